This design comes from an exercise in tuning for small area on the open sky130 flow, not from production work. The RTL was checked by simulation tests, not by an equivalence proof against the original design. The runs stand in the order in which they began. Some may have run side by side, so a run need not build on the results above it, and the first need not be the original design. Not every run is shown, and edits may drop behaviour that the tests do not exercise. Power and IR drop assume default switching activity.

## design.v

```verilog
`timescale 1ns / 1ps
module Reg_32bit(clk, en, d, q);
    input clk, en;
    input [31:0] d;
    output reg [31:0] q;
    always @(posedge clk) begin  
        if (en)
           q <= d;    
        else
           q <= q;
    end
endmodule
`timescale 1ns / 1ps
module RegFile_32bit
(
	clk, rst, RegWrite, Read_Reg_1, Read_Reg_2, 
	Read_Reg_1_en, Read_Reg_2_en,
	Write_Reg, Write_Bus_in,
	Read_Bus_1, Read_Bus_2
);
  input clk, rst;
  input RegWrite;  
  input Read_Reg_1_en;
  input Read_Reg_2_en; 
  input [4:0] Read_Reg_1;
  input [4:0] Read_Reg_2;
  input [4:0] Write_Reg;
  input [31:0] Write_Bus_in;
  output reg [31:0] Read_Bus_1;
  output reg [31:0] Read_Bus_2;
  localparam   REG_0     =    5'b00000;
  localparam   REG_1     =    5'b00001;
  localparam   REG_2     =    5'b00010;
  localparam   REG_3     =    5'b00011;
  localparam   REG_4     =    5'b00100;
  localparam   REG_5     =    5'b00101;
  localparam   REG_6     =    5'b00110;
  localparam   REG_7     =    5'b00111;
  localparam   REG_8     =    5'b01000;
  localparam   REG_9     =    5'b01001;
  localparam   REG_10    =    5'b01010;
  localparam   REG_11    =    5'b01011;
  localparam   REG_12    =    5'b01100;
  localparam   REG_13    =    5'b01101;
  localparam   REG_14    =    5'b01110;
  localparam   REG_15    =    5'b01111;
  localparam   REG_16    =    5'b10000;
  localparam   REG_17    =    5'b10001;
  localparam   REG_18    =    5'b10010;
  localparam   REG_19    =    5'b10011;
  localparam   REG_20    =    5'b10100;
  localparam   REG_21    =    5'b10101;
  localparam   REG_22    =    5'b10110;
  localparam   REG_23    =    5'b10111;
  localparam   REG_24    =    5'b11000;
  localparam   REG_25    =    5'b11001;
  localparam   REG_26    =    5'b11010;
  localparam   REG_27    =    5'b11011;
  localparam   REG_28    =    5'b11100;
  localparam   REG_29    =    5'b11101;
  localparam   REG_30    =    5'b11110;
  localparam   REG_31    =    5'b11111;
  wire [31:0] 	out1,out2,out3,out4,
              	out5,out6,out7,out8,
              	out9,out10,out11,out12,
              	out13,out14,out15,out16,
					out17,out18,out19,out20,
					out21,out22,out23,out24,
					out25,out26,out27,out28,
					out29,out30,out31;
	wire [31:0] Write_Bus;
	wire [31:0] zero,at,v0,v1,a0,a1,a2,a3,t0,t1,t2,t3,t4,t5,t6,t7,s0,s1,s2,s3,s4,s5,s6,s7,t8,t9,t10,au,idr,sp,epc,ra;
	assign zero = 32'h00000000;
	assign at = out1;
	assign v0 = out2;
	assign v1 = out3;
	assign a0 = out4;
	assign a1 = out5;
	assign a2 = out6;
	assign a3 = out7;
	assign t0 = out8;
	assign t1 = out9;
	assign t2 = out10;
	assign t3 = out11;
	assign t4 = out12;
	assign t5 = out13;
	assign t6 = out14;
	assign t7 = out15;
	assign s0 = out16;
	assign s1 = out17;
	assign s2 = out18;
	assign s3 = out19;
	assign s4 = out20;
	assign s5 = out21;
	assign s6 = out22;
	assign s7 = out23;
	assign t8 = out24;
	assign t9 = out25;
	assign t10 = out26;
	assign au = out27;
	assign idr = out28;
	assign sp = out29;
	assign epc = out30;
	assign ra = out31;
	assign Write_Bus = (rst) ? 32'h00000000 : Write_Bus_in;
  reg [30:0] RegWriteSel;
  Reg_32bit Assembler_Temp(.clk(clk), .en(RegWriteSel[0]), .d(Write_Bus), .q(out1));	 
  Reg_32bit Func_Result_1(.clk(clk), .en(RegWriteSel[1]), .d(Write_Bus), .q(out2));		 
  Reg_32bit Func_Result_2(.clk(clk), .en(RegWriteSel[2]), .d(Write_Bus), .q(out3));		 
  Reg_32bit Arg_Reg_1(.clk(clk), .en(RegWriteSel[3]), .d(Write_Bus), .q(out4));			 
  Reg_32bit Arg_Reg_2(.clk(clk), .en(RegWriteSel[4]), .d(Write_Bus), .q(out5));			 
  Reg_32bit Arg_Reg_3(.clk(clk), .en(RegWriteSel[5]), .d(Write_Bus), .q(out6));			 
  Reg_32bit Arg_Reg_4(.clk(clk), .en(RegWriteSel[6]), .d(Write_Bus), .q(out7));			 
  Reg_32bit Temp_Reg_1(.clk(clk), .en(RegWriteSel[7]), .d(Write_Bus), .q(out8));		 
  Reg_32bit Temp_Reg_2(.clk(clk), .en(RegWriteSel[8]), .d(Write_Bus), .q(out9));		 
  Reg_32bit Temp_Reg_3(.clk(clk), .en(RegWriteSel[9]), .d(Write_Bus), .q(out10));		 
  Reg_32bit Temp_Reg_4(.clk(clk), .en(RegWriteSel[10]), .d(Write_Bus), .q(out11));		 
  Reg_32bit Temp_Reg_5(.clk(clk), .en(RegWriteSel[11]), .d(Write_Bus), .q(out12));		 
  Reg_32bit Temp_Reg_6(.clk(clk), .en(RegWriteSel[12]), .d(Write_Bus), .q(out13));		 
  Reg_32bit Temp_Reg_7(.clk(clk), .en(RegWriteSel[13]), .d(Write_Bus), .q(out14));		 
  Reg_32bit Temp_Reg_8(.clk(clk), .en(RegWriteSel[14]), .d(Write_Bus), .q(out15));		 
  Reg_32bit Temp_Reg_9(.clk(clk), .en(RegWriteSel[15]), .d(Write_Bus), .q(out16));		 
  Reg_32bit Temp_Reg_10(.clk(clk), .en(RegWriteSel[16]), .d(Write_Bus), .q(out17));		 
  Reg_32bit Temp_Reg_11(.clk(clk), .en(RegWriteSel[17]), .d(Write_Bus), .q(out18));		 
  Reg_32bit Saved_Temp_Reg_1(.clk(clk), .en(RegWriteSel[18]), .d(Write_Bus), .q(out19));	 
  Reg_32bit Saved_Temp_Reg_2(.clk(clk), .en(RegWriteSel[19]), .d(Write_Bus), .q(out20));	 
  Reg_32bit Saved_Temp_Reg_3(.clk(clk), .en(RegWriteSel[20]), .d(Write_Bus), .q(out21));	 
  Reg_32bit Saved_Temp_Reg_4(.clk(clk), .en(RegWriteSel[21]), .d(Write_Bus), .q(out22));	 
  Reg_32bit Saved_Temp_Reg_5(.clk(clk), .en(RegWriteSel[22]), .d(Write_Bus), .q(out23));	 
  Reg_32bit Saved_Temp_Reg_6(.clk(clk), .en(RegWriteSel[23]), .d(Write_Bus), .q(out24));	 
  Reg_32bit Saved_Temp_Reg_7(.clk(clk), .en(RegWriteSel[24]), .d(Write_Bus), .q(out25));	 
  Reg_32bit Saved_Temp_Reg_8(.clk(clk), .en(RegWriteSel[25]), .d(Write_Bus), .q(out26));	 
  Reg_32bit Audio_Address(.clk(clk), .en(RegWriteSel[26]), .d(Write_Bus), .q(out27));		 
  Reg_32bit Global_Pointer(.clk(clk), .en(RegWriteSel[27]), .d(Write_Bus), .q(out28));		 
  Reg_32bit Stack_Pointer(.clk(clk), .en(RegWriteSel[28]), .d(Write_Bus_in), .q(out29));		 
  Reg_32bit Frame_Pointer(.clk(clk), .en(RegWriteSel[29]), .d(Write_Bus), .q(out30));		 
  Reg_32bit Return_Address(.clk(clk), .en(RegWriteSel[30]), .d(Write_Bus), .q(out31));		 
always @(negedge clk) begin
	if (Read_Reg_1_en) begin
		case(Read_Reg_1)
			REG_0 : Read_Bus_1 <= 32'h00000000;
			REG_1 : Read_Bus_1 <= out1;
			REG_2 : Read_Bus_1 <= out2;
			REG_3 : Read_Bus_1 <= out3;
			REG_4 : Read_Bus_1 <= out4;
			REG_5 : Read_Bus_1 <= out5;
			REG_6 : Read_Bus_1 <= out6;
			REG_7 : Read_Bus_1 <= out7;
			REG_8 : Read_Bus_1 <= out8;
			REG_9 : Read_Bus_1 <= out9;
			REG_10 : Read_Bus_1 <= out10;
			REG_11 : Read_Bus_1 <= out11;
			REG_12 : Read_Bus_1 <= out12;
			REG_13 : Read_Bus_1 <= out13;
			REG_14 : Read_Bus_1 <= out14;
			REG_15 : Read_Bus_1 <= out15;
			REG_16 : Read_Bus_1 <= out16;
			REG_17 : Read_Bus_1 <= out17;
			REG_18 : Read_Bus_1 <= out18;
			REG_19 : Read_Bus_1 <= out19;
			REG_20 : Read_Bus_1 <= out20;
			REG_21 : Read_Bus_1 <= out21;
			REG_22 : Read_Bus_1 <= out22;
			REG_23 : Read_Bus_1 <= out23;
			REG_24 : Read_Bus_1 <= out24;
			REG_25 : Read_Bus_1 <= out25;
			REG_26 : Read_Bus_1 <= out26;
			REG_27 : Read_Bus_1 <= out27;
			REG_28 : Read_Bus_1 <= out28;
			REG_29 : Read_Bus_1 <= out29;
			REG_30 : Read_Bus_1 <= out30;
			REG_31 : Read_Bus_1 <= out31;
		endcase
	end
	else begin
		Read_Bus_1 <= 32'h00000000;
	end
	if (Read_Reg_2_en) begin
		case(Read_Reg_2)
			REG_0 : Read_Bus_2 <= 32'h00000000;
			REG_1 : Read_Bus_2 <= out1;
			REG_2 : Read_Bus_2 <= out2;
			REG_3 : Read_Bus_2 <= out3;
			REG_4 : Read_Bus_2 <= out4;
			REG_5 : Read_Bus_2 <= out5;
			REG_6 : Read_Bus_2 <= out6;
			REG_7 : Read_Bus_2 <= out7;
			REG_8 : Read_Bus_2 <= out8;
			REG_9 : Read_Bus_2 <= out9;
			REG_10 : Read_Bus_2 <= out10;
			REG_11 : Read_Bus_2 <= out11;
			REG_12 : Read_Bus_2 <= out12;
			REG_13 : Read_Bus_2 <= out13;
			REG_14 : Read_Bus_2 <= out14;
			REG_15 : Read_Bus_2 <= out15;
			REG_16 : Read_Bus_2 <= out16;
			REG_17 : Read_Bus_2 <= out17;
			REG_18 : Read_Bus_2 <= out18;
			REG_19 : Read_Bus_2 <= out19;
			REG_20 : Read_Bus_2 <= out20;
			REG_21 : Read_Bus_2 <= out21;
			REG_22 : Read_Bus_2 <= out22;
			REG_23 : Read_Bus_2 <= out23;
			REG_24 : Read_Bus_2 <= out24;
			REG_25 : Read_Bus_2 <= out25;
			REG_26 : Read_Bus_2 <= out26;
			REG_27 : Read_Bus_2 <= out27;
			REG_28 : Read_Bus_2 <= out28;
			REG_29 : Read_Bus_2 <= out29;
			REG_30 : Read_Bus_2 <= out30;
			REG_31 : Read_Bus_2 <= out31;
		endcase
	end
	else begin
		Read_Bus_2 <= 32'h00000000;
	end
end
always @(negedge clk) begin
	if (rst) begin
			RegWriteSel 	<= 31'h7FFFFFFF;
	end
	else if (RegWrite) begin
		case(Write_Reg)
			REG_1 : RegWriteSel 	<= 31'h00000001;
			REG_2 : RegWriteSel 	<= 31'h00000002;
			REG_3 : RegWriteSel 	<= 31'h00000004;
			REG_4 : RegWriteSel 	<= 31'h00000008;
			REG_5 : RegWriteSel 	<= 31'h00000010;
			REG_6 : RegWriteSel 	<= 31'h00000020;
			REG_7 : RegWriteSel 	<= 31'h00000040;
			REG_8 : RegWriteSel 	<= 31'h00000080;
			REG_9 : RegWriteSel 	<= 31'h00000100;
			REG_10 : RegWriteSel 	<= 31'h00000200;
			REG_11 : RegWriteSel 	<= 31'h00000400;
			REG_12 : RegWriteSel 	<= 31'h00000800;
			REG_13 : RegWriteSel 	<= 31'h00001000;
			REG_14 : RegWriteSel 	<= 31'h00002000;
			REG_15 : RegWriteSel 	<= 31'h00004000;
			REG_16 : RegWriteSel 	<= 31'h00008000;
			REG_17 : RegWriteSel 	<= 31'h00010000;
			REG_18 : RegWriteSel 	<= 31'h00020000;
			REG_19 : RegWriteSel 	<= 31'h00040000;
			REG_20 : RegWriteSel 	<= 31'h00080000;
			REG_21 : RegWriteSel 	<= 31'h00100000;
			REG_22 : RegWriteSel 	<= 31'h00200000;
			REG_23 : RegWriteSel 	<= 31'h00400000;
			REG_24 : RegWriteSel 	<= 31'h00800000;
			REG_25 : RegWriteSel 	<= 31'h01000000;
			REG_26 : RegWriteSel 	<= 31'h02000000;
			REG_27 : RegWriteSel 	<= 31'h04000000;
			REG_28 : RegWriteSel 	<= 31'h08000000;
			REG_29 : RegWriteSel 	<= 31'h10000000;
			REG_30 : RegWriteSel 	<= 31'h20000000;
			REG_31 : RegWriteSel 	<= 31'h40000000;
			default : RegWriteSel	<= 31'h00000000;
		endcase
	end
	else begin
		RegWriteSel <= 31'h00000000;
	end
end
endmodule
`timescale 1ns / 1ps
module ALU(clk, N, Z, V, ALU_in1, ALU_in2, ALU_out, opcode, ALU_done);
   input [31:0] ALU_in1, ALU_in2;  
   input [4:0] opcode;
   input clk;
   reg V_hold;
   always @(posedge clk) V_hold <= V;
   output reg N, Z, V, ALU_done;
   output reg [31:0] ALU_out;
	localparam ADD		= 5'h00;
	localparam ADDI	= 5'h01;
	localparam SUB		= 5'h02;
	localparam NAND	= 5'h03;
	localparam AND		= 5'h04;
	localparam ANDI	= 5'h05;
	localparam SRL		= 5'h06; 
	localparam SLL		= 5'h07;
	localparam XOR		= 5'h08;
	localparam OR		= 5'h0A; 
	localparam NO_OP	= 5'h1F;
always@(*) begin
	case(opcode)
		ADD: begin
			{V, ALU_out} = ALU_in1 + ALU_in2;
			ALU_done = 1;
			if((ALU_out & 32'h8000_0000) > 0)
				N = 1;
			else
				N = 0;
			if((ALU_out | 32'h0000_0000) == 0)
				Z = 1;
			else
				Z = 0;
		end
		ADDI: begin
			{V, ALU_out} = ALU_in1 + ALU_in2;
			ALU_done = 1;      
			if((ALU_out & 32'h8000_0000) > 0)
				N = 1;
			else
				N = 0;
			if((ALU_out | 32'h0000_0000) == 0)
				Z = 1;
			else
				Z = 0;
		end
		SUB: begin
			{V, ALU_out} = (ALU_in1 - ALU_in2);  
			ALU_done = 1;
			if((ALU_out & 32'h8000_0000) > 0)
				N = 1;
			else
				N = 0;
			if((ALU_out | 32'h0000_0000) == 0)
				Z = 1;
			else
				Z = 0;
		end
		AND: begin
			ALU_out = (ALU_in1 & ALU_in2);
			ALU_done = 1;
			V = 0;
			if((ALU_out & 32'h8000_0000) > 0)
				N = 1;
			else
				N = 0;
			if((ALU_out | 32'h0000_0000) == 0)
				Z = 1;
			else
				Z = 0;
		end
		ANDI: begin
			V = 0;
			ALU_out = (ALU_in1 & ALU_in2);
			ALU_done = 1;
			if((ALU_out & 32'h8000_0000) > 0)
				N = 1;
			else
				N = 0;
			if((ALU_out | 32'h0000_0000) == 0)
				Z = 1;
			else
				Z = 0;
		end
		SLL: begin
			ALU_out = (ALU_in1 << ALU_in2);
			ALU_done = 1;
			V = V_hold;
			if((ALU_out & 32'h8000_0000) > 0)
				N = 1;
			else
				N = 0;
			if((ALU_out | 32'h0000_0000) == 0)
				Z = 1;
			else
				Z = 0;
		end
		SRL: begin
			ALU_out = (ALU_in1 >> ALU_in2);
			ALU_done = 1;
			V = V_hold;
			if((ALU_out & 32'h8000_0000) > 0)
				N = 1;
			else
				N = 0;
			if((ALU_out | 32'h0000_0000) == 0)
				Z = 1;
			else
				Z = 0;
		end
		NAND: begin
			ALU_out = ~(ALU_in1 & ALU_in2);
			ALU_done = 1;
			V = 0;
			if((ALU_out & 32'h8000_0000) > 0)
				N = 1;
			else
				N = 0;
			if((ALU_out | 32'h0000_0000) == 0)
				Z = 1;
			else
				Z = 0;
		end
		XOR: begin
			ALU_out = (ALU_in1 ^ ALU_in2);
			ALU_done = 1;
			V = 0;
			if((ALU_out & 32'h8000_0000) > 0)
				N = 1;
			else
				N = 0;
			if((ALU_out | 32'h0000_0000) == 0)
				Z = 1;
			else
				Z = 0;
		end   
		OR: begin
			ALU_out = (ALU_in1 | ALU_in2);
			ALU_done = 1;
			V = 0;
			if((ALU_out & 32'h8000_0000) > 0)
				N = 1;
			else
				N = 0;
			if((ALU_out | 32'h0000_0000) == 0)
				Z = 1;
			else
				Z = 0;
		end		
		NO_OP: begin 
			N = 0;
			Z = 0;
			V = 0;
			ALU_done = 0;
			ALU_out = 32'h00000000;
		end 
		default: begin
			N = 0;
			Z = 0;
			V = 0;
			ALU_done = 0;
			ALU_out = 32'h00000000;
		end
	endcase
end
endmodule
`timescale 1ns / 1ps
module Flags_reg(clk, en, d, q, rst);
    input clk, en, rst;
    input [2:0] d;
    output reg [2:0] q;
    always @(posedge clk, posedge rst) begin  
        if(rst)
			  q <= 3'b000;
		  else if (en)
           q <= d;    
        else
           q <= q;
    end
endmodule
`timescale 1ns / 1ps
module IF_Unit
(	
	clk, rst, 								 
	data_hazard, PC_hazard,				 
	keyboard_hazard, pop_haz,	
	PC_control, PC_src,					 
	instruction_in,						 
	ld_idr, ld_epc,						 
	branch_to_keyboard_ISR,
	branch_to_gametick_ISR,
	branch_to_stackoverflow_ISR,
	idr_data, EPC,
	jreg_noRead,
	stack_overflow_hazard,
	game_tick_hazard,
	PC_plus_1, PC_curr,	PC_IM,	 
	keep_flags, instr_en,
	instruction_out						 
);
input				clk, rst;
input 			PC_src;
input [31:0]	PC_control;
input				PC_hazard;
input				data_hazard;
input				pop_haz;
input 			ld_idr;
input				ld_epc;
input				branch_to_keyboard_ISR;
input				branch_to_stackoverflow_ISR;
input				branch_to_gametick_ISR;
input [7:0]		idr_data;
input [31:0]	EPC;
input				keyboard_hazard;
input				game_tick_hazard;
input				stack_overflow_hazard;
input				jreg_noRead;
input [31:0]	instruction_in;
output 					keep_flags;
output reg 	[31:0]	PC_plus_1;
output reg	[31:0]	PC_curr;		 
output		[31:0]	PC_IM;		 
output					instr_en;
output 		[31:0]	instruction_out;
wire						interrupt_hazard;
reg [31:0]				PC_update;
assign instr_en 			= !(data_hazard | PC_hazard | pop_haz);
assign cond_jreg 			= (jreg_noRead & !rst);
assign interrupt_hazard = (game_tick_hazard | stack_overflow_hazard | keyboard_hazard);
assign interrupt_branch = (branch_to_keyboard_ISR | branch_to_stackoverflow_ISR | branch_to_gametick_ISR);
assign PC_IM				=	(branch_to_keyboard_ISR) 			? 32'h0000_03FE:  
									(branch_to_gametick_ISR) 			? 32'h0000_03FD:
									(branch_to_stackoverflow_ISR) 	? 32'h0000_03FF:
									PC_curr;
assign instruction_out	=	(ld_epc) 																			? {16'b001001_11110_00000, EPC[15:0]}:				 
									(ld_idr) 																			? {24'b001001_11100_00000_00000000, idr_data}:	 
									((interrupt_hazard&~interrupt_branch&~ld_idr&~ld_epc)|cond_jreg)	?	32'hFFFF_FFFF:	
									instruction_in;
assign keep_flags = (ld_epc | ld_idr); 
always @(negedge clk, posedge rst) begin
	if(rst) begin
		PC_plus_1 <= 32'h0000_0001;
	end
	else if(!PC_hazard) begin
		PC_plus_1 <= PC_IM + 1;
	end
	else begin
		PC_plus_1 <= PC_plus_1;
	end
end
always @(*) begin
	if (PC_src) begin
		PC_update = PC_control;
	end
	else begin
		PC_update = PC_plus_1;
	end
end
always @(posedge clk) begin
	if (rst) begin
		PC_curr <= 32'h00000000;
	end
	else if (!data_hazard & !pop_haz) begin
		PC_curr <= PC_update;
	end
	else begin
		PC_curr <= PC_curr;
	end
end
endmodule
`timescale 1ns / 1ps
module IFID_reg
(
	clk, rst, keep_flags_in,
	data_hazard, PC_hazard, pop_haz,
	instruction_in, PC_in, 
	PC_out, instruction_out,
	pop_haz_out, keep_flags_out
);
input clk, rst, data_hazard, PC_hazard, pop_haz, keep_flags_in;
input [31:0] instruction_in;   		 
input [31:0] PC_in;         			 
output reg [31:0] PC_out;        	 
output reg [31:0] instruction_out;	 
output reg	  		pop_haz_out;
output reg 			keep_flags_out;
always @(posedge clk) begin
	if (rst) begin
		instruction_out	<= 32'hFC000000;
		PC_out 				<= 32'h00000000;
		pop_haz_out			<= 1'b0;
		keep_flags_out		<= 1'b0;
	end
   else if (!data_hazard & !PC_hazard & !pop_haz) begin
		instruction_out 	<= instruction_in;
		PC_out 				<= PC_in;
		pop_haz_out			<= pop_haz;
		keep_flags_out		<= keep_flags_in;
   end
   else begin
		instruction_out	<= instruction_out;
		PC_out 				<= PC_out;
		pop_haz_out			<= pop_haz;
		keep_flags_out		<= keep_flags_in;
   end
end
endmodule
`timescale 1ns / 1ps
module ID_Unit
(
	clk, rst, data_hazard,
	call, ret, branch, push, jreg,				 
	pop, reg_2_sel, sign_ext_sel,
	alu_src, Read_Reg_1_en, Read_Reg_2_en,
	RegWrite_in,										 
	RegWrite_Reg_in,	
	RegWrite_Data_in,
	instruction_in, PC_in,							 
	ID_forward_src_in1, ID_forward_src_in2,	 
	opcode,												 
	DestReg, J_type_imm_out, 						 
	ALU_input1_mux_out, ALU_input2_mux_out,
	PC_out,
	Read_Reg_1_out, Read_Reg_2_out,
	Read_Reg_1_en_haz, Read_Reg_2_en_haz,
	MemWrite_data, intr_return,
	S_type_index, S_type_value						 
);
input 			clk, rst, data_hazard;
input 			call, ret, branch, push, jreg,
					pop, reg_2_sel, sign_ext_sel,
					Read_Reg_1_en, Read_Reg_2_en;
input [1:0] 	alu_src;				 
input 			RegWrite_in;
input [4:0]		RegWrite_Reg_in;	 
input [31:0] 	RegWrite_Data_in;	 
input [31:0]	instruction_in;	 
input [31:0] 	PC_in;        		 
input 			ID_forward_src_in1;
input 			ID_forward_src_in2;
output 		[5:0] 	opcode;					 
output reg	[4:0]		DestReg;					 
output reg	[4:0]		Read_Reg_1_out;		 
output reg	[4:0]		Read_Reg_2_out;		 
output		[25:0] 	J_type_imm_out;		 
output 		[31:0] 	PC_out;					 
output		[31:0] 	ALU_input1_mux_out;	 
output		[31:0] 	ALU_input2_mux_out;	 
output		[31:0] 	MemWrite_data;			 
output 					Read_Reg_1_en_haz;
output 					Read_Reg_2_en_haz;
output					intr_return;			 
output 		[9:0]		S_type_index;	
output 		[31:0]	S_type_value;	
wire	[4:0] 	R_I_A_type_rd;	 
wire	[4:0] 	R_I_type_rs;	 
wire	[4:0] 	R_type_rt;		 
wire	[4:0] 	R_type_shamt;	 
wire	[15:0] 	I_type_imm;		 
wire	[25:0] 	J_type_imm;		 
wire	[20:0] 	A_type_imm;		 
reg 				RegWrite;
reg	[4:0]		RegWrite_Reg;	 
reg	[31:0] 	RegWrite_Data;	 
wire	[31:0] 	Read_Bus_1;		 
wire	[31:0] 	Read_Bus_2;		 
reg 	[31:0] 	sign_ext;		 
wire 				SP_update;		 
reg 	[31:0] 	ALU_input_1;	
reg 	[31:0] 	ALU_input_2;
assign SP_update 				= (call | ret | push | pop);
assign PC_out					= PC_in;
assign J_type_imm_out 		= J_type_imm;
assign Read_Reg_1_en_haz 	= (Read_Reg_1_en & (~data_hazard));
assign Read_Reg_2_en_haz 	= (Read_Reg_2_en & (~data_hazard));
assign intr_return 			=	1'b1 ? (jreg & (Read_Reg_1_out == 5'h1E)):
										1'b0;
assign opcode 			= instruction_in[31:26];																				
assign R_I_A_type_rd = instruction_in[25:21];																				
assign R_I_type_rs 	= instruction_in[20:16];																				
assign R_type_rt 		= instruction_in[15:11];																				
assign R_type_shamt 	= instruction_in[10:6];																					
assign I_type_imm 	= instruction_in[15:0];																					
assign J_type_imm 	= instruction_in[25:0];																					
assign S_type_value 	= (ID_forward_src_in1 == 1'b1) ? RegWrite_Data_in: Read_Bus_1;								
assign S_type_index 	= ((ID_forward_src_in2 == 1'b1)&&(~SP_update)) ? RegWrite_Data_in: Read_Bus_2[9:0];	
assign A_type_imm 	= instruction_in[20:0];																					
RegFile_32bit RegFile
( 	
	.clk(clk), .rst(rst),
	.RegWrite(RegWrite),
	.Read_Reg_1(Read_Reg_1_out),
	.Read_Reg_2(Read_Reg_2_out),
	.Read_Reg_1_en(Read_Reg_1_en_haz),
	.Read_Reg_2_en(Read_Reg_2_en_haz),
	.Write_Reg(RegWrite_Reg),
	.Write_Bus_in(RegWrite_Data),
	.Read_Bus_1(Read_Bus_1),
	.Read_Bus_2(Read_Bus_2)
);
always @(*) begin
	case (alu_src)
		2'b00 :	begin
			ALU_input_1 = Read_Bus_1;
			ALU_input_2 = Read_Bus_2;
		end
		2'b01 :	begin
			if (branch) begin
				ALU_input_1 = PC_in; 
			end
			else begin
				ALU_input_1 = Read_Bus_1;
			end
			ALU_input_2 = sign_ext;
		end
		2'b10 :	begin
			ALU_input_1 = Read_Bus_1;
			if (SP_update) begin
				ALU_input_2 = 32'h0001;
			end
			else begin
				ALU_input_2 = {26'h0000000, R_type_shamt};
			end
		end
		2'b11 :	begin
			ALU_input_1 = 32'h00000000;
			ALU_input_2 = 32'h00000000;
		end
	endcase
end
assign ALU_input1_mux_out 	= (ID_forward_src_in1 == 1'b1) ? RegWrite_Data_in: ALU_input_1;
assign ALU_input2_mux_out 	= ((ID_forward_src_in2 == 1'b1)&&(~SP_update)) ? RegWrite_Data_in: ALU_input_2;
assign MemWrite_data	  		= (ID_forward_src_in2 == 1'b1) ? RegWrite_Data_in: Read_Bus_2;
always @(*) begin
	if (SP_update) begin
		Read_Reg_1_out = 5'b11101;
	end
	else if (jreg) begin
		Read_Reg_1_out = 5'h1E;
	end
	else begin
		Read_Reg_1_out = R_I_type_rs;
	end
end
always @(*) begin
	if (reg_2_sel) begin
		Read_Reg_2_out = R_type_rt;
	end
	else begin
		Read_Reg_2_out = R_I_A_type_rd;
	end
end
always @(*) begin
	if (sign_ext_sel) begin
		sign_ext = {{6{J_type_imm[25]}}, J_type_imm};
	end
	else begin
 		sign_ext = {{16{I_type_imm[15]}}, I_type_imm};
	end
end
always @(*) begin
	if (call | ret | push) begin
		DestReg = 5'h1D;
	end
	else begin
 		DestReg = R_I_A_type_rd;
	end
end
always @(*) begin
	if (rst) begin
		RegWrite  		= 1'b1;       		 
		RegWrite_Reg  	= 5'b11101;  		 
		RegWrite_Data 	= 32'h00000FFF; 	 
	end
	else begin
		RegWrite  		= RegWrite_in;
		RegWrite_Reg  	= RegWrite_Reg_in;
		RegWrite_Data 	= RegWrite_Data_in;
	end
end
endmodule
`timescale 1ns / 1ps
module CPU_control
(
	rst, opcode_in,
	call, ret, branch, branch_cond, push, pop, jreg,
	reg_2_sel, mem_to_reg, mem_src, sign_ext_sel,
	load_imm, alu_src, RegWrite, MemWrite, MemRead,
	OAMWrite, Read_Reg_1_en, Read_Reg_2_en, opcode_out
);
input					rst;
input [5:0]  		opcode_in; 	 
output reg			call;				 
output reg			ret;				 
output reg			branch;			 
output reg [1:0]	branch_cond;	 
output reg			push;				 
output reg			pop;				 
output reg			jreg;				 
output reg			Read_Reg_1_en;	 
output reg			Read_Reg_2_en;
output reg			reg_2_sel;		 
output reg			mem_to_reg;		 
output reg			mem_src;			
output reg			load_imm;		 
output reg			sign_ext_sel;	
output reg [1:0] 	alu_src;			 
output reg			RegWrite;		 
output reg			MemWrite;		 
output reg			OAMWrite;		 
output reg			MemRead;			 
output reg [4:0] 	opcode_out;		 
always @(rst, opcode_in) begin
	if (rst | &opcode_in) begin
		call				= 1'b0;
		ret				= 1'b0;
		branch			= 1'b0;
		branch_cond		= 2'b11;
		push				= 1'b0;
		pop				= 1'b0;
		jreg				= 1'b0;
		reg_2_sel		= 1'b0;
		mem_to_reg		= 1'b0;
		mem_src			= 1'b0;
		load_imm 		= 1'b0;
		sign_ext_sel 	= 1'b0;
		alu_src 			= 2'b11;
		RegWrite			= 1'b0;
		MemWrite			= 1'b0;
		OAMWrite			= 1'b0;
		MemRead			= 1'b0;
		Read_Reg_1_en	= 1'b0;
		Read_Reg_2_en	= 1'b0;
		opcode_out		= opcode_in[4:0]; 
	end
	else if (opcode_in[5]) begin
		call				= 1'b0;
		ret				= 1'b0;
		branch			= 1'b0;
		branch_cond		= 2'b11;
		push				= 1'b0;
		pop				= 1'b0;
		jreg				= 1'b0;
		reg_2_sel		= 1'b1;
		mem_to_reg		= 1'b0;
		mem_src			= 1'b0;
		load_imm 		= 1'b0;
		sign_ext_sel 	= 1'b0;
		RegWrite			= 1'b1;
		MemWrite			= 1'b0;
		OAMWrite			= 1'b0;
		MemRead			= 1'b0;
		opcode_out	= opcode_in[4:0];
		if (!opcode_in[1]) begin
			if (opcode_in[0]) begin
				alu_src			= 2'b01;
				Read_Reg_1_en	= 1'b1;
				Read_Reg_2_en	= 1'b0;
			end
			else begin
				alu_src 			= 2'b00;
				Read_Reg_1_en	= 1'b1;
				Read_Reg_2_en	= 1'b1;
			end
		end
		else begin
			if (opcode_in[2]) begin
				alu_src 			= 2'b10;
				Read_Reg_1_en	= 1'b1;
				Read_Reg_2_en	= 1'b0;
			end
			else begin
				alu_src 			= 2'b00;
				Read_Reg_1_en	= 1'b1;
				Read_Reg_2_en	= 1'b1;
			end
		end
	end
	else if (~(|opcode_in[5:3])) begin
		OAMWrite			= 1'b0;
		load_imm 		= 1'b0;
		sign_ext_sel 	= 1'b1;
		push				= 1'b0;
		pop				= 1'b0;
		reg_2_sel		= 1'b0;
		Read_Reg_2_en	= 1'b0;
		if (!opcode_in[2]) begin
			call				= 1'b0;
			ret				= 1'b0;
			branch			= 1'b1;
			jreg				= 1'b0;
			branch_cond		= opcode_in[1:0];
			mem_to_reg		= 1'b0;
			mem_src			= 1'b0;
			RegWrite			= 1'b0;
			MemWrite			= 1'b0;
			MemRead			= 1'b0;
			alu_src 			= 2'b01;
			Read_Reg_1_en	= 1'b0;
			opcode_out	= 5'b00000;
		end
		else if (opcode_in[1]) begin
			call				= 1'b0;
			ret				= 1'b0;
			branch			= 1'b0;
			jreg 				= 1'b1;
			branch_cond		= 2'b11;
			mem_to_reg		= 1'b0;
			mem_src			= 1'b0;
			RegWrite			= 1'b0;
			MemWrite			= 1'b0;
			MemRead			= 1'b0;
			alu_src			= 2'b00;
			Read_Reg_1_en	= 1'b1;
			opcode_out	= 5'b00000;
		end
		else begin
			branch			= 1'b0;
			jreg 				= 1'b0;
			branch_cond		= 2'b11;
			RegWrite			= 1'b1;
			alu_src 			= 2'b10;
			mem_to_reg		= 1'b0;
			Read_Reg_1_en	= 1'b1;
			if (!opcode_in[0]) begin
				call			= 1'b1;
				ret			= 1'b0;
				mem_src		= 1'b1;
				MemWrite		= 1'b1;
				MemRead		= 1'b0;
				opcode_out	= 5'b00010;
			end
			else begin
				call			= 1'b0;
				ret			= 1'b1;
				mem_src		= 1'b0;
				MemWrite		= 1'b0;
				MemRead		= 1'b1;
				opcode_out	= 5'b00000;
			end
		end
	end
	else if (~(|opcode_in[5:4])) begin
		call				= 1'b0;
		ret				= 1'b0;
		branch			= 1'b0;
		jreg 				= 1'b0;
		branch_cond		= 2'b11;
		OAMWrite			= 1'b0;
		sign_ext_sel 	= 1'b0;
		Read_Reg_1_en	= 1'b1;
		if (!(opcode_in[2])) begin
			mem_to_reg		= !(opcode_in[0]);
			mem_src			= 1'b0;
			load_imm 		= opcode_in[0];
			push				= 1'b0;
			RegWrite			= 1'b1;
			MemWrite			= 1'b0;
			MemRead			= !(opcode_in[0]);
			reg_2_sel		= 1'b1;
			Read_Reg_2_en	= 1'b0;
			opcode_out		= 5'b00000;
			if (opcode_in[1]) begin
				alu_src		= 2'b10;
				pop			= 1'b1;
			end
			else begin
				alu_src		= 2'b01;
				pop			= 1'b0;
			end
		end
		else begin
			mem_to_reg	= 1'b0;
			load_imm 	= 1'b0;
			pop		= 1'b0;
			RegWrite	= opcode_in[1];
			MemWrite	= 1'b1;
			MemRead		= 1'b0;
			reg_2_sel	= 1'b0;
			Read_Reg_2_en	= 1'b1;
			if (opcode_in[1]) begin
				alu_src		= 2'b10;
				push		= 1'b1;
				mem_src		= 1'b1;
				opcode_out	= 5'b00010;
			end
			else begin
				alu_src		= 2'b01;
				push		= 1'b0;
				mem_src		= 1'b0;
				opcode_out	= 5'b00000;
			end
		end
	end
	else if (opcode_in[4]) begin
		call				= 1'b0;
		ret				= 1'b0;
		branch			= 1'b0;
		jreg 				= 1'b0;
		branch_cond		= 2'b11;
		push				= 1'b0;
		pop				= 1'b0;
		reg_2_sel		= 1'b0;
		mem_to_reg		= 1'b0;
		mem_src			= 1'b0;
		load_imm 		= 1'b0;
		sign_ext_sel 	= 1'b0;
		alu_src 			= 2'b11;
		RegWrite			= 1'b0;
		MemWrite			= 1'b0;
		OAMWrite			= 1'b1;
		MemRead			= 1'b0;
		Read_Reg_1_en	= 1'b1;
		Read_Reg_2_en	= 1'b1;
		opcode_out		= 5'b00000;
	end
	else begin
		call				= 1'b0;
		ret				= 1'b0;
		branch			= 1'b0;
		jreg 				= 1'b0;
		branch_cond		= 2'b11;
		push				= 1'b0;
		pop				= 1'b0;
		reg_2_sel		= 1'b0;
		mem_to_reg		= 1'b0;
		mem_src			= 1'b0;
		load_imm 		= 1'b0;
		sign_ext_sel 	= 1'b0;
		alu_src 			= 2'b11;
		RegWrite			= 1'b0;
		MemWrite			= 1'b0;
		OAMWrite			= 1'b0;
		MemRead			= 1'b0;
		Read_Reg_1_en	= 1'b0;
		Read_Reg_2_en	= 1'b0;
		opcode_out		= 5'b00000; 
	end
  end
endmodule
`timescale 1ns / 1ps
module Hazard_Detect
(
	clk, rst, Read_Reg_1, Read_Reg_2,
	Read_Reg_1_en, Read_Reg_2_en,
	IDEX_reg_rd,
	IDEX_RegWrite, EXMEM_RegWrite, MEMWB_RegWrite,
	call, ret, branch, PC_update, ID_MemToReg,
	pop, PC_src, PC_branch_ff,
	jreg, keyboard_hazard,
	data_hazard, PC_hazard, pop_haz
);
input clk, rst, call, ret, branch, PC_update;
input [4:0] Read_Reg_1;		 
input [4:0] Read_Reg_2;
input Read_Reg_1_en;
input Read_Reg_2_en;
input [4:0] IDEX_reg_rd;  	 
input IDEX_RegWrite;
input EXMEM_RegWrite;
input MEMWB_RegWrite;
input ID_MemToReg;
input pop;
input PC_src;
input PC_branch_ff;
input jreg;
input keyboard_hazard;
output reg 	data_hazard;
reg			data_hazard_hold;
always @(posedge clk) data_hazard_hold <= data_hazard;
output	 	PC_hazard;
output 		pop_haz;
reg 			pop_square;
reg			POPPER;
reg 			PC_hazard_initial;	 
assign PC_hazard = PC_hazard_initial;
always @(*) begin
	if (rst) begin
		data_hazard			= 1'b0;
	end
   else if (PC_update | PC_branch_ff) begin
		if (	!IDEX_RegWrite &
				!EXMEM_RegWrite &
				!MEMWB_RegWrite) begin
			data_hazard = 1'b0;
		end
		else begin
			data_hazard = data_hazard_hold;
		end
   end
	else if (branch | jreg) begin
		data_hazard 		= 1'b0; 
	end
	else begin
		if ((Read_Reg_1_en & IDEX_RegWrite & ID_MemToReg)&(&(Read_Reg_1 ~^ IDEX_reg_rd))) begin
				data_hazard = 1'b1;
		end
		else if ((Read_Reg_2_en & IDEX_RegWrite & ID_MemToReg)&(&(Read_Reg_2 ~^ IDEX_reg_rd))) begin
				data_hazard = 1'b1;
		end
		else begin
				data_hazard = 1'b0;
		end
	end
end
always @(*) begin
	PC_hazard_initial	= 1'b0;
	if (rst) begin
		PC_hazard_initial	= 1'b0;
	end
   else if (PC_update | PC_branch_ff) begin
		PC_hazard_initial = 1'b0;
   end
	else if (branch | jreg) begin
		PC_hazard_initial = 1'b1; 
	end
	else if (call | ret) begin
		PC_hazard_initial = !data_hazard;
	end
end
always @(posedge clk) begin
	if (rst) begin
		pop_square <= 1'b0;
	end
	else if (pop & ~PC_src) begin
		pop_square <= ~pop_square; 
	end
	else begin
		pop_square <= 1'b0;
	end
end
always @(rst, pop) begin
	if (rst)
		POPPER = 1'b0;
	else if (pop)
		POPPER = 1'b1;
	else
		POPPER = 1'b0;
end
assign pop_haz = (~PC_src & ~rst) ? (POPPER & ~pop_square) : 1'b0;
endmodule
`timescale 1ns / 1ps
module PC_control
(
	clk, PC_in, PC_stack_pointer, ALU_result, flags,
	J_type_imm, branch, branch_cond, call, ret, data_hazard,
	reg_1_data, jreg, rst,
	PC_update, PC_src,
	clr_branch_hazard_ff,
	clr_call_hazard_ff,
	clr_ret_hazard_ff,
	clr_jreg_hazard_ff
);
input				clk, rst;
input				branch;
input [1:0]		branch_cond;
input				data_hazard;
input				call;
input 			jreg;
input [25:0]	J_type_imm;
input [5:0]		PC_in;
input [31:0]	reg_1_data;
input [31:0]	ALU_result;
input [2:0]		flags;           
input				ret;              
input [31:0]	PC_stack_pointer;
output reg		clr_branch_hazard_ff;
output reg		clr_call_hazard_ff;
output reg		clr_ret_hazard_ff;
output reg		clr_jreg_hazard_ff;
output reg [31:0] 	PC_update;
output reg        	PC_src;
reg		clr_branch_hazard;
reg		clr_call_hazard;
reg		clr_ret_hazard;
reg		clr_jreg_hazard;
reg		clr_branch_hazard_ff_2;
wire branch_en;
assign branch_en = !(clr_branch_hazard_ff | clr_branch_hazard_ff_2);
localparam EQ	= 2'b00;
localparam NE	= 2'b01;
localparam LT	= 2'b10;
always @(*) begin
	if (branch && branch_en) begin
		PC_update = ALU_result;
		case(branch_cond)
			EQ : begin
				if (flags[2])
					PC_src = 1;
				else
					PC_src = 0;
			end
			NE : begin
				if (!flags[2])
					PC_src = 1;
				else
					PC_src = 0;
			end
			LT : begin
				if (flags[0] & !flags[1])
					PC_src = 1;
				else
					PC_src = 0;
			end
			default : begin
				PC_src = 1;
			end
		endcase  
		clr_branch_hazard 	= 1;	 
		clr_call_hazard 		= 0;
		clr_ret_hazard 		= 0;
		clr_jreg_hazard		= 0;
	end  
	else if (call & !data_hazard) begin
		PC_update	= {PC_in, J_type_imm};
		PC_src		= 1;
		clr_call_hazard		= 1;	 
		clr_branch_hazard 	= 0;
		clr_ret_hazard 		= 0;
		clr_jreg_hazard		= 0;
	end
	else if (ret & !data_hazard) begin
		PC_update	= PC_stack_pointer;
		PC_src		= ~clr_ret_hazard_ff;
		clr_call_hazard		= 0;
		clr_branch_hazard 	= 0;
		clr_ret_hazard 		= 1;	 
		clr_jreg_hazard		= 0;
	end
	else if (jreg & !data_hazard) begin
		PC_update	= reg_1_data;
		PC_src		= 1'b1;
		clr_call_hazard		= 0;
		clr_branch_hazard 	= 0;
		clr_ret_hazard 		= 0;
		clr_jreg_hazard		= 1;	 
	end 
	else begin
		PC_update	= 32'h00000000;
		PC_src		= 0;
		clr_call_hazard		= 0;
		clr_branch_hazard 	= 0;
		clr_ret_hazard 		= 0;
		clr_jreg_hazard		= 0;
	end
end
always @(posedge clk, posedge rst) begin
if(rst) begin
	clr_branch_hazard_ff		<= 1'b0;
	clr_call_hazard_ff		<= 1'b0;
	clr_ret_hazard_ff			<= 1'b0;
	clr_jreg_hazard_ff		<= 1'b0;
	clr_branch_hazard_ff_2	<= 1'b0;
end
else begin
	clr_branch_hazard_ff		<= clr_branch_hazard;
	clr_call_hazard_ff		<= clr_call_hazard;
	clr_ret_hazard_ff			<= clr_ret_hazard;
	clr_jreg_hazard_ff		<= clr_jreg_hazard;
	clr_branch_hazard_ff_2	<= clr_branch_hazard_ff;
end
end
endmodule
`timescale 1ns / 1ps
module IDEX_reg
(
	clk, rst, alu_src_in,		 
	branch_in, call_in, ret_in,		
	MemToReg_in, MemSrc_in,
	load_imm_in, RegWrite_in,
	MemWrite_in, MemRead_in,
	opcode_in, branch_cond_in,
	data_hazard,					 
	PC_hazard,
	pop_haz_in,
	DestReg_in,						 
	ALU_input_1_in,
	ALU_input_2_in,
	PC_in, MemWrite_data_in,
	Read_Reg_1_en_in,
	Read_Reg_2_en_in,
	reg_read_addr1_in,
	reg_read_addr2_in,
	jreg_in,
	clr_ret_hazard,				 
	push_in,
	branch_out, branch_cond_out, call_out,
	ret_out, MemToReg_out, MemSrc_out,
	load_imm_out, RegWrite_out, MemWrite_out,
	MemRead_out, DestReg_out, opcode_out,
	ALU_input_1_out, ALU_input_2_out,
	PC_out, MemWrite_data_out,
	alu_src_out,
	Read_Reg_1_en_out,			 
	Read_Reg_2_en_out,
	reg_read_addr1_out,
	reg_read_addr2_out,
	pop_haz_out,
	jreg_out,
	push_out
);
input				clk, rst,
					branch_in,
					call_in,
					ret_in,
					jreg_in,
					MemToReg_in, MemSrc_in, 
					load_imm_in, RegWrite_in,
					MemWrite_in, MemRead_in,
					push_in;
input				data_hazard, PC_hazard, pop_haz_in;
input [1:0]		branch_cond_in, alu_src_in;
input [4:0]		DestReg_in;
input [4:0] 	opcode_in;
input [31:0] 	ALU_input_1_in;
input [31:0] 	ALU_input_2_in;
input [31:0]	PC_in;
input [31:0]	MemWrite_data_in;
input [4:0] 	reg_read_addr1_in;
input [4:0]		reg_read_addr2_in;
input				Read_Reg_1_en_in;
input				Read_Reg_2_en_in;
input				clr_ret_hazard;
output reg		branch_out,
					call_out,
					ret_out, 
					jreg_out,
					MemToReg_out, MemSrc_out,
					load_imm_out, RegWrite_out,
					MemWrite_out, MemRead_out,
					push_out;
output reg [1:0]	branch_cond_out, alu_src_out;
output reg [4:0]	DestReg_out;
output reg [4:0] 	opcode_out;  
output reg [31:0] ALU_input_1_out;
output reg [31:0] ALU_input_2_out;
output reg [31:0]	PC_out;
output reg [31:0]	MemWrite_data_out;
output reg [4:0]	reg_read_addr1_out;
output reg [4:0]	reg_read_addr2_out;
output reg			Read_Reg_1_en_out;
output reg			Read_Reg_2_en_out;
output reg			pop_haz_out;
always @(posedge clk) begin
	if (rst) begin
		MemToReg_out			<= 0;
		MemSrc_out				<= 0;
		load_imm_out			<= 0;
		RegWrite_out			<= 0;
		MemWrite_out			<= 0;
		MemRead_out				<= 0;
		DestReg_out				<= 0;
		branch_out				<= 0;
		branch_cond_out		<= 0;
		alu_src_out				<= 0;
		call_out					<= 0;
		ret_out					<= 0;
		jreg_out					<= 0;
		opcode_out				<= 0;
		ALU_input_1_out		<= 0;
		ALU_input_2_out		<= 0;
		PC_out					<= 0;
		MemWrite_data_out 	<= 0;
		reg_read_addr1_out	<= 0;
		reg_read_addr2_out	<= 0;
		Read_Reg_1_en_out		<= 0;
		Read_Reg_2_en_out		<= 0;
		pop_haz_out				<= 0;
		push_out 				<= 0;
	end
	else if (!data_hazard & !PC_hazard & !pop_haz_in) begin
		MemToReg_out			<= MemToReg_in;
		MemSrc_out				<= MemSrc_in;
		load_imm_out			<= load_imm_in;
		RegWrite_out			<= RegWrite_in;
		MemWrite_out			<= MemWrite_in;
		MemRead_out				<= MemRead_in;
		DestReg_out				<= DestReg_in;
		branch_out				<= branch_in;
		branch_cond_out		<= branch_cond_in;
		alu_src_out				<= alu_src_in;
		call_out					<= call_in;
		ret_out					<= ret_in & ~clr_ret_hazard;
		jreg_out					<= jreg_in;
		opcode_out				<= opcode_in;
		ALU_input_1_out		<= ALU_input_1_in;
		ALU_input_2_out		<= ALU_input_2_in;
		PC_out					<= PC_in;
		MemWrite_data_out 	<= MemWrite_data_in;
		reg_read_addr1_out	<= reg_read_addr1_in;
		reg_read_addr2_out	<= reg_read_addr2_in;
		Read_Reg_1_en_out		<= Read_Reg_1_en_in;
		Read_Reg_2_en_out		<= Read_Reg_2_en_in;
		pop_haz_out				<= pop_haz_in;
		push_out 				<= push_in;
	end
	else begin
		MemToReg_out			<= 1'b0;
		MemSrc_out				<= 1'b0;
		load_imm_out			<= 1'b0;
		RegWrite_out			<= 1'b0;
		MemWrite_out			<= 1'b0;
		MemRead_out				<= 1'b0;
		if (PC_hazard)
			DestReg_out			<= 5'b00000;
		else
			DestReg_out			<= DestReg_in;
		branch_out				<= branch_in;
		branch_cond_out		<= branch_cond_in;
		alu_src_out				<= alu_src_in;
		call_out					<= call_in;
		ret_out					<= ret_in & ~clr_ret_hazard;
		jreg_out					<= jreg_in;
		opcode_out				<= opcode_in;
		ALU_input_1_out		<= ALU_input_1_in;
		ALU_input_2_out		<= ALU_input_2_in;
		PC_out					<= PC_in;
		MemWrite_data_out 	<= MemWrite_data_in;
		reg_read_addr1_out	<= reg_read_addr1_in;
		reg_read_addr2_out	<= reg_read_addr2_in;
		Read_Reg_1_en_out		<= Read_Reg_1_en_in;
		Read_Reg_2_en_out		<= Read_Reg_2_en_in;
		pop_haz_out				<= pop_haz_in;
		push_out 				<= push_in;
	end
end
endmodule
`timescale 1ns / 1ps
module EX_Unit
(
	clk, opcode,
	RegWrite_in, MemWrite_in, MemRead_in,
	MemToReg_in, MemSrc_in, DestReg_in,
	ALU_input_1, ALU_input_2, branch_in,
	call_in, ret_in, pop_haz_in,
	load_imm, MemWrite_data_in,
	EX_forward_src_in1,
	EX_forward_src_in2,
	MEM_ALUfrwd_data,
	WB_ALUfrwd_data,
	MEM_Memfrwd_data,
	EXMEM_ALU_addr,
	push, alu_src,
	RegWrite_out, MemWrite_out, MemRead_out,
	MemToReg_out, MemSrc_out, DestReg_out,
	MemWrite_data_out, ALU_addr, NON_ALU_addr,
	reg_1_data, PC_in, branch_out, ret_out,
	N_out, Z_out, V_out,
	ALU_done, call_out
);
input			clk;
input [4:0] opcode;			 
input			branch_in;		 
input			call_in;			 
input			ret_in;
input 		pop_haz_in;
input			load_imm;		 
input			RegWrite_in;	 
input			MemWrite_in;
input			MemRead_in;
input			MemToReg_in;
input			MemSrc_in;
input 		push;
input	[1:0]	alu_src;
input [4:0]		DestReg_in;			 
input [31:0] 	PC_in;				 
input [31:0] 	ALU_input_1;		 
input [31:0] 	ALU_input_2;		 
input [31:0]	MemWrite_data_in;	 
input [1:0] 	EX_forward_src_in1; 
input [1:0]		EX_forward_src_in2;
input [31:0]	MEM_ALUfrwd_data;
input [31:0]	WB_ALUfrwd_data;
input [31:0]	MEM_Memfrwd_data;
input [31:0]	EXMEM_ALU_addr;
output			RegWrite_out;	 
output			MemWrite_out;
output			MemRead_out;
output			MemToReg_out;
output			MemSrc_out;
output			ret_out;
output			call_out;
output			ALU_done;
output [4:0] 			DestReg_out;		 
output reg 	[31:0] 	ALU_addr;			 
output 		[31:0]	NON_ALU_addr;		 
output	 	[31:0] 	MemWrite_data_out;
output		[31:0]	reg_1_data;
output			branch_out;					 
output 			N_out, Z_out, V_out;		 
wire				ALU_mux_in2_src;
wire [31:0]		ALU_out;
wire [31:0]		ALU_mux_in1, ALU_mux_in2;
wire [31:0]		ALU_mux_in2_push;
assign reg_1_data		= ALU_mux_in1;
assign NON_ALU_addr	= ALU_mux_in1; 
assign MemWrite_out 	= MemWrite_in;
assign MemRead_out 	= MemRead_in;
assign MemToReg_out 	= MemToReg_in;
assign MemSrc_out 	= MemSrc_in;
assign branch_out		= branch_in;
assign call_out		= call_in;
assign ret_out			= ret_in;
assign ALU_mux_in1 		= 	(EX_forward_src_in1 == 2'b01) ? MEM_ALUfrwd_data:
									(EX_forward_src_in1 == 2'b10) ? WB_ALUfrwd_data:
									(EX_forward_src_in1 == 2'b11) ? MEM_Memfrwd_data:
									ALU_input_1;
assign ALU_mux_in2 		= 	(EX_forward_src_in2 == 2'b01) ? MEM_ALUfrwd_data:
									(EX_forward_src_in2 == 2'b10) ? WB_ALUfrwd_data:
									(EX_forward_src_in2 == 2'b11) ? MEM_Memfrwd_data:
									ALU_input_2;
assign ALU_mux_in2_src	= 	(alu_src == 2'b01) ? 1'b1:
									(alu_src == 2'b10) ? 1'b1:
									1'b0;
assign ALU_mux_in2_push = (push | ALU_mux_in2_src) ? ALU_input_2: ALU_mux_in2;
assign MemWrite_data_out = (call_in) ? PC_in:
									(EX_forward_src_in2 == 2'b01) ? MEM_ALUfrwd_data:
									(EX_forward_src_in2 == 2'b10) ? WB_ALUfrwd_data:
									(EX_forward_src_in2 == 2'b11) ? MEM_Memfrwd_data:
									MemWrite_data_in;
assign DestReg_out	= (pop_haz_in) ? 5'b11101 : DestReg_in;
assign RegWrite_out	= (pop_haz_in) ? 1'b1 : RegWrite_in;
ALU ALU1(.clk(clk), .N(N_out), .Z(Z_out), .V(V_out), .ALU_in1(ALU_mux_in1), .ALU_in2(ALU_mux_in2_push), .ALU_out(ALU_out), .opcode(opcode), .ALU_done(ALU_done));
always @(*) begin
	if (load_imm) begin
		ALU_addr = ALU_input_2;  
	end
	else if(pop_haz_in)begin
		ALU_addr = EXMEM_ALU_addr;
	end
	else begin
		ALU_addr = ALU_out;
	end
end
endmodule
`timescale 1ns / 1ps
module EXMEM_reg
(
	clk, rst, RegWrite_in, MemWrite_in, MemRead_in, 
	MemToReg_in, MemSrc_in, DestReg_in, ALU_addr_in,
	NON_ALU_addr_in, MemWrite_data_in, call_in, ret_in,
	clr_ret_hazard,
	RegWrite_out, MemWrite_out, MemRead_out,
	MemToReg_out, MemSrc_out, DestReg_out,
	ALU_addr_out, NON_ALU_addr_out,
	MemWrite_data_out, call_out, ret_out
);
input			clk;
input			rst;
input			RegWrite_in;
input			MemWrite_in;
input			MemRead_in;
input			MemToReg_in;
input			MemSrc_in;
input			call_in;
input			ret_in;
input 		clr_ret_hazard;
input [4:0] 		DestReg_in;
input [31:0] 		ALU_addr_in;
input [31:0] 		NON_ALU_addr_in;
input [31:0] 		MemWrite_data_in;
output reg		RegWrite_out;
output reg		MemWrite_out;
output reg		MemRead_out;
output reg		MemToReg_out;
output reg		MemSrc_out;
output reg		call_out;
output reg		ret_out;
output reg [4:0] 		DestReg_out;
output reg [31:0] 	ALU_addr_out;
output reg [31:0] 	NON_ALU_addr_out;
output reg [31:0] 	MemWrite_data_out;
always @(posedge clk) begin
	if (rst) begin
		RegWrite_out		<= 1'b0;
		MemWrite_out		<= 1'b0;
		MemRead_out			<= 1'b0;
		MemToReg_out		<= 1'b0;
		MemSrc_out			<= 1'b0;
		call_out				<= 1'b0;
		ret_out				<= 1'b0;
		DestReg_out			<= 0;
		ALU_addr_out		<= 0;
		NON_ALU_addr_out	<= 0;
		MemWrite_data_out	<= 0;
	end
	else begin
		RegWrite_out		<= RegWrite_in;
		MemWrite_out		<= MemWrite_in;
		MemRead_out			<= MemRead_in;
		MemToReg_out		<= MemToReg_in;
		MemSrc_out			<= MemSrc_in;
		call_out				<= call_in;
		ret_out				<= ret_in & ~clr_ret_hazard;
		DestReg_out			<= DestReg_in;
		ALU_addr_out		<= ALU_addr_in;
		NON_ALU_addr_out	<= NON_ALU_addr_in;
		MemWrite_data_out	<= MemWrite_data_in;
	end
end
endmodule
`timescale 1ns / 1ps
module MEM_Unit
(
	RegWrite_in, MemWrite, 					 
	MemRead, MemToReg_in, MemSrc,
	DestReg_in, ALU_addr, NON_ALU_addr,
	MemWrite_data, call_in, ret_in,
	MemRead_data_frm_MemCtrl,				 
	RegWrite_out,								 
	MemToReg_out,
	DestReg_out,
	ALU_result_out,
	MemRead_data,
	ret_out,
	MemAddr_to_MemCtrl,						 
	MemRead_to_MemCtrl,
	MemWrite_to_MemCtrl,
	MemWrite_data_to_MemCtrl
);
input 		call_in;
input 		ret_in;
input 		RegWrite_in;		
input 		MemWrite;			 
input 		MemRead;				 
input 		MemSrc;				 
input 		MemToReg_in;		 
input [4:0]  	DestReg_in;		 
input [31:0] 	ALU_addr;		 
input [31:0] 	NON_ALU_addr;	 
input [31:0] 	MemWrite_data;	 
input [31:0] 	MemRead_data_frm_MemCtrl;
output				ret_out;
output 				RegWrite_out;
output 				MemToReg_out;
output [4:0] 		DestReg_out;
output [31:0] 		ALU_result_out;
output [31:0] 		MemRead_data;
output 				MemRead_to_MemCtrl;
output 				MemWrite_to_MemCtrl;
output [31:0] 		MemWrite_data_to_MemCtrl;
output reg [31:0] MemAddr_to_MemCtrl;
assign ALU_result_out 	= ALU_addr;
assign DestReg_out 		= DestReg_in;
assign RegWrite_out 		= RegWrite_in;
assign MemToReg_out 		= MemToReg_in;
assign ret_out 			= ret_in;
assign MemRead_to_MemCtrl 			= (MemRead | ret_in);
assign MemWrite_to_MemCtrl 		= (MemWrite | call_in);
assign MemWrite_data_to_MemCtrl 	= MemWrite_data;
assign MemRead_data	= MemRead_data_frm_MemCtrl;
always @(*) begin
	if (MemSrc | call_in) begin
		MemAddr_to_MemCtrl = NON_ALU_addr;
	end
	else begin
		MemAddr_to_MemCtrl = ALU_addr; 
	end
end
endmodule
`timescale 1ns / 1ps
module MEMWB_reg
(
	clk, rst, RegWrite_in, MemToReg_in,
	DestReg_in, ALU_result_in, MemRead_data_in,
	RegWrite_out, MemToReg_out, DestReg_out,
	ALU_result_out, MemRead_data_out
);
input 			clk;
input				rst;
input 			RegWrite_in;
input 			MemToReg_in;
input [4:0]		DestReg_in;
input [31:0] 	ALU_result_in;
input [31:0] 	MemRead_data_in;
output reg 				RegWrite_out;
output reg 				MemToReg_out;
output reg [4:0]		DestReg_out;
output reg [31:0] 	ALU_result_out;
output reg [31:0] 	MemRead_data_out;
always @(posedge clk) begin
	if (rst) begin
		RegWrite_out		<= 1'b0;
		MemToReg_out		<= 1'b0;
		DestReg_out			<= 0;
		ALU_result_out		<= 0;
		MemRead_data_out	<= 0;
	end
	else begin
		RegWrite_out		<= RegWrite_in;
		MemToReg_out		<= MemToReg_in;
		DestReg_out			<= DestReg_in;
		ALU_result_out		<= ALU_result_in;
		MemRead_data_out	<= MemRead_data_in;
	end
end
endmodule
`timescale 1ns / 1ps
module WB_Unit
(
	MemToReg, MemRead_data, ALU_result, 
	DestReg_in, RegWrite_in,
	DestReg_out, RegWrite_out,
	RegWrite_data
);
input 			RegWrite_in;
input 			MemToReg;
input [4:0]		DestReg_in;
input [31:0] 	ALU_result;
input [31:0] 	MemRead_data;
output					RegWrite_out;
output 		[4:0]		DestReg_out;
output reg 	[31:0] 	RegWrite_data;
assign DestReg_out	= DestReg_in;
assign RegWrite_out	= RegWrite_in;
always @(MemRead_data, ALU_result, MemToReg) begin
	if (MemToReg) begin
		RegWrite_data = MemRead_data;
	end
	else begin
		RegWrite_data = ALU_result;
	end
end
endmodule
`timescale 1ns / 1ps
module Data_Forward
(
	reg_addr_MEM,
	reg_write_MEM,
	reg_addr_WB,
	reg_write_WB,
	reg_addr_ALUin1,
	reg_addr_ALUin2,
	regfile_addr1,
	regfile_addr2,
	MemtoReg_MEM,
	MemtoReg_WB,
	reg_read1_ID,
	reg_read2_ID,
	reg_read1_EX,
	reg_read2_EX,
	ID_forward_src_in1,
	ID_forward_src_in2,
	EX_forward_src_in1,
	EX_forward_src_in2
);
input [4:0] reg_addr_MEM;
input 		reg_write_MEM;
input [4:0] reg_addr_WB;
input 		reg_write_WB;
input 		MemtoReg_MEM, MemtoReg_WB;
input 		reg_read1_ID, reg_read2_ID;
input 		reg_read1_EX, reg_read2_EX;
input [4:0] reg_addr_ALUin1;
input [4:0] reg_addr_ALUin2;
input [4:0] regfile_addr1;
input [4:0] regfile_addr2;
output [1:0] EX_forward_src_in1; 
output [1:0] EX_forward_src_in2;
output  ID_forward_src_in1; 
output  ID_forward_src_in2; 
	wire en_ALUforward_frm_MEM; 
	wire en_ALUforward_frm_WB;  
	wire en_Memforward_frm_WB;  
	assign en_ALUforward_frm_MEM = (reg_write_MEM & ~MemtoReg_MEM);
	assign en_ALUforward_frm_WB = (reg_write_WB & ~MemtoReg_WB);
	assign en_Memforward_frm_WB = (reg_write_WB & MemtoReg_WB);
	assign EX_forward_src_in1 = 	((reg_addr_MEM == reg_addr_ALUin1) && reg_read1_EX && en_ALUforward_frm_MEM)? 2'b01:	 
											((reg_addr_WB == reg_addr_ALUin1) && reg_read1_EX && en_ALUforward_frm_WB) 	? 2'b10:	 
											((reg_addr_WB == reg_addr_ALUin1) && reg_read1_EX && en_Memforward_frm_WB) 	? 2'b11:	 
				   						2'b00;	 
	assign EX_forward_src_in2 = 	((reg_addr_MEM == reg_addr_ALUin2) && reg_read2_EX && en_ALUforward_frm_MEM)? 2'b01:	 
											((reg_addr_WB == reg_addr_ALUin2) && reg_read2_EX && en_ALUforward_frm_WB) 	? 2'b10:
											((reg_addr_WB == reg_addr_ALUin2) && reg_read2_EX && en_Memforward_frm_WB) 	? 2'b11:	 
				   						2'b00;	 
	assign ID_forward_src_in1 = ((reg_addr_WB == regfile_addr1) && reg_read1_ID && reg_write_WB);
	assign ID_forward_src_in2 = ((reg_addr_WB == regfile_addr2) && reg_read2_ID && reg_write_WB); 
endmodule 
`timescale 1ns / 1ps
module Trap_Handler
(
	clk,
	rst,
	data_hazard, 
	control_hazard,
	pop_hazard,
	keyboard_intr,
	game_tick_intr,
	stack_overflow_intr,
	keyboard_data_in,
	IF_PC,
	keyboard_hazard,
	game_tick_hazard,
	stack_overflow_hazard,
	keyboard_data_out,
	ld_idr,
	ld_epc,
	branch_to_keyboard_ISR,
	branch_to_gametick_ISR,
	branch_to_stackoverflow_ISR,
	EPC
);
input 			clk, rst;
input				data_hazard;
input				control_hazard;
input				pop_hazard;
input				keyboard_intr;
input				game_tick_intr;
input				stack_overflow_intr;
input [7:0]		keyboard_data_in;
input [31:0]	IF_PC;
output reg [7:0]	keyboard_data_out;
output reg [31:0] EPC;
output reg			ld_idr, ld_epc;
output reg			branch_to_keyboard_ISR;
output reg			branch_to_gametick_ISR;
output reg			branch_to_stackoverflow_ISR;
output reg 			keyboard_hazard;
output reg			game_tick_hazard;
output reg			stack_overflow_hazard;
reg [1:0]	cnt;
reg [3:0]	state, next_state;
reg			game_tick_intr_ff;
reg			stack_overflow_intr_ff;
reg			keyboard_intr_ff;
reg			clr_game_tick_intr;
reg			clr_stack_overflow_intr;
reg			clr_keyboard_intr;
wire 			hazard;
reg 			save_keyboard_data;
reg 			get_EPC;
reg 			clr_cnt;
localparam IDLE 									= 4'b0000;
localparam HOLD_KEYBOARD_INTERRUPT			= 4'b0001;
localparam HOLD_GAMETICK_INTERRUPT			= 4'b0010;
localparam HOLD_STACKOVERFLOW_INTERRUPT	= 4'b0011;
localparam EX_KEYBOARD_INTERRUPT 			= 4'b0100;
localparam EX_GAMETICK_INTERRUPT 			= 4'b0101;
localparam EX_STACKOVERFLOW_INTERRUPT		= 4'b0111;
assign hazard = (control_hazard | pop_hazard | data_hazard);
always@(posedge clk, posedge rst) begin
	if(rst)
		state <= IDLE;
	else
		state <= next_state;
end
always@(posedge clk, posedge rst) begin
	if(rst)
		keyboard_data_out <= 8'h00;
	else if(keyboard_intr)
		keyboard_data_out <= keyboard_data_in;
	else
		keyboard_data_out <= keyboard_data_out;
end
always@(posedge clk, posedge rst) begin
	if(rst)
		EPC <= 32'h00000000;
	else if(get_EPC)
		EPC <= IF_PC;
end
always@(posedge clk, posedge rst) begin
	if(rst) 
		cnt <= 2'b00;
	else if(clr_cnt)
		cnt <= 2'b00;
	else 
		cnt <= cnt + 1; 
end
always@(posedge clk, posedge rst) begin
	if(rst) 
		keyboard_intr_ff <= 1'b0;
	else if(keyboard_intr)
		keyboard_intr_ff <= 1'b1;
	else if(clr_keyboard_intr)
		keyboard_intr_ff <= 1'b0;
	else
		keyboard_intr_ff <= keyboard_intr_ff;
end
always@(posedge clk, posedge rst) begin
	if(rst) 
		stack_overflow_intr_ff <= 1'b0;
	else if(stack_overflow_intr)
		stack_overflow_intr_ff <= 1'b1;
	else if(clr_stack_overflow_intr)
		stack_overflow_intr_ff <= 1'b0;
	else
		stack_overflow_intr_ff <= stack_overflow_intr_ff;
end
always@(posedge clk, posedge rst) begin
	if(rst) 
		game_tick_intr_ff <= 1'b0;
	else if(game_tick_intr)
		game_tick_intr_ff <= 1'b1;
	else if(clr_game_tick_intr)
		game_tick_intr_ff <= 1'b0;
	else
		game_tick_intr_ff <= game_tick_intr_ff;
end
always@(*) begin	
keyboard_hazard					= 1'b1;		 
game_tick_hazard					= 1'b1;
stack_overflow_hazard			= 1'b1;
save_keyboard_data				= 1'b0;
clr_cnt								= 1'b0;
get_EPC								= 1'b0;
ld_idr								= 1'b0;
ld_epc								= 1'b0;
branch_to_keyboard_ISR			= 1'b0;
branch_to_gametick_ISR			= 1'b0;
branch_to_stackoverflow_ISR	= 1'b0;
clr_game_tick_intr				= 1'b0;
clr_keyboard_intr					= 1'b0;
clr_stack_overflow_intr			= 1'b0;
case(state)
	IDLE:begin
		keyboard_hazard = 1'b0;
		game_tick_hazard = 1'b0;
		stack_overflow_hazard = 1'b0;
		if(keyboard_intr & hazard) begin		 
			save_keyboard_data = 1'b1;
			next_state = HOLD_KEYBOARD_INTERRUPT;	
			keyboard_hazard = 1'b1;
		end
		else if(keyboard_intr & ~hazard) begin
			save_keyboard_data = 1'b1;
			get_EPC = 1'b1;
			next_state = EX_KEYBOARD_INTERRUPT;
			keyboard_hazard = 1'b1;
			clr_cnt = 1'b1;
		end
		else if(game_tick_intr & hazard) begin
			game_tick_hazard = 1'b1;
			next_state = HOLD_GAMETICK_INTERRUPT;			
		end
		else if(game_tick_intr & ~hazard) begin
			get_EPC = 1'b1;
			game_tick_hazard = 1'b1;
			next_state = EX_GAMETICK_INTERRUPT;	
			clr_cnt = 1'b1;		
		end
		else if(stack_overflow_intr & hazard) begin
			stack_overflow_hazard = 1'b1;
			next_state = HOLD_STACKOVERFLOW_INTERRUPT;			
		end
		else if(stack_overflow_intr & ~hazard) begin
			get_EPC = 1'b1;
			stack_overflow_hazard = 1'b1;
			next_state = EX_STACKOVERFLOW_INTERRUPT;	
			clr_cnt = 1'b1;		
		end
		else begin
			next_state = IDLE;
		end		
	end
	HOLD_KEYBOARD_INTERRUPT: begin
		get_EPC = 1'b1;
		game_tick_hazard = 1'b0;
		stack_overflow_hazard = 1'b0;
		if(hazard) begin
			next_state = HOLD_KEYBOARD_INTERRUPT;
		end
		else begin
			next_state = EX_KEYBOARD_INTERRUPT;
			clr_cnt = 1'b1;
		end
	end
	EX_KEYBOARD_INTERRUPT: begin
		game_tick_hazard = 1'b0;
		stack_overflow_hazard = 1'b0;
		if(cnt[1]) begin			 
			branch_to_keyboard_ISR = 1'b1;   
			next_state = IDLE;
			clr_keyboard_intr = 1'b1;
		end
		else begin
			ld_idr = ~cnt[0]; 		 
			ld_epc = cnt[0];		 
			next_state = EX_KEYBOARD_INTERRUPT;
		end
	end
	HOLD_GAMETICK_INTERRUPT: begin
		keyboard_hazard = 1'b0;
		stack_overflow_hazard = 1'b0;
		get_EPC = 1'b1;		
		if(hazard) begin
			next_state = HOLD_GAMETICK_INTERRUPT;
		end
		else begin
			next_state = EX_GAMETICK_INTERRUPT;
			clr_cnt = 1'b1;
		end
	end
	EX_GAMETICK_INTERRUPT: begin
		stack_overflow_hazard = 1'b0;
		keyboard_hazard = 1'b0;
		if(cnt[0]) begin
			branch_to_gametick_ISR = 1'b1;
			next_state = IDLE;
			clr_game_tick_intr = 1'b1;
		end
		else begin
			ld_epc = ~cnt[0];
			next_state = EX_GAMETICK_INTERRUPT;
		end
	end
	HOLD_STACKOVERFLOW_INTERRUPT: begin
		keyboard_hazard = 1'b0;
		game_tick_hazard = 1'b0;
		get_EPC = 1'b1;
		if(hazard)begin
			next_state = HOLD_STACKOVERFLOW_INTERRUPT;
		end
		else begin
			next_state = EX_STACKOVERFLOW_INTERRUPT;
			clr_cnt = 1'b1;
		end
	end
	EX_STACKOVERFLOW_INTERRUPT: begin
		keyboard_hazard = 1'b0;
		game_tick_hazard = 1'b0;
		if(cnt[0]) begin
			branch_to_stackoverflow_ISR = 1'b1;
			next_state = IDLE;	
			clr_stack_overflow_intr = 1'b1;
		end
		else begin
			next_state = EX_STACKOVERFLOW_INTERRUPT;
			ld_epc = ~cnt[0];
		end
	end
	default: begin
		next_state = IDLE;
	end
endcase
end
endmodule 
`timescale 1ns / 1ps
module CPU
(
	clk, rst,
	keyboard_intr, keyboard_data,
	game_tick_intr, stack_overflow_intr,
	imem_rdata, dmem_rdata,
	imem_en, imem_addr,
	dmem_en, dmem_we, dmem_addr, dmem_wdata,
	S_type_index, S_type_value,
	PPU_en, opcode,
	interrupt_return,
	EX_forward_src_in1,
	EX_forward_src_in2,
	MEM_ALUfrwd_data,
	WB_ALUfrwd_data,
	MEM_Memfrwd_data
);
input 		clk;
input 		rst;				 
input 		keyboard_intr;
input 		game_tick_intr;
input 		stack_overflow_intr;
input [7:0]	keyboard_data;			 
input [31:0]	imem_rdata;
input [31:0]	dmem_rdata;
output			imem_en;
output [11:0]	imem_addr;
output			dmem_en;
output			dmem_we;
output [11:0]	dmem_addr;
output [31:0]	dmem_wdata;
output 			PPU_en;
output [5:0]	opcode;
output [9:0]  	S_type_index;
output [31:0] 	S_type_value;
output			interrupt_return;
output [1:0]	EX_forward_src_in1;
output [1:0]	EX_forward_src_in2;
output [31:0]	MEM_ALUfrwd_data;
output [31:0]	WB_ALUfrwd_data;
output [31:0]	MEM_Memfrwd_data;
wire [31:0]	IFU_PC_IM;
wire [31:0] IFU_PC_curr;
wire [31:0]	IFU_PC_plus_1;
wire [31:0]	IFU_instruction_out;
wire			IFU_instr_en;
wire			IFU_keep_flags;
wire [31:0] IFID_PC_out;
wire [31:0] IFID_instruction_out;
wire			IFID_pop_haz;
wire			IFID_keep_flags;
wire			CPU_cntrl_call;
wire			CPU_cntrl_ret;
wire			CPU_cntrl_branch;
wire			CPU_cntrl_jreg;
wire [1:0]	CPU_cntrl_branch_cond;
wire			CPU_cntrl_push;
wire			CPU_cntrl_pop;
wire			CPU_cntrl_reg_2_sel;
wire			CPU_cntrl_mem_to_reg;
wire			CPU_cntrl_mem_src;
wire			CPU_cntrl_load_imm;
wire			CPU_cntrl_sign_ext_sel;
wire [1:0] 	CPU_cntrl_alu_src;
wire			CPU_cntrl_RegWrite;
wire			CPU_cntrl_MemWrite;
wire			CPU_cntrl_OAMWrite;
wire			CPU_cntrl_MemRead;
wire			CPU_cntrl_Read_Reg_1_en;
wire			CPU_cntrl_Read_Reg_2_en;
wire [4:0] 	CPU_cntrl_opcode_out;
wire 			data_hazard;
wire 			PC_hazard;
wire			pop_haz;
wire			clr_branch_hazard;
wire			clr_call_hazard;
wire			clr_ret_hazard;
wire 			clr_jreg_hazard;
wire [31:0] PC_cntrl_PC_update;
wire        PC_cntrl_PC_src;
reg 			PC_branch_ff;
wire [2:0]	Flags_in;
wire [2:0]	Flags_reg_flags;
wire [2:0]	Flags_reg_flags_hold;
wire [5:0]	IDU_opcode;
wire [4:0]	IDU_DestReg;
wire [4:0]	IDU_Read_Reg_1_out;
wire [4:0]	IDU_Read_Reg_2_out;
wire [25:0] IDU_J_type_imm;
wire [31:0]	IDU_PC_out;
wire [31:0] IDU_ALU_input_1;
wire [31:0] IDU_ALU_input_2;
wire [31:0]	IDU_MemWrite_data;
wire			IDU_Read_Reg_1_en;
wire			IDU_Read_Reg_2_en;
wire [9:0] 	IDU_S_type_index;
wire [31:0] IDU_S_type_value;
wire			IDEX_branch_out;
wire [1:0]	IDEX_branch_cond_out;
wire			IDEX_call_out;
wire			IDEX_ret_out;
wire			IDEX_jreg;
wire			IDEX_pop_haz;
wire			IDEX_MemToReg_out;
wire			IDEX_MemSrc_out;
wire			IDEX_load_imm_out;
wire			IDEX_RegWrite_out;
wire			IDEX_MemWrite_out;
wire			IDEX_MemRead_out;
wire			IDEX_Read_Reg_1_en;
wire			IDEX_Read_Reg_2_en;
wire [4:0]	IDEX_DestReg_out;
wire [4:0] 	IDEX_opcode_out;
wire [4:0]	IDEX_reg_read_addr1;
wire [4:0]	IDEX_reg_read_addr2;
wire [31:0] IDEX_ALU_input_1_out;
wire [31:0] IDEX_ALU_input_2_out;
wire [31:0]	IDEX_PC_out;
wire [31:0]	IDEX_MemWrite_data_out;
wire			IDEX_push;
wire [1:0]	IDEX_alu_src_out;
wire			EXU_RegWrite_out;
wire			EXU_MemWrite_out;
wire			EXU_MemRead_out;
wire			EXU_MemToReg_out;
wire			EXU_MemSrc_out;
wire			EXU_branch_out;
wire			EXU_ret_out;
wire			EXU_call_out;
wire [4:0] 	EXU_DestReg_out;
wire [31:0]	EXU_ALU_addr;
wire [31:0]	EXU_ALU_mux_in1;
wire [31:0]	EXU_NON_ALU_addr;
wire [31:0]	EXU_MemWrite_data_out;
wire 			N_flag, Z_flag, V_flag;
wire			EXU_ALU_done;
wire			EXMEM_RegWrite_out;
wire			EXMEM_MemWrite_out;
wire			EXMEM_MemRead_out;
wire			EXMEM_MemToReg_out;
wire			EXMEM_ret_out;
wire			EXMEM_call_out;
wire			EXMEM_MemSrc_out;
wire [4:0] 	EXMEM_DestReg_out;
wire [31:0] EXMEM_ALU_addr_out;
wire [31:0]	EXMEM_NON_ALU_addr_out;
wire [31:0] EXMEM_MemWrite_data_out;
wire 			MEM_RegWrite_out;
wire 			MEM_MemToReg_out;
wire			MEM_ret_out;
wire [4:0]	MEM_DestReg_out;
wire [31:0] MEM_ALU_result_out;
wire [31:0] MEM_MemRead_data_out;
wire [31:0]	MEM_MemAddr;
wire			MEM_MemRead;
wire			MEM_MemWrite;
wire [31:0]	MEM_MemWrite_data;
wire [31:0] MemRead_data_frm_MemCtrl;
wire [31:0] instr_frm_MemCtrl;
wire 			MEMWB_RegWrite_out;
wire 			MEMWB_MemToReg_out;
wire [4:0]	MEMWB_DestReg_out;
wire [31:0] MEMWB_ALU_result_out;
wire [31:0] MEMWB_MemRead_data_out;
wire			WBU_RegWrite_out;
wire [4:0]	WBU_DestReg_out;
wire [31:0] WBU_RegWrite_data;
wire 			ID_forward_src_in1;
wire 			ID_forward_src_in2;
wire [7:0] 	TH_keyboard_data_trap;
wire			TH_ld_idr;
wire			TH_ld_epc;
wire [31:0]	TH_EPC;	
wire			TH_keyboard_hazard;
wire			TH_branch_to_keyboard_ISR;
wire			TH_stack_overflow_hazard;
wire			TH_game_tick_hazard;
wire			TH_branch_to_stackoverflow_ISR;
wire			TH_branch_to_gametick_ISR;
assign S_type_index	= IDU_S_type_index;
assign S_type_value	= IDU_S_type_value;
assign PPU_en			= CPU_cntrl_OAMWrite;
assign opcode			= IDU_opcode;
assign MEM_ALUfrwd_data = EXMEM_ALU_addr_out;
assign WB_ALUfrwd_data	= MEMWB_ALU_result_out;
assign MEM_Memfrwd_data = MEM_MemRead_data_out;
IF_Unit IFU 
(	
		.clk(clk),
		.rst(rst),	 	
		.data_hazard(data_hazard),
		.PC_hazard(PC_hazard),
		.pop_haz(pop_haz),
		.PC_control(PC_cntrl_PC_update),
		.PC_src(PC_cntrl_PC_src),
		.instruction_in(instr_frm_MemCtrl),
		.keyboard_hazard(TH_keyboard_hazard),
		.game_tick_hazard(TH_game_tick_hazard),
		.stack_overflow_hazard(TH_stack_overflow_hazard),
		.ld_idr(TH_ld_idr),
		.ld_epc(TH_ld_epc),
		.EPC(TH_EPC),
		.idr_data(TH_keyboard_data_trap),
		.branch_to_keyboard_ISR(TH_branch_to_keyboard_ISR),
		.branch_to_gametick_ISR(TH_branch_to_gametick_ISR),
		.branch_to_stackoverflow_ISR(TH_branch_to_stackoverflow_ISR),
		.jreg_noRead(CPU_cntrl_jreg),
		.PC_curr(IFU_PC_curr),
		.PC_IM(IFU_PC_IM),
		.PC_plus_1(IFU_PC_plus_1),
		.instruction_out(IFU_instruction_out),
		.instr_en(IFU_instr_en),
		.keep_flags(IFU_keep_flags)
);
IFID_reg IFID
(
		.clk(clk),
		.rst(rst),		
		.data_hazard(data_hazard),
		.PC_hazard(PC_hazard),
		.instruction_in(IFU_instruction_out),
		.PC_in(IFU_PC_plus_1),
		.pop_haz(pop_haz),
		.keep_flags_in(IFU_keep_flags),
		.instruction_out(IFID_instruction_out),
		.PC_out(IFID_PC_out),
		.pop_haz_out(IFID_pop_haz),
		.keep_flags_out(IFID_keep_flags)
);
ID_Unit IDU
(
		.clk(clk), .rst(rst),
		.data_hazard(data_hazard),
		.call(CPU_cntrl_call),
		.ret(CPU_cntrl_ret),
		.branch(CPU_cntrl_branch),
		.jreg(CPU_cntrl_jreg),
		.push(CPU_cntrl_push),
		.pop(CPU_cntrl_pop), 
		.reg_2_sel(CPU_cntrl_reg_2_sel),
		.sign_ext_sel(CPU_cntrl_sign_ext_sel),
		.alu_src(CPU_cntrl_alu_src),
		.RegWrite_in(WBU_RegWrite_out), 
		.RegWrite_Reg_in(WBU_DestReg_out),
		.RegWrite_Data_in(WBU_RegWrite_data),
		.Read_Reg_1_en(CPU_cntrl_Read_Reg_1_en),
		.Read_Reg_2_en(CPU_cntrl_Read_Reg_2_en),
		.ID_forward_src_in1(ID_forward_src_in1),
		.ID_forward_src_in2(ID_forward_src_in2),
		.instruction_in(IFID_instruction_out),
		.PC_in(IFID_PC_out),
		.opcode(IDU_opcode),
		.J_type_imm_out(IDU_J_type_imm),
		.ALU_input1_mux_out(IDU_ALU_input_1),
		.ALU_input2_mux_out(IDU_ALU_input_2),
		.Read_Reg_1_out(IDU_Read_Reg_1_out),
		.Read_Reg_2_out(IDU_Read_Reg_2_out),
		.DestReg(IDU_DestReg),
		.PC_out(IDU_PC_out),
		.MemWrite_data(IDU_MemWrite_data),
		.Read_Reg_1_en_haz(IDU_Read_Reg_1_en),
		.Read_Reg_2_en_haz(IDU_Read_Reg_2_en),
		.intr_return(interrupt_return),
		.S_type_index(IDU_S_type_index),
		.S_type_value(IDU_S_type_value)
);
CPU_control CPU_cntrl
(
		.rst(rst),
		.opcode_in(IDU_opcode),
		.call(CPU_cntrl_call),
		.ret(CPU_cntrl_ret),
		.branch(CPU_cntrl_branch),
		.jreg(CPU_cntrl_jreg),
		.branch_cond(CPU_cntrl_branch_cond),
		.push(CPU_cntrl_push),
		.pop(CPU_cntrl_pop),
		.reg_2_sel(CPU_cntrl_reg_2_sel),
		.mem_to_reg(CPU_cntrl_mem_to_reg),
		.mem_src(CPU_cntrl_mem_src),
		.sign_ext_sel(CPU_cntrl_sign_ext_sel),
		.load_imm(CPU_cntrl_load_imm),
		.alu_src(CPU_cntrl_alu_src),
		.opcode_out(CPU_cntrl_opcode_out),
		.RegWrite(CPU_cntrl_RegWrite),
		.MemWrite(CPU_cntrl_MemWrite),
		.MemRead(CPU_cntrl_MemRead), 
		.OAMWrite(CPU_cntrl_OAMWrite),
		.Read_Reg_1_en(CPU_cntrl_Read_Reg_1_en),
		.Read_Reg_2_en(CPU_cntrl_Read_Reg_2_en)
);
always @(posedge clk) begin
	PC_branch_ff <= clr_branch_hazard;
end
Hazard_Detect Hazard_Detect
(
		.clk(clk),
		.rst(rst),
		.Read_Reg_1(IDU_Read_Reg_1_out),
		.Read_Reg_2(IDU_Read_Reg_2_out),
		.Read_Reg_1_en(CPU_cntrl_Read_Reg_1_en),
		.Read_Reg_2_en(CPU_cntrl_Read_Reg_2_en),
		.IDEX_reg_rd(IDEX_DestReg_out),
		.IDEX_RegWrite(IDEX_RegWrite_out),
		.EXMEM_RegWrite(EXMEM_RegWrite_out),
		.MEMWB_RegWrite(MEMWB_RegWrite_out),
		.call(CPU_cntrl_call),
		.ret(CPU_cntrl_ret),
		.branch(CPU_cntrl_branch),
		.PC_update(clr_branch_hazard|clr_call_hazard|clr_ret_hazard|clr_jreg_hazard),
		.PC_branch_ff(PC_branch_ff),
		.ID_MemToReg(IDEX_MemToReg_out),
		.pop(CPU_cntrl_pop),
		.PC_src(PC_cntrl_PC_src),
		.jreg(CPU_cntrl_jreg),
		.keyboard_hazard(TH_keyboard_hazard),		
		.data_hazard(data_hazard),
		.PC_hazard(PC_hazard),
		.pop_haz(pop_haz)
);
PC_control PC_cntrl
(
		.clk(clk),
		.rst(rst),
		.PC_in(IFID_PC_out[31:26]),
		.PC_stack_pointer(MEM_MemRead_data_out),
		.ALU_result(EXU_ALU_addr),
		.flags(Flags_reg_flags),
		.J_type_imm(IDU_J_type_imm),
		.branch(EXU_branch_out),
		.branch_cond(IDEX_branch_cond_out),
		.data_hazard(data_hazard),
		.call(CPU_cntrl_call),
		.ret(MEM_ret_out), 
		.jreg(IDEX_jreg),
		.reg_1_data(EXU_ALU_mux_in1),
		.PC_update(PC_cntrl_PC_update),
		.PC_src(PC_cntrl_PC_src),
		.clr_branch_hazard_ff(clr_branch_hazard),
		.clr_call_hazard_ff(clr_call_hazard),
		.clr_ret_hazard_ff(clr_ret_hazard),
		.clr_jreg_hazard_ff(clr_jreg_hazard)
);
assign Flags_in = (interrupt_return) ? Flags_reg_flags_hold : {Z_flag,V_flag,N_flag};
Flags_reg flags
(
		.clk(clk),
		.rst(rst),
		.en((EXU_ALU_done & !EXU_MemWrite_out & !EXU_MemRead_out & !EXU_branch_out & !IFID_keep_flags) | interrupt_return),
		.d(Flags_in),
		.q(Flags_reg_flags)
);
Flags_reg flags_hold
(
		.clk(clk),
		.rst(rst),
		.en(IFID_keep_flags),
		.d(Flags_reg_flags),
		.q(Flags_reg_flags_hold)
);
IDEX_reg IDEX
(
		.clk(clk),
		.rst(rst),
		.branch_in(CPU_cntrl_branch),
		.branch_cond_in(CPU_cntrl_branch_cond),
		.alu_src_in(CPU_cntrl_alu_src),
		.call_in(CPU_cntrl_call),
		.ret_in(CPU_cntrl_ret),
		.jreg_in(CPU_cntrl_jreg),
		.clr_ret_hazard(clr_ret_hazard),
		.MemToReg_in(CPU_cntrl_mem_to_reg),
		.MemSrc_in(CPU_cntrl_mem_src), 
		.load_imm_in(CPU_cntrl_load_imm),
		.RegWrite_in(CPU_cntrl_RegWrite),
		.MemWrite_in(CPU_cntrl_MemWrite),
		.MemRead_in(CPU_cntrl_MemRead),
		.opcode_in(CPU_cntrl_opcode_out),
		.data_hazard(data_hazard),
		.PC_hazard(PC_hazard),
		.ALU_input_1_in(IDU_ALU_input_1),
		.ALU_input_2_in(IDU_ALU_input_2),
		.DestReg_in(IDU_DestReg),
		.PC_in(IDU_PC_out),
		.MemWrite_data_in(IDU_MemWrite_data),
		.reg_read_addr1_in(IDU_Read_Reg_1_out),	
		.reg_read_addr2_in(IDU_Read_Reg_2_out),
		.Read_Reg_1_en_in(IDU_Read_Reg_1_en),
		.Read_Reg_2_en_in(IDU_Read_Reg_2_en),
		.pop_haz_in(IFID_pop_haz),
		.push_in(CPU_cntrl_push),
		.branch_out(IDEX_branch_out),
		.branch_cond_out(IDEX_branch_cond_out),
		.alu_src_out(IDEX_alu_src_out),
		.call_out(IDEX_call_out),
		.ret_out(IDEX_ret_out),
		.jreg_out(IDEX_jreg),
		.MemToReg_out(IDEX_MemToReg_out),
		.MemSrc_out(IDEX_MemSrc_out), 
		.load_imm_out(IDEX_load_imm_out),
		.RegWrite_out(IDEX_RegWrite_out),
		.MemWrite_out(IDEX_MemWrite_out),
		.MemRead_out(IDEX_MemRead_out),
		.opcode_out(IDEX_opcode_out),
		.ALU_input_1_out(IDEX_ALU_input_1_out),
		.ALU_input_2_out(IDEX_ALU_input_2_out),
		.DestReg_out(IDEX_DestReg_out),
		.PC_out(IDEX_PC_out),
		.MemWrite_data_out(IDEX_MemWrite_data_out),
		.reg_read_addr1_out(IDEX_reg_read_addr1),	
		.reg_read_addr2_out(IDEX_reg_read_addr2),
		.Read_Reg_1_en_out(IDEX_Read_Reg_1_en),
		.Read_Reg_2_en_out(IDEX_Read_Reg_2_en),
		.pop_haz_out(IDEX_pop_haz),
		.push_out(IDEX_push)
);
EX_Unit EXU
(
		.clk(clk),
		.opcode(IDEX_opcode_out), 
		.RegWrite_in(IDEX_RegWrite_out),
		.MemWrite_in(IDEX_MemWrite_out),
		.MemRead_in(IDEX_MemRead_out),
		.MemToReg_in(IDEX_MemToReg_out),
		.MemSrc_in(IDEX_MemSrc_out),
		.DestReg_in(IDEX_DestReg_out),
		.ALU_input_1(IDEX_ALU_input_1_out),
		.ALU_input_2(IDEX_ALU_input_2_out), 
		.MemWrite_data_in(IDEX_MemWrite_data_out),
		.branch_in(IDEX_branch_out),
		.call_in(IDEX_call_out),
		.ret_in(IDEX_ret_out),
		.load_imm(IDEX_load_imm_out),
		.PC_in(IDEX_PC_out),
		.EX_forward_src_in1(EX_forward_src_in1),
		.EX_forward_src_in2(EX_forward_src_in2),
		.MEM_ALUfrwd_data(EXMEM_ALU_addr_out),
		.WB_ALUfrwd_data(MEMWB_ALU_result_out),
		.MEM_Memfrwd_data(MEM_MemRead_data_out),
		.pop_haz_in(IDEX_pop_haz),
		.EXMEM_ALU_addr(EXMEM_ALU_addr_out),
		.push(IDEX_push),
		.alu_src(IDEX_alu_src_out),
		.RegWrite_out(EXU_RegWrite_out),
		.MemWrite_out(EXU_MemWrite_out),
		.MemRead_out(EXU_MemRead_out),
		.MemToReg_out(EXU_MemToReg_out),
		.MemSrc_out(EXU_MemSrc_out),
		.call_out(EXU_call_out),
		.ret_out(EXU_ret_out),
		.DestReg_out(EXU_DestReg_out),
		.ALU_addr(EXU_ALU_addr),
		.NON_ALU_addr(EXU_NON_ALU_addr),
		.reg_1_data(EXU_ALU_mux_in1),
		.MemWrite_data_out(EXU_MemWrite_data_out),
		.branch_out(EXU_branch_out),
		.N_out(N_flag), .Z_out(Z_flag), .V_out(V_flag),
		.ALU_done(EXU_ALU_done)
);
EXMEM_reg EXMEM
(
		.clk(clk),
		.rst(rst),
		.RegWrite_in(EXU_RegWrite_out),
		.MemWrite_in(EXU_MemWrite_out),
		.MemRead_in(EXU_MemRead_out), 
		.MemToReg_in(EXU_MemToReg_out),
		.MemSrc_in(EXU_MemSrc_out),
		.call_in(EXU_call_out),
		.ret_in(EXU_ret_out),
		.clr_ret_hazard(clr_ret_hazard),
		.DestReg_in(EXU_DestReg_out),
		.ALU_addr_in(EXU_ALU_addr),
		.NON_ALU_addr_in(EXU_NON_ALU_addr),
		.MemWrite_data_in(EXU_MemWrite_data_out),
		.RegWrite_out(EXMEM_RegWrite_out),
		.MemWrite_out(EXMEM_MemWrite_out),
		.MemRead_out(EXMEM_MemRead_out),
		.MemToReg_out(EXMEM_MemToReg_out),
		.MemSrc_out(EXMEM_MemSrc_out),
		.call_out(EXMEM_call_out),
		.ret_out(EXMEM_ret_out),
		.DestReg_out(EXMEM_DestReg_out),
		.ALU_addr_out(EXMEM_ALU_addr_out),
		.NON_ALU_addr_out(EXMEM_NON_ALU_addr_out),
		.MemWrite_data_out(EXMEM_MemWrite_data_out)
);
MEM_Unit MEMU
(
		.RegWrite_in(EXMEM_RegWrite_out),
		.MemWrite(EXMEM_MemWrite_out),
		.MemRead(EXMEM_MemRead_out),
		.MemToReg_in(EXMEM_MemToReg_out),
		.MemSrc(EXMEM_MemSrc_out),
		.call_in(EXMEM_call_out),
		.ret_in(EXMEM_ret_out),
		.DestReg_in(EXMEM_DestReg_out),
		.ALU_addr(EXMEM_ALU_addr_out),
		.NON_ALU_addr(EXMEM_NON_ALU_addr_out),
		.MemWrite_data(EXMEM_MemWrite_data_out),
		.MemRead_data_frm_MemCtrl(MemRead_data_frm_MemCtrl),
		.RegWrite_out(MEM_RegWrite_out),
		.MemToReg_out(MEM_MemToReg_out),
		.DestReg_out(MEM_DestReg_out),
		.ALU_result_out(MEM_ALU_result_out),
		.MemRead_data(MEM_MemRead_data_out),
		.ret_out(MEM_ret_out),
		.MemAddr_to_MemCtrl(MEM_MemAddr),
		.MemRead_to_MemCtrl(MEM_MemRead),
		.MemWrite_to_MemCtrl(MEM_MemWrite),
		.MemWrite_data_to_MemCtrl(MEM_MemWrite_data)
);
assign imem_en		= (IFU_PC_IM < 32'h00000400) ? IFU_instr_en : 1'b0;
assign imem_addr	= IFU_PC_IM[11:0];
assign dmem_en		= (MEM_MemAddr > 32'h00000400) ? (MEM_MemWrite | MEM_MemRead) : 1'b0;
assign dmem_we		= MEM_MemWrite;
assign dmem_addr	= MEM_MemAddr[11:0];
assign dmem_wdata	= MEM_MemWrite_data;
assign instr_frm_MemCtrl			= imem_rdata;
assign MemRead_data_frm_MemCtrl	= dmem_rdata;
MEMWB_reg MEMWB
(
		.clk(clk),
		.rst(rst),
		.RegWrite_in(MEM_RegWrite_out),
		.MemToReg_in(MEM_MemToReg_out),
		.DestReg_in(MEM_DestReg_out),
		.ALU_result_in(MEM_ALU_result_out),
		.MemRead_data_in(MEM_MemRead_data_out),
		.RegWrite_out(MEMWB_RegWrite_out),
		.MemToReg_out(MEMWB_MemToReg_out),
		.DestReg_out(MEMWB_DestReg_out),
		.ALU_result_out(MEMWB_ALU_result_out),
		.MemRead_data_out(MEMWB_MemRead_data_out)
);
WB_Unit WBU
(
		.RegWrite_in(MEMWB_RegWrite_out),
		.MemToReg(MEMWB_MemToReg_out),
		.DestReg_in(MEMWB_DestReg_out),
		.ALU_result(MEMWB_ALU_result_out), 
		.MemRead_data(MEMWB_MemRead_data_out),
		.RegWrite_out(WBU_RegWrite_out),
		.DestReg_out(WBU_DestReg_out),
		.RegWrite_data(WBU_RegWrite_data)
);
Data_Forward DataForward
(
		.reg_addr_MEM(EXMEM_DestReg_out),
		.reg_write_MEM(EXMEM_RegWrite_out),
		.reg_addr_WB(MEMWB_DestReg_out),
		.reg_write_WB(MEMWB_RegWrite_out),
		.reg_addr_ALUin1(IDEX_reg_read_addr1),
		.reg_addr_ALUin2(IDEX_reg_read_addr2),
		.MemtoReg_MEM(EXMEM_MemToReg_out),
		.MemtoReg_WB(MEMWB_MemToReg_out),
		.reg_read1_EX(IDEX_Read_Reg_1_en),
		.reg_read2_EX(IDEX_Read_Reg_2_en),
		.reg_read1_ID(IDU_Read_Reg_1_en),
		.reg_read2_ID(IDU_Read_Reg_2_en),
		.regfile_addr1(IDU_Read_Reg_1_out),
		.regfile_addr2(IDU_Read_Reg_2_out),
		.EX_forward_src_in1(EX_forward_src_in1),
		.EX_forward_src_in2(EX_forward_src_in2),	
		.ID_forward_src_in1(ID_forward_src_in1),
		.ID_forward_src_in2(ID_forward_src_in2)
);
Trap_Handler TrapHandler
(
	  	   .clk(clk),
		   .rst(rst),
		   .data_hazard(data_hazard),
		   .control_hazard(PC_hazard),
		   .pop_hazard(pop_haz),
		   .keyboard_intr(keyboard_intr),
		   .game_tick_intr(game_tick_intr),						 
		   .stack_overflow_intr(stack_overflow_intr),		 
		   .keyboard_data_in(keyboard_data),
		   .IF_PC(IFU_PC_curr),
		   .keyboard_hazard(TH_keyboard_hazard),
		   .game_tick_hazard(TH_game_tick_hazard),
		   .stack_overflow_hazard(TH_stack_overflow_hazard),
		   .keyboard_data_out(TH_keyboard_data_trap),
		   .ld_idr(TH_ld_idr),
		   .ld_epc(TH_ld_epc),
		   .branch_to_keyboard_ISR(TH_branch_to_keyboard_ISR),
		   .branch_to_stackoverflow_ISR(TH_branch_to_stackoverflow_ISR),
		   .branch_to_gametick_ISR(TH_branch_to_gametick_ISR),
		   .EPC(TH_EPC)
);
endmodule
`timescale 1ns / 1ps
module CPU_PPU_Interface
(
	clk,
	rst,
	enable,
	opcode,
	S_type_index,
	S_type_value,
	EX_forward_src_in1,
	EX_forward_src_in2,
	MEM_ALUfrwd_data,
	WB_ALUfrwd_data,
	MEM_Memfrwd_data,
	BGTTWrite,
	BGATWrite,
	BGWrite_addr,
	BGWrite_data,
	OAMWrite,
	OAMWrite_addr,
	OAMWrite_data
);
input clk;
input rst;
input 			enable;			 
input [3:0] 	opcode;			 
input [9:0]		S_type_index;	
input [31:0]	S_type_value;
input	[1:0]		EX_forward_src_in1;
input	[1:0]		EX_forward_src_in2;
input [31:0]	MEM_ALUfrwd_data;
input [31:0]	WB_ALUfrwd_data;
input [31:0]	MEM_Memfrwd_data;
output reg			BGTTWrite;
output reg			BGATWrite;
output reg [9:0]	BGWrite_addr;
output reg [7:0]	BGWrite_data;
output reg [3:0]	OAMWrite;
output reg [5:0]	OAMWrite_addr;
output reg [31:0]	OAMWrite_data;
localparam SRM		= 4'h1;
localparam SSL		= 4'h2;
localparam SLD		= 4'h3;
localparam SFT		= 4'h4;
localparam SBT		= 4'h5;
localparam SFA		= 4'h6;
localparam SBA		= 4'h7;
reg 					enable_ff;
reg [3:0]			opcode_ff;
reg [9:0]			S_type_index_ff;
reg [31:0]			S_type_value_ff;
wire [9:0] 			S_type_index_mux;
wire [31:0] 		S_type_value_mux;
always@(posedge clk, posedge rst) begin
	if(rst) begin
		enable_ff 			<= 1'b0;
		opcode_ff 			<= 4'h0;
		S_type_index_ff	<= 10'h000;
		S_type_value_ff	<= 32'h0000_0000;
	end
	else begin
		enable_ff			<= enable;
		opcode_ff 			<= opcode;
		S_type_index_ff	<= S_type_index;
		S_type_value_ff	<= S_type_value;
	end
end
assign S_type_value_mux = 	(EX_forward_src_in1 == 2'b01) ? MEM_ALUfrwd_data:
									(EX_forward_src_in1 == 2'b10) ? WB_ALUfrwd_data:
									(EX_forward_src_in1 == 2'b11) ? MEM_Memfrwd_data:
																				S_type_value_ff;
assign S_type_index_mux = 	(EX_forward_src_in2 == 2'b01) ? MEM_ALUfrwd_data[9:0]:
									(EX_forward_src_in2 == 2'b10) ? WB_ALUfrwd_data[9:0]:
									(EX_forward_src_in2 == 2'b11) ? MEM_Memfrwd_data[9:0]:
																				S_type_index_ff;
always @(*) begin
	if (enable_ff) begin
		BGWrite_addr = S_type_index_mux;
		BGWrite_data = S_type_value_mux[7:0];
		OAMWrite_addr = S_type_index_mux[5:0];
		case (opcode_ff)
			SRM : begin
				BGTTWrite = 1'b0;
				BGATWrite = 1'b0;
				OAMWrite = 4'b1111;
				OAMWrite_data = 32'hFFFFFFFF;
			end
			SSL : begin
				BGTTWrite = 1'b0;
				BGATWrite = 1'b0;
				OAMWrite = 4'b1001;
				OAMWrite_data = {S_type_value_mux[15:8], 8'd0, 8'd0, S_type_value_mux[7:0]};
			end
			SLD : begin
				BGTTWrite = 1'b0;
				BGATWrite = 1'b0;
				OAMWrite = 4'b1111;
				OAMWrite_data = S_type_value_mux; 
			end
			SFT : begin
				BGTTWrite = 1'b0;
				BGATWrite = 1'b0;
				OAMWrite = 4'b0010;
				OAMWrite_data = {8'd0, 0, S_type_value_mux[7:0], 8'd0};
			end
			SBT : begin
				BGTTWrite = 1'b1;
				BGATWrite = 1'b0;
				OAMWrite = 4'b0000;
				OAMWrite_data = 32'h00000000;
			end
			SFA : begin
				BGTTWrite = 1'b0;
				BGATWrite = 1'b0;
				OAMWrite = 4'b0100;
				OAMWrite_data = {8'd0, S_type_value_mux[7:0], 8'd0, 8'd0};
			end
			SBA : begin
				BGTTWrite = 1'b0;
				BGATWrite = 1'b1;
				OAMWrite = 4'b0000;
				OAMWrite_data = 32'h00000000;
			end
			default : begin  
				BGTTWrite = 1'b0;
				BGATWrite = 1'b0;
				OAMWrite = 4'h0;
				OAMWrite_addr = 6'd0;
				OAMWrite_data = 32'd0;
			end
		endcase
	end
	else begin
			BGWrite_addr = 10'd0;
			BGWrite_data = 10'd0;
			BGTTWrite = 1'b0;
			BGATWrite = 1'b0;
			OAMWrite = 4'h0;
			OAMWrite_addr = 6'd0;
			OAMWrite_data = 32'd0;
	end
end
endmodule
`timescale 1ns / 1ps
module tron_top
(
	input				clk,
	input				rst,
	input				keyboard_intr,
	input [7:0]		keyboard_data,
	input				game_tick_intr,
	input				stack_overflow_intr,
	output			imem_en,
	output [11:0]	imem_addr,
	input [31:0]	imem_rdata,
	output			dmem_en,
	output			dmem_we,
	output [11:0]	dmem_addr,
	output [31:0]	dmem_wdata,
	input [31:0]	dmem_rdata,
	output			BGTTWrite,
	output			BGATWrite,
	output [9:0]	BGWrite_addr,
	output [7:0]	BGWrite_data,
	output [3:0]	OAMWrite,
	output [5:0]	OAMWrite_addr,
	output [31:0]	OAMWrite_data,
	output			interrupt_return
);
wire			PPU_en;
wire [5:0]	S_opcode;
wire [9:0]	S_type_index;
wire [31:0]	S_type_value;
wire [1:0]	EX_forward_src_in1;
wire [1:0]	EX_forward_src_in2;
wire [31:0]	MEM_ALUfrwd_data;
wire [31:0]	WB_ALUfrwd_data;
wire [31:0]	MEM_Memfrwd_data;
CPU CPU
(
	.clk(clk),
	.rst(rst),
	.keyboard_intr(keyboard_intr),
	.keyboard_data(keyboard_data),
	.game_tick_intr(game_tick_intr),
	.stack_overflow_intr(stack_overflow_intr),
	.imem_rdata(imem_rdata),
	.dmem_rdata(dmem_rdata),
	.imem_en(imem_en),
	.imem_addr(imem_addr),
	.dmem_en(dmem_en),
	.dmem_we(dmem_we),
	.dmem_addr(dmem_addr),
	.dmem_wdata(dmem_wdata),
	.S_type_index(S_type_index),
	.S_type_value(S_type_value),
	.PPU_en(PPU_en),
	.opcode(S_opcode),
	.interrupt_return(interrupt_return),
	.EX_forward_src_in1(EX_forward_src_in1),
	.EX_forward_src_in2(EX_forward_src_in2),
	.MEM_ALUfrwd_data(MEM_ALUfrwd_data),
	.WB_ALUfrwd_data(WB_ALUfrwd_data),
	.MEM_Memfrwd_data(MEM_Memfrwd_data)
);
CPU_PPU_Interface Interface
(
	.clk(clk),
	.rst(rst),
	.enable(PPU_en),
	.opcode(S_opcode[3:0]),
	.S_type_index(S_type_index),
	.S_type_value(S_type_value),
	.EX_forward_src_in1(EX_forward_src_in1),
	.EX_forward_src_in2(EX_forward_src_in2),
	.MEM_ALUfrwd_data(MEM_ALUfrwd_data),
	.WB_ALUfrwd_data(WB_ALUfrwd_data),
	.MEM_Memfrwd_data(MEM_Memfrwd_data),
	.BGTTWrite(BGTTWrite),
	.BGATWrite(BGATWrite),
	.BGWrite_addr(BGWrite_addr),
	.BGWrite_data(BGWrite_data),
	.OAMWrite(OAMWrite),
	.OAMWrite_addr(OAMWrite_addr),
	.OAMWrite_data(OAMWrite_data)
);
endmodule
```

## run.sh

```bash
#!/bin/bash
# synth_recipe.tcl (not shown) runs the flow's synth.tcl, then flattens the netlist and writes it again
# the make line also repeats each setting of config.mk as NAME=value (left out here)
make -C /OpenROAD-flow-scripts/flow DESIGN_CONFIG=/design/flow/config.mk WORK_HOME=/design/flow/orfs CLKGATE_MAP_FILE= SYNTH_SCRIPT=/design/flow/synth_recipe.tcl finish
```

## config.mk

```make
export PLATFORM = sky130hd
export DESIGN_NAME = tron_top
export DESIGN_NICKNAME = tron_top
export VERILOG_FILES = /design/flow/design.v
export SDC_FILE = /design/flow/constraint.sdc
export NUM_CORES = 4
export LEC_CHECK = 0
export CAP_MARGIN = 20
export CORE_MARGIN = 2
export CORE_UTILIZATION = 40
export SLEW_MARGIN = 20
```

## constraint.sdc

```tcl
create_clock -name core_clock -period 22.0 [get_ports {clk}]
set_input_delay 4.4000 -clock core_clock [delete_from_list [all_inputs] [get_ports {clk}]]
set_output_delay 4.4000 -clock core_clock [all_outputs]
set_load 0.01 [all_outputs]
```

==> impl_metrics.csv, run 1 <==
group,metric,value,unit
finish,seq_area,0.0437,sq mm
sta,worst_pin_slew,1.35,ns
min_path,hp-start,"CPU.PC_cntrl.clr_branch_hazard_ff",
synthesis,synth_top_cell_by_area,"edfxtp_1",
grt,grt_use_total,0.438,
detailed_routing,vias,76400,
clocking,clockBufferDepth,3,
finish,fin_area,0.0924,sq mm
sta,drv_slew,0,
die,die_h,450,um
synthesis,synth_cells,7483,
clocking,htree_levels,4,
worst_setup_path,reg2regPathDepth,11,
clocking,cts_root_buffer,"clkbuf_16",
placement,post_dp_cell_area,0.0858,sq mm
synthesis,async_reset_ff_frac,0.0720,
detailed_routing,drtPass1Iterations,12,
pwr,pwr-share-clk,0.257,
pwr,p_per_area,137,mW/mm^2
detailed_routing,wl_per_cell,43.7,um
grt,grt_pass1_vias,70800,
clocking,cts_setup_buffers,0,
placement,routabilityCongestion,1.09,
synthesis,synth_top_family_by_area,"compound AO/OA/AOI/OAI gates",
placement,dp_hpwl,303,mm
synthesis,ys_ff_latch,1653,
sta,finalHoldViolCount,0,
worst_setup_path,critPathSlowestCell,"nor2_4",
finish,nets,7887,
synthesis,syn_nets,7661,
grt,grt_pass1_wl,615,mm
finish,multiInputGateArea,0.0336,sq mm
finish,syn_to_final_growth,16.2,%
detailed_routing,vias_per_cell,7.26,
worst_setup_path,cp-end-kind,"register",
pwr,seqPwrFrac,0.332,
worst_setup_path,r2r-end,"CPU.IDU.RegFile.Read_Bus_2[1]",
pwr,swShare,0.445,
grt,grt_max_degree,79,
die,io_pins,199,
synthesis,synth_cell_types,110,
worst_setup_path,cp.arrival,8.92,ns
min_path,hold_end,"CPU.PC_branch_ff",
synthesis,synth_xor_area_frac,0.0124,
pwr,p_int,7.02,mW
worst_setup_path,rrSetupSlack,5.51,ns
synthesis,synth_common_cells,"992 x edfxtp_1, 648 x nor2_1, 542 x dfxtp_1",
pwr,vdd_drop_max,0.0920,mV
worst_setup_path,crit_path_cell_trace,"buf_8 > nor3_1 > nand3_1 > clkinv_1 > o21ai_0 > buf_4 > nor2_4 > buf_4 > a22o_1 > a221oi_1 > nand3_1 > nor3_1 > a21oi_1",
worst_setup_path,worstReg2RegStart,"CPU.IFID.instruction_out[27]",
synthesis,syn_area,0.0795,sq mm
min_path,hold_depth,0,
synthesis,synthTopCellsByArea,"edfxtp_1 37%, dfxtp_1 14%, a22oi_1 4.2%",
clocking,clkTransAtPathRegs,0.06,ns
sta,relSlewSlack,0.0886,
die,fp-row-count,163,
run,maxCapViolCount,0,
worst_setup_path,max_stage_delay,0.83,ns
placement,portBuffers,198,
finish,fillers,18300,
die,die_area,0.202,sq mm
grt,antenna_found_initial,42,
sta,skew,0.131,ns
synthesis,synthSimpleGateAreaFrac,0.125,
clocking,cts_hold_buf,0,
synthesis,synthFlopType,"edfxtp_1",
pwr,p_total,12.7,mW
worst_setup_path,critical_path_class,"in -> reg",
detailed_routing,routed_wl,459,mm
synthesis,synth.area.mux_share,0.0328,
worst_setup_path,cp-start-kind,"primary input",
die,start_util,0.403,
die,core,0.197,sq mm
clocking,clock-sinks,1653,
clocking,tritoncts,"yes",
synthesis,yosysMostFrequentCell,"edfxtp_1",
placement,dpl.cell_count,10100,
pwr,combPwrFrac,0.412,
detailed_routing,drt_iter0_drc,15800,
clocking,cts_buffers,174,
detailed_routing,ant_nets,0,
synthesis,synth_compound_area_frac,0.227,
min_path,hp-class,"reg -> reg",
clocking,clk_latency,0.89,ns
sta,setup_viol,0,
finish,instances_no_fill,10500,
synthesis,synth_warnings,21,
die,die_w,450,um
synthesis,synth_top_area_frac,0.375,
synthesis,avgSynthCellArea,10.6,sq um
detailed_routing,post-route-drc-count,0,
grt,overflow,0,
synthesis,yosys.area_share.adder,0.0162,
synthesis,synth_edf_count,992,
pwr,power.leakage,33.8,nW
sta,grt_setup_unrepaired,"no",
worst_setup_path,required,11.71,ns
worst_setup_path,critPathMaxFanout,32,
run_status,status,"no timing/DRC/antenna violations",
pwr,p_sw,5.64,mW
clocking,cts_resized,0,
synthesis,synth_seq_area_share,0.548,
finish,drive_gt1_frac,0.114,
sta,tns,0,ns
## power by group through the flow
stage / Sequential, mW / Combinational, mW / Clock, mW
2_1_floorplan: 3.95 / 2.70 / 0.0267
3_3_place_gp: 4.22 / 4.87 / 0.0267
3_5_place_dp: 4.21 / 4.88 / 0.0267
4_1_cts: 4.15 / 4.90 / 3.25
5_1_grt: 4.20 / 5.25 / 3.38
6_report: 4.20 / 5.21 / 3.25
## area by class of cell
class / count / share of cell area
Sequential cell: 1653 / 0.472
Multi-Input combinational cell: 5070 / 0.363
Clock buffer: 227 / 0.0529
Timing Repair Buffer: 527 / 0.0500
Tap cell: 2640 / 0.0357
Clock inverter: 195 / 0.0174
Inverter: 187 / 0.00768
Antenna cell: 18 / 0.000487
## worst max-delay path by stage
stage,startpoint,to,slack (ns),cells after the start
finish,rst,CPU.IDU.RegFile.Read_Bus_1[1],2.79,13
global route,rst,CPU.IDU.RegFile.Read_Bus_1[1],2.76,13
global placement,rst,CPU.IDU.RegFile.Read_Bus_2[14],2.42,12
CTS,rst,CPU.IDU.RegFile.Read_Bus_2[10],3.10,12
detailed placement,rst,CPU.IDU.RegFile.Read_Bus_2[10],2.23,12
floorplan,rst,CPU.IFU.PC_plus_1[10],1.63,3
## metrics by stage
stage	hold WS [ns]	setup slack, ns	util
after detailed placement	0.419	2.23	0.435
after floorplan	0.331	1.63	-
after global routing	0.461	2.76	0.468
final	0.435	2.79	0.468
after CTS	0.441	3.10	0.467
after global placement	0.416	2.42	0.434
## layer usage
| metal | track usage | vias up | part of all wire |
|---|---|---|---|
| li1 | - | 29500 | - |
| met1 | 0.527 | 36900 | 0.34 |
| met2 | 0.634 | 7483 | 0.41 |
| met3 | 0.158 | 2366 | 0.14 |
| met4 | 0.344 | 38 | 0.10 |
| met5 | 0.00118 | - | 0.00055 |
## critical path: cells and delay by family
| kind | cells | cell delay (ns) |
|---|---|---|
| compound gates | 4 | 0.62 |
| buf+inv | 4 | 1.46 |
| simple gates | 5 | 2.37 |
## logic make-up (layout without fill, tap and decap cells)
kind of cell	count (synthesis)	in the layout
flip-flops	1653	1653
AO/OA/AOI/OAI	2491	2491
other	0	18
XOR/XNOR	112	112
multiplexers	246	246
adder cells (fa/ha/maj)	102	102
buffers and inverters	760	1136
AND/OR/NAND/NOR	2119	2119
## cells in the final DEF, fill, tap and decap left out, types with 170 or more instances in the layout
cell type and count:
nor3_1 170, a221oi_1 306, buf_4 315, dfxtp_1 509, a21oi_1 413, a22oi_1 444
clkbuf_16 181, nand3_1 205, nand2_1 528, nor2_1 576, inv_1 279, edfxtp_1 992
o21ai_0 309, a22o_1 272, clkdlybuf4s50_1 197
==> inputs of run 2 (changes only) <==
--- a/design.v
+++ b/design.v
@@ -1,430 +1,84 @@
 `timescale 1ns / 1ps
-module Reg_32bit(clk, en, d, q);
-    input clk, en;
-    input [31:0] d;
-    output reg [31:0] q;
-    always @(posedge clk) begin  
-        if (en)
-           q <= d;    
-        else
-           q <= q;
-    end
-endmodule
-`timescale 1ns / 1ps
 module RegFile_32bit
 (
-	clk, rst, RegWrite, Read_Reg_1, Read_Reg_2, 
+	clk, rst, RegWrite, Read_Reg_1, Read_Reg_2,
 	Read_Reg_1_en, Read_Reg_2_en,
 	Write_Reg, Write_Bus_in,
 	Read_Bus_1, Read_Bus_2
 );
-  input clk, rst;
-  input RegWrite;  
-  input Read_Reg_1_en;
-  input Read_Reg_2_en; 
-  input [4:0] Read_Reg_1;
-  input [4:0] Read_Reg_2;
-  input [4:0] Write_Reg;
-  input [31:0] Write_Bus_in;
-  output reg [31:0] Read_Bus_1;
-  output reg [31:0] Read_Bus_2;
-  localparam   REG_0     =    5'b00000;
-  localparam   REG_1     =    5'b00001;
-  localparam   REG_2     =    5'b00010;
-  localparam   REG_3     =    5'b00011;
-  localparam   REG_4     =    5'b00100;
-  localparam   REG_5     =    5'b00101;
-  localparam   REG_6     =    5'b00110;
-  localparam   REG_7     =    5'b00111;
-  localparam   REG_8     =    5'b01000;
-  localparam   REG_9     =    5'b01001;
-  localparam   REG_10    =    5'b01010;
-  localparam   REG_11    =    5'b01011;
-  localparam   REG_12    =    5'b01100;
-  localparam   REG_13    =    5'b01101;
-  localparam   REG_14    =    5'b01110;
-  localparam   REG_15    =    5'b01111;
-  localparam   REG_16    =    5'b10000;
-  localparam   REG_17    =    5'b10001;
-  localparam   REG_18    =    5'b10010;
-  localparam   REG_19    =    5'b10011;
-  localparam   REG_20    =    5'b10100;
-  localparam   REG_21    =    5'b10101;
-  localparam   REG_22    =    5'b10110;
-  localparam   REG_23    =    5'b10111;
-  localparam   REG_24    =    5'b11000;
-  localparam   REG_25    =    5'b11001;
-  localparam   REG_26    =    5'b11010;
-  localparam   REG_27    =    5'b11011;
-  localparam   REG_28    =    5'b11100;
-  localparam   REG_29    =    5'b11101;
-  localparam   REG_30    =    5'b11110;
-  localparam   REG_31    =    5'b11111;
-  wire [31:0] 	out1,out2,out3,out4,
-              	out5,out6,out7,out8,
-              	out9,out10,out11,out12,
-              	out13,out14,out15,out16,
-					out17,out18,out19,out20,
-					out21,out22,out23,out24,
-					out25,out26,out27,out28,
-					out29,out30,out31;
-	wire [31:0] Write_Bus;
-	wire [31:0] zero,at,v0,v1,a0,a1,a2,a3,t0,t1,t2,t3,t4,t5,t6,t7,s0,s1,s2,s3,s4,s5,s6,s7,t8,t9,t10,au,idr,sp,epc,ra;
-	assign zero = 32'h00000000;
-	assign at = out1;
-	assign v0 = out2;
-	assign v1 = out3;
-	assign a0 = out4;
-	assign a1 = out5;
-	assign a2 = out6;
-	assign a3 = out7;
-	assign t0 = out8;
-	assign t1 = out9;
-	assign t2 = out10;
-	assign t3 = out11;
-	assign t4 = out12;
-	assign t5 = out13;
-	assign t6 = out14;
-	assign t7 = out15;
-	assign s0 = out16;
-	assign s1 = out17;
-	assign s2 = out18;
-	assign s3 = out19;
-	assign s4 = out20;
-	assign s5 = out21;
-	assign s6 = out22;
-	assign s7 = out23;
-	assign t8 = out24;
-	assign t9 = out25;
-	assign t10 = out26;
-	assign au = out27;
-	assign idr = out28;
-	assign sp = out29;
-	assign epc = out30;
-	assign ra = out31;
-	assign Write_Bus = (rst) ? 32'h00000000 : Write_Bus_in;
-  reg [30:0] RegWriteSel;
-  Reg_32bit Assembler_Temp(.clk(clk), .en(RegWriteSel[0]), .d(Write_Bus), .q(out1));	 
-  Reg_32bit Func_Result_1(.clk(clk), .en(RegWriteSel[1]), .d(Write_Bus), .q(out2));		 
-  Reg_32bit Func_Result_2(.clk(clk), .en(RegWriteSel[2]), .d(Write_Bus), .q(out3));		 
-  Reg_32bit Arg_Reg_1(.clk(clk), .en(RegWriteSel[3]), .d(Write_Bus), .q(out4));			 
-  Reg_32bit Arg_Reg_2(.clk(clk), .en(RegWriteSel[4]), .d(Write_Bus), .q(out5));			 
-  Reg_32bit Arg_Reg_3(.clk(clk), .en(RegWriteSel[5]), .d(Write_Bus), .q(out6));			 
-  Reg_32bit Arg_Reg_4(.clk(clk), .en(RegWriteSel[6]), .d(Write_Bus), .q(out7));			 
-  Reg_32bit Temp_Reg_1(.clk(clk), .en(RegWriteSel[7]), .d(Write_Bus), .q(out8));		 
-  Reg_32bit Temp_Reg_2(.clk(clk), .en(RegWriteSel[8]), .d(Write_Bus), .q(out9));		 
-  Reg_32bit Temp_Reg_3(.clk(clk), .en(RegWriteSel[9]), .d(Write_Bus), .q(out10));		 
-  Reg_32bit Temp_Reg_4(.clk(clk), .en(RegWriteSel[10]), .d(Write_Bus), .q(out11));		 
-  Reg_32bit Temp_Reg_5(.clk(clk), .en(RegWriteSel[11]), .d(Write_Bus), .q(out12));		 
-  Reg_32bit Temp_Reg_6(.clk(clk), .en(RegWriteSel[12]), .d(Write_Bus), .q(out13));		 
-  Reg_32bit Temp_Reg_7(.clk(clk), .en(RegWriteSel[13]), .d(Write_Bus), .q(out14));		 
-  Reg_32bit Temp_Reg_8(.clk(clk), .en(RegWriteSel[14]), .d(Write_Bus), .q(out15));		 
-  Reg_32bit Temp_Reg_9(.clk(clk), .en(RegWriteSel[15]), .d(Write_Bus), .q(out16));		 
-  Reg_32bit Temp_Reg_10(.clk(clk), .en(RegWriteSel[16]), .d(Write_Bus), .q(out17));		 
-  Reg_32bit Temp_Reg_11(.clk(clk), .en(RegWriteSel[17]), .d(Write_Bus), .q(out18));		 
-  Reg_32bit Saved_Temp_Reg_1(.clk(clk), .en(RegWriteSel[18]), .d(Write_Bus), .q(out19));	 
-  Reg_32bit Saved_Temp_Reg_2(.clk(clk), .en(RegWriteSel[19]), .d(Write_Bus), .q(out20));	 
-  Reg_32bit Saved_Temp_Reg_3(.clk(clk), .en(RegWriteSel[20]), .d(Write_Bus), .q(out21));	 
-  Reg_32bit Saved_Temp_Reg_4(.clk(clk), .en(RegWriteSel[21]), .d(Write_Bus), .q(out22));	 
-  Reg_32bit Saved_Temp_Reg_5(.clk(clk), .en(RegWriteSel[22]), .d(Write_Bus), .q(out23));	 
-  Reg_32bit Saved_Temp_Reg_6(.clk(clk), .en(RegWriteSel[23]), .d(Write_Bus), .q(out24));	 
-  Reg_32bit Saved_Temp_Reg_7(.clk(clk), .en(RegWriteSel[24]), .d(Write_Bus), .q(out25));	 
-  Reg_32bit Saved_Temp_Reg_8(.clk(clk), .en(RegWriteSel[25]), .d(Write_Bus), .q(out26));	 
-  Reg_32bit Audio_Address(.clk(clk), .en(RegWriteSel[26]), .d(Write_Bus), .q(out27));		 
-  Reg_32bit Global_Pointer(.clk(clk), .en(RegWriteSel[27]), .d(Write_Bus), .q(out28));		 
-  Reg_32bit Stack_Pointer(.clk(clk), .en(RegWriteSel[28]), .d(Write_Bus_in), .q(out29));		 
-  Reg_32bit Frame_Pointer(.clk(clk), .en(RegWriteSel[29]), .d(Write_Bus), .q(out30));		 
-  Reg_32bit Return_Address(.clk(clk), .en(RegWriteSel[30]), .d(Write_Bus), .q(out31));		 
-always @(negedge clk) begin
-	if (Read_Reg_1_en) begin
-		case(Read_Reg_1)
-			REG_0 : Read_Bus_1 <= 32'h00000000;
-			REG_1 : Read_Bus_1 <= out1;
-			REG_2 : Read_Bus_1 <= out2;
-			REG_3 : Read_Bus_1 <= out3;
-			REG_4 : Read_Bus_1 <= out4;
-			REG_5 : Read_Bus_1 <= out5;
-			REG_6 : Read_Bus_1 <= out6;
-			REG_7 : Read_Bus_1 <= out7;
-			REG_8 : Read_Bus_1 <= out8;
-			REG_9 : Read_Bus_1 <= out9;
-			REG_10 : Read_Bus_1 <= out10;
-			REG_11 : Read_Bus_1 <= out11;
-			REG_12 : Read_Bus_1 <= out12;
-			REG_13 : Read_Bus_1 <= out13;
-			REG_14 : Read_Bus_1 <= out14;
-			REG_15 : Read_Bus_1 <= out15;
-			REG_16 : Read_Bus_1 <= out16;
-			REG_17 : Read_Bus_1 <= out17;
-			REG_18 : Read_Bus_1 <= out18;
-			REG_19 : Read_Bus_1 <= out19;
-			REG_20 : Read_Bus_1 <= out20;
-			REG_21 : Read_Bus_1 <= out21;
-			REG_22 : Read_Bus_1 <= out22;
-			REG_23 : Read_Bus_1 <= out23;
-			REG_24 : Read_Bus_1 <= out24;
-			REG_25 : Read_Bus_1 <= out25;
-			REG_26 : Read_Bus_1 <= out26;
-			REG_27 : Read_Bus_1 <= out27;
-			REG_28 : Read_Bus_1 <= out28;
-			REG_29 : Read_Bus_1 <= out29;
-			REG_30 : Read_Bus_1 <= out30;
-			REG_31 : Read_Bus_1 <= out31;
-		endcase
-	end
-	else begin
-		Read_Bus_1 <= 32'h00000000;
-	end
-	if (Read_Reg_2_en) begin
-		case(Read_Reg_2)
-			REG_0 : Read_Bus_2 <= 32'h00000000;
-			REG_1 : Read_Bus_2 <= out1;
-			REG_2 : Read_Bus_2 <= out2;
-			REG_3 : Read_Bus_2 <= out3;
-			REG_4 : Read_Bus_2 <= out4;
-			REG_5 : Read_Bus_2 <= out5;
-			REG_6 : Read_Bus_2 <= out6;
-			REG_7 : Read_Bus_2 <= out7;
-			REG_8 : Read_Bus_2 <= out8;
-			REG_9 : Read_Bus_2 <= out9;
-			REG_10 : Read_Bus_2 <= out10;
-			REG_11 : Read_Bus_2 <= out11;
-			REG_12 : Read_Bus_2 <= out12;
-			REG_13 : Read_Bus_2 <= out13;
-			REG_14 : Read_Bus_2 <= out14;
-			REG_15 : Read_Bus_2 <= out15;
-			REG_16 : Read_Bus_2 <= out16;
-			REG_17 : Read_Bus_2 <= out17;
-			REG_18 : Read_Bus_2 <= out18;
-			REG_19 : Read_Bus_2 <= out19;
-			REG_20 : Read_Bus_2 <= out20;
-			REG_21 : Read_Bus_2 <= out21;
-			REG_22 : Read_Bus_2 <= out22;
-			REG_23 : Read_Bus_2 <= out23;
-			REG_24 : Read_Bus_2 <= out24;
-			REG_25 : Read_Bus_2 <= out25;
-			REG_26 : Read_Bus_2 <= out26;
-			REG_27 : Read_Bus_2 <= out27;
-			REG_28 : Read_Bus_2 <= out28;
-			REG_29 : Read_Bus_2 <= out29;
-			REG_30 : Read_Bus_2 <= out30;
-			REG_31 : Read_Bus_2 <= out31;
-		endcase
-	end
-	else begin
-		Read_Bus_2 <= 32'h00000000;
-	end
-end
-always @(negedge clk) begin
-	if (rst) begin
-			RegWriteSel 	<= 31'h7FFFFFFF;
-	end
-	else if (RegWrite) begin
-		case(Write_Reg)
-			REG_1 : RegWriteSel 	<= 31'h00000001;
-			REG_2 : RegWriteSel 	<= 31'h00000002;
-			REG_3 : RegWriteSel 	<= 31'h00000004;
-			REG_4 : RegWriteSel 	<= 31'h00000008;
-			REG_5 : RegWriteSel 	<= 31'h00000010;
-			REG_6 : RegWriteSel 	<= 31'h00000020;
-			REG_7 : RegWriteSel 	<= 31'h00000040;
-			REG_8 : RegWriteSel 	<= 31'h00000080;
-			REG_9 : RegWriteSel 	<= 31'h00000100;
-			REG_10 : RegWriteSel 	<= 31'h00000200;
-			REG_11 : RegWriteSel 	<= 31'h00000400;
-			REG_12 : RegWriteSel 	<= 31'h00000800;
-			REG_13 : RegWriteSel 	<= 31'h00001000;
-			REG_14 : RegWriteSel 	<= 31'h00002000;
-			REG_15 : RegWriteSel 	<= 31'h00004000;
-			REG_16 : RegWriteSel 	<= 31'h00008000;
-			REG_17 : RegWriteSel 	<= 31'h00010000;
-			REG_18 : RegWriteSel 	<= 31'h00020000;
-			REG_19 : RegWriteSel 	<= 31'h00040000;
-			REG_20 : RegWriteSel 	<= 31'h00080000;
-			REG_21 : RegWriteSel 	<= 31'h00100000;
-			REG_22 : RegWriteSel 	<= 31'h00200000;
-			REG_23 : RegWriteSel 	<= 31'h00400000;
-			REG_24 : RegWriteSel 	<= 31'h00800000;
-			REG_25 : RegWriteSel 	<= 31'h01000000;
-			REG_26 : RegWriteSel 	<= 31'h02000000;
-			REG_27 : RegWriteSel 	<= 31'h04000000;
-			REG_28 : RegWriteSel 	<= 31'h08000000;
-			REG_29 : RegWriteSel 	<= 31'h10000000;
-			REG_30 : RegWriteSel 	<= 31'h20000000;
-			REG_31 : RegWriteSel 	<= 31'h40000000;
-			default : RegWriteSel	<= 31'h00000000;
-		endcase
-	end
-	else begin
-		RegWriteSel <= 31'h00000000;
-	end
-end
+input clk, rst;
+input RegWrite;
+input Read_Reg_1_en;
+input Read_Reg_2_en;
+input [4:0] Read_Reg_1;
+input [4:0] Read_Reg_2;
+input [4:0] Write_Reg;
+input [31:0] Write_Bus_in;
+output reg [31:0] Read_Bus_1;
+output [31:0] Read_Bus_2;
+wire [31:0] Write_Bus = rst ? 32'h00000000 : Write_Bus_in;
+wire [31:0] Write_Bus_sp = rst ? 32'h00000FFF : Write_Bus_in;
+wire [31:0] regs [0:31];
+assign regs[0] = 32'h00000000;
+genvar i;
+generate
+	for (i = 1; i < 32; i = i + 1) begin : r
+		reg [31:0] q;
+		always @(posedge clk) begin
+			if (rst | (RegWrite & (Write_Reg == i)))
+				q <= (i == 29) ? Write_Bus_sp : Write_Bus;
+		end
+		assign regs[i] = q;
+	end
+endgenerate
+reg ph_pos, ph_neg;
+always @(posedge clk) ph_pos <= rst ? 1'b0 : ~ph_pos;
+always @(negedge clk) ph_neg <= rst ? 1'b1 : ph_pos;
+wire first_half = ph_pos ^ ph_neg;
+wire [4:0] rd_addr = first_half ? (Read_Reg_1 & {5{Read_Reg_1_en}})
+                                : (Read_Reg_2 & {5{Read_Reg_2_en}});
+wire [31:0] rd_data = regs[rd_addr];
+always @(negedge clk) Read_Bus_1 <= rd_data;
+assign Read_Bus_2 = rd_data;
 endmodule
 `timescale 1ns / 1ps
 module ALU(clk, N, Z, V, ALU_in1, ALU_in2, ALU_out, opcode, ALU_done);
-   input [31:0] ALU_in1, ALU_in2;  
+   input [31:0] ALU_in1, ALU_in2;
    input [4:0] opcode;
    input clk;
+   output N, Z, V, ALU_done;
+   output [31:0] ALU_out;
    reg V_hold;
    always @(posedge clk) V_hold <= V;
-   output reg N, Z, V, ALU_done;
-   output reg [31:0] ALU_out;
-	localparam ADD		= 5'h00;
-	localparam ADDI	= 5'h01;
-	localparam SUB		= 5'h02;
-	localparam NAND	= 5'h03;
-	localparam AND		= 5'h04;
-	localparam ANDI	= 5'h05;
-	localparam SRL		= 5'h06; 
-	localparam SLL		= 5'h07;
-	localparam XOR		= 5'h08;
-	localparam OR		= 5'h0A; 
-	localparam NO_OP	= 5'h1F;
-always@(*) begin
-	case(opcode)
-		ADD: begin
-			{V, ALU_out} = ALU_in1 + ALU_in2;
-			ALU_done = 1;
-			if((ALU_out & 32'h8000_0000) > 0)
-				N = 1;
-			else
-				N = 0;
-			if((ALU_out | 32'h0000_0000) == 0)
-				Z = 1;
-			else
-				Z = 0;
-		end
-		ADDI: begin
-			{V, ALU_out} = ALU_in1 + ALU_in2;
-			ALU_done = 1;      
-			if((ALU_out & 32'h8000_0000) > 0)
-				N = 1;
-			else
-				N = 0;
-			if((ALU_out | 32'h0000_0000) == 0)
-				Z = 1;
-			else
-				Z = 0;
-		end
-		SUB: begin
-			{V, ALU_out} = (ALU_in1 - ALU_in2);  
-			ALU_done = 1;
-			if((ALU_out & 32'h8000_0000) > 0)
-				N = 1;
-			else
-				N = 0;
-			if((ALU_out | 32'h0000_0000) == 0)
-				Z = 1;
-			else
-				Z = 0;
-		end
-		AND: begin
-			ALU_out = (ALU_in1 & ALU_in2);
-			ALU_done = 1;
-			V = 0;
-			if((ALU_out & 32'h8000_0000) > 0)
-				N = 1;
-			else
-				N = 0;
-			if((ALU_out | 32'h0000_0000) == 0)
-				Z = 1;
-			else
-				Z = 0;
-		end
-		ANDI: begin
-			V = 0;
-			ALU_out = (ALU_in1 & ALU_in2);
-			ALU_done = 1;
-			if((ALU_out & 32'h8000_0000) > 0)
-				N = 1;
-			else
-				N = 0;
-			if((ALU_out | 32'h0000_0000) == 0)
-				Z = 1;
-			else
-				Z = 0;
-		end
-		SLL: begin
-			ALU_out = (ALU_in1 << ALU_in2);
-			ALU_done = 1;
-			V = V_hold;
-			if((ALU_out & 32'h8000_0000) > 0)
-				N = 1;
-			else
-				N = 0;
-			if((ALU_out | 32'h0000_0000) == 0)
-				Z = 1;
-			else
-				Z = 0;
-		end
-		SRL: begin
-			ALU_out = (ALU_in1 >> ALU_in2);
-			ALU_done = 1;
-			V = V_hold;
-			if((ALU_out & 32'h8000_0000) > 0)
-				N = 1;
-			else
-				N = 0;
-			if((ALU_out | 32'h0000_0000) == 0)
-				Z = 1;
-			else
-				Z = 0;
-		end
-		NAND: begin
-			ALU_out = ~(ALU_in1 & ALU_in2);
-			ALU_done = 1;
-			V = 0;
-			if((ALU_out & 32'h8000_0000) > 0)
-				N = 1;
-			else
-				N = 0;
-			if((ALU_out | 32'h0000_0000) == 0)
-				Z = 1;
-			else
-				Z = 0;
-		end
-		XOR: begin
-			ALU_out = (ALU_in1 ^ ALU_in2);
-			ALU_done = 1;
-			V = 0;
-			if((ALU_out & 32'h8000_0000) > 0)
-				N = 1;
-			else
-				N = 0;
-			if((ALU_out | 32'h0000_0000) == 0)
-				Z = 1;
-			else
-				Z = 0;
-		end   
-		OR: begin
-			ALU_out = (ALU_in1 | ALU_in2);
-			ALU_done = 1;
-			V = 0;
-			if((ALU_out & 32'h8000_0000) > 0)
-				N = 1;
-			else
-				N = 0;
-			if((ALU_out | 32'h0000_0000) == 0)
-				Z = 1;
-			else
-				Z = 0;
-		end		
-		NO_OP: begin 
-			N = 0;
-			Z = 0;
-			V = 0;
-			ALU_done = 0;
-			ALU_out = 32'h00000000;
-		end 
-		default: begin
-			N = 0;
-			Z = 0;
-			V = 0;
-			ALU_done = 0;
-			ALU_out = 32'h00000000;
-		end
-	endcase
-end
+   wire op_add   = (opcode == 5'h00) | (opcode == 5'h01);
+   wire op_sub   = (opcode == 5'h02);
+   wire op_nand  = (opcode == 5'h03);
+   wire op_and   = (opcode == 5'h04) | (opcode == 5'h05);
+   wire op_srl   = (opcode == 5'h06);
+   wire op_sll   = (opcode == 5'h07);
+   wire op_xor   = (opcode == 5'h08);
+   wire op_or    = (opcode == 5'h0A);
+   wire op_arith = op_add | op_sub;
+   wire op_shift = op_srl | op_sll;
+   wire [32:0] sum = {1'b0, ALU_in1} + {1'b0, ALU_in2 ^ {32{op_sub}}} + {32'd0, op_sub};
+   wire        carry = sum[32] ^ op_sub;
+   function [31:0] rev(input [31:0] x);
+      integer k;
+      for (k = 0; k < 32; k = k + 1) rev[k] = x[31-k];
+   endfunction
+   wire [31:0] sh_in  = op_sll ? ALU_in1 : rev(ALU_in1);
+   wire [31:0] sh_l   = sh_in << ALU_in2[4:0];
+   wire [31:0] sh_out = op_sll ? sh_l : rev(sh_l);
+   assign ALU_out = ({32{op_arith}} & sum[31:0])
+                  | ({32{op_and}}   & (ALU_in1 & ALU_in2))
+                  | ({32{op_nand}}  & ~(ALU_in1 & ALU_in2))
+                  | ({32{op_xor}}   & (ALU_in1 ^ ALU_in2))
+                  | ({32{op_or}}    & (ALU_in1 | ALU_in2))
+                  | ({32{op_shift}} & sh_out);
+   assign ALU_done = op_arith | op_and | op_nand | op_xor | op_or | op_shift;
+   assign N = ALU_out[31];
+   assign Z = ALU_done & (ALU_out == 32'd0);
+   assign V = (op_arith & carry) | (op_shift & V_hold);
 endmodule
 `timescale 1ns / 1ps
 module Flags_reg(clk, en, d, q, rst);
@@ -586,7 +240,7 @@
 	Read_Reg_1_out, Read_Reg_2_out,
 	Read_Reg_1_en_haz, Read_Reg_2_en_haz,
 	MemWrite_data, intr_return,
-	S_type_index, S_type_value						 
+	zero_in1
 );
 input 			clk, rst, data_hazard;
 input 			call, ret, branch, push, jreg,
@@ -612,8 +266,7 @@
 output 					Read_Reg_1_en_haz;
 output 					Read_Reg_2_en_haz;
 output					intr_return;			 
-output 		[9:0]		S_type_index;	
-output 		[31:0]	S_type_value;	
+output					zero_in1;
 wire	[4:0] 	R_I_A_type_rd;	 
 wire	[4:0] 	R_I_type_rs;	 
 wire	[4:0] 	R_type_rt;		 
@@ -644,8 +297,6 @@
 assign R_type_shamt 	= instruction_in[10:6];																					
 assign I_type_imm 	= instruction_in[15:0];																					
 assign J_type_imm 	= instruction_in[25:0];																					
-assign S_type_value 	= (ID_forward_src_in1 == 1'b1) ? RegWrite_Data_in: Read_Bus_1;								
-assign S_type_index 	= ((ID_forward_src_in2 == 1'b1)&&(~SP_update)) ? RegWrite_Data_in: Read_Bus_2[9:0];	
 assign A_type_imm 	= instruction_in[20:0];																					
 RegFile_32bit RegFile
 ( 	
@@ -661,38 +312,18 @@
 	.Read_Bus_2(Read_Bus_2)
 );
 always @(*) begin
+	ALU_input_1 = branch ? PC_in : Read_Bus_1;	 
 	case (alu_src)
-		2'b00 :	begin
-			ALU_input_1 = Read_Bus_1;
-			ALU_input_2 = Read_Bus_2;
-		end
-		2'b01 :	begin
-			if (branch) begin
-				ALU_input_1 = PC_in; 
-			end
-			else begin
-				ALU_input_1 = Read_Bus_1;
-			end
-			ALU_input_2 = sign_ext;
-		end
-		2'b10 :	begin
-			ALU_input_1 = Read_Bus_1;
-			if (SP_update) begin
-				ALU_input_2 = 32'h0001;
-			end
-			else begin
-				ALU_input_2 = {26'h0000000, R_type_shamt};
-			end
-		end
-		2'b11 :	begin
-			ALU_input_1 = 32'h00000000;
-			ALU_input_2 = 32'h00000000;
-		end
+		2'b00 :	ALU_input_2 = Read_Bus_2;
+		2'b01 :	ALU_input_2 = sign_ext;
+		2'b10 :	ALU_input_2 = SP_update ? 32'h00000001 : {27'h0000000, R_type_shamt};
+		2'b11 :	ALU_input_2 = 32'h00000000;
 	endcase
 end
+assign zero_in1 = (alu_src == 2'b11) & ~ID_forward_src_in1;
 assign ALU_input1_mux_out 	= (ID_forward_src_in1 == 1'b1) ? RegWrite_Data_in: ALU_input_1;
 assign ALU_input2_mux_out 	= ((ID_forward_src_in2 == 1'b1)&&(~SP_update)) ? RegWrite_Data_in: ALU_input_2;
-assign MemWrite_data	  		= (ID_forward_src_in2 == 1'b1) ? RegWrite_Data_in: Read_Bus_2;
+assign MemWrite_data	  		= ((ID_forward_src_in2 == 1'b1) ? RegWrite_Data_in: Read_Bus_2) | (call ? PC_in : 32'h00000000);
 always @(*) begin
 	if (SP_update) begin
 		Read_Reg_1_out = 5'b11101;
@@ -1238,7 +869,7 @@
 	DestReg_in,						 
 	ALU_input_1_in,
 	ALU_input_2_in,
-	PC_in, MemWrite_data_in,
+	zero_in1_in, MemWrite_data_in,
 	Read_Reg_1_en_in,
 	Read_Reg_2_en_in,
 	reg_read_addr1_in,
@@ -1251,7 +882,7 @@
 	load_imm_out, RegWrite_out, MemWrite_out,
 	MemRead_out, DestReg_out, opcode_out,
 	ALU_input_1_out, ALU_input_2_out,
-	PC_out, MemWrite_data_out,
+	zero_in1_out, MemWrite_data_out,
 	alu_src_out,
 	Read_Reg_1_en_out,			 
 	Read_Reg_2_en_out,
@@ -1276,7 +907,7 @@
 input [4:0] 	opcode_in;
 input [31:0] 	ALU_input_1_in;
 input [31:0] 	ALU_input_2_in;
-input [31:0]	PC_in;
+input			zero_in1_in;
 input [31:0]	MemWrite_data_in;
 input [4:0] 	reg_read_addr1_in;
 input [4:0]		reg_read_addr2_in;
@@ -1296,7 +927,7 @@
 output reg [4:0] 	opcode_out;  
 output reg [31:0] ALU_input_1_out;
 output reg [31:0] ALU_input_2_out;
-output reg [31:0]	PC_out;
+output reg			zero_in1_out;
 output reg [31:0]	MemWrite_data_out;
 output reg [4:0]	reg_read_addr1_out;
 output reg [4:0]	reg_read_addr2_out;
@@ -1321,7 +952,7 @@
 		opcode_out				<= 0;
 		ALU_input_1_out		<= 0;
 		ALU_input_2_out		<= 0;
-		PC_out					<= 0;
+		zero_in1_out			<= 0;
 		MemWrite_data_out 	<= 0;
 		reg_read_addr1_out	<= 0;
 		reg_read_addr2_out	<= 0;
@@ -1347,7 +978,7 @@
 		opcode_out				<= opcode_in;
 		ALU_input_1_out		<= ALU_input_1_in;
 		ALU_input_2_out		<= ALU_input_2_in;
-		PC_out					<= PC_in;
+		zero_in1_out			<= zero_in1_in;
 		MemWrite_data_out 	<= MemWrite_data_in;
 		reg_read_addr1_out	<= reg_read_addr1_in;
 		reg_read_addr2_out	<= reg_read_addr2_in;
@@ -1376,7 +1007,7 @@
 		opcode_out				<= opcode_in;
 		ALU_input_1_out		<= ALU_input_1_in;
 		ALU_input_2_out		<= ALU_input_2_in;
-		PC_out					<= PC_in;
+		zero_in1_out			<= zero_in1_in;
 		MemWrite_data_out 	<= MemWrite_data_in;
 		reg_read_addr1_out	<= reg_read_addr1_in;
 		reg_read_addr2_out	<= reg_read_addr2_in;
@@ -1396,6 +1027,7 @@
 	ALU_input_1, ALU_input_2, branch_in,
 	call_in, ret_in, pop_haz_in,
 	load_imm, MemWrite_data_in,
+	zero_in1,
 	EX_forward_src_in1,
 	EX_forward_src_in2,
 	MEM_ALUfrwd_data,
@@ -1403,220 +1035,141 @@
 	MEM_Memfrwd_data,
 	EXMEM_ALU_addr,
 	push, alu_src,
-	RegWrite_out, MemWrite_out, MemRead_out,
-	MemToReg_out, MemSrc_out, DestReg_out,
-	MemWrite_data_out, ALU_addr, NON_ALU_addr,
-	reg_1_data, PC_in, branch_out, ret_out,
+	clr_ret_hazard,
+	RegWrite_out, MemToReg_out, DestReg_out,
+	MemWrite_data_out, ALU_addr,
+	reg_1_data, branch_out, ret_out,
+	MemAddr_out, MemAddr_high, MemEn_out, MemWe_out,
 	N_out, Z_out, V_out,
-	ALU_done, call_out
+	ALU_done
 );
 input			clk;
-input [4:0] opcode;			 
-input			branch_in;		 
-input			call_in;			 
+input [4:0] opcode;
+input			branch_in;
+input			call_in;
 input			ret_in;
 input 		pop_haz_in;
-input			load_imm;		 
-input			RegWrite_in;	 
+input			load_imm;
+input			RegWrite_in;
 input			MemWrite_in;
 input			MemRead_in;
 input			MemToReg_in;
 input			MemSrc_in;
 input 		push;
 input	[1:0]	alu_src;
-input [4:0]		DestReg_in;			 
-input [31:0] 	PC_in;				 
-input [31:0] 	ALU_input_1;		 
-input [31:0] 	ALU_input_2;		 
+input			zero_in1;		 
+input			clr_ret_hazard;
+input [4:0]		DestReg_in;
+input [31:0] 	ALU_input_1;
+input [31:0] 	ALU_input_2;
 input [31:0]	MemWrite_data_in;	 
-input [1:0] 	EX_forward_src_in1; 
+input [1:0] 	EX_forward_src_in1;
 input [1:0]		EX_forward_src_in2;
 input [31:0]	MEM_ALUfrwd_data;
 input [31:0]	WB_ALUfrwd_data;
 input [31:0]	MEM_Memfrwd_data;
 input [31:0]	EXMEM_ALU_addr;
-output			RegWrite_out;	 
-output			MemWrite_out;
-output			MemRead_out;
+output			RegWrite_out;
 output			MemToReg_out;
-output			MemSrc_out;
 output			ret_out;
-output			call_out;
 output			ALU_done;
-output [4:0] 			DestReg_out;		 
-output reg 	[31:0] 	ALU_addr;			 
-output 		[31:0]	NON_ALU_addr;		 
+output [4:0] 	DestReg_out;
+output reg 	[31:0] 	ALU_addr;
 output	 	[31:0] 	MemWrite_data_out;
-output		[31:0]	reg_1_data;
-output			branch_out;					 
-output 			N_out, Z_out, V_out;		 
-wire				ALU_mux_in2_src;
+output		[31:0]	reg_1_data;		 
+output			branch_out;
+output 			N_out, Z_out, V_out;
+output [11:0]	MemAddr_out;		 
+output			MemAddr_high;		 
+output			MemEn_out;			 
+output			MemWe_out;			 
 wire [31:0]		ALU_out;
-wire [31:0]		ALU_mux_in1, ALU_mux_in2;
-wire [31:0]		ALU_mux_in2_push;
-assign reg_1_data		= ALU_mux_in1;
-assign NON_ALU_addr	= ALU_mux_in1; 
-assign MemWrite_out 	= MemWrite_in;
-assign MemRead_out 	= MemRead_in;
+wire [31:0]		fwd1, fwd2;
+wire [31:0]		ALU_mux_in1, ALU_in2;
 assign MemToReg_out 	= MemToReg_in;
-assign MemSrc_out 	= MemSrc_in;
 assign branch_out		= branch_in;
-assign call_out		= call_in;
 assign ret_out			= ret_in;
-assign ALU_mux_in1 		= 	(EX_forward_src_in1 == 2'b01) ? MEM_ALUfrwd_data:
-									(EX_forward_src_in1 == 2'b10) ? WB_ALUfrwd_data:
-									(EX_forward_src_in1 == 2'b11) ? MEM_Memfrwd_data:
-									ALU_input_1;
-assign ALU_mux_in2 		= 	(EX_forward_src_in2 == 2'b01) ? MEM_ALUfrwd_data:
-									(EX_forward_src_in2 == 2'b10) ? WB_ALUfrwd_data:
-									(EX_forward_src_in2 == 2'b11) ? MEM_Memfrwd_data:
-									ALU_input_2;
-assign ALU_mux_in2_src	= 	(alu_src == 2'b01) ? 1'b1:
-									(alu_src == 2'b10) ? 1'b1:
-									1'b0;
-assign ALU_mux_in2_push = (push | ALU_mux_in2_src) ? ALU_input_2: ALU_mux_in2;
-assign MemWrite_data_out = (call_in) ? PC_in:
-									(EX_forward_src_in2 == 2'b01) ? MEM_ALUfrwd_data:
-									(EX_forward_src_in2 == 2'b10) ? WB_ALUfrwd_data:
-									(EX_forward_src_in2 == 2'b11) ? MEM_Memfrwd_data:
-									MemWrite_data_in;
+assign fwd1 = 	(EX_forward_src_in1 == 2'b01) ? MEM_ALUfrwd_data:
+					(EX_forward_src_in1 == 2'b10) ? WB_ALUfrwd_data:
+					MEM_Memfrwd_data;
+assign fwd2 = 	(EX_forward_src_in2 == 2'b01) ? MEM_ALUfrwd_data:
+					(EX_forward_src_in2 == 2'b10) ? WB_ALUfrwd_data:
+					MEM_Memfrwd_data;
+assign reg_1_data = (|EX_forward_src_in1) ? fwd1 : ALU_input_1;
+assign ALU_mux_in1 = (|EX_forward_src_in1) ? fwd1 : (ALU_input_1 & {32{~zero_in1}});
+assign ALU_in2 = ((|EX_forward_src_in2) & ~push & (alu_src[1] ~^ alu_src[0])) ? fwd2 : ALU_input_2;
+assign MemWrite_data_out = (|EX_forward_src_in2) ? fwd2 : MemWrite_data_in;
 assign DestReg_out	= (pop_haz_in) ? 5'b11101 : DestReg_in;
 assign RegWrite_out	= (pop_haz_in) ? 1'b1 : RegWrite_in;
-ALU ALU1(.clk(clk), .N(N_out), .Z(Z_out), .V(V_out), .ALU_in1(ALU_mux_in1), .ALU_in2(ALU_mux_in2_push), .ALU_out(ALU_out), .opcode(opcode), .ALU_done(ALU_done));
+ALU ALU1(.clk(clk), .N(N_out), .Z(Z_out), .V(V_out), .ALU_in1(ALU_mux_in1), .ALU_in2(ALU_in2), .ALU_out(ALU_out), .opcode(opcode), .ALU_done(ALU_done));
 always @(*) begin
-	if (load_imm) begin
-		ALU_addr = ALU_input_2;  
-	end
-	else if(pop_haz_in)begin
+	if (load_imm)
+		ALU_addr = ALU_input_2;
+	else if (pop_haz_in)
 		ALU_addr = EXMEM_ALU_addr;
-	end
-	else begin
+	else
 		ALU_addr = ALU_out;
-	end
 end
+wire [31:0] MemAddr_full = (MemSrc_in | call_in) ? reg_1_data : ALU_addr;
+assign MemAddr_out  = MemAddr_full[11:0];
+assign MemAddr_high = (MemAddr_full > 32'h00000400);
+assign MemWe_out    = MemWrite_in | call_in;
+assign MemEn_out    = MemWrite_in | call_in | MemRead_in | (ret_in & ~clr_ret_hazard);
 endmodule
 `timescale 1ns / 1ps
 module EXMEM_reg
 (
-	clk, rst, RegWrite_in, MemWrite_in, MemRead_in, 
-	MemToReg_in, MemSrc_in, DestReg_in, ALU_addr_in,
-	NON_ALU_addr_in, MemWrite_data_in, call_in, ret_in,
-	clr_ret_hazard,
-	RegWrite_out, MemWrite_out, MemRead_out,
-	MemToReg_out, MemSrc_out, DestReg_out,
-	ALU_addr_out, NON_ALU_addr_out,
-	MemWrite_data_out, call_out, ret_out
+	clk, rst, RegWrite_in, MemToReg_in, ret_in, clr_ret_hazard,
+	DestReg_in, ALU_addr_in, MemWrite_data_in,
+	MemAddr_in, MemAddr_high_in, MemEn_in, MemWe_in,
+	RegWrite_out, MemToReg_out, ret_out,
+	DestReg_out, ALU_addr_out, MemWrite_data_out,
+	MemAddr_out, MemEn_out, MemWe_out
 );
 input			clk;
 input			rst;
 input			RegWrite_in;
-input			MemWrite_in;
-input			MemRead_in;
 input			MemToReg_in;
-input			MemSrc_in;
-input			call_in;
 input			ret_in;
 input 		clr_ret_hazard;
 input [4:0] 		DestReg_in;
 input [31:0] 		ALU_addr_in;
-input [31:0] 		NON_ALU_addr_in;
 input [31:0] 		MemWrite_data_in;
+input [11:0]		MemAddr_in;
+input				MemAddr_high_in;
+input				MemEn_in;
+input				MemWe_in;
 output reg		RegWrite_out;
-output reg		MemWrite_out;
-output reg		MemRead_out;
 output reg		MemToReg_out;
-output reg		MemSrc_out;
-output reg		call_out;
 output reg		ret_out;
 output reg [4:0] 		DestReg_out;
 output reg [31:0] 	ALU_addr_out;
-output reg [31:0] 	NON_ALU_addr_out;
 output reg [31:0] 	MemWrite_data_out;
+output reg [11:0]		MemAddr_out;
+output reg				MemEn_out;
+output reg				MemWe_out;
 always @(posedge clk) begin
 	if (rst) begin
 		RegWrite_out		<= 1'b0;
-		MemWrite_out		<= 1'b0;
-		MemRead_out			<= 1'b0;
 		MemToReg_out		<= 1'b0;
-		MemSrc_out			<= 1'b0;
-		call_out				<= 1'b0;
 		ret_out				<= 1'b0;
 		DestReg_out			<= 0;
 		ALU_addr_out		<= 0;
-		NON_ALU_addr_out	<= 0;
 		MemWrite_data_out	<= 0;
+		MemAddr_out			<= 0;
+		MemEn_out			<= 1'b0;
+		MemWe_out			<= 1'b0;
 	end
 	else begin
 		RegWrite_out		<= RegWrite_in;
-		MemWrite_out		<= MemWrite_in;
-		MemRead_out			<= MemRead_in;
 		MemToReg_out		<= MemToReg_in;
-		MemSrc_out			<= MemSrc_in;
-		call_out				<= call_in;
 		ret_out				<= ret_in & ~clr_ret_hazard;
 		DestReg_out			<= DestReg_in;
 		ALU_addr_out		<= ALU_addr_in;
-		NON_ALU_addr_out	<= NON_ALU_addr_in;
 		MemWrite_data_out	<= MemWrite_data_in;
-	end
-end
-endmodule
-`timescale 1ns / 1ps
-module MEM_Unit
-(
-	RegWrite_in, MemWrite, 					 
-	MemRead, MemToReg_in, MemSrc,
-	DestReg_in, ALU_addr, NON_ALU_addr,
-	MemWrite_data, call_in, ret_in,
-	MemRead_data_frm_MemCtrl,				 
-	RegWrite_out,								 
-	MemToReg_out,
-	DestReg_out,
-	ALU_result_out,
-	MemRead_data,
-	ret_out,
-	MemAddr_to_MemCtrl,						 
-	MemRead_to_MemCtrl,
-	MemWrite_to_MemCtrl,
-	MemWrite_data_to_MemCtrl
-);
-input 		call_in;
-input 		ret_in;
-input 		RegWrite_in;		
-input 		MemWrite;			 
-input 		MemRead;				 
-input 		MemSrc;				 
-input 		MemToReg_in;		 
-input [4:0]  	DestReg_in;		 
-input [31:0] 	ALU_addr;		 
-input [31:0] 	NON_ALU_addr;	 
-input [31:0] 	MemWrite_data;	 
-input [31:0] 	MemRead_data_frm_MemCtrl;
-output				ret_out;
-output 				RegWrite_out;
-output 				MemToReg_out;
-output [4:0] 		DestReg_out;
-output [31:0] 		ALU_result_out;
-output [31:0] 		MemRead_data;
-output 				MemRead_to_MemCtrl;
-output 				MemWrite_to_MemCtrl;
-output [31:0] 		MemWrite_data_to_MemCtrl;
-output reg [31:0] MemAddr_to_MemCtrl;
-assign ALU_result_out 	= ALU_addr;
-assign DestReg_out 		= DestReg_in;
-assign RegWrite_out 		= RegWrite_in;
-assign MemToReg_out 		= MemToReg_in;
-assign ret_out 			= ret_in;
-assign MemRead_to_MemCtrl 			= (MemRead | ret_in);
-assign MemWrite_to_MemCtrl 		= (MemWrite | call_in);
-assign MemWrite_data_to_MemCtrl 	= MemWrite_data;
-assign MemRead_data	= MemRead_data_frm_MemCtrl;
-always @(*) begin
-	if (MemSrc | call_in) begin
-		MemAddr_to_MemCtrl = NON_ALU_addr;
-	end
-	else begin
-		MemAddr_to_MemCtrl = ALU_addr; 
+		MemAddr_out			<= MemAddr_in;
+		MemEn_out			<= MemEn_in & MemAddr_high_in;
+		MemWe_out			<= MemWe_in;
 	end
 end
 endmodule
@@ -1626,7 +1179,7 @@
 	clk, rst, RegWrite_in, MemToReg_in,
 	DestReg_in, ALU_result_in, MemRead_data_in,
 	RegWrite_out, MemToReg_out, DestReg_out,
-	ALU_result_out, MemRead_data_out
+	RegWrite_data_out
 );
 input 			clk;
 input				rst;
@@ -1638,49 +1191,19 @@
 output reg 				RegWrite_out;
 output reg 				MemToReg_out;
 output reg [4:0]		DestReg_out;
-output reg [31:0] 	ALU_result_out;
-output reg [31:0] 	MemRead_data_out;
+output reg [31:0] 	RegWrite_data_out;
 always @(posedge clk) begin
 	if (rst) begin
 		RegWrite_out		<= 1'b0;
 		MemToReg_out		<= 1'b0;
 		DestReg_out			<= 0;
-		ALU_result_out		<= 0;
-		MemRead_data_out	<= 0;
+		RegWrite_data_out	<= 0;
 	end
 	else begin
 		RegWrite_out		<= RegWrite_in;
 		MemToReg_out		<= MemToReg_in;
 		DestReg_out			<= DestReg_in;
-		ALU_result_out		<= ALU_result_in;
-		MemRead_data_out	<= MemRead_data_in;
-	end
-end
-endmodule
-`timescale 1ns / 1ps
-module WB_Unit
-(
-	MemToReg, MemRead_data, ALU_result, 
-	DestReg_in, RegWrite_in,
-	DestReg_out, RegWrite_out,
-	RegWrite_data
-);
-input 			RegWrite_in;
-input 			MemToReg;
-input [4:0]		DestReg_in;
-input [31:0] 	ALU_result;
-input [31:0] 	MemRead_data;
-output					RegWrite_out;
-output 		[4:0]		DestReg_out;
-output reg 	[31:0] 	RegWrite_data;
-assign DestReg_out	= DestReg_in;
-assign RegWrite_out	= RegWrite_in;
-always @(MemRead_data, ALU_result, MemToReg) begin
-	if (MemToReg) begin
-		RegWrite_data = MemRead_data;
-	end
-	else begin
-		RegWrite_data = ALU_result;
+		RegWrite_data_out	<= MemToReg_in ? MemRead_data_in : ALU_result_in;
 	end
 end
 endmodule
@@ -2007,12 +1530,7 @@
 	dmem_en, dmem_we, dmem_addr, dmem_wdata,
 	S_type_index, S_type_value,
 	PPU_en, opcode,
-	interrupt_return,
-	EX_forward_src_in1,
-	EX_forward_src_in2,
-	MEM_ALUfrwd_data,
-	WB_ALUfrwd_data,
-	MEM_Memfrwd_data
+	interrupt_return
 );
 input 		clk;
 input 		rst;				 
@@ -2033,11 +1551,8 @@
 output [9:0]  	S_type_index;
 output [31:0] 	S_type_value;
 output			interrupt_return;
-output [1:0]	EX_forward_src_in1;
-output [1:0]	EX_forward_src_in2;
-output [31:0]	MEM_ALUfrwd_data;
-output [31:0]	WB_ALUfrwd_data;
-output [31:0]	MEM_Memfrwd_data;
+wire [1:0]	EX_forward_src_in1;
+wire [1:0]	EX_forward_src_in2;
 wire [31:0]	IFU_PC_IM;
 wire [31:0] IFU_PC_curr;
 wire [31:0]	IFU_PC_plus_1;
@@ -2160,7 +1675,16 @@
 wire 			MEMWB_MemToReg_out;
 wire [4:0]	MEMWB_DestReg_out;
 wire [31:0] MEMWB_ALU_result_out;
-wire [31:0] MEMWB_MemRead_data_out;
+wire [31:0]	MEMWB_RegWrite_data_out;
+wire			IDU_zero_in1;
+wire			IDEX_zero_in1;
+wire [11:0]	EXU_MemAddr;
+wire			EXU_MemAddr_high;
+wire			EXU_MemEn;
+wire			EXU_MemWe;
+wire [11:0]	EXMEM_MemAddr;
+wire			EXMEM_MemEn;
+wire			EXMEM_MemWe;
 wire			WBU_RegWrite_out;
 wire [4:0]	WBU_DestReg_out;
 wire [31:0] WBU_RegWrite_data;
@@ -2176,13 +1700,10 @@
 wire			TH_game_tick_hazard;
 wire			TH_branch_to_stackoverflow_ISR;
 wire			TH_branch_to_gametick_ISR;
-assign S_type_index	= IDU_S_type_index;
-assign S_type_value	= IDU_S_type_value;
+assign S_type_index	= EXU_MemWrite_data_out[9:0];
+assign S_type_value	= EXU_ALU_mux_in1;
 assign PPU_en			= CPU_cntrl_OAMWrite;
 assign opcode			= IDU_opcode;
-assign MEM_ALUfrwd_data = EXMEM_ALU_addr_out;
-assign WB_ALUfrwd_data	= MEMWB_ALU_result_out;
-assign MEM_Memfrwd_data = MEM_MemRead_data_out;
 IF_Unit IFU 
 (	
 		.clk(clk),
@@ -2260,8 +1781,7 @@
 		.Read_Reg_1_en_haz(IDU_Read_Reg_1_en),
 		.Read_Reg_2_en_haz(IDU_Read_Reg_2_en),
 		.intr_return(interrupt_return),
-		.S_type_index(IDU_S_type_index),
-		.S_type_value(IDU_S_type_value)
+		.zero_in1(IDU_zero_in1)
 );
 CPU_control CPU_cntrl
 (
@@ -2322,7 +1842,7 @@
 		.clk(clk),
 		.rst(rst),
 		.PC_in(IFID_PC_out[31:26]),
-		.PC_stack_pointer(MEM_MemRead_data_out),
+		.PC_stack_pointer(dmem_rdata),
 		.ALU_result(EXU_ALU_addr),
 		.flags(Flags_reg_flags),
 		.J_type_imm(IDU_J_type_imm),
@@ -2330,7 +1850,7 @@
 		.branch_cond(IDEX_branch_cond_out),
 		.data_hazard(data_hazard),
 		.call(CPU_cntrl_call),
-		.ret(MEM_ret_out), 
+		.ret(EXMEM_ret_out), 
 		.jreg(IDEX_jreg),
 		.reg_1_data(EXU_ALU_mux_in1),
 		.PC_update(PC_cntrl_PC_update),
@@ -2345,7 +1865,7 @@
 (
 		.clk(clk),
 		.rst(rst),
-		.en((EXU_ALU_done & !EXU_MemWrite_out & !EXU_MemRead_out & !EXU_branch_out & !IFID_keep_flags) | interrupt_return),
+		.en((EXU_ALU_done & !IDEX_MemWrite_out & !IDEX_MemRead_out & !IDEX_branch_out & !IFID_keep_flags) | interrupt_return),
 		.d(Flags_in),
 		.q(Flags_reg_flags)
 );
@@ -2380,7 +1900,7 @@
 		.ALU_input_1_in(IDU_ALU_input_1),
 		.ALU_input_2_in(IDU_ALU_input_2),
 		.DestReg_in(IDU_DestReg),
-		.PC_in(IDU_PC_out),
+		.zero_in1_in(IDU_zero_in1),
 		.MemWrite_data_in(IDU_MemWrite_data),
 		.reg_read_addr1_in(IDU_Read_Reg_1_out),	
 		.reg_read_addr2_in(IDU_Read_Reg_2_out),
@@ -2404,7 +1924,7 @@
 		.ALU_input_1_out(IDEX_ALU_input_1_out),
 		.ALU_input_2_out(IDEX_ALU_input_2_out),
 		.DestReg_out(IDEX_DestReg_out),
-		.PC_out(IDEX_PC_out),
+		.zero_in1_out(IDEX_zero_in1),
 		.MemWrite_data_out(IDEX_MemWrite_data_out),
 		.reg_read_addr1_out(IDEX_reg_read_addr1),	
 		.reg_read_addr2_out(IDEX_reg_read_addr2),
@@ -2430,29 +1950,29 @@
 		.call_in(IDEX_call_out),
 		.ret_in(IDEX_ret_out),
 		.load_imm(IDEX_load_imm_out),
-		.PC_in(IDEX_PC_out),
+		.zero_in1(IDEX_zero_in1),
 		.EX_forward_src_in1(EX_forward_src_in1),
 		.EX_forward_src_in2(EX_forward_src_in2),
 		.MEM_ALUfrwd_data(EXMEM_ALU_addr_out),
-		.WB_ALUfrwd_data(MEMWB_ALU_result_out),
-		.MEM_Memfrwd_data(MEM_MemRead_data_out),
+		.WB_ALUfrwd_data(MEMWB_RegWrite_data_out),
+		.MEM_Memfrwd_data(dmem_rdata),
 		.pop_haz_in(IDEX_pop_haz),
 		.EXMEM_ALU_addr(EXMEM_ALU_addr_out),
 		.push(IDEX_push),
 		.alu_src(IDEX_alu_src_out),
+		.clr_ret_hazard(clr_ret_hazard),
 		.RegWrite_out(EXU_RegWrite_out),
-		.MemWrite_out(EXU_MemWrite_out),
-		.MemRead_out(EXU_MemRead_out),
 		.MemToReg_out(EXU_MemToReg_out),
-		.MemSrc_out(EXU_MemSrc_out),
-		.call_out(EXU_call_out),
 		.ret_out(EXU_ret_out),
 		.DestReg_out(EXU_DestReg_out),
 		.ALU_addr(EXU_ALU_addr),
-		.NON_ALU_addr(EXU_NON_ALU_addr),
 		.reg_1_data(EXU_ALU_mux_in1),
 		.MemWrite_data_out(EXU_MemWrite_data_out),
 		.branch_out(EXU_branch_out),
+		.MemAddr_out(EXU_MemAddr),
+		.MemAddr_high(EXU_MemAddr_high),
+		.MemEn_out(EXU_MemEn),
+		.MemWe_out(EXU_MemWe),
 		.N_out(N_flag), .Z_out(Z_flag), .V_out(V_flag),
 		.ALU_done(EXU_ALU_done)
 );
@@ -2461,88 +1981,50 @@
 		.clk(clk),
 		.rst(rst),
 		.RegWrite_in(EXU_RegWrite_out),
-		.MemWrite_in(EXU_MemWrite_out),
-		.MemRead_in(EXU_MemRead_out), 
 		.MemToReg_in(EXU_MemToReg_out),
-		.MemSrc_in(EXU_MemSrc_out),
-		.call_in(EXU_call_out),
 		.ret_in(EXU_ret_out),
 		.clr_ret_hazard(clr_ret_hazard),
 		.DestReg_in(EXU_DestReg_out),
 		.ALU_addr_in(EXU_ALU_addr),
-		.NON_ALU_addr_in(EXU_NON_ALU_addr),
 		.MemWrite_data_in(EXU_MemWrite_data_out),
+		.MemAddr_in(EXU_MemAddr),
+		.MemAddr_high_in(EXU_MemAddr_high),
+		.MemEn_in(EXU_MemEn),
+		.MemWe_in(EXU_MemWe),
 		.RegWrite_out(EXMEM_RegWrite_out),
-		.MemWrite_out(EXMEM_MemWrite_out),
-		.MemRead_out(EXMEM_MemRead_out),
 		.MemToReg_out(EXMEM_MemToReg_out),
-		.MemSrc_out(EXMEM_MemSrc_out),
-		.call_out(EXMEM_call_out),
 		.ret_out(EXMEM_ret_out),
 		.DestReg_out(EXMEM_DestReg_out),
 		.ALU_addr_out(EXMEM_ALU_addr_out),
-		.NON_ALU_addr_out(EXMEM_NON_ALU_addr_out),
-		.MemWrite_data_out(EXMEM_MemWrite_data_out)
-);
-MEM_Unit MEMU
-(
-		.RegWrite_in(EXMEM_RegWrite_out),
-		.MemWrite(EXMEM_MemWrite_out),
-		.MemRead(EXMEM_MemRead_out),
-		.MemToReg_in(EXMEM_MemToReg_out),
-		.MemSrc(EXMEM_MemSrc_out),
-		.call_in(EXMEM_call_out),
-		.ret_in(EXMEM_ret_out),
-		.DestReg_in(EXMEM_DestReg_out),
-		.ALU_addr(EXMEM_ALU_addr_out),
-		.NON_ALU_addr(EXMEM_NON_ALU_addr_out),
-		.MemWrite_data(EXMEM_MemWrite_data_out),
-		.MemRead_data_frm_MemCtrl(MemRead_data_frm_MemCtrl),
-		.RegWrite_out(MEM_RegWrite_out),
-		.MemToReg_out(MEM_MemToReg_out),
-		.DestReg_out(MEM_DestReg_out),
-		.ALU_result_out(MEM_ALU_result_out),
-		.MemRead_data(MEM_MemRead_data_out),
-		.ret_out(MEM_ret_out),
-		.MemAddr_to_MemCtrl(MEM_MemAddr),
-		.MemRead_to_MemCtrl(MEM_MemRead),
-		.MemWrite_to_MemCtrl(MEM_MemWrite),
-		.MemWrite_data_to_MemCtrl(MEM_MemWrite_data)
+		.MemWrite_data_out(EXMEM_MemWrite_data_out),
+		.MemAddr_out(EXMEM_MemAddr),
+		.MemEn_out(EXMEM_MemEn),
+		.MemWe_out(EXMEM_MemWe)
 );
 assign imem_en		= (IFU_PC_IM < 32'h00000400) ? IFU_instr_en : 1'b0;
 assign imem_addr	= IFU_PC_IM[11:0];
-assign dmem_en		= (MEM_MemAddr > 32'h00000400) ? (MEM_MemWrite | MEM_MemRead) : 1'b0;
-assign dmem_we		= MEM_MemWrite;
-assign dmem_addr	= MEM_MemAddr[11:0];
-assign dmem_wdata	= MEM_MemWrite_data;
+assign dmem_en		= EXMEM_MemEn;
+assign dmem_we		= EXMEM_MemWe;
+assign dmem_addr	= EXMEM_MemAddr;
+assign dmem_wdata	= EXMEM_MemWrite_data_out;
 assign instr_frm_MemCtrl			= imem_rdata;
-assign MemRead_data_frm_MemCtrl	= dmem_rdata;
 MEMWB_reg MEMWB
 (
 		.clk(clk),
 		.rst(rst),
-		.RegWrite_in(MEM_RegWrite_out),
-		.MemToReg_in(MEM_MemToReg_out),
-		.DestReg_in(MEM_DestReg_out),
-		.ALU_result_in(MEM_ALU_result_out),
-		.MemRead_data_in(MEM_MemRead_data_out),
+		.RegWrite_in(EXMEM_RegWrite_out),
+		.MemToReg_in(EXMEM_MemToReg_out),
+		.DestReg_in(EXMEM_DestReg_out),
+		.ALU_result_in(EXMEM_ALU_addr_out),
+		.MemRead_data_in(dmem_rdata),
 		.RegWrite_out(MEMWB_RegWrite_out),
 		.MemToReg_out(MEMWB_MemToReg_out),
 		.DestReg_out(MEMWB_DestReg_out),
-		.ALU_result_out(MEMWB_ALU_result_out),
-		.MemRead_data_out(MEMWB_MemRead_data_out)
-);
-WB_Unit WBU
-(
-		.RegWrite_in(MEMWB_RegWrite_out),
-		.MemToReg(MEMWB_MemToReg_out),
-		.DestReg_in(MEMWB_DestReg_out),
-		.ALU_result(MEMWB_ALU_result_out), 
-		.MemRead_data(MEMWB_MemRead_data_out),
-		.RegWrite_out(WBU_RegWrite_out),
-		.DestReg_out(WBU_DestReg_out),
-		.RegWrite_data(WBU_RegWrite_data)
+		.RegWrite_data_out(MEMWB_RegWrite_data_out)
 );
+assign WBU_RegWrite_out	= MEMWB_RegWrite_out;
+assign WBU_DestReg_out	= MEMWB_DestReg_out;
+assign WBU_RegWrite_data	= MEMWB_RegWrite_data_out;
 Data_Forward DataForward
 (
 		.reg_addr_MEM(EXMEM_DestReg_out),
@@ -2597,11 +2079,6 @@
 	opcode,
 	S_type_index,
 	S_type_value,
-	EX_forward_src_in1,
-	EX_forward_src_in2,
-	MEM_ALUfrwd_data,
-	WB_ALUfrwd_data,
-	MEM_Memfrwd_data,
 	BGTTWrite,
 	BGATWrite,
 	BGWrite_addr,
@@ -2614,122 +2091,50 @@
 input rst;
 input 			enable;			 
 input [3:0] 	opcode;			 
-input [9:0]		S_type_index;	
-input [31:0]	S_type_value;
-input	[1:0]		EX_forward_src_in1;
-input	[1:0]		EX_forward_src_in2;
-input [31:0]	MEM_ALUfrwd_data;
-input [31:0]	WB_ALUfrwd_data;
-input [31:0]	MEM_Memfrwd_data;
-output reg			BGTTWrite;
-output reg			BGATWrite;
-output reg [9:0]	BGWrite_addr;
-output reg [7:0]	BGWrite_data;
-output reg [3:0]	OAMWrite;
-output reg [5:0]	OAMWrite_addr;
-output reg [31:0]	OAMWrite_data;
-localparam SRM		= 4'h1;
-localparam SSL		= 4'h2;
-localparam SLD		= 4'h3;
-localparam SFT		= 4'h4;
-localparam SBT		= 4'h5;
-localparam SFA		= 4'h6;
-localparam SBA		= 4'h7;
-reg 					enable_ff;
-reg [3:0]			opcode_ff;
-reg [9:0]			S_type_index_ff;
-reg [31:0]			S_type_value_ff;
-wire [9:0] 			S_type_index_mux;
-wire [31:0] 		S_type_value_mux;
+input [9:0]		S_type_index;	 
+input [31:0]	S_type_value;	 
+output			BGTTWrite;
+output			BGATWrite;
+output [9:0]	BGWrite_addr;
+output [7:0]	BGWrite_data;
+output [3:0]	OAMWrite;
+output [5:0]	OAMWrite_addr;
+output [31:0]	OAMWrite_data;
+localparam SRM		= 3'h1;
+localparam SSL		= 3'h2;
+localparam SLD		= 3'h3;
+localparam SFT		= 3'h4;
+localparam SBT		= 3'h5;
+localparam SFA		= 3'h6;
+localparam SBA		= 3'h7;
+reg 			enable_ff;
+reg [2:0]	opcode_ff;
 always@(posedge clk, posedge rst) begin
 	if(rst) begin
 		enable_ff 			<= 1'b0;
-		opcode_ff 			<= 4'h0;
-		S_type_index_ff	<= 10'h000;
-		S_type_value_ff	<= 32'h0000_0000;
+		opcode_ff 			<= 3'h0;
 	end
 	else begin
-		enable_ff			<= enable;
-		opcode_ff 			<= opcode;
-		S_type_index_ff	<= S_type_index;
-		S_type_value_ff	<= S_type_value;
-	end
-end
-assign S_type_value_mux = 	(EX_forward_src_in1 == 2'b01) ? MEM_ALUfrwd_data:
-									(EX_forward_src_in1 == 2'b10) ? WB_ALUfrwd_data:
-									(EX_forward_src_in1 == 2'b11) ? MEM_Memfrwd_data:
-																				S_type_value_ff;
-assign S_type_index_mux = 	(EX_forward_src_in2 == 2'b01) ? MEM_ALUfrwd_data[9:0]:
-									(EX_forward_src_in2 == 2'b10) ? WB_ALUfrwd_data[9:0]:
-									(EX_forward_src_in2 == 2'b11) ? MEM_Memfrwd_data[9:0]:
-																				S_type_index_ff;
-always @(*) begin
-	if (enable_ff) begin
-		BGWrite_addr = S_type_index_mux;
-		BGWrite_data = S_type_value_mux[7:0];
-		OAMWrite_addr = S_type_index_mux[5:0];
-		case (opcode_ff)
-			SRM : begin
-				BGTTWrite = 1'b0;
-				BGATWrite = 1'b0;
-				OAMWrite = 4'b1111;
-				OAMWrite_data = 32'hFFFFFFFF;
-			end
-			SSL : begin
-				BGTTWrite = 1'b0;
-				BGATWrite = 1'b0;
-				OAMWrite = 4'b1001;
-				OAMWrite_data = {S_type_value_mux[15:8], 8'd0, 8'd0, S_type_value_mux[7:0]};
-			end
-			SLD : begin
-				BGTTWrite = 1'b0;
-				BGATWrite = 1'b0;
-				OAMWrite = 4'b1111;
-				OAMWrite_data = S_type_value_mux; 
-			end
-			SFT : begin
-				BGTTWrite = 1'b0;
-				BGATWrite = 1'b0;
-				OAMWrite = 4'b0010;
-				OAMWrite_data = {8'd0, 0, S_type_value_mux[7:0], 8'd0};
-			end
-			SBT : begin
-				BGTTWrite = 1'b1;
-				BGATWrite = 1'b0;
-				OAMWrite = 4'b0000;
-				OAMWrite_data = 32'h00000000;
-			end
-			SFA : begin
-				BGTTWrite = 1'b0;
-				BGATWrite = 1'b0;
-				OAMWrite = 4'b0100;
-				OAMWrite_data = {8'd0, S_type_value_mux[7:0], 8'd0, 8'd0};
-			end
-			SBA : begin
-				BGTTWrite = 1'b0;
-				BGATWrite = 1'b1;
-				OAMWrite = 4'b0000;
-				OAMWrite_data = 32'h00000000;
-			end
-			default : begin  
-				BGTTWrite = 1'b0;
-				BGATWrite = 1'b0;
-				OAMWrite = 4'h0;
-				OAMWrite_addr = 6'd0;
-				OAMWrite_data = 32'd0;
-			end
-		endcase
-	end
-	else begin
-			BGWrite_addr = 10'd0;
-			BGWrite_data = 10'd0;
-			BGTTWrite = 1'b0;
-			BGATWrite = 1'b0;
-			OAMWrite = 4'h0;
-			OAMWrite_addr = 6'd0;
-			OAMWrite_data = 32'd0;
+		enable_ff			<= enable & ~opcode[3];
+		opcode_ff 			<= opcode[2:0];
 	end
 end
+wire [31:0] v = S_type_value;
+assign BGTTWrite = enable_ff & (opcode_ff == SBT);
+assign BGATWrite = enable_ff & (opcode_ff == SBA);
+assign BGWrite_addr = S_type_index;
+assign BGWrite_data = v[7:0];
+assign OAMWrite[0] = enable_ff & ((opcode_ff == SRM) | (opcode_ff == SSL) | (opcode_ff == SLD));
+assign OAMWrite[1] = enable_ff & ((opcode_ff == SRM) | (opcode_ff == SLD) | (opcode_ff == SFT));
+assign OAMWrite[2] = enable_ff & ((opcode_ff == SRM) | (opcode_ff == SLD) | (opcode_ff == SFA));
+assign OAMWrite[3] = enable_ff & ((opcode_ff == SRM) | (opcode_ff == SSL) | (opcode_ff == SLD));
+assign OAMWrite_addr = S_type_index[5:0];
+wire srm = (opcode_ff == SRM);
+wire sld = (opcode_ff == SLD);
+assign OAMWrite_data[7:0]   = srm ? 8'hFF : v[7:0];
+assign OAMWrite_data[15:8]  = srm ? 8'hFF : sld ? v[15:8]  : v[7:0];
+assign OAMWrite_data[23:16] = srm ? 8'hFF : sld ? v[23:16] : v[7:0];
+assign OAMWrite_data[31:24] = srm ? 8'hFF : sld ? v[31:24] : v[15:8];
 endmodule
 `timescale 1ns / 1ps
 module tron_top
@@ -2761,11 +2166,6 @@
 wire [5:0]	S_opcode;
 wire [9:0]	S_type_index;
 wire [31:0]	S_type_value;
-wire [1:0]	EX_forward_src_in1;
-wire [1:0]	EX_forward_src_in2;
-wire [31:0]	MEM_ALUfrwd_data;
-wire [31:0]	WB_ALUfrwd_data;
-wire [31:0]	MEM_Memfrwd_data;
 CPU CPU
 (
 	.clk(clk),
@@ -2786,12 +2186,7 @@
 	.S_type_value(S_type_value),
 	.PPU_en(PPU_en),
 	.opcode(S_opcode),
-	.interrupt_return(interrupt_return),
-	.EX_forward_src_in1(EX_forward_src_in1),
-	.EX_forward_src_in2(EX_forward_src_in2),
-	.MEM_ALUfrwd_data(MEM_ALUfrwd_data),
-	.WB_ALUfrwd_data(WB_ALUfrwd_data),
-	.MEM_Memfrwd_data(MEM_Memfrwd_data)
+	.interrupt_return(interrupt_return)
 );
 CPU_PPU_Interface Interface
 (
@@ -2801,11 +2196,6 @@
 	.opcode(S_opcode[3:0]),
 	.S_type_index(S_type_index),
 	.S_type_value(S_type_value),
-	.EX_forward_src_in1(EX_forward_src_in1),
-	.EX_forward_src_in2(EX_forward_src_in2),
-	.MEM_ALUfrwd_data(MEM_ALUfrwd_data),
-	.WB_ALUfrwd_data(WB_ALUfrwd_data),
-	.MEM_Memfrwd_data(MEM_Memfrwd_data),
 	.BGTTWrite(BGTTWrite),
 	.BGATWrite(BGATWrite),
 	.BGWrite_addr(BGWrite_addr),
==> impl_metrics.csv, run 2 <==
group,metric,value,unit
detailed_routing,drtPass1Iterations,10,
clocking,htree_levels,4,
min_path,hold_depth,0,
synthesis,synth_common_cells,"992 x edfxtp_1, 578 x nand2_1, 549 x nor2_1",
grt,grt_max_degree,144,
detailed_routing,wl_met1,118,mm
clocking,clock-sinks,1464,
synthesis,synth.area.mux_share,0.0321,
synthesis,synth_top_area_frac,0.441,
pwr,pwr-share-clk,0.289,
worst_setup_path,cp-start-kind,"primary input",
die,fp-row-count,150,
synthesis,yosys.area_share.adder,0.0185,
pwr,seqPwrFrac,0.392,
sta,setup_ws,2.01,ns
run_status,status,"no timing/DRC/antenna violations",
synthesis,synth_top_family_by_area,"compound AO/OA/AOI/OAI gates",
worst_setup_path,cp.arrival,9.56,ns
die,core,0.167,sq mm
detailed_routing,ant_nets,0,
sta,grt_setup_unrepaired,"no",
clocking,cts_buffers,153,
die,die_area,0.172,sq mm
die,die_h,415,um
clocking,clkTransAtPathRegs,0.06,ns
grt,grt_pass1_vias,52900,
run,maxCapViolCount,0,
finish,final_cell_mix,"992 x edfxtp_1, 566 x nand2_1, 534 x nor2_1",
worst_setup_path,required,11.56,ns
pwr,p_int,5.78,mW
finish,postLayoutCoreUtil,0.470,
die,die_w,415,um
synthesis,async_reset_ff_frac,0.0519,
sta,holdWs,0.425,ns
finish,drive_gt1_frac,0.121,
placement,dpl_worst_slack,1.46,ns
synthesis,synthSimpleGateAreaFrac,0.126,
worst_setup_path,critical_path_class,"in -> reg",
synthesis,avgSynthCellArea,11.1,sq um
synthesis,synthTopCellsByArea,"edfxtp_1 44%, dfxtp_1 12%, nand2_1 3.2%",
pwr,p_sw,3.58,mW
synthesis,synth_compound_area_frac,0.187,
placement,portBuffers,198,
clocking,cts_hold_buf,0,
synthesis,synth_warnings,18,
synthesis,ys_ff_latch,1464,
finish,regMostFlops,"CPU.IDU.RegFile.r.q",
pwr,p_total,9.36,mW
pwr,power.leakage,29.3,nW
die,start_util,0.403,
detailed_routing,vias_per_cell,6.60,
detailed_routing,vias,56900,
clocking,cts_setup_buffers,0,
worst_setup_path,critPathMaxFanout,51,
detailed_routing,routed_wl,323,mm
synthesis,syn_nets,6249,
sta,worst_pin_slew,1.32,ns
synthesis,syn_area,0.0675,sq mm
finish,nets,6464,
min_path,hp-class,"reg -> reg",
die,io_pins,199,
synthesis,synth_cell_types,112,
detailed_routing,met2WireLength,144,mm
worst_setup_path,reg2regPathDepth,16,
clocking,clk_latency,0.80,ns
synthesis,synthFlopType,"edfxtp_1",
detailed_routing,top_layer,"met5",
worst_setup_path,cp-end-kind,"register",
synthesis,synth_cells,6073,
grt,grt_pass1_wl,440,mm
grt,antenna_found_initial,18,
clocking,tritoncts,"yes",
pwr,swShare,0.382,
grt,overflow,0,
clocking,cts_root_buffer,"clkbuf_16",
synthesis,synth_edf_count,992,
finish,largest_reg_flops,992,
sta,skew,0.0927,ns
synthesis,synth_seq_area_share,0.587,
placement,routabilityCongestion,1.09,
clocking,clockBufferDepth,3,
pwr,vdd_drop_max,0.0790,mV
detailed_routing,post-route-drc-count,0,
sta,drv_slew,0,
sta,finalHoldViolCount,0,
sta,relSlewSlack,0.115,
sta,setup_viol,0,
synthesis,synth_xor_area_frac,0.0153,
detailed_routing,dr_wl_met3,33.0,mm
detailed_routing,wl_per_cell,37.5,um
synthesis,yosysMostFrequentCell,"edfxtp_1",
detailed_routing,drt_iter0_drc,8387,
placement,dp_hpwl,221,mm
finish,fillers,15300,
finish,final_common_cell,"edfxtp_1",
pwr,combPwrFrac,0.319,
synthesis,synth_top_cell_by_area,"edfxtp_1",
grt,grt_use_total,0.364,
sta,tns,0,ns
pwr,p_per_area,119,mW/mm^2
finish,syn_to_final_growth,16.5,%
clocking,cts_resized,0,
-- run 2: through the flow --
step,instances,area [sq um]
after floorplan,6073,67500
after detailed placement,8298,73200
after global routing,8617,78600
final,8623,78600
after global placement,8298,73100
after CTS,8611,78500
-- run 2: final timing paths --
kind	slack, ns	from	endpoint
max reg2reg	4.89	CPU.IFID.instruction_out[29]	CPU.IDU.RegFile.Read_Bus_1[17]
max	2.01	rst	CPU.IDU.RegFile.Read_Bus_1[17]
max in group asynchronous	4.87	rst	CPU.IFU.PC_plus_1[2]
min reg2reg	0.43	CPU.PC_cntrl.clr_branch_hazard_ff	CPU.PC_branch_ff
min	0.43	CPU.PC_cntrl.clr_branch_hazard_ff	CPU.PC_branch_ff
min in group asynchronous	4.13	rst	CPU.TrapHandler.EPC[14]
-- run 2: per-layer routing --
layer / up-vias / track usage
met5: - / 0
met4: 16 / 0.255
met3: 954 / 0.0875
met2: 3857 / 0.564
met1: 28500 / 0.449
li1: 23600 / -
-- run 2: logic make-up (layout without fill, tap and decap cells) --
logic type                 Yosys count  count (layout)
muxes                              203             203
other                                0               6
xor gates and xnor gates           118             118
AOI/OAI and AO/OA                 1782            1782
DFF                               1464            1464
adders and majority gates           99              99
and+or+nand+nor                   1833            1833
buffers and inverters              574             914
-- run 2: area by class of cell --
| cell class | count | area [sq um] | area share |
|---|---|---|---|
| Multi-Input combinational cell | 4035 | 26400 | 0.336 |
| Clock inverter | 110 | 1070 | 0.0136 |
| Sequential cell | 1464 | 39600 | 0.504 |
| Antenna cell | 6 | 15.0 | 0.000191 |
| Timing Repair Buffer | 455 | 3960 | 0.0503 |
| Tap cell | 2204 | 2760 | 0.0351 |
| Inverter | 145 | 549 | 0.00699 |
| Clock buffer | 204 | 4250 | 0.0541 |
-- run 2: power groups by stage --
stage | clock (mW) | combinational [mW] | sequential (mW)
after floorplan | 0.00972 | 1.53 | 3.52
after global placement | 0.00972 | 2.85 | 3.71
after detailed placement | 0.00972 | 2.85 | 3.70
after CTS | 2.72 | 2.86 | 3.65
after global routing | 2.84 | 3.06 | 3.69
final | 2.71 | 2.98 | 3.67
-- run 2: worst max-delay path, cell delays in order --
cell and delay (ns):
buf_8 0.31, nor2b_1 0.09, nand2_1 0.34, inv_2 0.21
o21ai_0 0.67, a32oi_1 0.25, a2bb2oi_1 0.18, a211o_1 0.31
a21oi_4 0.33, buf_4 0.43, nor4_2 0.23, buf_4 0.39
a22o_1 0.25, a221oi_1 0.20, nand3_1 0.11, nor2_1 0.45
nand4_1 0.30
==> inputs of run 3 (changes only) <==
--- a/design.v
+++ b/design.v
@@ -3,7 +3,7 @@
 (
 	clk, rst, RegWrite, Read_Reg_1, Read_Reg_2,
 	Read_Reg_1_en, Read_Reg_2_en,
-	Write_Reg, Write_Bus_in,
+	Write_Reg, Write_Bus_in, Reg0_data,
 	Read_Bus_1, Read_Bus_2
 );
 input clk, rst;
@@ -14,12 +14,14 @@
 input [4:0] Read_Reg_2;
 input [4:0] Write_Reg;
 input [31:0] Write_Bus_in;
+input [31:0] Reg0_data;		 
 output reg [31:0] Read_Bus_1;
 output [31:0] Read_Bus_2;
 wire [31:0] Write_Bus = rst ? 32'h00000000 : Write_Bus_in;
 wire [31:0] Write_Bus_sp = rst ? 32'h00000FFF : Write_Bus_in;
 wire [31:0] regs [0:31];
-assign regs[0] = 32'h00000000;
+wire rd_en;
+assign regs[0] = Reg0_data & {32{rd_en}};
 genvar i;
 generate
 	for (i = 1; i < 32; i = i + 1) begin : r
@@ -35,8 +37,8 @@
 always @(posedge clk) ph_pos <= rst ? 1'b0 : ~ph_pos;
 always @(negedge clk) ph_neg <= rst ? 1'b1 : ph_pos;
 wire first_half = ph_pos ^ ph_neg;
-wire [4:0] rd_addr = first_half ? (Read_Reg_1 & {5{Read_Reg_1_en}})
-                                : (Read_Reg_2 & {5{Read_Reg_2_en}});
+assign rd_en = first_half ? Read_Reg_1_en : Read_Reg_2_en;
+wire [4:0] rd_addr = (first_half ? Read_Reg_1 : Read_Reg_2) & {5{rd_en}};
 wire [31:0] rd_data = regs[rd_addr];
 always @(negedge clk) Read_Bus_1 <= rd_data;
 assign Read_Bus_2 = rd_data;
@@ -60,8 +62,18 @@
    wire op_or    = (opcode == 5'h0A);
    wire op_arith = op_add | op_sub;
    wire op_shift = op_srl | op_sll;
-   wire [32:0] sum = {1'b0, ALU_in1} + {1'b0, ALU_in2 ^ {32{op_sub}}} + {32'd0, op_sub};
-   wire        carry = sum[32] ^ op_sub;
+   wire [31:0] b = ALU_in2 ^ {32{op_sub}};
+   wire [32:0] c;
+   wire [31:0] sum;
+   assign c[0] = op_sub;
+   genvar i;
+   generate
+      for (i = 0; i < 32; i = i + 1) begin : add
+         assign sum[i]   = ALU_in1[i] ^ b[i] ^ c[i];
+         assign c[i+1]   = (ALU_in1[i] & b[i]) | (c[i] & (ALU_in1[i] ^ b[i]));
+      end
+   endgenerate
+   wire        carry = c[32] ^ op_sub;
    function [31:0] rev(input [31:0] x);
       integer k;
       for (k = 0; k < 32; k = k + 1) rev[k] = x[31-k];
@@ -200,25 +212,23 @@
 output reg [31:0] instruction_out;	 
 output reg	  		pop_haz_out;
 output reg 			keep_flags_out;
+wire load = !data_hazard & !PC_hazard & !pop_haz;
 always @(posedge clk) begin
 	if (rst) begin
 		instruction_out	<= 32'hFC000000;
-		PC_out 				<= 32'h00000000;
 		pop_haz_out			<= 1'b0;
 		keep_flags_out		<= 1'b0;
 	end
-   else if (!data_hazard & !PC_hazard & !pop_haz) begin
-		instruction_out 	<= instruction_in;
-		PC_out 				<= PC_in;
-		pop_haz_out			<= pop_haz;
-		keep_flags_out		<= keep_flags_in;
-   end
-   else begin
-		instruction_out	<= instruction_out;
-		PC_out 				<= PC_out;
+	else begin
+		if (load)
+			instruction_out 	<= instruction_in;
 		pop_haz_out			<= pop_haz;
 		keep_flags_out		<= keep_flags_in;
-   end
+	end
+end
+always @(posedge clk) begin
+	if (load)
+		PC_out 				<= PC_in;
 end
 endmodule
 `timescale 1ns / 1ps
@@ -231,6 +241,7 @@
 	RegWrite_in,										 
 	RegWrite_Reg_in,	
 	RegWrite_Data_in,
+	MEM_RegWrite, MEM_DestReg, MEM_Result,			 
 	instruction_in, PC_in,							 
 	ID_forward_src_in1, ID_forward_src_in2,	 
 	opcode,												 
@@ -250,6 +261,9 @@
 input 			RegWrite_in;
 input [4:0]		RegWrite_Reg_in;	 
 input [31:0] 	RegWrite_Data_in;	 
+input 			MEM_RegWrite;
+input [4:0]		MEM_DestReg;
+input [31:0] 	MEM_Result;
 input [31:0]	instruction_in;	 
 input [31:0] 	PC_in;        		 
 input 			ID_forward_src_in1;
@@ -274,9 +288,6 @@
 wire	[15:0] 	I_type_imm;		 
 wire	[25:0] 	J_type_imm;		 
 wire	[20:0] 	A_type_imm;		 
-reg 				RegWrite;
-reg	[4:0]		RegWrite_Reg;	 
-reg	[31:0] 	RegWrite_Data;	 
 wire	[31:0] 	Read_Bus_1;		 
 wire	[31:0] 	Read_Bus_2;		 
 reg 	[31:0] 	sign_ext;		 
@@ -301,13 +312,14 @@
 RegFile_32bit RegFile
 ( 	
 	.clk(clk), .rst(rst),
-	.RegWrite(RegWrite),
+	.RegWrite(MEM_RegWrite),
 	.Read_Reg_1(Read_Reg_1_out),
 	.Read_Reg_2(Read_Reg_2_out),
 	.Read_Reg_1_en(Read_Reg_1_en_haz),
 	.Read_Reg_2_en(Read_Reg_2_en_haz),
-	.Write_Reg(RegWrite_Reg),
-	.Write_Bus_in(RegWrite_Data),
+	.Write_Reg(MEM_DestReg),
+	.Write_Bus_in(MEM_Result),
+	.Reg0_data(Reg0_data),
 	.Read_Bus_1(Read_Bus_1),
 	.Read_Bus_2(Read_Bus_2)
 );
@@ -321,9 +333,10 @@
 	endcase
 end
 assign zero_in1 = (alu_src == 2'b11) & ~ID_forward_src_in1;
-assign ALU_input1_mux_out 	= (ID_forward_src_in1 == 1'b1) ? RegWrite_Data_in: ALU_input_1;
-assign ALU_input2_mux_out 	= ((ID_forward_src_in2 == 1'b1)&&(~SP_update)) ? RegWrite_Data_in: ALU_input_2;
-assign MemWrite_data	  		= ((ID_forward_src_in2 == 1'b1) ? RegWrite_Data_in: Read_Bus_2) | (call ? PC_in : 32'h00000000);
+wire [31:0] Reg0_data = (RegWrite_in & (RegWrite_Reg_in == 5'd0)) ? RegWrite_Data_in : 32'h00000000;
+assign ALU_input1_mux_out 	= ALU_input_1;
+assign ALU_input2_mux_out 	= ((ID_forward_src_in2 == 1'b1) && (~SP_update) && alu_src[0]) ? RegWrite_Data_in: ALU_input_2;
+assign MemWrite_data	  		= Read_Bus_2 | (call ? PC_in : 32'h00000000);
 always @(*) begin
 	if (SP_update) begin
 		Read_Reg_1_out = 5'b11101;
@@ -359,18 +372,6 @@
  		DestReg = R_I_A_type_rd;
 	end
 end
-always @(*) begin
-	if (rst) begin
-		RegWrite  		= 1'b1;       		 
-		RegWrite_Reg  	= 5'b11101;  		 
-		RegWrite_Data 	= 32'h00000FFF; 	 
-	end
-	else begin
-		RegWrite  		= RegWrite_in;
-		RegWrite_Reg  	= RegWrite_Reg_in;
-		RegWrite_Data 	= RegWrite_Data_in;
-	end
-end
 endmodule
 `timescale 1ns / 1ps
 module CPU_control
@@ -934,6 +935,7 @@
 output reg			Read_Reg_1_en_out;
 output reg			Read_Reg_2_en_out;
 output reg			pop_haz_out;
+wire stall = data_hazard | PC_hazard | pop_haz_in;
 always @(posedge clk) begin
 	if (rst) begin
 		MemToReg_out			<= 0;
@@ -942,7 +944,6 @@
 		RegWrite_out			<= 0;
 		MemWrite_out			<= 0;
 		MemRead_out				<= 0;
-		DestReg_out				<= 0;
 		branch_out				<= 0;
 		branch_cond_out		<= 0;
 		alu_src_out				<= 0;
@@ -950,54 +951,19 @@
 		ret_out					<= 0;
 		jreg_out					<= 0;
 		opcode_out				<= 0;
-		ALU_input_1_out		<= 0;
-		ALU_input_2_out		<= 0;
 		zero_in1_out			<= 0;
-		MemWrite_data_out 	<= 0;
-		reg_read_addr1_out	<= 0;
-		reg_read_addr2_out	<= 0;
 		Read_Reg_1_en_out		<= 0;
 		Read_Reg_2_en_out		<= 0;
 		pop_haz_out				<= 0;
 		push_out 				<= 0;
 	end
-	else if (!data_hazard & !PC_hazard & !pop_haz_in) begin
-		MemToReg_out			<= MemToReg_in;
-		MemSrc_out				<= MemSrc_in;
-		load_imm_out			<= load_imm_in;
-		RegWrite_out			<= RegWrite_in;
-		MemWrite_out			<= MemWrite_in;
-		MemRead_out				<= MemRead_in;
-		DestReg_out				<= DestReg_in;
-		branch_out				<= branch_in;
-		branch_cond_out		<= branch_cond_in;
-		alu_src_out				<= alu_src_in;
-		call_out					<= call_in;
-		ret_out					<= ret_in & ~clr_ret_hazard;
-		jreg_out					<= jreg_in;
-		opcode_out				<= opcode_in;
-		ALU_input_1_out		<= ALU_input_1_in;
-		ALU_input_2_out		<= ALU_input_2_in;
-		zero_in1_out			<= zero_in1_in;
-		MemWrite_data_out 	<= MemWrite_data_in;
-		reg_read_addr1_out	<= reg_read_addr1_in;
-		reg_read_addr2_out	<= reg_read_addr2_in;
-		Read_Reg_1_en_out		<= Read_Reg_1_en_in;
-		Read_Reg_2_en_out		<= Read_Reg_2_en_in;
-		pop_haz_out				<= pop_haz_in;
-		push_out 				<= push_in;
-	end
 	else begin
-		MemToReg_out			<= 1'b0;
-		MemSrc_out				<= 1'b0;
-		load_imm_out			<= 1'b0;
-		RegWrite_out			<= 1'b0;
-		MemWrite_out			<= 1'b0;
-		MemRead_out				<= 1'b0;
-		if (PC_hazard)
-			DestReg_out			<= 5'b00000;
-		else
-			DestReg_out			<= DestReg_in;
+		MemToReg_out			<= MemToReg_in & ~stall;
+		MemSrc_out				<= MemSrc_in & ~stall;
+		load_imm_out			<= load_imm_in & ~stall;
+		RegWrite_out			<= RegWrite_in & ~stall;
+		MemWrite_out			<= MemWrite_in & ~stall;
+		MemRead_out				<= MemRead_in & ~stall;
 		branch_out				<= branch_in;
 		branch_cond_out		<= branch_cond_in;
 		alu_src_out				<= alu_src_in;
@@ -1005,18 +971,21 @@
 		ret_out					<= ret_in & ~clr_ret_hazard;
 		jreg_out					<= jreg_in;
 		opcode_out				<= opcode_in;
-		ALU_input_1_out		<= ALU_input_1_in;
-		ALU_input_2_out		<= ALU_input_2_in;
 		zero_in1_out			<= zero_in1_in;
-		MemWrite_data_out 	<= MemWrite_data_in;
-		reg_read_addr1_out	<= reg_read_addr1_in;
-		reg_read_addr2_out	<= reg_read_addr2_in;
 		Read_Reg_1_en_out		<= Read_Reg_1_en_in;
 		Read_Reg_2_en_out		<= Read_Reg_2_en_in;
 		pop_haz_out				<= pop_haz_in;
 		push_out 				<= push_in;
 	end
 end
+always @(posedge clk) begin
+	DestReg_out				<= PC_hazard ? 5'b00000 : DestReg_in;
+	ALU_input_1_out		<= ALU_input_1_in;
+	ALU_input_2_out		<= ALU_input_2_in;
+	MemWrite_data_out 	<= MemWrite_data_in;
+	reg_read_addr1_out	<= reg_read_addr1_in;
+	reg_read_addr2_out	<= reg_read_addr2_in;
+end
 endmodule
 `timescale 1ns / 1ps
 module EX_Unit
@@ -1153,25 +1122,22 @@
 		RegWrite_out		<= 1'b0;
 		MemToReg_out		<= 1'b0;
 		ret_out				<= 1'b0;
-		DestReg_out			<= 0;
-		ALU_addr_out		<= 0;
-		MemWrite_data_out	<= 0;
-		MemAddr_out			<= 0;
 		MemEn_out			<= 1'b0;
-		MemWe_out			<= 1'b0;
 	end
 	else begin
 		RegWrite_out		<= RegWrite_in;
 		MemToReg_out		<= MemToReg_in;
 		ret_out				<= ret_in & ~clr_ret_hazard;
-		DestReg_out			<= DestReg_in;
-		ALU_addr_out		<= ALU_addr_in;
-		MemWrite_data_out	<= MemWrite_data_in;
-		MemAddr_out			<= MemAddr_in;
 		MemEn_out			<= MemEn_in & MemAddr_high_in;
-		MemWe_out			<= MemWe_in;
 	end
 end
+always @(posedge clk) begin
+	DestReg_out			<= DestReg_in;
+	ALU_addr_out		<= ALU_addr_in;
+	MemWrite_data_out	<= MemWrite_data_in;
+	MemAddr_out			<= MemAddr_in;
+	MemWe_out			<= MemWe_in;
+end
 endmodule
 `timescale 1ns / 1ps
 module MEMWB_reg
@@ -1196,16 +1162,16 @@
 	if (rst) begin
 		RegWrite_out		<= 1'b0;
 		MemToReg_out		<= 1'b0;
-		DestReg_out			<= 0;
-		RegWrite_data_out	<= 0;
 	end
 	else begin
 		RegWrite_out		<= RegWrite_in;
 		MemToReg_out		<= MemToReg_in;
-		DestReg_out			<= DestReg_in;
-		RegWrite_data_out	<= MemToReg_in ? MemRead_data_in : ALU_result_in;
 	end
 end
+always @(posedge clk) begin
+	DestReg_out			<= DestReg_in;
+	RegWrite_data_out	<= MemToReg_in ? MemRead_data_in : ALU_result_in;
+end
 endmodule
 `timescale 1ns / 1ps
 module Data_Forward
@@ -1763,6 +1729,9 @@
 		.RegWrite_in(WBU_RegWrite_out), 
 		.RegWrite_Reg_in(WBU_DestReg_out),
 		.RegWrite_Data_in(WBU_RegWrite_data),
+		.MEM_RegWrite(EXMEM_RegWrite_out),
+		.MEM_DestReg(EXMEM_DestReg_out),
+		.MEM_Result(EXMEM_MemToReg_out ? dmem_rdata : EXMEM_ALU_addr_out),
 		.Read_Reg_1_en(CPU_cntrl_Read_Reg_1_en),
 		.Read_Reg_2_en(CPU_cntrl_Read_Reg_2_en),
 		.ID_forward_src_in1(ID_forward_src_in1),
==> flow/run.sh (new file) <==
#!/bin/bash
# The standard layout (standard.sh), with two settings changed:
#  - each port gets the smallest buffer cell (buf_1) instead of clkdlybuf4s50_1;
#  - the clock tree uses clkbuf_8 buffers, clusters of up to 14 sinks within
#    70 um, and no dummy loads.
# The full output of the layout goes to standard.log in the work folder; the
# ORFS logs of each step are under orfs/logs/.
set -euo pipefail
cd "$(dirname "$0")/.."
export BUFFER_PORTS_ARGS="-buffer_cell sky130_fd_sc_hd__buf_1"
export CTS_ARGS="-sink_clustering_enable -repair_clock_nets -dont_use_dummy_load -buf_list sky130_fd_sc_hd__clkbuf_8 -sink_clustering_size 14 -sink_clustering_max_diameter 70"
bash standard.sh finish > standard.log 2>&1
==> standard.sh (new file) <==
#!/bin/bash
# synth_recipe.tcl (not shown) runs the flow's synth.tcl, then flattens the netlist and writes it again
# the make line also repeats each setting of config.mk as NAME=value (left out here)
make -C /OpenROAD-flow-scripts/flow DESIGN_CONFIG=/design/flow/config.mk WORK_HOME=/design/flow/orfs CLKGATE_MAP_FILE= SYNTH_SCRIPT=/design/flow/synth_recipe.tcl "${@:-finish}"
--- a/config.mk
+++ b/config.mk
@@ -7,5 +7,5 @@
 export LEC_CHECK = 0
 export CAP_MARGIN = 20
 export CORE_MARGIN = 2
-export CORE_UTILIZATION = 40
+export CORE_UTILIZATION = 60
 export SLEW_MARGIN = 20
removed: run.sh
==> impl_metrics.csv, run 3 <==
group,metric,value,unit
worst_setup_path,cp-start-kind,"primary input",
placement,portBuffers,198,
sta,skew,0.156,ns
worst_setup_path,crit_buf_inv,5,
finish,drive_gt1_frac,0.123,
grt,grt_use_total,0.469,
detailed_routing,vias_per_cell,7.34,
detailed_routing,vias,52000,
synthesis,synth_cells,5494,
clocking,cts_hold_buf,0,
worst_setup_path,critPathMaxFanout,16,
die,fp-row-count,121,
die,die_area,0.112,sq mm
synthesis,synth_top_area_frac,0.468,
worst_setup_path,cp.arrival,10.31,ns
die,die_w,335,um
synthesis,synth_edf_count,1024,
sta,setup_viol,0,
synthesis,syn_area,0.0657,sq mm
grt,grt_max_degree,65,
placement,dpl_worst_slack,0.974,ns
run_status,status,"no timing/DRC/antenna violations",
clocking,clock-sinks,1464,
min_path,hp-class,"reg -> reg",
synthesis,synthFlopType,"edfxtp_1",
sta,finalHoldViolCount,0,
grt,antenna_found_initial,14,
grt,overflow,0,
pwr,p_total,8.24,mW
finish,nets,5834,
die,core,0.109,sq mm
synthesis,synth_warnings,18,
worst_setup_path,crit_path_cell_trace,"clkbuf_4 > or3_1 > nor2_2 > nor2_1 > a22oi_1 > a2111oi_2 > a31oi_1 > o41ai_2 > nand2_2 > buf_4 > inv_2 > buf_4 > nor4_4 > buf_4 > a22o_1 > a2111oi_0 > nand4_1 > a21o_1",
sta,setup_ws,1.35,ns
clocking,clk_latency,0.90,ns
placement,routabilityCongestion,1.05,
detailed_routing,wl_per_cell,37.7,um
clocking,cts_root_buffer,"clkbuf_8",
finish,final_cell_mix,"1024 x edfxtp_1, 490 x nand2_1, 361 x dfxtp_1",
sta,drv_slew,0,
placement,dp_hpwl,183,mm
worst_setup_path,path_common_cell,"buf_4",
detailed_routing,drtPass1Iterations,10,
clocking,clkTransAtPathRegs,0.10,ns
clocking,cts_resized,0,
grt,grt_pass1_vias,47700,
worst_setup_path,max_stage_delay,0.68,ns
clocking,clockBufferDepth,3,
worst_setup_path,critical_path_class,"in -> reg",
worst_setup_path,crit_family,"compound AO/OA/AOI/OAI gates",
sta,worst_pin_slew,1.32,ns
clocking,htree_levels,3,
sta,relSlewSlack,0.112,
finish,final_common_cell,"edfxtp_1",
pwr,vdd_drop_max,0.0695,mV
finish,largest_reg_flops,992,
run,maxCapViolCount,0,
worst_setup_path,critPathSlowestCell,"a2111oi_0",
grt,grt_pass1_wl,369,mm
clocking,cts_setup_buffers,0,
die,start_util,0.604,
clocking,cts_buffers,118,
detailed_routing,drt_iter0_drc,9421,
sta,grt_setup_unrepaired,"no",
synthesis,ys_ff_latch,1464,
synthesis,syn_nets,5669,
synthesis,synth_top_cell_by_area,"edfxtp_1",
synthesis,synth_common_cells,"1024 x edfxtp_1, 507 x nand2_1, 364 x dfxtp_1",
finish,postLayoutCoreUtil,0.648,
sta,tns,0,ns
synthesis,synth_seq_area_share,0.608,
worst_setup_path,cp-end-kind,"register",
synthesis,avgSynthCellArea,12.0,sq um
die,io_pins,199,
pwr,power.leakage,26.3,nW
finish,syn_to_final_growth,7.20,%
worst_setup_path,required,11.66,ns
pwr,p_per_area,117,mW/mm^2
clocking,tritoncts,"yes",
synthesis,synthTopCellsByArea,"edfxtp_1 47%, dfxtp_1 11%, mux2_2 3.5%",
synthesis,async_reset_ff_frac,0.0519,
finish,regMostFlops,"CPU.IDU.RegFile.r.q",
synthesis,yosysMostFrequentCell,"edfxtp_1",
detailed_routing,post-route-drc-count,0,
die,die_h,335,um
detailed_routing,ant_nets,0,
synthesis,synth_cell_types,111,
detailed_routing,routed_wl,267,mm
[run 3: cell count changes after synthesis, sizes merged, moves of 59 or more]
cell,change
a22oi,-78
nand3,-67
mux2,+139
nor2,-200
nand2,-69
a21oi,-96
clkbuf,-59
[run 3: metrics by stage]
step	hold slack, ns	instance area, sq um	instances
after global placement	0.407	68500	6916
after floorplan	0.326	65700	5494
after detailed placement	0.406	68600	6917
after global routing	0.464	70400	7074
final	0.428	70400	7085
after CTS	0.430	70300	7068
[run 3: routing by layer]
layer / global-route usage / up-vias / wire length (um)
met5: 0 / - / 91
met4: 0.308 / 12 / 23000
met1: 0.601 / 25200 / 91600
met2: 0.706 / 4548 / 117000
li1: - / 21100 / -
met3: 0.124 / 1063 / 35900
[run 3: where the power goes]
part	total [mW]	switching [mW]	internal [mW]	leakage, nW
logic	3.07	2.18	0.891	10.7
clock network	1.37	0.889	0.483	1.03
registers	3.80	0.376	3.42	14.6
total	8.24	3.45	4.80	26.3
[run 3: layout make-up]
class	count	area [sq um]
Sequential cell	1464	39900
Timing Repair Buffer	402	2330
Clock buffer	118	1620
Tap cell	1414	1770
Antenna cell	14	35.0
Multi-Input combinational cell	3496	24000
Inverter	143	547
Fill cell	8273	38300
Clock inverter	34	128
[run 3: path summary, 6_finish.rpt]
kind                                                         from                              to  slack, ns  cells past startpoint
min in group asynchronous                                     rst             CPU.flags_hold.q[2]       4.28                      3
worst min register to register  CPU.PC_cntrl.clr_branch_hazard_ff                CPU.PC_branch_ff       0.43                      0
max in group asynchronous                                     rst           CPU.IFU.PC_plus_1[16]       5.51                      4
worst max register to register           CPU.EXMEM.DestReg_out[3]             CPU.IFU.PC_curr[31]       3.66                     50
worst max-delay path                                          rst  CPU.IDU.RegFile.Read_Bus_1[14]       1.35                     18
worst min-delay path            CPU.PC_cntrl.clr_branch_hazard_ff                CPU.PC_branch_ff       0.43                      0
[run 3: cells by family (layout without fill, tap and decap cells)]
kind of cell	Yosys count	count (layout)	synth area share
other	0	14	0
AOI/OAI and AO/OA	1487	1487	0.159
and+or+nand+nor	1453	1453	0.104
DFF	1464	1464	0.608
buffers and inverters	534	697	0.0338
xor gates and xnor gates	94	94	0.0126
muxes	364	364	0.0600
adders and majority gates	98	98	0.0222
==> inputs of run 4 (changes only) <==
==> run.sh (new file) <==
#!/bin/bash
# synth_recipe.tcl (not shown) runs the flow's synth.tcl, then flattens the netlist and writes it again
# the make line also repeats each setting of config.mk as NAME=value (left out here)
make -C /OpenROAD-flow-scripts/flow DESIGN_CONFIG=/design/flow/config.mk WORK_HOME=/design/flow/orfs CLKGATE_MAP_FILE= SYNTH_SCRIPT=/design/flow/synth_recipe.tcl finish
--- a/config.mk
+++ b/config.mk
@@ -8,4 +8,5 @@
 export CAP_MARGIN = 20
 export CORE_MARGIN = 2
 export CORE_UTILIZATION = 60
+export CTS_BUF_LIST = sky130_fd_sc_hd__clkbuf_8
 export SLEW_MARGIN = 20
removed: flow/run.sh
removed: standard.sh
==> impl_metrics.csv, run 4 <==
group,metric,value,unit
detailed_routing,drtPass1Iterations,7,
worst_setup_path,critical_path_class,"in -> reg",
finish,seq_area,0.0399,sq mm
grt,grt_pass1_wl,375,mm
detailed_routing,ant_nets,0,
clocking,cts_resized,0,
sta,setup_viol,0,
detailed_routing,vias_per_cell,7.22,
clocking,cts_buffers,222,
synthesis,synth_top_family_by_area,"compound AO/OA/AOI/OAI gates",
finish,fillers,8009,
die,start_util,0.604,
clocking,clockBufferDepth,3,
synthesis,syn_area,0.0657,sq mm
run_status,status,"no timing/DRC/antenna violations",
sta,skew,0.165,ns
pwr,power.leakage,28.5,nW
clocking,tritoncts,"yes",
worst_setup_path,cp-start-kind,"primary input",
synthesis,syn_nets,5669,
sta,setup_ws,1.47,ns
sta,holdWs,0.456,ns
die,die_w,335,um
detailed_routing,post-route-drc-count,0,
synthesis,synth_top_area_frac,0.468,
sta,worst_pin_slew,1.25,ns
synthesis,synth_xor_area_frac,0.0126,
synthesis,ys_ff_latch,1464,
synthesis,synth_seq_area_share,0.608,
finish,final_common_cell,"edfxtp_1",
worst_setup_path,rrSetupSlack,3.98,ns
finish,drive_gt1_frac,0.149,
grt,grt_use_total,0.476,
min_path,hp-class,"reg -> reg",
grt,global_route.usage.met2,0.706,
finish,multiInputGateArea,0.0241,sq mm
sta,relSlewSlack,0.166,
grt,grt_max_degree,70,
die,core,0.109,sq mm
placement,dp_hpwl,184,mm
worst_setup_path,required,11.74,ns
synthesis,synth_top_cell_by_area,"edfxtp_1",
worst_setup_path,cp-end-kind,"register",
synthesis,yosysMostFrequentCell,"edfxtp_1",
detailed_routing,drt_iter0_drc,9895,
worst_setup_path,critPathMaxFanout,41,
die,io_pins,199,
synthesis,avgSynthCellArea,12.0,sq um
synthesis,synth_cell_types,111,
clocking,clkTransAtPathRegs,0.07,ns
finish,regMostFlops,"CPU.IDU.RegFile.r.q",
die,fp-row-count,121,
synthesis,synth_warnings,18,
run,maxCapViolCount,0,
sta,tns,0,ns
finish,nets,5946,
placement,portBuffers,198,
detailed_routing,routed_wl,270,mm
grt,antenna_found_initial,20,
clocking,clk_latency,0.97,ns
grt,overflow,0,
synthesis,synth_common_cells,"1024 x edfxtp_1, 507 x nand2_1, 364 x dfxtp_1",
synthesis,async_reset_ff_frac,0.0519,
synthesis,synth_compound_area_frac,0.159,
finish,postLayoutCoreUtil,0.686,
clocking,cts_setup_buffers,0,
detailed_routing,vias,53400,
grt,grt_pass1_vias,49100,
grt,busiest_layer,"met2",
finish,syn_to_final_growth,13.5,%
sta,drv_slew,0,
synthesis,synth_edf_count,1024,
synthesis,synth.area.mux_share,0.0600,
grt,use_met1,0.599,
die,die_area,0.112,sq mm
grt,globalRouteMet3Util,0.149,
worst_setup_path,reg2regPathDepth,50,
clocking,htree_levels,4,
synthesis,yosys.area_share.adder,0.0222,
pwr,vdd_drop_max,0.0707,mV
synthesis,synthTopCellsByArea,"edfxtp_1 47%, dfxtp_1 11%, mux2_2 3.5%",
clocking,cts_hold_buf,0,
sta,finalHoldViolCount,0,
placement,routabilityCongestion,1.08,
detailed_routing,wl_per_cell,36.5,um
synthesis,synthFlopType,"edfxtp_1",
clocking,clock-sinks,1464,
worst_setup_path,cp.arrival,10.27,ns
pwr,p_per_area,124,mW/mm^2
synthesis,synth_cells,5494,
die,die_h,335,um
min_path,hold_depth,0,
clocking,cts_root_buffer,"clkbuf_8",
finish,largest_reg_flops,992,
finish,final_cell_mix,"1024 x edfxtp_1, 489 x nand2_1, 361 x dfxtp_1",
placement,dpl_worst_slack,1.09,ns
sta,grt_setup_unrepaired,"no",
synthesis,synthSimpleGateAreaFrac,0.104,
==> run 4: cell counts after synthesis <==
No cell type changed its count.
==> run 4: kinds of logic after synthesis <==
logic type | Yosys count
AOI/OAI and AO/OA | 1487
xor gates and xnor gates | 94
adders and majority gates | 98
buffers and inverters | 534
DFF | 1464
muxes | 364
and+or+nand+nor | 1453
==> run 4: final timing paths <==
path	from	end
worst max-delay path	rst	CPU.IDU.RegFile.Read_Bus_1[13]
worst min-delay path	CPU.PC_cntrl.clr_branch_hazard_ff	CPU.PC_branch_ff
worst max register to register	CPU.EXMEM.MemToReg_out	CPU.IFU.PC_curr[30]
worst min register to register	CPU.PC_cntrl.clr_branch_hazard_ff	CPU.PC_branch_ff
min in group asynchronous	rst	CPU.TrapHandler.EPC[7]
max in group asynchronous	rst	CPU.IFU.PC_plus_1[0]
==> run 4: power by group <==
group | switching [mW] | internal, mW
logic | 2.20 | 0.988
clock network | 1.14 | 1.14
registers | 0.375 | 3.43
==> run 4: per-layer routing <==
| layer | vias up | routed length (um) |
|---|---|---|
| li1 | 21600 | - |
| met1 | 25700 | 91500 |
| met2 | 4909 | 117000 |
| met3 | 1205 | 38500 |
| met4 | 18 | 23400 |
| met5 | - | 132 |
==> run 4: final cells by class <==
cell class	count	area share
Clock inverter	208	0.0160
Sequential cell	1464	0.536
Antenna cell	23	0.000772
Clock buffer	243	0.0449
Multi-Input combinational cell	3496	0.323
Timing Repair Buffer	410	0.0487
Inverter	143	0.00733
Tap cell	1414	0.0237
==> run 4: critical path, cell delays in order <==
cell      delay, ns
buf_4          0.43
inv_8          0.30
o221ai_2       0.25
mux2i_1        0.61
xnor2_1        0.13
nor4_1         0.24
a31oi_1        0.18
o41ai_2        0.61
a21oi_1        0.15
buf_4          0.25
and3_1         0.45
a221o_1        0.48
a221oi_1       0.28
nand4_1        0.20
a211oi_1       0.69
a21boi_1       0.30
buf_4          0.18
inv_1          0.04
==> run 4: metrics by stage <==
step           std cells  area, sq um  power, mW
6_report            7401        74600       9.27
5_1_grt             7380        74500       9.47
4_1_cts             7375        74400       9.04
3_5_place_dp        6925        69900       6.83
3_3_place_gp        6923        69800       6.80
2_1_floorplan       5494        65700       5.37
==> inputs of run 5 (changes only) <==
--- a/design.v
+++ b/design.v
@@ -162,7 +162,7 @@
 									PC_curr;
 assign instruction_out	=	(ld_epc) 																			? {16'b001001_11110_00000, EPC[15:0]}:				 
 									(ld_idr) 																			? {24'b001001_11100_00000_00000000, idr_data}:	 
-									((interrupt_hazard&~interrupt_branch&~ld_idr&~ld_epc)|cond_jreg)	?	32'hFFFF_FFFF:	
+									((interrupt_hazard&~interrupt_branch&~ld_idr&~ld_epc)|cond_jreg|rst)	?	32'hFFFF_FFFF:	 
 									instruction_in;
 assign keep_flags = (ld_epc | ld_idr); 
 always @(negedge clk, posedge rst) begin
@@ -177,12 +177,7 @@
 	end
 end
 always @(*) begin
-	if (PC_src) begin
-		PC_update = PC_control;
-	end
-	else begin
-		PC_update = PC_plus_1;
-	end
+	PC_update = PC_control | ({32{~PC_src}} & PC_plus_1);
 end
 always @(posedge clk) begin
 	if (rst) begin
@@ -215,16 +210,15 @@
 wire load = !data_hazard & !PC_hazard & !pop_haz;
 always @(posedge clk) begin
 	if (rst) begin
-		instruction_out	<= 32'hFC000000;
 		pop_haz_out			<= 1'b0;
 		keep_flags_out		<= 1'b0;
 	end
 	else begin
-		if (load)
-			instruction_out 	<= instruction_in;
 		pop_haz_out			<= pop_haz;
 		keep_flags_out		<= keep_flags_in;
 	end
+	if (load)
+		instruction_out 	<= instruction_in;
 end
 always @(posedge clk) begin
 	if (load)
@@ -774,69 +768,31 @@
 localparam EQ	= 2'b00;
 localparam NE	= 2'b01;
 localparam LT	= 2'b10;
+wire branch_act = branch & branch_en;
+reg  branch_taken;
 always @(*) begin
-	if (branch && branch_en) begin
-		PC_update = ALU_result;
-		case(branch_cond)
-			EQ : begin
-				if (flags[2])
-					PC_src = 1;
-				else
-					PC_src = 0;
-			end
-			NE : begin
-				if (!flags[2])
-					PC_src = 1;
-				else
-					PC_src = 0;
-			end
-			LT : begin
-				if (flags[0] & !flags[1])
-					PC_src = 1;
-				else
-					PC_src = 0;
-			end
-			default : begin
-				PC_src = 1;
-			end
-		endcase  
-		clr_branch_hazard 	= 1;	 
-		clr_call_hazard 		= 0;
-		clr_ret_hazard 		= 0;
-		clr_jreg_hazard		= 0;
-	end  
-	else if (call & !data_hazard) begin
-		PC_update	= {PC_in, J_type_imm};
-		PC_src		= 1;
-		clr_call_hazard		= 1;	 
-		clr_branch_hazard 	= 0;
-		clr_ret_hazard 		= 0;
-		clr_jreg_hazard		= 0;
-	end
-	else if (ret & !data_hazard) begin
-		PC_update	= PC_stack_pointer;
-		PC_src		= ~clr_ret_hazard_ff;
-		clr_call_hazard		= 0;
-		clr_branch_hazard 	= 0;
-		clr_ret_hazard 		= 1;	 
-		clr_jreg_hazard		= 0;
-	end
-	else if (jreg & !data_hazard) begin
-		PC_update	= reg_1_data;
-		PC_src		= 1'b1;
-		clr_call_hazard		= 0;
-		clr_branch_hazard 	= 0;
-		clr_ret_hazard 		= 0;
-		clr_jreg_hazard		= 1;	 
-	end 
-	else begin
-		PC_update	= 32'h00000000;
-		PC_src		= 0;
-		clr_call_hazard		= 0;
-		clr_branch_hazard 	= 0;
-		clr_ret_hazard 		= 0;
-		clr_jreg_hazard		= 0;
-	end
+	case (branch_cond)
+		EQ :		branch_taken = flags[2];
+		NE :		branch_taken = !flags[2];
+		LT :		branch_taken = flags[0] & !flags[1];
+		default :	branch_taken = 1'b1;
+	endcase
+end
+wire call_act = ~branch_act & call & ~data_hazard;
+wire ret_act  = ~branch_act & ~(call & ~data_hazard) & ret & ~data_hazard;
+wire jreg_act = ~branch_act & ~(call & ~data_hazard) & ~(ret & ~data_hazard) & jreg & ~data_hazard;
+wire sel_branch = branch_act & branch_taken;
+wire sel_ret    = ret_act & ~clr_ret_hazard_ff;
+always @(*) begin
+	PC_src = sel_branch | call_act | sel_ret | jreg_act;
+	PC_update = ({32{sel_branch}} & ALU_result)
+	          | ({32{call_act}}   & {PC_in, J_type_imm})
+	          | ({32{sel_ret}}    & PC_stack_pointer)
+	          | ({32{jreg_act}}   & reg_1_data);
+	clr_branch_hazard	= branch_act;
+	clr_call_hazard	= call_act;
+	clr_ret_hazard		= ret_act;
+	clr_jreg_hazard	= jreg_act;
 end
 always @(posedge clk, posedge rst) begin
 if(rst) begin
@@ -1295,18 +1251,12 @@
 	else
 		state <= next_state;
 end
-always@(posedge clk, posedge rst) begin
-	if(rst)
-		keyboard_data_out <= 8'h00;
-	else if(keyboard_intr)
+always@(posedge clk) begin
+	if(keyboard_intr)
 		keyboard_data_out <= keyboard_data_in;
-	else
-		keyboard_data_out <= keyboard_data_out;
 end
-always@(posedge clk, posedge rst) begin
-	if(rst)
-		EPC <= 32'h00000000;
-	else if(get_EPC)
+always@(posedge clk) begin
+	if(get_EPC)
 		EPC <= IF_PC;
 end
 always@(posedge clk, posedge rst) begin
==> flow/run.sh (new file) <==
#!/bin/bash
# The standard layout (standard.sh), with these changes:
#  - synthesis maps the logic with an area-oriented ABC script (flow/synth.tcl,
#    flow/abc_area.script); otherwise it is synth_recipe.tcl unchanged;
#  - each port gets the smallest buffer cell (buf_1) instead of clkdlybuf4s50_1;
#  - the clock tree uses clkbuf_8 buffers, clusters of up to 14 sinks within
#    70 um, and no dummy loads.
# The full output of the layout goes to standard.log in the work folder; the
# ORFS logs of each step are under orfs/logs/.
set -euo pipefail
cd "$(dirname "$0")/.."
WORK=$(pwd)
export FLOW_SYNTH_TCL="$WORK/synth_recipe.tcl"
export FLOW_ABC_SCRIPT="$WORK/flow/abc_area.script"
export BUFFER_PORTS_ARGS="-buffer_cell sky130_fd_sc_hd__buf_1"
export CTS_ARGS="-sink_clustering_enable -repair_clock_nets -dont_use_dummy_load -buf_list sky130_fd_sc_hd__clkbuf_8 -sink_clustering_size 14 -sink_clustering_max_diameter 70"
# standard.sh with only its synthesis script replaced
sed "s|SYNTH_SCRIPT=[^ ]*|SYNTH_SCRIPT=$WORK/flow/synth.tcl|" standard.sh > own_standard.sh
grep -q "SYNTH_SCRIPT=$WORK/flow/synth.tcl" own_standard.sh
bash own_standard.sh finish > standard.log 2>&1
==> flow/abc_area.script (new file) <==
strash
dc2
&get -n
&dch -f
&nf -R 1000
&put
==> flow/synth.tcl (new file) <==
# The standard flow's synthesis script (synth_recipe.tcl in the work folder), with ABC run
# on an area-oriented script (flow/abc_area.script) instead of ORFS's speed
# script. ABC only maps the combinational logic, so the registers are the
# standard synthesis's.
proc abc {args} {
  set i [lsearch -exact $args -script]
  if {$i >= 0} { lset args [expr {$i + 1}] $::env(FLOW_ABC_SCRIPT) }
  yosys abc {*}$args
}
source $::env(FLOW_SYNTH_TCL)
==> standard.sh (new file) <==
#!/bin/bash
# synth_recipe.tcl (not shown) runs the flow's synth.tcl, then flattens the netlist and writes it again
# the make line also repeats each setting of config.mk as NAME=value (left out here)
make -C /OpenROAD-flow-scripts/flow DESIGN_CONFIG=/design/flow/config.mk WORK_HOME=/design/flow/orfs CLKGATE_MAP_FILE= SYNTH_SCRIPT=/design/flow/synth_recipe.tcl "${@:-finish}"
--- a/config.mk
+++ b/config.mk
@@ -8,5 +8,4 @@
 export CAP_MARGIN = 20
 export CORE_MARGIN = 2
 export CORE_UTILIZATION = 60
-export CTS_BUF_LIST = sky130_fd_sc_hd__clkbuf_8
 export SLEW_MARGIN = 20
removed: run.sh
==> impl_metrics.csv, run 5 <==
group,metric,value,unit
sta,holdWs,0.436,ns
synthesis,async_reset_ff_frac,0.0355,
min_path,hp-class,"reg -> reg",
detailed_routing,wl_per_cell,34.8,um
die,die_area,0.103,sq mm
sta,tns,0,ns
clocking,cts_resized,0,
sta,worst_pin_slew,1.22,ns
worst_setup_path,cp-end-kind,"register",
pwr,p_per_area,136,mW/mm^2
synthesis,synth_seq_area_share,0.672,
placement,dpl_worst_slack,0.202,ns
synthesis,ys_ff_latch,1464,
worst_setup_path,required,11.62,ns
placement,portBuffers,198,
finish,multiInputGateArea,0.0194,sq mm
clocking,cts_setup_buffers,0,
finish,drive_gt1_frac,0.0848,
placement,routabilityCongestion,1.01,
sta,relSlewSlack,0.184,
finish,regMostFlops,"CPU.IDU.RegFile.r.q",
synthesis,synthTopCellsByArea,"edfxtp_1 54%, dfxtp_1 11%, nand2_1 4.0%",
synthesis,synth_edf_count,1080,
clocking,cts_root_buffer,"clkbuf_8",
clocking,htree_levels,3,
finish,fillers,7506,
synthesis,syn_area,0.0601,sq mm
clocking,cts_hold_buf,0,
synthesis,synth_common_cells,"1080 x edfxtp_1, 641 x nand2_1, 376 x nor2_1",
die,core,0.0997,sq mm
clocking,clockBufferDepth,3,
detailed_routing,vias,47600,
finish,fin_area,0.0665,sq mm
worst_setup_path,critical_path_class,"in -> reg",
synthesis,yosysMostFrequentCell,"edfxtp_1",
clocking,cts_buffers,117,
worst_setup_path,cp-start-kind,"primary input",
synthesis,avgSynthCellArea,12.6,sq um
sta,drv_slew,0,
pwr,p_total,9.05,mW
placement,post_dp_cell_area,0.0647,sq mm
detailed_routing,routed_wl,231,mm
run_status,status,"no timing/DRC/antenna violations",
detailed_routing,ant_nets,0,
finish,largest_reg_flops,992,
synthesis,synthFlopType,"edfxtp_1",
sta,setup_viol,0,
pwr,power.leakage,24.5,nW
finish,nets,5519,
placement,dp_hpwl,149,mm
die,io_pins,199,
synthesis,synth_cell_types,62,
pwr,vdd_drop_max,0.128,mV
die,die_w,321,um
sta,skew,0.183,ns
grt,grt_use_total,0.445,
die,fp-row-count,116,
finish,syn_to_final_growth,10.6,%
synthesis,synth_cells,4776,
synthesis,synth_warnings,18,
sta,grt_setup_unrepaired,"no",
detailed_routing,vias_per_cell,7.16,
grt,grt_pass1_wl,322,mm
clocking,clkTransAtPathRegs,0.10,ns
clocking,clock-sinks,1464,
synthesis,synth_top_area_frac,0.539,
worst_setup_path,critPathMaxFanout,16,
finish,final_common_cell,"edfxtp_1",
worst_setup_path,cp.arrival,10.76,ns
detailed_routing,drt_iter0_drc,9808,
synthesis,synth_top_cell_by_area,"edfxtp_1",
grt,antenna_found_initial,12,
clocking,tritoncts,"yes",
detailed_routing,drtPass1Iterations,9,
die,start_util,0.603,
sta,finalHoldViolCount,0,
run,maxCapViolCount,0,
clocking,clk_latency,0.89,ns
sta,setup_ws,0.863,ns
detailed_routing,post-route-drc-count,0,
grt,overflow,0,
worst_setup_path,rrSetupSlack,2.81,ns
finish,seq_area,0.0404,sq mm
finish,final_cell_mix,"1080 x edfxtp_1, 618 x nand2_1, 351 x nor2_1",
grt,grt_pass1_vias,43900,
synthesis,syn_nets,4951,
grt,grt_max_degree,65,
die,die_h,321,um
==> run 5: cell count changes in the layout (fill, tap and decap cells not counted), sizes merged, moves of 125 or more <==
cell | previous run | this run
a222oi | 53 | 193
buf | 212 | 432
clkbuf | 243 | 118
clkdlybuf4s50 | 197 | 0
clkinv | 77 | 217
inv | 257 | 2
mux2 | 207 | 8
nand2 | 509 | 641
==> run 5: metrics by stage <==
stage	utilization	instances
6_report	0.667	6647
3_5_place_dp	0.649	6490
4_1_cts	0.666	6640
2_1_floorplan	-	4776
3_3_place_gp	0.649	6490
5_1_grt	0.667	6643
==> run 5: layout make-up <==
class	count	share of cell area
clock buffers	117	0.0242
inverters	185	0.0105
well taps	1298	0.0244
repair buffers	433	0.0394
multi-input cells	3109	0.292
flip-flops and latches	1464	0.607
diodes	7	0.000264
clock inverters	34	0.00192
==> run 5: path summary, 6_finish.rpt <==
| check | cells after the start | end | from |
|---|---|---|---|
| worst max-delay path | 27 | CPU.IDU.RegFile.Read_Bus_1[5] | rst |
| worst max register to register | 54 | CPU.EXMEM.MemEn_out | CPU.EXMEM.DestReg_out[0] |
| worst min-delay path | 1 | CPU.Hazard_Detect.pop_square | CPU.Hazard_Detect.pop_square |
| worst min register to register | 1 | CPU.Hazard_Detect.pop_square | CPU.Hazard_Detect.pop_square |
| min in group asynchronous | 3 | CPU.flags.q[1] | rst |
| max in group asynchronous | 4 | CPU.IFU.PC_plus_1[20] | rst |
==> run 5: cell families after synthesis <==
kind of cell / after synthesis / share of synthesized area
compound gates: 1386 / 0.158
xor+xnor: 85 / 0.0124
fa+ha+maj: 98 / 0.0243
buf+inv: 203 / 0.0137
flops: 1464 / 0.672
mux: 77 / 0.0130
simple gates: 1463 / 0.107
==> run 5: per-layer routing <==
metal / GRT usage / vias to the layer above / wire length [um]
met1: 0.640 / 23200 / 84500
met3: 0.126 / 611 / 37200
li1: - / 19600 / -
met5: 0 / - / 69
met2: 0.642 / 4116 / 98000
met4: 0.176 / 10 / 11400
==> run 5: critical path, stage by stage <==
cell and delay, ns:
clkbuf_2 0.19, nor2_1 0.10, a21o_1 0.22, and3_1 0.19, o21bai_1 0.17, nand2b_1 0.26, or3_1 0.43, xnor2_1 0.15
nand3_1 0.07, o41ai_1 0.07, o21ai_0 0.28, clkinv_1 0.14, nor3_1 0.31, mux2i_1 0.28, buf_4 0.30, a21oi_1 0.54
or2_0 0.19, buf_4 0.19, nor3_4 0.06, buf_4 0.30, a222oi_1 0.38, nand2_1 0.08, a2111oi_0 0.53, buf_4 0.21
nand3_1 0.15, a21oi_1 0.43, clkinv_1 0.12
==> run 5: power by group <==
| group | total (mW) | switching [mW] | internal [mW] |
|---|---|---|---|
| logic | 3.64 | 2.59 | 1.05 |
| clock network | 1.36 | 0.876 | 0.481 |
| registers | 4.05 | 0.372 | 3.68 |
| total | 9.05 | 3.84 | 5.21 |
==> inputs of run 6 (changes only) <==
--- a/design.v
+++ b/design.v
@@ -62,31 +62,26 @@
    wire op_or    = (opcode == 5'h0A);
    wire op_arith = op_add | op_sub;
    wire op_shift = op_srl | op_sll;
+   wire [31:0] a = ALU_in1;
    wire [31:0] b = ALU_in2 ^ {32{op_sub}};
+   wire [31:0] p = a ^ b;
+   wire [31:0] g = a & b;
    wire [32:0] c;
-   wire [31:0] sum;
    assign c[0] = op_sub;
    genvar i;
-   generate
-      for (i = 0; i < 32; i = i + 1) begin : add
-         assign sum[i]   = ALU_in1[i] ^ b[i] ^ c[i];
-         assign c[i+1]   = (ALU_in1[i] & b[i]) | (c[i] & (ALU_in1[i] ^ b[i]));
-      end
-   endgenerate
-   wire        carry = c[32] ^ op_sub;
+   generate for (i = 0; i < 32; i = i + 1) begin : add
+      assign c[i+1] = g[i] | (c[i] & p[i]);
+   end endgenerate
+   wire carry = c[32] ^ op_sub;
    function [31:0] rev(input [31:0] x);
       integer k;
       for (k = 0; k < 32; k = k + 1) rev[k] = x[31-k];
    endfunction
    wire [31:0] sh_in  = op_sll ? ALU_in1 : rev(ALU_in1);
    wire [31:0] sh_l   = sh_in << ALU_in2[4:0];
-   wire [31:0] sh_out = op_sll ? sh_l : rev(sh_l);
-   assign ALU_out = ({32{op_arith}} & sum[31:0])
-                  | ({32{op_and}}   & (ALU_in1 & ALU_in2))
-                  | ({32{op_nand}}  & ~(ALU_in1 & ALU_in2))
-                  | ({32{op_xor}}   & (ALU_in1 ^ ALU_in2))
-                  | ({32{op_or}}    & (ALU_in1 | ALU_in2))
-                  | ({32{op_shift}} & sh_out);
+   wire [31:0] t = p ^ (c[31:0] & {32{op_arith}});
+   assign ALU_out = ({32{op_arith|op_xor}} & t) | ({32{op_and}} & g) | ({32{op_nand}} & ~g) | ({32{op_or}} & (p|g))
+                  | ({32{op_sll}} & sh_l) | ({32{op_srl}} & rev(sh_l));
    assign ALU_done = op_arith | op_and | op_nand | op_xor | op_or | op_shift;
    assign N = ALU_out[31];
    assign Z = ALU_done & (ALU_out == 32'd0);
@@ -318,7 +313,7 @@
 	.Read_Bus_2(Read_Bus_2)
 );
 always @(*) begin
-	ALU_input_1 = branch ? PC_in : Read_Bus_1;	 
+	ALU_input_1 = Read_Bus_1 | ({32{branch}} & PC_in);	 
 	case (alu_src)
 		2'b00 :	ALU_input_2 = Read_Bus_2;
 		2'b01 :	ALU_input_2 = sign_ext;
@@ -958,6 +953,7 @@
 	MEM_ALUfrwd_data,
 	WB_ALUfrwd_data,
 	MEM_Memfrwd_data,
+	WB_MemToReg,
 	EXMEM_ALU_addr,
 	push, alu_src,
 	clr_ret_hazard,
@@ -993,6 +989,7 @@
 input [31:0]	MEM_ALUfrwd_data;
 input [31:0]	WB_ALUfrwd_data;
 input [31:0]	MEM_Memfrwd_data;
+input			WB_MemToReg;		 
 input [31:0]	EXMEM_ALU_addr;
 output			RegWrite_out;
 output			MemToReg_out;
@@ -1014,12 +1011,9 @@
 assign MemToReg_out 	= MemToReg_in;
 assign branch_out		= branch_in;
 assign ret_out			= ret_in;
-assign fwd1 = 	(EX_forward_src_in1 == 2'b01) ? MEM_ALUfrwd_data:
-					(EX_forward_src_in1 == 2'b10) ? WB_ALUfrwd_data:
-					MEM_Memfrwd_data;
-assign fwd2 = 	(EX_forward_src_in2 == 2'b01) ? MEM_ALUfrwd_data:
-					(EX_forward_src_in2 == 2'b10) ? WB_ALUfrwd_data:
-					MEM_Memfrwd_data;
+wire [31:0] wb_fwd = WB_MemToReg ? MEM_Memfrwd_data : WB_ALUfrwd_data;
+assign fwd1 = (EX_forward_src_in1 == 2'b01) ? MEM_ALUfrwd_data : wb_fwd;
+assign fwd2 = (EX_forward_src_in2 == 2'b01) ? MEM_ALUfrwd_data : wb_fwd;
 assign reg_1_data = (|EX_forward_src_in1) ? fwd1 : ALU_input_1;
 assign ALU_mux_in1 = (|EX_forward_src_in1) ? fwd1 : (ALU_input_1 & {32{~zero_in1}});
 assign ALU_in2 = ((|EX_forward_src_in2) & ~push & (alu_src[1] ~^ alu_src[0])) ? fwd2 : ALU_input_2;
@@ -1035,9 +1029,9 @@
 	else
 		ALU_addr = ALU_out;
 end
-wire [31:0] MemAddr_full = (MemSrc_in | call_in) ? reg_1_data : ALU_addr;
-assign MemAddr_out  = MemAddr_full[11:0];
-assign MemAddr_high = (MemAddr_full > 32'h00000400);
+wire addr_sp = push | call_in;
+assign MemAddr_out  = addr_sp ? reg_1_data[11:0] : ALU_addr[11:0];
+assign MemAddr_high = addr_sp ? (reg_1_data > 32'h00000400) : (ALU_addr > 32'h00000400);
 assign MemWe_out    = MemWrite_in | call_in;
 assign MemEn_out    = MemWrite_in | call_in | MemRead_in | (ret_in & ~clr_ret_hazard);
 endmodule
@@ -1875,6 +1869,7 @@
 		.MEM_ALUfrwd_data(EXMEM_ALU_addr_out),
 		.WB_ALUfrwd_data(MEMWB_RegWrite_data_out),
 		.MEM_Memfrwd_data(dmem_rdata),
+		.WB_MemToReg(MEMWB_MemToReg_out),
 		.pop_haz_in(IDEX_pop_haz),
 		.EXMEM_ALU_addr(EXMEM_ALU_addr_out),
 		.push(IDEX_push),
==> impl_metrics.csv, run 6 <==
group,metric,value,unit
sta,drv_slew,0,
clocking,clockBufferDepth,3,
grt,use_met1,0.614,
finish,final_cell_mix,"1080 x edfxtp_1, 448 x nand2_1, 422 x nor2_1",
die,die_w,319,um
clocking,clock-sinks,1463,
grt,overflow,0,
clocking,tritoncts,"yes",
grt,antenna_found_initial,11,
synthesis,syn_area,0.0595,sq mm
grt,busiest_layer,"met2",
placement,routabilityCongestion,1.02,
synthesis,synth_top_cell_by_area,"edfxtp_1",
pwr,pwr-share-clk,0.160,
finish,nets,5325,
grt,grt_pass1_wl,312,mm
pwr,p_per_area,130,mW/mm^2
finish,final_common_cell,"edfxtp_1",
detailed_routing,vias_per_cell,7.16,
synthesis,synthFlopType,"edfxtp_1",
die,io_pins,199,
pwr,combPwrFrac,0.368,
sta,relSlewSlack,0.180,
pwr,seqPwrFrac,0.472,
sta,setup_viol,0,
finish,drive_gt1_frac,0.0815,
synthesis,async_reset_ff_frac,0.0355,
pwr,vdd_drop_max,0.0922,mV
synthesis,avgSynthCellArea,12.8,sq um
worst_setup_path,cp-end-kind,"register",
worst_setup_path,crit_path_cell_trace,"clkbuf_2 > a41o_1 > or2_0 > mux2i_1 > o221ai_1 > a2111oi_0 > a21oi_1 > nor2_1 > a21oi_1 > a211oi_1 > nor3_1 > o21ai_0 > nor2_1 > nand2_1 > nor2_4 > buf_4 > a222oi_1 > nand4_1 > nor3_1 > buf_4 > nand4_1",
detailed_routing,routed_wl,222,mm
finish,seq_area,0.0404,sq mm
pwr,p_sw,3.45,mW
finish,syn_to_final_growth,10.2,%
clocking,cts_root_buffer,"clkbuf_8",
worst_setup_path,required,11.62,ns
finish,multiInputGateArea,0.0188,sq mm
die,die_h,319,um
grt,grt_use_total,0.431,
die,start_util,0.605,
min_path,hp-class,"reg -> reg",
die,core,0.0983,sq mm
clocking,clkTransAtPathRegs,0.09,ns
clocking,htree_levels,3,
run,maxCapViolCount,0,
pwr,power.leakage,24.3,nW
run_status,status,"no timing/DRC/antenna violations",
worst_setup_path,critPathMaxFanout,32,
pwr,p_int,5.06,mW
grt,grt_pass1_vias,42800,
worst_setup_path,critical_path_class,"in -> reg",
finish,regMostFlops,"CPU.IDU.RegFile.r.q",
min_path,hold_depth,1,
placement,portBuffers,198,
sta,worst_pin_slew,1.22,ns
synthesis,yosysMostFrequentCell,"edfxtp_1",
sta,tns,0,ns
synthesis,syn_nets,4787,
synthesis,synth_cells,4643,
detailed_routing,post-route-drc-count,0,
grt,globalRouteMet3Util,0.124,
clocking,cts_resized,0,
clocking,cts_setup_buffers,0,
pwr,swShare,0.406,
sta,grt_setup_unrepaired,"no",
placement,dp_hpwl,141,mm
synthesis,synthTopCellsByArea,"edfxtp_1 55%, dfxtp_1 11%, a222oi_1 3.6%",
clocking,cts_hold_buf,0,
worst_setup_path,reg2regPathDepth,21,
grt,grt_max_degree,77,
worst_setup_path,critPathSlowestCell,"o21ai_0",
die,die_area,0.102,sq mm
clocking,cts_buffers,117,
worst_setup_path,cp-start-kind,"primary input",
sta,skew,0.169,ns
detailed_routing,drtPass1Iterations,9,
synthesis,synth_seq_area_share,0.679,
finish,largest_reg_flops,992,
die,fp-row-count,115,
detailed_routing,drt_iter0_drc,9203,
synthesis,synth_top_area_frac,0.545,
grt,global_route.usage.met2,0.623,
clocking,clk_latency,0.86,ns
synthesis,synth_cell_types,62,
worst_setup_path,cp.arrival,10.94,ns
detailed_routing,wl_per_cell,34.4,um
detailed_routing,vias,46400,
worst_setup_path,max_stage_delay,0.86,ns
sta,finalHoldViolCount,0,
synthesis,synth_common_cells,"1080 x edfxtp_1, 469 x nand2_1, 451 x nor2_1",
finish,fillers,7383,
pwr,p_total,8.51,mW
detailed_routing,ant_nets,0,
synthesis,synth_edf_count,1080,
synthesis,synth_warnings,18,
synthesis,ys_ff_latch,1463,
[run 6: cell count changes after synthesis, moves of 35 or more]
cell	previous run	this run
nand2_1	641	469
nor2_1	376	451
a21o_1	18	92
o21ai_0	296	253
a31oi_1	42	78
a22oi_1	183	148
mux2_1	8	43
[run 6: layout make-up]
cell class,count,area share
clock buffers,117,0.0246
well taps,1287,0.0246
inverters,154,0.00889
flip-flops and latches,1463,0.616
clock inverters,34,0.00195
diodes,8,0.000305
repair buffers,403,0.0365
multi-input cells,3008,0.287
[run 6: layer usage]
metal | wire length [um] | share of wire
met1 | 82000 | 0.37
met2 | 93600 | 0.42
met3 | 35000 | 0.16
met4 | 11900 | 0.053
met5 | 30 | 0.00013
[run 6: critical path, delay by kind of cell]
| kind | cells | cell delay, ns |
|---|---|---|
| compound gates | 8 | 2.85 |
| simple gates | 9 | 2.37 |
| buf+inv | 3 | 0.75 |
| mux | 1 | 0.51 |
[run 6: path summary, 6_finish.rpt]
kind,from,slack [ns],to
max in group asynchronous,rst,5.22,CPU.IFU.PC_plus_1[14]
hold / removal,CPU.IFID.PC_out[21],0.43,CPU.IDEX.MemWrite_data_out[21]
setup reg to reg,CPU.IFID.instruction_out[31],3.46,CPU.IDU.RegFile.Read_Bus_1[28]
setup / recovery,rst,0.68,CPU.IDU.RegFile.Read_Bus_1[28]
min in group asynchronous,rst,5.17,CPU.TrapHandler.state[0]
hold reg to reg,CPU.IFID.PC_out[21],0.43,CPU.IDEX.MemWrite_data_out[21]
[run 6: power groups by stage]
stage	clock [mW]	sequential (mW)	combinational (mW)
detailed placement	0.00970	4.05	3.00
global route	1.44	4.06	3.30
global placement	0.00970	4.05	2.98
floorplan	0.00970	3.92	1.74
finish	1.36	4.02	3.14
CTS	1.35	4.00	3.01
[run 6: stage by stage]
| stage | util | hold WS, ns | setup WS [ns] | cell area (sq um) | cells |
|---|---|---|---|---|---|
| global placement | 0.649 | 0.406 | 0.141 | 63800 | 6315 |
| CTS | 0.667 | 0.424 | 0.920 | 65500 | 6466 |
| finish | 0.667 | 0.427 | 0.683 | 65500 | 6474 |
| detailed placement | 0.649 | 0.411 | 0.154 | 63800 | 6316 |
| floorplan | - | 0.386 | 0.122 | 59500 | 4643 |
| global route | 0.667 | 0.453 | 0.513 | 65500 | 6469 |
[run 6: logic make-up after synthesis]
| kind of cell | synth area share |
|---|---|
| xor gates and xnor gates | 0.0122 |
| muxes | 0.0211 |
| DFF | 0.679 |
| AOI/OAI and AO/OA | 0.161 |
| adders and majority gates | 0.0141 |
| and+or+nand+nor | 0.101 |
| buffers and inverters | 0.0119 |
==> inputs of run 7 (changes only) <==
--- a/design.v
+++ b/design.v
@@ -160,16 +160,10 @@
 									((interrupt_hazard&~interrupt_branch&~ld_idr&~ld_epc)|cond_jreg|rst)	?	32'hFFFF_FFFF:	 
 									instruction_in;
 assign keep_flags = (ld_epc | ld_idr); 
-always @(negedge clk, posedge rst) begin
-	if(rst) begin
-		PC_plus_1 <= 32'h0000_0001;
-	end
-	else if(!PC_hazard) begin
+always @(negedge clk) begin
+	if(!PC_hazard) begin
 		PC_plus_1 <= PC_IM + 1;
 	end
-	else begin
-		PC_plus_1 <= PC_plus_1;
-	end
 end
 always @(*) begin
 	PC_update = PC_control | ({32{~PC_src}} & PC_plus_1);
@@ -822,10 +816,8 @@
 	ALU_input_1_in,
 	ALU_input_2_in,
 	zero_in1_in, MemWrite_data_in,
-	Read_Reg_1_en_in,
-	Read_Reg_2_en_in,
-	reg_read_addr1_in,
-	reg_read_addr2_in,
+	EX_forward_src_in1_in,
+	EX_forward_src_in2_in,
 	jreg_in,
 	clr_ret_hazard,				 
 	push_in,
@@ -836,10 +828,8 @@
 	ALU_input_1_out, ALU_input_2_out,
 	zero_in1_out, MemWrite_data_out,
 	alu_src_out,
-	Read_Reg_1_en_out,			 
-	Read_Reg_2_en_out,
-	reg_read_addr1_out,
-	reg_read_addr2_out,
+	EX_forward_src_in1_out,
+	EX_forward_src_in2_out,
 	pop_haz_out,
 	jreg_out,
 	push_out
@@ -861,10 +851,8 @@
 input [31:0] 	ALU_input_2_in;
 input			zero_in1_in;
 input [31:0]	MemWrite_data_in;
-input [4:0] 	reg_read_addr1_in;
-input [4:0]		reg_read_addr2_in;
-input				Read_Reg_1_en_in;
-input				Read_Reg_2_en_in;
+input [1:0]		EX_forward_src_in1_in;
+input [1:0]		EX_forward_src_in2_in;
 input				clr_ret_hazard;
 output reg		branch_out,
 					call_out,
@@ -881,10 +869,8 @@
 output reg [31:0] ALU_input_2_out;
 output reg			zero_in1_out;
 output reg [31:0]	MemWrite_data_out;
-output reg [4:0]	reg_read_addr1_out;
-output reg [4:0]	reg_read_addr2_out;
-output reg			Read_Reg_1_en_out;
-output reg			Read_Reg_2_en_out;
+output reg [1:0]	EX_forward_src_in1_out;
+output reg [1:0]	EX_forward_src_in2_out;
 output reg			pop_haz_out;
 wire stall = data_hazard | PC_hazard | pop_haz_in;
 always @(posedge clk) begin
@@ -903,8 +889,8 @@
 		jreg_out					<= 0;
 		opcode_out				<= 0;
 		zero_in1_out			<= 0;
-		Read_Reg_1_en_out		<= 0;
-		Read_Reg_2_en_out		<= 0;
+		EX_forward_src_in1_out	<= 2'b00;
+		EX_forward_src_in2_out	<= 2'b00;
 		pop_haz_out				<= 0;
 		push_out 				<= 0;
 	end
@@ -923,8 +909,8 @@
 		jreg_out					<= jreg_in;
 		opcode_out				<= opcode_in;
 		zero_in1_out			<= zero_in1_in;
-		Read_Reg_1_en_out		<= Read_Reg_1_en_in;
-		Read_Reg_2_en_out		<= Read_Reg_2_en_in;
+		EX_forward_src_in1_out	<= EX_forward_src_in1_in;
+		EX_forward_src_in2_out	<= EX_forward_src_in2_in;
 		pop_haz_out				<= pop_haz_in;
 		push_out 				<= push_in;
 	end
@@ -934,8 +920,6 @@
 	ALU_input_1_out		<= ALU_input_1_in;
 	ALU_input_2_out		<= ALU_input_2_in;
 	MemWrite_data_out 	<= MemWrite_data_in;
-	reg_read_addr1_out	<= reg_read_addr1_in;
-	reg_read_addr2_out	<= reg_read_addr2_in;
 end
 endmodule
 `timescale 1ns / 1ps
@@ -1126,57 +1110,45 @@
 `timescale 1ns / 1ps
 module Data_Forward
 (
-	reg_addr_MEM,
+	EX_DestReg,			 
+	EX_RegWrite,
+	EX_MemToReg,
+	reg_addr_MEM,		 
 	reg_write_MEM,
-	reg_addr_WB,
+	reg_addr_WB,		 
 	reg_write_WB,
-	reg_addr_ALUin1,
-	reg_addr_ALUin2,
-	regfile_addr1,
+	regfile_addr1,		 
 	regfile_addr2,
-	MemtoReg_MEM,
-	MemtoReg_WB,
 	reg_read1_ID,
 	reg_read2_ID,
-	reg_read1_EX,
-	reg_read2_EX,
 	ID_forward_src_in1,
 	ID_forward_src_in2,
-	EX_forward_src_in1,
-	EX_forward_src_in2
+	EX_forward_next_in1,
+	EX_forward_next_in2
 );
+input [4:0] EX_DestReg;
+input 		EX_RegWrite;
+input 		EX_MemToReg;
 input [4:0] reg_addr_MEM;
 input 		reg_write_MEM;
 input [4:0] reg_addr_WB;
 input 		reg_write_WB;
-input 		MemtoReg_MEM, MemtoReg_WB;
-input 		reg_read1_ID, reg_read2_ID;
-input 		reg_read1_EX, reg_read2_EX;
-input [4:0] reg_addr_ALUin1;
-input [4:0] reg_addr_ALUin2;
 input [4:0] regfile_addr1;
 input [4:0] regfile_addr2;
-output [1:0] EX_forward_src_in1; 
-output [1:0] EX_forward_src_in2;
-output  ID_forward_src_in1; 
-output  ID_forward_src_in2; 
-	wire en_ALUforward_frm_MEM; 
-	wire en_ALUforward_frm_WB;  
-	wire en_Memforward_frm_WB;  
-	assign en_ALUforward_frm_MEM = (reg_write_MEM & ~MemtoReg_MEM);
-	assign en_ALUforward_frm_WB = (reg_write_WB & ~MemtoReg_WB);
-	assign en_Memforward_frm_WB = (reg_write_WB & MemtoReg_WB);
-	assign EX_forward_src_in1 = 	((reg_addr_MEM == reg_addr_ALUin1) && reg_read1_EX && en_ALUforward_frm_MEM)? 2'b01:	 
-											((reg_addr_WB == reg_addr_ALUin1) && reg_read1_EX && en_ALUforward_frm_WB) 	? 2'b10:	 
-											((reg_addr_WB == reg_addr_ALUin1) && reg_read1_EX && en_Memforward_frm_WB) 	? 2'b11:	 
-				   						2'b00;	 
-	assign EX_forward_src_in2 = 	((reg_addr_MEM == reg_addr_ALUin2) && reg_read2_EX && en_ALUforward_frm_MEM)? 2'b01:	 
-											((reg_addr_WB == reg_addr_ALUin2) && reg_read2_EX && en_ALUforward_frm_WB) 	? 2'b10:
-											((reg_addr_WB == reg_addr_ALUin2) && reg_read2_EX && en_Memforward_frm_WB) 	? 2'b11:	 
-				   						2'b00;	 
-	assign ID_forward_src_in1 = ((reg_addr_WB == regfile_addr1) && reg_read1_ID && reg_write_WB);
-	assign ID_forward_src_in2 = ((reg_addr_WB == regfile_addr2) && reg_read2_ID && reg_write_WB); 
-endmodule 
+input 		reg_read1_ID, reg_read2_ID;
+output		ID_forward_src_in1;
+output		ID_forward_src_in2;
+output [1:0] EX_forward_next_in1;
+output [1:0] EX_forward_next_in2;
+wire mem1 = (EX_DestReg == regfile_addr1) && reg_read1_ID && EX_RegWrite && ~EX_MemToReg;
+wire mem2 = (EX_DestReg == regfile_addr2) && reg_read2_ID && EX_RegWrite && ~EX_MemToReg;
+wire wb1  = (reg_addr_MEM == regfile_addr1) && reg_read1_ID && reg_write_MEM;
+wire wb2  = (reg_addr_MEM == regfile_addr2) && reg_read2_ID && reg_write_MEM;
+assign EX_forward_next_in1 = mem1 ? 2'b01 : wb1 ? 2'b10 : 2'b00;
+assign EX_forward_next_in2 = mem2 ? 2'b01 : wb2 ? 2'b10 : 2'b00;
+assign ID_forward_src_in1 = ((reg_addr_WB == regfile_addr1) && reg_read1_ID && reg_write_WB);
+assign ID_forward_src_in2 = ((reg_addr_WB == regfile_addr2) && reg_read2_ID && reg_write_WB);
+endmodule
 `timescale 1ns / 1ps
 module Trap_Handler
 (
@@ -1463,6 +1435,8 @@
 output			interrupt_return;
 wire [1:0]	EX_forward_src_in1;
 wire [1:0]	EX_forward_src_in2;
+wire [1:0]	EX_forward_next_in1;
+wire [1:0]	EX_forward_next_in2;
 wire [31:0]	IFU_PC_IM;
 wire [31:0] IFU_PC_curr;
 wire [31:0]	IFU_PC_plus_1;
@@ -1815,10 +1789,8 @@
 		.DestReg_in(IDU_DestReg),
 		.zero_in1_in(IDU_zero_in1),
 		.MemWrite_data_in(IDU_MemWrite_data),
-		.reg_read_addr1_in(IDU_Read_Reg_1_out),	
-		.reg_read_addr2_in(IDU_Read_Reg_2_out),
-		.Read_Reg_1_en_in(IDU_Read_Reg_1_en),
-		.Read_Reg_2_en_in(IDU_Read_Reg_2_en),
+		.EX_forward_src_in1_in(EX_forward_next_in1),
+		.EX_forward_src_in2_in(EX_forward_next_in2),
 		.pop_haz_in(IFID_pop_haz),
 		.push_in(CPU_cntrl_push),
 		.branch_out(IDEX_branch_out),
@@ -1839,10 +1811,8 @@
 		.DestReg_out(IDEX_DestReg_out),
 		.zero_in1_out(IDEX_zero_in1),
 		.MemWrite_data_out(IDEX_MemWrite_data_out),
-		.reg_read_addr1_out(IDEX_reg_read_addr1),	
-		.reg_read_addr2_out(IDEX_reg_read_addr2),
-		.Read_Reg_1_en_out(IDEX_Read_Reg_1_en),
-		.Read_Reg_2_en_out(IDEX_Read_Reg_2_en),
+		.EX_forward_src_in1_out(EX_forward_src_in1),
+		.EX_forward_src_in2_out(EX_forward_src_in2),
 		.pop_haz_out(IDEX_pop_haz),
 		.push_out(IDEX_push)
 );
@@ -1941,22 +1911,19 @@
 assign WBU_RegWrite_data	= MEMWB_RegWrite_data_out;
 Data_Forward DataForward
 (
+		.EX_DestReg(EXU_DestReg_out),
+		.EX_RegWrite(EXU_RegWrite_out),
+		.EX_MemToReg(IDEX_MemToReg_out),
 		.reg_addr_MEM(EXMEM_DestReg_out),
 		.reg_write_MEM(EXMEM_RegWrite_out),
 		.reg_addr_WB(MEMWB_DestReg_out),
 		.reg_write_WB(MEMWB_RegWrite_out),
-		.reg_addr_ALUin1(IDEX_reg_read_addr1),
-		.reg_addr_ALUin2(IDEX_reg_read_addr2),
-		.MemtoReg_MEM(EXMEM_MemToReg_out),
-		.MemtoReg_WB(MEMWB_MemToReg_out),
-		.reg_read1_EX(IDEX_Read_Reg_1_en),
-		.reg_read2_EX(IDEX_Read_Reg_2_en),
 		.reg_read1_ID(IDU_Read_Reg_1_en),
 		.reg_read2_ID(IDU_Read_Reg_2_en),
 		.regfile_addr1(IDU_Read_Reg_1_out),
 		.regfile_addr2(IDU_Read_Reg_2_out),
-		.EX_forward_src_in1(EX_forward_src_in1),
-		.EX_forward_src_in2(EX_forward_src_in2),	
+		.EX_forward_next_in1(EX_forward_next_in1),
+		.EX_forward_next_in2(EX_forward_next_in2),
 		.ID_forward_src_in1(ID_forward_src_in1),
 		.ID_forward_src_in2(ID_forward_src_in2)
 );
@@ -2024,14 +1991,13 @@
 reg 			enable_ff;
 reg [2:0]	opcode_ff;
 always@(posedge clk, posedge rst) begin
-	if(rst) begin
+	if(rst)
 		enable_ff 			<= 1'b0;
-		opcode_ff 			<= 3'h0;
-	end
-	else begin
+	else
 		enable_ff			<= enable & ~opcode[3];
-		opcode_ff 			<= opcode[2:0];
-	end
+end
+always@(posedge clk) begin
+	opcode_ff 			<= opcode[2:0];
 end
 wire [31:0] v = S_type_value;
 assign BGTTWrite = enable_ff & (opcode_ff == SBT);
==> impl_metrics.csv, run 7 <==
group,metric,value,unit
run_status,status,"no timing/DRC/antenna violations",
synthesis,syn_area,0.0593,sq mm
sta,relSlewSlack,0.148,
finish,final_common_cell,"edfxtp_1",
clocking,cts_setup_buffers,0,
synthesis,synth.area.mux_share,0.0198,
synthesis,yosys.area_share.adder,0.0141,
worst_setup_path,worstReg2RegStart,"CPU.IFID.instruction_out[28]",
finish,syn_to_final_growth,10.4,%
grt,grt_pass1_vias,42900,
min_path,hold_depth,1,
pwr,vdd_drop_max,0.114,mV
clocking,clkTransAtPathRegs,0.10,ns
synthesis,synth_top_area_frac,0.563,
min_path,hp-start,"CPU.Hazard_Detect.pop_square",
die,die_area,0.101,sq mm
synthesis,synth_cell_types,61,
sta,drv_slew,0,
synthesis,ys_ff_latch,1455,
synthesis,syn_nets,4714,
die,io_pins,199,
worst_setup_path,required,11.60,ns
worst_setup_path,reg2regPathDepth,26,
worst_setup_path,cp-end-kind,"register",
pwr,power.leakage,23.4,nW
sta,tns,0,ns
synthesis,yosysMostFrequentCell,"edfxtp_1",
detailed_routing,ant_nets,0,
min_path,hp-class,"reg -> reg",
sta,setup_viol,0,
worst_setup_path,critPathMaxFanout,20,
finish,largest_reg_flops,992,
grt,antenna_found_initial,15,
placement,dp_hpwl,140,mm
clocking,cts_buffers,116,
clocking,cts_resized,0,
worst_setup_path,critical_path_class,"in -> reg",
placement,portBuffers,198,
synthesis,synthSimpleGateAreaFrac,0.101,
placement,routabilityCongestion,1.03,
synthesis,synthTopCellsByArea,"edfxtp_1 56%, dfxtp_1 11%, nand2_1 3.4%",
grt,grt_pass1_wl,309,mm
synthesis,synth_xor_area_frac,0.0123,
clocking,cts_hold_buf,0,
worst_setup_path,r2r-end,"CPU.IDU.RegFile.Read_Bus_1[3]",
synthesis,synth_top_family_by_area,"compound AO/OA/AOI/OAI gates",
worst_setup_path,cp-start-kind,"primary input",
sta,skew,0.145,ns
finish,fin_area,0.0654,sq mm
clocking,clock-sinks,1455,
synthesis,avgSynthCellArea,13.0,sq um
sta,finalHoldViolCount,0,
die,die_h,318,um
detailed_routing,routed_wl,220,mm
pwr,p_total,8.64,mW
detailed_routing,drt_iter0_drc,8730,
clocking,clockBufferDepth,3,
synthesis,synth_compound_area_frac,0.159,
synthesis,synth_top_cell_by_area,"edfxtp_1",
die,start_util,0.604,
sta,grt_setup_unrepaired,"no",
placement,post_dp_cell_area,0.0636,sq mm
detailed_routing,post-route-drc-count,0,
clocking,cts_root_buffer,"clkbuf_8",
sta,worst_pin_slew,1.27,ns
finish,drive_gt1_frac,0.0821,
die,core,0.0981,sq mm
clocking,clk_latency,0.86,ns
synthesis,synth_edf_count,1112,
grt,grt_max_degree,66,
worst_setup_path,rrSetupSlack,3.06,ns
finish,nets,5289,
synthesis,synthFlopType,"edfxtp_1",
pwr,p_per_area,132,mW/mm^2
clocking,htree_levels,3,
detailed_routing,vias_per_cell,7.12,
run,maxCapViolCount,0,
detailed_routing,vias,45800,
synthesis,synth_cells,4570,
die,fp-row-count,115,
min_path,hold_end,"CPU.Hazard_Detect.pop_square",
synthesis,async_reset_ff_frac,0.0117,
finish,regMostFlops,"CPU.IDU.RegFile.r.q",
synthesis,synth_common_cells,"1112 x edfxtp_1, 538 x nand2_1, 326 x dfxtp_1",
synthesis,synth_warnings,18,
finish,final_cell_mix,"1112 x edfxtp_1, 518 x nand2_1, 322 x dfxtp_1",
clocking,tritoncts,"yes",
detailed_routing,wl_per_cell,34.2,um
synthesis,synth_seq_area_share,0.681,
grt,grt_use_total,0.427,
worst_setup_path,cp.arrival,11.10,ns
detailed_routing,drtPass1Iterations,10,
grt,overflow,0,
die,die_w,318,um
-- run 7: where the power goes --
part	switching (mW)	leakage (nW)	internal, mW
Clock	0.882	0.936	0.485
Combinational	2.34	8.00	0.941
Sequential	0.342	14.4	3.65
-- run 7: critical path, cell delays in order --
cell and delay [ns]:
clkbuf_2 0.12, a41o_1 0.31, or2_0 0.32, nor2_1 0.29
nor3_1 0.09, buf_4 0.18, xnor2_1 0.12, a2111oi_0 0.08
a31oi_1 0.17, nor2_1 0.07, a21oi_1 0.15, a211oi_1 0.08
or2_0 0.28, mux2i_1 0.76, nand2_1 0.34, nand2_1 0.27
or2_0 0.32, nor2_4 0.19, buf_4 0.31, a222oi_1 0.38
nand4_1 0.16, nor4_1 0.70, buf_4 0.23, nand4_1 0.25
a21oi_1 0.41, clkinv_1 0.10
-- run 7: layout make-up --
type	count	area, sq um
Fill cell	7388	32700
Timing Repair Buffer	410	2370
Sequential cell	1455	40300
Clock inverter	65	244
Antenna cell	10	25.0
Multi-Input combinational cell	2922	18600
Inverter	175	659
Clock buffer	116	1600
Tap cell	1287	1610
-- run 7: logic make-up (layout without fill, tap and decap cells) --
logic type | after synthesis | in the layout
other | 0 | 10
flip-flops | 1455 | 1455
multiplexers | 112 | 112
AND/OR/NAND/NOR | 1324 | 1324
adder cells (fa/ha/maj) | 67 | 67
XOR/XNOR | 83 | 83
AO/OA/AOI/OAI | 1336 | 1336
buffers and inverters | 193 | 766
-- run 7: through the flow --
step                       util  setup slack [ns]  instances  hold WS [ns]
final                     0.667             0.496       6440         0.428
after global routing      0.667             0.130       6434         0.435
after CTS                 0.667             0.798       6430         0.425
after detailed placement  0.648            0.0410       6250         0.412
after global placement    0.648            0.0941       6250         0.406
after floorplan               -            0.0618       4570         0.386
-- run 7: worst max-delay path by stage --
stage / depth (start not counted) / from / slack [ns] / endpoint
6_report: 26 / rst / 0.50 / CPU.IDU.RegFile.Read_Bus_1[3]
5_1_grt: 26 / rst / 0.13 / CPU.IDU.RegFile.Read_Bus_1[3]
4_1_cts: 26 / rst / 0.80 / CPU.IDU.RegFile.Read_Bus_1[3]
3_5_place_dp: 26 / rst / 0.04 / CPU.IDU.RegFile.Read_Bus_1[3]
3_3_place_gp: 26 / rst / 0.09 / CPU.IDU.RegFile.Read_Bus_1[3]
2_1_floorplan: 19 / rst / 0.06 / CPU.IDU.RegFile.Read_Bus_1[18]
-- run 7: metal layers --
metal	track usage	vias up	share of wire
met5	0	-	0.00042
met4	0.210	14	0.057
met3	0.115	669	0.16
met2	0.612	4015	0.42
met1	0.607	22000	0.36
li1	-	19100	-
==> inputs of run 8 (changes only) <==
--- a/design.v
+++ b/design.v
@@ -78,7 +78,12 @@
       for (k = 0; k < 32; k = k + 1) rev[k] = x[31-k];
    endfunction
    wire [31:0] sh_in  = op_sll ? ALU_in1 : rev(ALU_in1);
-   wire [31:0] sh_l   = sh_in << ALU_in2[4:0];
+   wire [4:0]  s = ALU_in2[4:0];
+   wire [31:0] y1 = s[4] ? {sh_in[15:0], 16'b0} : sh_in;
+   wire [31:0] y2 = s[3] ? {y1[23:0], 8'b0} : y1;
+   wire [31:0] y3 = s[2] ? {y2[27:0], 4'b0} : y2;
+   wire [31:0] y4 = s[1] ? {y3[29:0], 2'b0} : y3;
+   wire [31:0] sh_l = s[0] ? {y4[30:0], 1'b0} : y4;
    wire [31:0] t = p ^ (c[31:0] & {32{op_arith}});
    assign ALU_out = ({32{op_arith|op_xor}} & t) | ({32{op_and}} & g) | ({32{op_nand}} & ~g) | ({32{op_or}} & (p|g))
                   | ({32{op_sll}} & sh_l) | ({32{op_srl}} & rev(sh_l));
@@ -387,8 +392,8 @@
 output reg			OAMWrite;		 
 output reg			MemRead;			 
 output reg [4:0] 	opcode_out;		 
-always @(rst, opcode_in) begin
-	if (rst | &opcode_in) begin
+always @(opcode_in) begin
+	if (&opcode_in) begin
 		call				= 1'b0;
 		ret				= 1'b0;
 		branch			= 1'b0;
==> impl_metrics.csv, run 8 <==
group,metric,value,unit
run_status,status,"no timing/DRC/antenna violations",
sta,tns,0,ns
grt,antenna_found_initial,10,
detailed_routing,routed_wl,215,mm
min_path,hp-start,"CPU.PC_cntrl.clr_branch_hazard_ff",
sta,drv_slew,0,
worst_setup_path,worstReg2RegStart,"CPU.IFID.instruction_out[31]",
sta,relSlewSlack,0.166,
synthesis,synthFlopType,"edfxtp_1",
synthesis,ys_ff_latch,1455,
finish,postLayoutCoreUtil,0.662,
synthesis,yosysMostFrequentCell,"edfxtp_1",
synthesis,synth_top_cell_by_area,"edfxtp_1",
clocking,cts_root_buffer,"clkbuf_8",
worst_setup_path,rrSetupSlack,3.34,ns
finish,final_cell_mix,"1112 x edfxtp_1, 494 x nand2_1, 322 x dfxtp_1",
worst_setup_path,required,11.57,ns
pwr,vdd_drop_max,0.100,mV
finish,largest_reg_flops,992,
finish,nets,5197,
sta,finalHoldViolCount,0,
finish,drive_gt1_frac,0.0752,
grt,grt_pass1_vias,41800,
synthesis,syn_nets,4666,
min_path,hold_end,"CPU.PC_branch_ff",
die,start_util,0.603,
grt,grt_pass1_wl,302,mm
grt,overflow,0,
placement,dp_hpwl,137,mm
synthesis,async_reset_ff_frac,0.0117,
sta,grt_setup_unrepaired,"no",
finish,seq_area,0.0403,sq mm
clocking,clock-sinks,1455,
clocking,clk_latency,0.85,ns
detailed_routing,wl_per_cell,33.9,um
finish,regMostFlops,"CPU.IDU.RegFile.r.q",
synthesis,syn_area,0.0591,sq mm
worst_setup_path,critPathMaxFanout,23,
pwr,p_total,9.84,mW
detailed_routing,vias_per_cell,7.10,
clocking,tritoncts,"yes",
die,io_pins,199,
pwr,p_per_area,152,mW/mm^2
synthesis,avgSynthCellArea,13.1,sq um
grt,grt_max_degree,66,
detailed_routing,ant_nets,0,
worst_setup_path,max_stage_delay,0.75,ns
finish,instances_no_fill,6345,
sta,worst_pin_slew,1.24,ns
worst_setup_path,crit_buf_inv,3,
synthesis,synth_seq_area_share,0.683,
clocking,cts_buffers,115,
grt,grt_use_total,0.418,
die,die_w,318,um
clocking,htree_levels,3,
placement,dpl_worst_slack,2.21,ns
synthesis,synth_cell_types,61,
worst_setup_path,crit_path_cell_trace,"clkbuf_2 > a21oi_1 > o21ai_0 > nand3_1 > a21oi_1 > buf_4 > and2_1 > nor2_4 > buf_4 > a222oi_1 > nand2_1 > a221oi_1 > nand4_1 > nor3_1 > nand2_1",
min_path,hold_depth,0,
clocking,clockBufferDepth,3,
placement,routabilityCongestion,0.988,
die,core,0.0980,sq mm
detailed_routing,post-route-drc-count,0,
detailed_routing,drtPass1Iterations,9,
die,die_h,318,um
die,fp-row-count,115,
worst_setup_path,critPathSlowestCell,"nor3_1",
synthesis,synth_edf_count,1112,
clocking,clkTransAtPathRegs,0.11,ns
die,die_area,0.101,sq mm
finish,multiInputGateArea,0.0185,sq mm
clocking,cts_setup_buffers,0,
placement,dpl.cell_count,6159,
worst_setup_path,cp.arrival,8.61,ns
synthesis,synth_cells,4522,
pwr,power.leakage,23.3,nW
detailed_routing,vias,45100,
synthesis,synth_common_cells,"1112 x edfxtp_1, 512 x nand2_1, 327 x nor2_1",
sta,skew,0.114,ns
worst_setup_path,reg2regPathDepth,21,
synthesis,synth_top_area_frac,0.565,
worst_setup_path,cp-end-kind,"register",
finish,fillers,7332,
synthesis,synthTopCellsByArea,"edfxtp_1 57%, dfxtp_1 11%, a222oi_1 3.6%",
finish,final_common_cell,"edfxtp_1",
worst_setup_path,cp-start-kind,"primary input",
min_path,hp-class,"reg -> reg",
sta,setup_viol,0,
worst_setup_path,critical_path_class,"in -> reg",
worst_setup_path,crit_family,"simple AND/OR/NAND/NOR gates",
finish,syn_to_final_growth,9.85,%
worst_setup_path,r2r-end,"CPU.IDU.RegFile.Read_Bus_1[29]",
run,maxCapViolCount,0,
clocking,cts_hold_buf,0,
sta,setup_ws,2.96,ns
detailed_routing,drt_iter0_drc,8969,
clocking,cts_resized,0,
synthesis,synth_warnings,18,
placement,portBuffers,198,
run 8: changes by cell type after synthesis, sizes merged, moves of 13 or more:
cell	previous run	this run
a222oi	199	212
nand4	96	77
clkinv	176	143
nand3	73	104
nand2	538	512
a21o	53	95
a22o	26	44
o21a	42	20
a22oi	191	160
a31oi	27	41
run 8: worst max path at each step:
stage | slack, ns | to | start | cells after the start
2_1_floorplan | 2.17 | CPU.IDU.RegFile.Read_Bus_1[30] | rst | 11
3_3_place_gp | 2.19 | CPU.IDU.RegFile.Read_Bus_1[18] | rst | 16
3_5_place_dp | 2.21 | CPU.IDU.RegFile.Read_Bus_1[18] | rst | 16
4_1_cts | 2.97 | CPU.IDU.RegFile.Read_Bus_1[18] | rst | 16
5_1_grt | 2.74 | CPU.IDU.RegFile.Read_Bus_1[18] | rst | 16
6_report | 2.96 | CPU.IDU.RegFile.Read_Bus_1[29] | rst | 15
run 8: cells by family after synthesis:
| kind of cell | synth area share |
|---|---|
| simple gates | 0.0991 |
| flops | 0.683 |
| compound gates | 0.159 |
| buf+inv | 0.0112 |
| fa+ha+maj | 0.0142 |
| mux | 0.0192 |
| xor+xnor | 0.0139 |
run 8: per-layer routing:
metal / wire length (um) / global-route usage / up-vias
met4: 11300 / 0.182 / 4
met1: 79800 / 0.609 / 21800
li1: - / - / 18900
met3: 33000 / 0.101 / 562
met5: 31 / 0 / -
met2: 90900 / 0.602 / 3819
run 8: where the power goes:
part	total (mW)	leakage (nW)	switching (mW)	internal, mW
Clock	1.36	0.929	0.877	0.481
Sequential	4.09	14.4	0.354	3.74
Combinational	4.39	8.00	3.10	1.29
run 8: layout make-up:
type | instances | share of cell area
well taps | 1287 | 0.0248
clock buffers | 115 | 0.0244
multi-input cells | 2907 | 0.286
diodes | 7 | 0.000270
clock inverters | 65 | 0.00376
flip-flops and latches | 1455 | 0.622
inverters | 142 | 0.00825
repair buffers | 367 | 0.0312
run 8: through the flow:
step | hold WS [ns] | area (sq um)
6_report | 0.448 | 64900
4_1_cts | 0.448 | 64900
5_1_grt | 0.467 | 64900
3_3_place_gp | 0.431 | 63000
3_5_place_dp | 0.426 | 63100
2_1_floorplan | 0.386 | 59100
